This design comes from an exercise in tuning for small area on the open sky130 flow, not from production work.
Where RTL was checked, it was by simulation tests only, not by an equivalence proof against the original.
The runs stand in the order in which they began. Some may have run side by side, so a run need not build on the results above it, and the first need not be the original design.
Not every run is shown, and edits may drop behaviour that the tests do not exercise.
No functional check of the RTL was part of runs 3, 4 and 10.
No activity file was given, so power comes from the tool's default toggle rates.

`design/flow/run.sh`:
```
#!/bin/bash
# synth_recipe.tcl (not shown) runs the flow's synth.tcl, then flattens the netlist and writes it again
# the make line also repeats each setting of config.mk as NAME=value (left out here)
make -C /OpenROAD-flow-scripts/flow DESIGN_CONFIG=/design/flow/config.mk WORK_HOME=/design/flow/orfs CLKGATE_MAP_FILE= SYNTH_SCRIPT=/design/flow/synth_recipe.tcl finish
```
`design/flow/config.mk`:
```
export PLATFORM = sky130hd
export DESIGN_NAME = riscv
export DESIGN_NICKNAME = riscv
export VERILOG_FILES = /design/flow/design.v
export SDC_FILE = /design/flow/constraint.sdc
export NUM_CORES = 4
export LEC_CHECK = 0
export CAP_MARGIN = 20
export CORE_MARGIN = 2
export CORE_UTILIZATION = 40
export SETUP_SLACK_MARGIN = 0.8
export SLEW_MARGIN = 20
```
`design/flow/constraint.sdc`:
```
create_clock -name core_clock -period 10.0 [get_ports {clk}]
set_input_delay 2.0000 -clock core_clock [delete_from_list [all_inputs] [get_ports {clk}]]
set_output_delay 2.0000 -clock core_clock [all_outputs]
set_load 0.01 [all_outputs]
```
`design/flow/design.v`:
```
`timescale 1ns / 1ps
module PC(
	input	wire 		clk,
	input	wire		rst,
	input 	wire		Branch,   
	input 	wire[31:0] 	Addr,	  
	output 	reg 	 	ce,
	output	reg [31:0] 	PC
);
always @ (posedge clk) begin
	if (rst)
		ce <= 1'b0;
	else
		ce <= 1'b1;
end
always @ (posedge clk) begin
	if (rst)
		PC <= 32'b0;
	else if (Branch)
		PC <= Addr;
	else
		PC <= PC + 32'd4;  
end
endmodule
`timescale 1ns / 1ps
module ID(
    input   wire        rst,
    input   wire[31:0]  pc_i,
    input   wire[31:0]  inst_i,
    input   wire[31:0]  RegData1,
    input   wire[31:0]  RegData2,
    output  reg         RegRead1,      
    output  reg         RegRead2,      
    output  reg [4:0]   RegAddr1,
    output  reg [4:0]   RegAddr2,
    output  reg [4:0]   ALUop,
    output  reg [31:0]  Reg1,
    output  reg [31:0]  Reg2,
    output  reg [4:0]   WriteData,
    output  reg         WriteReg,      
    output  reg         Branch,        
    output  reg [31:0]  BranchAddr,    
    output  reg [31:0]  LinkAddr,      
    output  wire[31:0]  inst_o
);
    reg inst_valid;
    reg [31:0] imm;
    wire[31:0] pc_add_4;
    wire[31:0] pc_add_imm_B;
    wire[31:0] pc_add_imm_J;
    wire[4:0]  rs1_addr = inst_i[19:15];
    wire[4:0]  rs2_addr = inst_i[24:20];
    wire[4:0]  rd_addr  = inst_i[11:7];
    wire[31:0] imm_I = {{21{inst_i[31:31]}}, inst_i[30:20]};
    wire[31:0] imm_B = {{20{inst_i[31:31]}}, inst_i[ 7: 7], inst_i[30:25], inst_i[11:8], 1'b0};
    wire[31:0] imm_J = {{12{inst_i[31:31]}}, inst_i[19:12], inst_i[20:20], inst_i[30:25], inst_i[24:21], 1'b0};
    assign inst_o = inst_i;
    assign pc_add_4 = pc_i + 4;
    assign pc_add_imm_B = pc_i + imm_B;
    assign pc_add_imm_J = pc_i + imm_J;
always @ (*) begin
    if (rst)
        ALUop <= 5'b0;
    else begin
        casex (inst_i)
            32'bxxxxxxxxxxxxxxxxxxxxxxxxx1101111: ALUop <= 5'b10000;   
            32'bxxxxxxxxxxxxxxxxx000xxxxx1100011: ALUop <= 5'b10001;   
            32'bxxxxxxxxxxxxxxxxx100xxxxx1100011: ALUop <= 5'b10010;   
            32'bxxxxxxxxxxxxxxxxx010xxxxx0000011: ALUop <= 5'b10100;   
            32'bxxxxxxxxxxxxxxxxx010xxxxx0100011: ALUop <= 5'b10101;   
            32'bxxxxxxxxxxxxxxxxx000xxxxx0010011: ALUop <= 5'b01100;   
            32'b0000000xxxxxxxxxx000xxxxx0110011: ALUop <= 5'b01101;   
            32'b0100000xxxxxxxxxx000xxxxx0110011: ALUop <= 5'b01110;   
            32'b0000000xxxxxxxxxx001xxxxx0110011: ALUop <= 5'b01000;   
            32'b0000000xxxxxxxxxx100xxxxx0110011: ALUop <= 5'b00110;   
            32'b0000000xxxxxxxxxx101xxxxx0110011: ALUop <= 5'b01001;   
            32'b0000000xxxxxxxxxx110xxxxx0110011: ALUop <= 5'b00101;   
            32'b0000000xxxxxxxxxx111xxxxx0110011: ALUop <= 5'b00100;   
            default: ALUop <= 5'b0;
        endcase
    end
end
always @ (*) begin
    if (rst)
        WriteReg <= 1'b0;
    else begin
        casex (inst_i)
            32'bxxxxxxxxxxxxxxxxxxxxxxxxx1101111: WriteReg <= 1'b1;   
            32'bxxxxxxxxxxxxxxxxx000xxxxx1100011: WriteReg <= 1'b0;   
            32'bxxxxxxxxxxxxxxxxx100xxxxx1100011: WriteReg <= 1'b0;   
            32'bxxxxxxxxxxxxxxxxx010xxxxx0000011: WriteReg <= 1'b1;   
            32'bxxxxxxxxxxxxxxxxx010xxxxx0100011: WriteReg <= 1'b0;   
            32'bxxxxxxxxxxxxxxxxx000xxxxx0010011: WriteReg <= 1'b1;   
            32'b0000000xxxxxxxxxx000xxxxx0110011: WriteReg <= 1'b1;   
            32'b0100000xxxxxxxxxx000xxxxx0110011: WriteReg <= 1'b1;   
            32'b0000000xxxxxxxxxx001xxxxx0110011: WriteReg <= 1'b1;   
            32'b0000000xxxxxxxxxx100xxxxx0110011: WriteReg <= 1'b1;   
            32'b0000000xxxxxxxxxx101xxxxx0110011: WriteReg <= 1'b1;   
            32'b0000000xxxxxxxxxx110xxxxx0110011: WriteReg <= 1'b1;   
            32'b0000000xxxxxxxxxx111xxxxx0110011: WriteReg <= 1'b1;   
            default: WriteReg <= 1'b0;
        endcase
    end
end
always @ (*) begin
    if (rst)
        inst_valid <= 1'b0;
    else begin
        casex (inst_i)
            32'bxxxxxxxxxxxxxxxxxxxxxxxxx1101111: inst_valid <= 1'b0;   
            32'bxxxxxxxxxxxxxxxxx000xxxxx1100011: inst_valid <= 1'b0;   
            32'bxxxxxxxxxxxxxxxxx100xxxxx1100011: inst_valid <= 1'b0;   
            32'bxxxxxxxxxxxxxxxxx010xxxxx0000011: inst_valid <= 1'b0;   
            32'bxxxxxxxxxxxxxxxxx010xxxxx0100011: inst_valid <= 1'b0;   
            32'bxxxxxxxxxxxxxxxxx000xxxxx0010011: inst_valid <= 1'b0;   
            32'b0000000xxxxxxxxxx000xxxxx0110011: inst_valid <= 1'b0;   
            32'b0100000xxxxxxxxxx000xxxxx0110011: inst_valid <= 1'b0;   
            32'b0000000xxxxxxxxxx001xxxxx0110011: inst_valid <= 1'b0;   
            32'b0000000xxxxxxxxxx100xxxxx0110011: inst_valid <= 1'b0;   
            32'b0000000xxxxxxxxxx101xxxxx0110011: inst_valid <= 1'b0;   
            32'b0000000xxxxxxxxxx110xxxxx0110011: inst_valid <= 1'b0;   
            32'b0000000xxxxxxxxxx111xxxxx0110011: inst_valid <= 1'b0;   
            default: inst_valid <= 1'b1;
        endcase
    end
end
always @ (*) begin
    if (rst)
        RegRead1 <= 1'b0;
    else begin
        casex (inst_i)
            32'bxxxxxxxxxxxxxxxxxxxxxxxxx1101111: RegRead1 <= 1'b0;   
            32'bxxxxxxxxxxxxxxxxx000xxxxx1100011: RegRead1 <= 1'b1;   
            32'bxxxxxxxxxxxxxxxxx100xxxxx1100011: RegRead1 <= 1'b1;   
            32'bxxxxxxxxxxxxxxxxx010xxxxx0000011: RegRead1 <= 1'b1;   
            32'bxxxxxxxxxxxxxxxxx010xxxxx0100011: RegRead1 <= 1'b1;   
            32'bxxxxxxxxxxxxxxxxx000xxxxx0010011: RegRead1 <= 1'b1;   
            32'b0000000xxxxxxxxxx000xxxxx0110011: RegRead1 <= 1'b1;   
            32'b0100000xxxxxxxxxx000xxxxx0110011: RegRead1 <= 1'b1;   
            32'b0000000xxxxxxxxxx001xxxxx0110011: RegRead1 <= 1'b1;   
            32'b0000000xxxxxxxxxx100xxxxx0110011: RegRead1 <= 1'b1;   
            32'b0000000xxxxxxxxxx101xxxxx0110011: RegRead1 <= 1'b1;   
            32'b0000000xxxxxxxxxx110xxxxx0110011: RegRead1 <= 1'b1;   
            32'b0000000xxxxxxxxxx111xxxxx0110011: RegRead1 <= 1'b1;   
            default: RegRead1 <= 1'b0;
        endcase
    end
end
always @ (*) begin
    if (rst)
        RegRead2 <= 1'b0;
    else begin
        casex (inst_i)
            32'bxxxxxxxxxxxxxxxxxxxxxxxxx1101111: RegRead2 <= 1'b0;   
            32'bxxxxxxxxxxxxxxxxx000xxxxx1100011: RegRead2 <= 1'b1;   
            32'bxxxxxxxxxxxxxxxxx100xxxxx1100011: RegRead2 <= 1'b1;   
            32'bxxxxxxxxxxxxxxxxx010xxxxx0000011: RegRead2 <= 1'b0;   
            32'bxxxxxxxxxxxxxxxxx010xxxxx0100011: RegRead2 <= 1'b1;   
            32'bxxxxxxxxxxxxxxxxx000xxxxx0010011: RegRead2 <= 1'b0;   
            32'b0000000xxxxxxxxxx000xxxxx0110011: RegRead2 <= 1'b1;   
            32'b0100000xxxxxxxxxx000xxxxx0110011: RegRead2 <= 1'b1;   
            32'b0000000xxxxxxxxxx001xxxxx0110011: RegRead2 <= 1'b1;   
            32'b0000000xxxxxxxxxx100xxxxx0110011: RegRead2 <= 1'b1;   
            32'b0000000xxxxxxxxxx101xxxxx0110011: RegRead2 <= 1'b1;   
            32'b0000000xxxxxxxxxx110xxxxx0110011: RegRead2 <= 1'b1;   
            32'b0000000xxxxxxxxxx111xxxxx0110011: RegRead2 <= 1'b1;   
            default: RegRead2 <= 1'b0;
        endcase
    end
end
always @ (*) begin
    if (rst)
        imm <= 32'b0;
    else if (inst_i[14:12] == 3'b000 && inst_i[6:0] == 7'b0010011)   
        imm <= imm_I;
    else
        imm <= 32'b0;
end
always @ (*) begin
    if (rst)
        LinkAddr <= 32'b0;
    else if (inst_i[6:0] == 7'b1101111)   
        LinkAddr <= pc_add_4;  
    else
        LinkAddr <= 32'b0;
end
always @ (*) begin
    if (rst)
        BranchAddr <= 32'b0;
    else if (inst_i[6:0] == 7'b1101111)   
        BranchAddr <= pc_add_imm_J;  
    else if (inst_i[6:0] == 7'b1100011 && inst_i[13:12] == 2'b0) begin  
        if (inst_i[14] && $signed(RegData1) < $signed(RegData2)) begin        
            BranchAddr <= pc_add_imm_B;
        end
        else if (!inst_i[14] && RegData1 == RegData2) begin                    
            BranchAddr <= pc_add_imm_B;
        end
        else begin
            BranchAddr <= pc_add_4;
        end
    end
    else
        BranchAddr <= 32'b0;
end
always @ (*) begin
    if (rst)
        Branch <= 1'b0;
    else if (inst_i[6:0] == 7'b1101111 || (inst_i[6:0] == 7'b1100011 && inst_i[13:12] == 2'b0))   
        Branch <= 1'b1;
    else
        Branch <= 1'b0;
end
always @ (*) begin
    if (rst)
        WriteData <= 5'b0;
    else
        WriteData <= rd_addr;
end
always @ (*) begin
    if (rst)
        RegAddr1 <= 5'b0;
    else
        RegAddr1 <= rs1_addr;
end
always @ (*) begin
    if (rst)
        RegAddr2 <= 5'b0;
    else
        RegAddr2 <= rs2_addr;
end
always @ (*) begin
    if (rst)
        Reg1 <= 32'b0;
    else if (RegRead1)
        Reg1 <= RegData1;
    else
        Reg1 <= imm;
end
always @ (*) begin
    if (rst)
        Reg2 <=  32'b0;
    else if (RegRead2)
        Reg2 <= RegData2;
    else
        Reg2 <= imm;
end
endmodule
`timescale 1ns / 1ps
module EX(
	input	wire	    rst,
	input	wire[4:0]   ALUop_i,
    input   wire[31:0]  Oprend1,
    input   wire[31:0]  Oprend2,
    input   wire[4:0]   WriteDataNum_i,
	input 	wire		WriteReg_i,
	input	wire[31:0]  LinkAddr,
	input   wire[31:0]  inst_i,
	output	reg 		WriteReg_o,
	output	wire[4:0]	ALUop_o,
	output	reg [4:0]	WriteDataNum_o,
	output	reg [31:0]	WriteData_o,
    output  wire[31:0]  MemAddr_o,
    output  wire[31:0]  Result
);
always @ (*) begin
	if (rst)
		WriteDataNum_o <= 5'b0;
	else
    	WriteDataNum_o <= WriteDataNum_i;
end
always @ (*) begin
  if (rst)
    WriteReg_o <= 1'b0;
  else
    WriteReg_o <= WriteReg_i;
end
always @ (*) begin
  if (rst)
    WriteData_o <= 32'b0;
  else begin
    case (ALUop_i)
      5'b10000: WriteData_o <= LinkAddr; 					       
      5'b10001: WriteData_o <= LinkAddr; 				         
      5'b10010: WriteData_o <= LinkAddr; 					       
      5'b10100: WriteData_o <= 32'b0;                    
      5'b10101: WriteData_o <= 32'b0;                    
      5'b01100: WriteData_o <= Oprend1 +  Oprend2;  		 
      5'b01101: WriteData_o <= Oprend1 +  Oprend2;  		 
      5'b01110: WriteData_o <= Oprend1 -  Oprend2;  		 
      5'b01000: WriteData_o <= Oprend1 << Oprend2[4:0];	 
      5'b00110: WriteData_o <= Oprend1 ^  Oprend2; 		   
      5'b01001: WriteData_o <= Oprend1 >> Oprend2[4:0];  
      5'b00101: WriteData_o <= Oprend1 |  Oprend2;  		 
      5'b00100: WriteData_o <= Oprend1 &  Oprend2;  		 
      default:  WriteData_o <= 32'b0;
    endcase
  end
end
assign ALUop_o   = ALUop_i;
assign Result    = Oprend2;
assign MemAddr_o = Oprend1 + ((inst_i[6:0] == 7'b0000011) ? {{20{inst_i[31:31]}}, 
        inst_i[31:20]} :  {{20{inst_i[31:31]}}, inst_i[31:25], inst_i[11:7]});
endmodule
`timescale 1ns / 1ps
module MEM (
    input   wire        rst,
    input   wire        WriteReg_i,
    input   wire[4:0]   WriteDataAddr_i,
    input   wire[4:0]   ALUop_i,
    input   wire[31:0]  WriteData_i,
    input   wire[31:0]  MemAddr_i,
    input   wire[31:0]  Reg_i,
    input   wire[31:0]  MemData_i,
    output  wire        MemWE_o,
    output  reg         WriteReg_o,
    output  reg         MemCE_o,
    output  reg [4:0]   WriteDataAddr_o,
    output  reg [31:0]  WriteData_o,
    output  reg [31:0]  MemAddr_o,
    output  reg [31:0]  MemData_o
);
    reg mem_we;
    assign MemWE_o = mem_we;
always @ (*) begin
    if (rst)
        WriteDataAddr_o <= 5'b0;
    else
        WriteDataAddr_o <= WriteDataAddr_i;
end
always @ (*) begin
    if (rst)
        WriteReg_o <= 1'b0;
    else
        WriteReg_o <= WriteReg_i;
end
always @ (*) begin
    if (rst)
        MemData_o <= 32'b0;
    else if (ALUop_i == 5'b10101)   
        MemData_o <= Reg_i;
    else
        MemData_o <= 32'b0;
end
always @ (*) begin
    if (rst)
        WriteData_o <= 32'b0;
    else begin
        if (ALUop_i == 5'b10100)   
            WriteData_o <= MemData_i;
        else
            WriteData_o <= WriteData_i;
    end
end
always @ (*) begin
    if (rst)
        MemAddr_o <= 32'b0;
    else begin
        if (ALUop_i == 5'b10101 || ALUop_i ==5'b10100)   
            MemAddr_o <= MemAddr_i;  
        else
            MemAddr_o <= 32'b0;
    end
end
always @ (*) begin
    if (rst)
        MemCE_o <= 1'b0;
    else begin
        if (ALUop_i == 5'b10101 || ALUop_i==5'b10100)   
            MemCE_o <= 1'b1;
        else
            MemCE_o <= 1'b0;
    end
end
always @ (*) begin
    if (rst)
        mem_we <= 1'b0;
    else begin
        if (ALUop_i == 5'b10100)   
            mem_we <= 1'b0;
        else if (ALUop_i == 5'b10101)   
            mem_we <= 1'b1;
        else
            mem_we <= 1'b0;
    end
end
endmodule
`timescale 1ns / 1ps
module WB (
    input   wire        rst,
    input   wire[4:0]   MemWriteNum,
    input   wire        MemWriteReg,
    input   wire[31:0]  MemWriteData,
    output  reg [4:0]   WriteBackNum,
    output  reg         WriteBackReg,
    output  reg [31:0]  WriteBackData
);
always @ (*) begin
    if (rst)
        WriteBackNum <= 5'b0;
    else
        WriteBackNum <= MemWriteNum;
end
always @ (*) begin
    if (rst)
        WriteBackReg <= 1'b0;
    else
        WriteBackReg <= MemWriteReg;
end
always @ (*) begin
    if (rst)
        WriteBackData <= 32'b0;
    else
        WriteBackData <= MemWriteData;
end
endmodule
`timescale 1ns / 1ps
module Registers(
    input   wire clk, rst, we,
    input   wire[4:0]   WriteAddr,
    input   wire[31:0]  WriteData,
    input   wire ReadReg1, ReadReg2,
    input   wire[4:0]   ReadAddr1,
    input   wire[4:0]   ReadAddr2,
    output  reg [31:0]  ReadData1,
    output  reg [31:0]  ReadData2
    );
    integer i;
    reg [31:0] regFile [0:32];  
always @ (posedge clk) begin
    regFile[32'b0] <= 32'b0;  
    if (rst)
        for (i = 0; i < 32; i = i + 1)
            regFile[i] <= 32'b0;  
    if (!rst && we && WriteAddr != 5'h0) begin
        regFile[WriteAddr] <= WriteData;  
    end
end
always @ (*) begin
    if (rst || ReadAddr1 == 5'h0)
        ReadData1 <= 32'b0;
    else if (ReadReg1) begin
        ReadData1 <= regFile[ReadAddr1];
    end else
        ReadData1 <= 32'b0;
end
always @ (*) begin
    if (rst || ReadAddr2 == 5'h0)
        ReadData2 <= 32'b0;
    else if (ReadReg2) begin
        ReadData2 <= regFile[ReadAddr2];
    end else
        ReadData2 <= 32'b0;
end
endmodule
`timescale 1ns / 1ps
module riscv(
	input wire				 clk,
	input wire				 rst,          
	input wire[31:0]         inst_i,	   
	output wire[31:0]        inst_addr_o,  
	output wire              inst_ce_o,	   
	input wire[31:0]         data_i,       
	output wire              data_we_o,
    output wire              data_ce_o,
	output wire[31:0]        data_addr_o,
	output wire[31:0]        data_o        
);
	wire [4:0] 	id_ex_ALUop;
	wire [31:0] id_ex_Reg1;
	wire [31:0] id_ex_Reg2;
	wire        id_ex_WriteReg;
	wire [4:0] 	id_ex_WriteData;
	wire [31:0] id_ex_LinkAddress;	
	wire [31:0] id_ex_Inst;
	wire 		id_reg_Read1;
	wire 	    id_reg_Read2;
	wire [31:0] id_reg_Data1;
	wire [31:0] id_reg_Data2;
	wire [4:0] 	id_reg_Addr1;
	wire [4:0] 	id_reg_Addr2;
	wire 		ex_mem_WriteReg;
	wire [4:0]  ex_mem_WriteNum;
	wire [31:0] ex_mem_WriteData;
	wire [4:0]  ex_mem_ALUop;
	wire [31:0] ex_mem_Addr;
	wire [31:0] ex_mem_Reg;
	wire 		mem_wb_WriteReg;
	wire [4:0]  mem_wb_WriteNum;
	wire [31:0] mem_wb_WriteData;
	wire [4:0]  wb_reg_WriteAddr;
	wire 		wb_reg_we;
	wire [31:0] wb_reg_WriteData;
	wire 		pc_id_branch;
	wire [31:0] pc_id_address;
	PC pc(
		.clk(clk),
		.rst(rst),
		.Branch(pc_id_branch),
		.Addr(pc_id_address),
		.ce(inst_ce_o),
		.PC(inst_addr_o)
	);
	ID id(
		.rst(rst),
		.pc_i(inst_addr_o),
		.inst_i(inst_i),
		.RegData1(id_reg_Data1),
		.RegData2(id_reg_Data2),
		.RegRead1(id_reg_Read1),
		.RegRead2(id_reg_Read2),
		.RegAddr1(id_reg_Addr1),
		.RegAddr2(id_reg_Addr2),
		.ALUop(id_ex_ALUop),
		.Reg1(id_ex_Reg1),
		.Reg2(id_ex_Reg2),
		.WriteData(id_ex_WriteData),
		.WriteReg(id_ex_WriteReg),
		.Branch(pc_id_branch),
		.BranchAddr(pc_id_address),
		.LinkAddr(id_ex_LinkAddress),
		.inst_o(id_ex_Inst)
	);
	Registers registers(
		.clk(clk),
		.rst(rst),
		.we(wb_reg_we),
		.WriteAddr(wb_reg_WriteAddr),
		.WriteData(wb_reg_WriteData),
		.ReadReg1(id_reg_Read1),
		.ReadReg2(id_reg_Read2),
		.ReadAddr1(id_reg_Addr1),
		.ReadAddr2(id_reg_Addr2),
		.ReadData1(id_reg_Data1),
		.ReadData2(id_reg_Data2)
	);
	EX ex(
		.rst(rst),
		.ALUop_i(id_ex_ALUop),
		.Oprend1(id_ex_Reg1),
		.Oprend2(id_ex_Reg2),
		.WriteDataNum_i(id_ex_WriteData),
		.WriteReg_i(id_ex_WriteReg),
		.LinkAddr(id_ex_LinkAddress),
		.inst_i(id_ex_Inst),
		.WriteReg_o(ex_mem_WriteReg),
		.ALUop_o(ex_mem_ALUop),
		.WriteDataNum_o(ex_mem_WriteNum),
		.WriteData_o(ex_mem_WriteData),
		.MemAddr_o(ex_mem_Addr),
		.Result(ex_mem_Reg)
	);
	MEM mem(
		.rst(rst),
		.WriteReg_i(ex_mem_WriteReg),
		.WriteDataAddr_i(ex_mem_WriteNum),
		.ALUop_i(ex_mem_ALUop),
		.WriteData_i(ex_mem_WriteData),
		.MemAddr_i(ex_mem_Addr),
		.Reg_i(ex_mem_Reg),
		.MemData_i(data_i),
		.MemWE_o(data_we_o),
		.WriteReg_o(mem_wb_WriteReg),
		.MemCE_o(data_ce_o),
		.WriteDataAddr_o(mem_wb_WriteNum),
		.WriteData_o(mem_wb_WriteData),
		.MemAddr_o(data_addr_o),
		.MemData_o(data_o)
	);
	WB wb(
		.rst(rst),
		.MemWriteNum(mem_wb_WriteNum),
		.MemWriteReg(mem_wb_WriteReg),
		.MemWriteData(mem_wb_WriteData),
		.WriteBackNum(wb_reg_WriteAddr),
		.WriteBackReg(wb_reg_we),
		.WriteBackData(wb_reg_WriteData)
	);
endmodule
```
==> run notes, run 1 <==
* Status: no timing/DRC/antenna violations
* Post-DP HPWL at roughly 310 mm
* Final period util at 92.7%
* Relative slew slack at 16.8%
* Global-route wire length before repair at ~560 mm
* Hold buffers post-CTS at 0
* Iter 0 DRT Violations at 11,200
* Ys Warns at 6
* Setup TNS at 0 ps
* Root Driver: clkbuf_16
* Vias per Instance at 6.67
* PortBufs at 163
* Nature of the critical path startpoint: primary input
* Final Hold Vio Count at 0
* Clock Path Buffers at 3
* Tot Pwr at 11.7 mW
* CP max stage delay at 860 ps
* Worst Path Arrival at slightly above 7000 ps
* XOR/XNOR share of the synthesized area at 1.67%
* Num rows at 155
* Fin area at 88,100 µm²
* Post-synth EDFFs at just under 1,000
* Yosys reg bits at 1,056
* Tot GR Track Use at 45.3%
* DRC Markers at 0
* Vias at about 70,000
* Critical Path Slowest Stage Cell: a221oi_1
* Max Cap Violations at 0
* Cell variety after synth at 136
* Setup-failing EPs final at 0
* DRT Pass-1 Iters at 9
* R2R Setup Slk at 2390 ps
* Post-synthesis sequential area ratio at 43.5%
* Cell count after synthesis at 7,132
* Worst Tran Pin Value at approximately 1200 ps
* Clk latency of the worst-skew pair at 810 ps
* GPL Wtd Cong at 1.07
* Clock share of power at 39.8%
* Pwr/cell area at 133 nW/µm²
* Largest family of logic cells by synthesized area: compound AO/OA/AOI/OAI gates
* GR Overflow Total at 0
* Total CTS buffers at approximately 120
* Finished Core Util at 49.6%
* CORE AREA at 178,000 µm²
* Number of global-route vias before repair at 65,000
* Comb power frac at 16.9%
* Worst VDD drop at 0.164 mV
* HP Class: reg2reg
* Clock sink count at 1,056
* Largest net degree at the start of global routing at 70
* Final Hold Slack at 790 ps
* Post-Syn Area at 71,300 µm²
* Worst path cell trace: buf_12, buf_16, o21ba_2, buf_12, buf_4, buf_4, o221a_2, a221oi_1, a211oi_1, o21ai_1, inv_1, ha_1, and3_1, a211oi_4, o31ai_2, a21o_1, a21oi_2, xnor2_1, nor2_1, dlygate4sd2_1
* Async set or reset register ratio after synthesis at 0%
* Buf+Inv Stages, Crit Path at 7
* RSZ-0062 raised after global routing: false
* Mux cell area share after synthesis at between 10 and 15%
* Initial core utilization at 40.1%
* Post-Synth Adder-Cell Area at about 3.7%
* WP data required at approximately 8000 ps
* Final wirelength at 424 mm
* Nets at 8,243
* I/O Pins at 165
* Full die area at 182,000 µm²
* Fillcell total at 16,600
* Int Power at 8.31 mW
* Critical path capture point type: output port
* Layout cells sized above 1 at 25.1%
* Final max-slew violation count at 0
* Sw Share at approximately 29%
* Compound-Gate Fraction of Synth Area at between 10% and 20%
* Sequential share of power at 43.3%
* Post-Synth Simple-Gate Area at 16.4%
* Top Family by Delay on Critical Path: compound AO/OA/AOI/OAI gates
* Crit path kind: in2out
* Placed Area at 83,100 µm²
* Wirelength per Cell at 40.6 µm
* Die Ht at between 400 and 500 µm
* Primary FF master, synth: edfxtp_1
* Worst-path fanout max at 22
* Area delta synth->final at 23.5%
* Peak Freq at 0.108 GHz
* Post-Syn Area per Cell at 10.0 µm²
* Clock skew at 86.5 ps
* Switching power at ~3.4 mW
* Tmin final at 9270 ps
* Final ANT Viol Nets at 0
* Width of the die at approximately 430 µm
* CTS tree: built
* CTS clk-pin slew, worst paths at 60 ps
* Leak at 33.2 nW
* Initial antenna violation count at 27
* Htree depth at 3
[metrics by stage]
stage / cells / worst slack [ps]
3_5_place_dp: 10200 / -83.1
6_report: 10400 / 731
5_1_grt: 10400 / 775
4_1_cts: 10400 / 688
2_1_floorplan: 7164 / 1350
3_3_place_gp: 10200 / -185
[synthesized netlist by cell type (34+ instances only)]
master    instances  area share (%)
buf_6            72             1.1
edfxtp_1        992              42
o221ai_1         85             1.0
a21oi_2          37            0.45
o21ai_1          60            0.42
o21a_1           36            0.38
a221oi_1        101             1.2
buf_4            87            0.92
or2_0            40            0.35
nor2_1         1262             6.6
mux2i_1         331             4.6
xor2_1           48            0.59
clkbuf_1        239             1.3
nor3_1          176             1.2
xnor2_1          88             1.1
or2_2            42            0.37
o211ai_1         53            0.56
buf_2           197             1.4
a31oi_1          66            0.58
nand2_1         466             2.5
ha_1            203             3.6
nor2_2           68            0.60
a211oi_1        132             1.4
nand3_1         109            0.76
nand2b_1         58            0.51
dfxtp_1          64             1.8
mux2_2          122             1.9
a221o_1          34            0.48
inv_1           138            0.73
nor2b_1          95            0.83
o21ai_0         292             2.0
a21oi_1         311             2.2
a21o_1           71            0.75
o22ai_1         127             1.1
mux4_2          140             4.4
[area by class of cell]
type	instances	area [µm²]	share of cell area (%)
multi-input cells	5339	37400	42.4
clock inverters	91	982	1.11
inverters	152	577	0.654
flip-flops and latches	1056	31100	35.3
clock buffers	134	3060	3.48
diodes	16	40.0	0.0454
repair buffers	1303	12100	13.7
well taps	2355	2950	3.34
[routing by layer]
| metal | wire (µm) | vias to the layer above | global-route usage [%] |
|---|---|---|---|
| li1 | - | 28400 | - |
| met4 | 39600 | 26 | 34.5 |
| met2 | 183000 | 5504 | 68.7 |
| met3 | 48700 | 1283 | 11.4 |
| met1 | 152000 | 34500 | 55.5 |
| met5 | 173 | - | 0.0265 |
[tightest hold or removal path, stage by stage (launching register included)]
cell,delay [ps]
dfxtp_1,400
xnor2_1,190
o22ai_1,150
[final timing paths]
| kind | from | to | cells after the start |
|---|---|---|---|
| max | inst_i[15] | data_addr_o[31] | 20 |
| min | pc.PC[14] | pc.PC[14] | 2 |
| max reg2reg | registers.regFile[25][1] | registers.regFile[16][30] | 33 |
| min reg2reg | pc.PC[14] | pc.PC[14] | 2 |
[placed cells by master (no fill, tap or decap), drive strengths merged, types with 96 or more instances in the layout]
cell type,netlist,final
buf,378,1149
a211oi,141,141
o22ai,127,127
mux2i,331,331
nand3,110,110
nor3,187,187
edfxtp,992,992
nor2b,96,96
a21oi,350,350
mux4,140,140
o21ai,370,370
nor2,1330,1330
a221oi,111,111
ha,203,203
clkdlybuf4s50,0,139
mux2,128,128
inv,151,153
nand2,469,469
or2,96,96
clkbuf,239,135
[registers in the layout (all words and copies together) (netlist names)]
name	flops
pc.PC	31
registers.regFile	1024
pc.ce	1
[power by group through the flow]
stage / Combinational (mW) / Clock, mW / Sequential (mW)
3_3_place_gp: 1.85 / 0 / 5.15
2_1_floorplan: 0.850 / 0 / 5.11
3_5_place_dp: 1.85 / 0 / 5.16
5_1_grt: 1.98 / 4.79 / 5.08
4_1_cts: 1.87 / 4.64 / 5.07
6_report: 1.98 / 4.66 / 5.07
[timing repair]
item	4_1_cts	5_1_grt
pin swaps	16	23
buffers inserted	15	9
resized for setup	71	68
endpoints found under the setup margin	52	108
[logic make-up (layout without fill, tap and decap cells)]
logic type,after synthesis,count (layout)
compound gates,1806,1806
other cells,1,49
mux,599,599
buf+inv,769,1680
flops,1056,1056
fa+ha+maj,207,207
xor+xnor,136,136
simple gates,2558,2558
==> inputs of run 2 (changes only) <==
==> design/flow/design.v (replaced) <==
`timescale 1ns / 1ps
module riscv(
    input  wire        clk,
    input  wire        rst,
    input  wire [31:0] inst_i,
    output wire [31:0] inst_addr_o,
    output reg         inst_ce_o,
    input  wire [31:0] data_i,
    output wire        data_we_o,
    output wire        data_ce_o,
    output wire [31:0] data_addr_o,
    output wire [31:0] data_o
);
always @(posedge clk) inst_ce_o <= ~rst;
reg  [2:0]  ph;
reg         clr;           
reg  [31:2] pc;
reg  [31:0] res;           
reg  [31:0] adr;           
reg         cy;            
reg         eqf;           
reg  [4:0]  sa;            
reg  [4:0]  sb;            
reg         wb_en, ld_p, st_p, srl_p;
reg  [4:0]  wb_rd;
wire ph0 = (ph == 3'd0);
wire ph1 = (ph == 3'd1);
wire ph7 = (ph == 3'd7);
wire [6:0] op = inst_i[6:0];
wire [2:0] f3 = inst_i[14:12];
wire [6:0] f7 = inst_i[31:25];
wire [4:0] rd  = inst_i[11:7];
wire [4:0] rs1 = inst_i[19:15];
wire [4:0] rs2 = inst_i[24:20];
wire is_jal  = (op == 7'b1101111);
wire is_br   = (op == 7'b1100011) && (f3[1:0] == 2'b00);
wire is_lw   = (op == 7'b0000011) && (f3 == 3'b010);
wire is_sw   = (op == 7'b0100011) && (f3 == 3'b010);
wire is_addi = (op == 7'b0010011) && (f3 == 3'b000);
wire r_op    = (op == 7'b0110011);
wire r_f7z   = (f7 == 7'b0000000);
wire is_add  = r_op && r_f7z && (f3 == 3'b000);
wire is_sub  = r_op && (f7 == 7'b0100000) && (f3 == 3'b000);
wire is_sll  = r_op && r_f7z && (f3 == 3'b001);
wire is_xor  = r_op && r_f7z && (f3 == 3'b100);
wire is_srl  = r_op && r_f7z && (f3 == 3'b101);
wire is_or   = r_op && r_f7z && (f3 == 3'b110);
wire is_and  = r_op && r_f7z && (f3 == 3'b111);
wire writes  = (is_jal | is_lw | is_addi | is_add | is_sub | is_sll | is_xor |
                is_srl | is_or | is_and) && (rd != 5'd0);
wire sub_op  = is_sub | is_br;
wire [3:0] wdata;
wire [3:0] wd = clr ? 4'd0 : wdata;
wire [3:0] tail [0:31];
assign tail[0] = 4'd0;
genvar r;
generate for (r = 1; r < 32; r = r + 1) begin : g_rf
    reg [31:0] q;
    wire we = clr | (wb_en && wb_rd == r);
    assign tail[r] = we ? wd : q[3:0];
    always @(posedge clk) q <= {tail[r], q[31:4]};
end endgenerate
wire [3:0] ra = tail[rs1];
wire [3:0] rb = tail[rs2];
wire [31:0] pcw   = {pc, 2'b00};
wire [3:0]  pcnib = pcw[{ph, 2'b00} +: 4];
wire [31:0] immI  = {{20{inst_i[31]}}, inst_i[31:20]};
wire [31:0] immS  = {{20{inst_i[31]}}, inst_i[31:25], inst_i[11:7]};
wire [31:0] immB  = {{20{inst_i[31]}}, inst_i[7], inst_i[30:25], inst_i[11:8], 1'b0};
wire [31:0] immJ  = {{12{inst_i[31]}}, inst_i[19:12], inst_i[20], inst_i[30:21], 1'b0};
wire [3:0]  iInib = immI[{ph, 2'b00} +: 4];
wire [3:0]  iSnib = immS[{ph, 2'b00} +: 4];
wire [3:0] a = is_jal ? pcnib : ra;
wire [3:0] b = (is_addi | is_lw) ? iInib :
               is_sw ? iSnib :
               is_jal ? {1'b0, ph0, 2'b00} :
               (is_sll | is_srl) ? 4'd0 : rb;
wire       cin = ph0 ? sub_op : cy;
wire [4:0] sum = {1'b0, a} + {1'b0, (sub_op ? ~b : b)} + {4'd0, cin};
wire       zero_now = (sum[3:0] == 4'd0) & (ph0 | eqf);
wire       lt = (a[3] ^ b[3]) ? a[3] : sum[3];
wire       taken = is_jal | (is_br & (f3[2] ? lt : zero_now));
wire [4:0] s_cur = ph0 ? {1'b0, rb} : ph1 ? {rb[0], sa[3:0]} : sa;
wire [35:0] vl  = {a, adr};
wire [35:0] shl = vl >> (6'd32 - {1'b0, s_cur});
wire [6:0]  kl  = {2'b00, ph, 2'b00} - {2'b00, s_cur};
wire [3:0]  win_l;
genvar j;
generate for (j = 0; j < 4; j = j + 1) begin : g_wl
    wire [6:0] m = {2'b00, ph, 2'b00} + j - {2'b00, s_cur};
    assign win_l[j] = shl[j] & ~m[6];
end endgenerate
wire [31:0] shr = adr >> sb;
wire [3:0]  win_r;
generate for (j = 0; j < 4; j = j + 1) begin : g_wr
    wire [6:0] m = {2'b00, ph, 2'b00} + j + {2'b00, sb};
    assign win_r[j] = shr[j] & ~m[5];
end endgenerate
wire [3:0] rnib = is_sw  ? rb :
                  is_sll ? win_l :
                  is_xor ? (a ^ b) :
                  is_or  ? (a | b) :
                  is_and ? (a & b) : sum[3:0];
wire ldin = ld_p & ph0;
assign wdata = ldin ? data_i[3:0] : srl_p ? win_r : res[3:0];
always @(posedge clk) begin
    cy  <= sum[4];
    eqf <= zero_now;
    adr <= {sum[3:0], adr[31:4]};
    res[31:28] <= rnib;
    res[27:24] <= ldin ? data_i[31:28] : (ph1 & is_sll & rb[0]) ? 4'd0 : res[31:28];
    res[23:0]  <= ldin ? data_i[27:4] : res[27:4];
    if (ph0) sa[3:0] <= rb;
    if (ph1) sa[4] <= rb[0];
end
wire [31:2] npc = pc + (taken ? (is_jal ? immJ[31:2] : immB[31:2]) : 30'd1);
always @(posedge clk) begin
    if (rst) begin
        ph    <= 3'd0;
        clr   <= 1'b1;
        pc    <= 30'd0;
        wb_en <= 1'b0;
        ld_p  <= 1'b0;
        st_p  <= 1'b0;
        srl_p <= 1'b0;
    end else begin
        ph <= ph + 3'd1;
        if (ph7) begin
            clr   <= 1'b0;
            pc    <= npc;
            wb_en <= writes;
            wb_rd <= rd;
            ld_p  <= is_lw;
            st_p  <= is_sw;
            srl_p <= is_srl;
            sb    <= s_cur;
        end
    end
end
assign inst_addr_o = {pc, 2'b00};
assign data_addr_o = adr;
assign data_o      = res;
assign data_ce_o   = ph0 & (ld_p | st_p);
assign data_we_o   = ph0 & st_p;
endmodule
==> run notes, run 2 <==
* CTS clk-pin slew, worst paths at 70 ps (about the same)
* Crit path kind: in2reg
* Tmin final at 9110 ps (-154 ps)
* Leak at 17.0 nW (-49%)
* Post-Syn Area per Cell at 11.3 µm² (+13%)
* Wirelength per Cell at 26.6 µm (-34%)
* Cell mode on critical path: buf_4
* Global-route wire length before repair at 178 mm (-68%)
* DRC Markers at 0 (unchanged)
* DRT Pass-1 Iters at 6 (-3)
* Register area at 22,400 µm² (-28%)
* Switching power at 1.86 mW (-45%)
* CP max stage delay at 510 ps (-350 ps)
* Final wirelength at 126 mm (-70%)
* Top cells by count, synth: dfxtp_1, nand2_1, o21ai_0, nand3_1, nor2_1
* Htree depth at 3 (unchanged)
* Final period util at 91.1% (-1.5 points)
* PortBufs at 162 (-0.61%)
* Clock Path Buffers at 3 (unchanged)
* Number of global-route vias before repair at 25,000 (-62%)
* Yosys reg bits at 1,112 (+5.3%)
* Largest regs: g_rf.q: 992 flops, adr: 32 flops, res: 32 flops
* Nature of the critical path startpoint: primary input
* Cell variety after synth at 95 (-30%)
* Die Ht at 299 µm (-30%)
* Final Hold Vio Count at 0 (unchanged)
* Dpl cells at 4,525 (-56%)
* GR Overflow Total at 0 (unchanged)
* Synth area leaders: dfxtp_1, nand2_1, o21ai_0, mux4_2, nand3_1
* Worst VDD drop at 0.210 mV (+28%)
* Iter 0 DRT Violations at 2,365 (-79%)
* Most frequent cell after synthesis: dfxtp_1
* Fillcell total at 7,741 (-53%)
* Layout cells sized above 1 at 18.0% (-7.1 points)
* RSZ-0062 raised after global routing: false
* Tot GR Track Use at 27.6% (-18 points)
* Sequential share of power at 51.7% (+8.4 points)
* Worst reg2reg path depth at 34 (+3.0%)
* Peak Freq at 0.110 GHz (+1.7%)
* Worst-path fanout max at 12 (-45%)
* Nets at 3,613 (-56%)
* Status: no timing/DRC/antenna violations
* CTS tree: built
* Clock share of power at 44.3% (+4.5 points)
* HP Class: reg2reg
* Critical path capture point type: flip-flop
* Post-DP HPWL at 93.4 mm (-70%)
* Largest net degree at the start of global routing at 62 (-11%)
* CORE AREA at 86,500 µm² (-51%)
* Post-synth top area share at 63.1% (+21 points)
* Vias per Instance at 5.45 (-18%)
* Worst Path Arrival at 9690 ps (+2420 ps)
* Synth area leader: dfxtp_1
* Clk latency of the worst-skew pair at 690 ps (-120 ps)
* GPL Wtd Cong at 1.07 (-0.30%)
* Multi-input logic area at 12,000 µm² (-68%)
* Int Power at 6.75 mW (-19%)
* Clock skew at 49.6 ps (-36.9 ps)
* Post-synthesis sequential area ratio at 64.4% (+21 points)
* Vias at 25,800 (-63%)
* Max Cap Violations at 0 (unchanged)
* Tot Pwr at 8.61 mW (-26%)
* Primary FF master, synth: dfxtp_1
* Area delta synth->final at 25.3%
* Root Driver: clkbuf_16
* Final max-slew violation count at 0 (unchanged)
* Worst Tran Pin Value at 1010 ps (-217 ps)
* Critical Path Slowest Stage Cell: clkdlybuf4s50_1
* Worst hold path depth at 0 (-2)
* Total CTS buffers at 101 (-14%)
* Async set or reset register ratio after synthesis at 0% (unchanged)
* Initial core utilization at 40.2% (+0.13 points)
* Setup-failing EPs final at 0 (unchanged)
* Largest Register: g_rf.q
* Max reg flops at 992 (-3.1%)
* Clock sink count at 1,112 (+5.3%)
* Relative slew slack at 32.3% (+15 points)
* Width of the die at 299 µm (-30%)
* Comb power frac at 4.0% (-13 points)
* Cell count after synthesis at 3,071 (-57%)
* Ys Warns at 1 (-5)
* Pwr/cell area at 197 nW/µm² (+49%)
* Post-Layout Cell Count at 4,735 (-55%)
* I/O Pins at 165 (unchanged)
* Initial antenna violation count at 4 (-85%)
* Post-Syn Area at 34,800 µm² (-51%)
* Commonest cells after routing, fill and taps aside: dfxtp_1, buf_4, nand2_1, o21ai_0, clkdlybuf4s50_1
* Num rows at 108 (-30%)
* Full die area at 89,400 µm² (-51%)
* Post-synth EDFFs at 15 (-98%)
* WP data required at 10,570 ps (+2570 ps)
* Final ANT Viol Nets at 0 (unchanged)
* Most common cell after layout, fill and taps aside: dfxtp_1
* Sw Share at 21.6% (-7.5 points)
[run 2: through the flow]
step	hold WS (ps)	setup slack [ps]	TNS [ps]	utilization (%)	cell area, µm²
3_5_place_dp	312	-332	-1700	45.8	39600
4_1_cts	292	854	0	49.8	43100
6_report	286	885	0	50.4	43600
5_1_grt	301	754	0	50.4	43600
2_1_floorplan	310	860	0	-	34800
3_3_place_gp	310	-284	-1150	45.8	39600
[run 2: final cells by class]
type | count | area share, %
Tap cell | 1155 | 3.31
Antenna cell | 2 | 0.0115
Clock inverter | 39 | 0.866
Clock buffer | 151 | 6.92
Multi-Input combinational cell | 1740 | 27.4
Timing Repair Buffer | 476 | 9.56
Inverter | 60 | 0.519
Sequential cell | 1112 | 51.4
[run 2: kinds of logic (layout without fill, tap and decap cells)]
logic type / Yosys count / count (layout) / synth area share [%]
buf+inv: 220 / 726 / 2.57
other cells: 1 / 4 / 0.0108
fa+ha+maj: 56 / 56 / 2.08
mux: 107 / 107 / 4.49
xor+xnor: 32 / 32 / 0.827
flops: 1112 / 1112 / 64.4
compound gates: 600 / 600 / 11.7
simple gates: 943 / 943 / 13.9
[run 2: routing by layer]
metal / GRT usage, % / share of wire (%) / vias up
met3: 5.07 / 7.0 / 355
met1: 35.9 / 42 / 12400
li1: - / - / 11800
met2: 42.4 / 44 / 1185
met4: 17.2 / 7.1 / 2
met5: 0 / 0.0087 / -
[run 2: path summary, 6_finish.rpt]
check                 startpoint             end  slack (ps)
setup reg to reg        wb_rd[0]          pc[30]         940
hold reg to reg   g_rf[11].q[16]  g_rf[11].q[12]         290
hold / removal    g_rf[11].q[16]  g_rf[11].q[12]         290
setup / recovery      inst_i[17]          pc[30]         890
[run 2: critical path, delay by kind of cell]
family | cells | cell delay (ps)
buffers and inverters | 14 | 2330
xor gates and xnor gates | 1 | 100
and+or+nand+nor | 11 | 2340
AOI/OAI and AO/OA | 11 | 2500
adders and majority gates | 2 | 410
[run 2: repair_timing]
action | CTS | global route
setup endpoints to repair | 14 | 17
gates cloned | 0 | 4
gates resized for setup | 17 | 86
hold buffers | 0 | 0
pin swaps | 7 | 34
hold endpoints to repair | 0 | 0
buffers inserted | 1 | 13
[run 2: power by group through the flow]
| stage | combinational (mW) | sequential [mW] | clock, mW |
|---|---|---|---|
| after floorplan | 0.199 | 4.55 | 0 |
| after global placement | 0.330 | 4.55 | 0 |
| after detailed placement | 0.329 | 4.55 | 0 |
| after CTS | 0.330 | 4.45 | 3.91 |
| after global routing | 0.368 | 4.45 | 4.08 |
| final | 0.346 | 4.45 | 3.82 |
==> inputs of run 3 (changes only) <==
--- a/design/flow/design.v
+++ b/design/flow/design.v
@@ -19,8 +19,9 @@
 reg  [31:0] adr;           
 reg         cy;            
+reg         cy2;           
 reg         eqf;           
 reg  [4:0]  sa;            
 reg  [4:0]  sb;            
-reg         wb_en, ld_p, st_p, srl_p;
+reg         wb_en, srl_p;
 reg  [4:0]  wb_rd;
 wire ph0 = (ph == 3'd0);
@@ -52,15 +53,15 @@
 wire [3:0] wdata;
 wire [3:0] wd = clr ? 4'd0 : wdata;
-wire [3:0] tail [0:31];
-assign tail[0] = 4'd0;
+wire [3:0] head [0:31];
+assign head[0] = 4'd0;
 genvar r;
 generate for (r = 1; r < 32; r = r + 1) begin : g_rf
     reg [31:0] q;
     wire we = clr | (wb_en && wb_rd == r);
-    assign tail[r] = we ? wd : q[3:0];
-    always @(posedge clk) q <= {tail[r], q[31:4]};
+    assign head[r] = q[3:0];
+    always @(posedge clk) q <= {(we ? wd : q[3:0]), q[31:4]};
 end endgenerate
-wire [3:0] ra = tail[rs1];
-wire [3:0] rb = tail[rs2];
+wire [3:0] ra = (clr | (wb_en && wb_rd == rs1)) ? wd : head[rs1];
+wire [3:0] rb = (clr | (wb_en && wb_rd == rs2)) ? wd : head[rs2];
 wire [31:0] pcw   = {pc, 2'b00};
 wire [3:0]  pcnib = pcw[{ph, 2'b00} +: 4];
@@ -82,37 +83,68 @@
 wire       taken = is_jal | (is_br & (f3[2] ? lt : zero_now));
 wire [4:0] s_cur = ph0 ? {1'b0, rb} : ph1 ? {rb[0], sa[3:0]} : sa;
-wire [35:0] vl  = {a, adr};
-wire [35:0] shl = vl >> (6'd32 - {1'b0, s_cur});
-wire [6:0]  kl  = {2'b00, ph, 2'b00} - {2'b00, s_cur};
-wire [3:0]  win_l;
-genvar j;
-generate for (j = 0; j < 4; j = j + 1) begin : g_wl
-    wire [6:0] m = {2'b00, ph, 2'b00} + j - {2'b00, s_cur};
-    assign win_l[j] = shl[j] & ~m[6];
-end endgenerate
-wire [31:0] shr = adr >> sb;
-wire [3:0]  win_r;
-generate for (j = 0; j < 4; j = j + 1) begin : g_wr
-    wire [6:0] m = {2'b00, ph, 2'b00} + j + {2'b00, sb};
-    assign win_r[j] = shr[j] & ~m[5];
-end endgenerate
-wire [3:0] rnib = is_sw  ? rb :
+wire [35:0] vv = {a, adr};
+wire [2:0] lc = s_cur[4:2];
+wire [1:0] lf = s_cur[1:0];
+reg  [3:0]  lsel;                                        
+always @(*) case (lc)
+    3'd0: lsel = a;
+    3'd1: lsel = adr[31:28];
+    3'd2: lsel = adr[27:24];
+    3'd3: lsel = adr[23:20];
+    3'd4: lsel = adr[19:16];
+    3'd5: lsel = adr[15:12];
+    3'd6: lsel = adr[11:8];
+    default: lsel = adr[7:4];
+endcase
+wire [3:0]  l_hi = (ph < lc) ? 4'd0 : lsel;
+reg  [3:1]  l_h;
+wire [3:1]  l_lo = (ph <= lc) ? 3'd0 : l_h;
+wire [6:0]  l_cat = {l_hi, l_lo};
+wire [3:0]  win_l = l_cat[3 - lf +: 4];
+wire [4:0]  s_r = ph7 ? sa : sb;
+reg  [3:0]  r_hi_raw;                                    
+always @(*) case (s_r[4:2])
+    3'd0: r_hi_raw = adr[7:4];
+    3'd1: r_hi_raw = adr[11:8];
+    3'd2: r_hi_raw = adr[15:12];
+    3'd3: r_hi_raw = adr[19:16];
+    3'd4: r_hi_raw = adr[23:20];
+    3'd5: r_hi_raw = adr[27:24];
+    3'd6: r_hi_raw = adr[31:28];
+    default: r_hi_raw = a;
+endcase
+reg  [3:0]  r_h;
+wire [3:0]  r_add = {1'b0, ph} + {1'b0, sb[4:2]};
+wire [3:0]  r_hi = (r_add >= 4'd7) ? 4'd0 : r_hi_raw;
+wire [3:0]  r_lo = (r_add >= 4'd8) ? 4'd0 : r_h;
+wire [7:0]  r_cat = {r_hi, r_lo};
+wire [3:0]  win_r = r_cat[sb[1:0] +: 4];
+always @(posedge clk) begin
+    l_h <= l_hi[3:1];
+    r_h <= r_hi_raw;
+end
+wire [3:0] rnib = is_lw  ? 4'd0 :
+                  is_sw  ? rb :
                   is_sll ? win_l :
                   is_xor ? (a ^ b) :
                   is_or  ? (a | b) :
                   is_and ? (a & b) : sum[3:0];
-wire ldin = ld_p & ph0;
-assign wdata = ldin ? data_i[3:0] : srl_p ? win_r : res[3:0];
+assign wdata = srl_p ? win_r : res[3:0];
 always @(posedge clk) begin
     cy  <= sum[4];
     eqf <= zero_now;
-    adr <= {sum[3:0], adr[31:4]};
-    res[31:28] <= rnib;
-    res[27:24] <= ldin ? data_i[31:28] : (ph1 & is_sll & rb[0]) ? 4'd0 : res[31:28];
-    res[23:0]  <= ldin ? data_i[27:4] : res[27:4];
+    adr <= {((is_jal | is_br) ? sum2[3:0] : sum[3:0]), adr[31:4]};
+    cy2 <= sum2[4];
+    res[31:28] <= rnib | data_i[31:28];
+    res[27:24] <= ((ph1 & is_sll & rb[0]) ? 4'd0 : res[31:28]) | data_i[27:24];
+    res[23:0]  <= res[27:4] | data_i[23:0];
     if (ph0) sa[3:0] <= rb;
     if (ph1) sa[4] <= rb[0];
 end
-wire [31:2] npc = pc + (taken ? (is_jal ? immJ[31:2] : immB[31:2]) : 30'd1);
+wire [31:0] immBJ = is_jal ? immJ : immB;
+wire [3:0]  bjnib = immBJ[{ph, 2'b00} +: 4];
+wire [4:0]  sum2  = {1'b0, pcnib} + {1'b0, bjnib} + {4'd0, ~ph0 & cy2};
+wire [31:2] tgt   = {sum2[3:0], adr[31:6]};
+wire [31:2] inc = pc + 30'd1;
 always @(posedge clk) begin
     if (rst) begin
@@ -121,6 +153,4 @@
         pc    <= 30'd0;
         wb_en <= 1'b0;
-        ld_p  <= 1'b0;
-        st_p  <= 1'b0;
         srl_p <= 1'b0;
     end else begin
@@ -128,9 +158,7 @@
         if (ph7) begin
             clr   <= 1'b0;
-            pc    <= npc;
+            pc    <= taken ? tgt : inc;
             wb_en <= writes;
             wb_rd <= rd;
-            ld_p  <= is_lw;
-            st_p  <= is_sw;
             srl_p <= is_srl;
             sb    <= s_cur;
@@ -139,7 +167,7 @@
 end
 assign inst_addr_o = {pc, 2'b00};
-assign data_addr_o = adr;
-assign data_o      = res;
-assign data_ce_o   = ph0 & (ld_p | st_p);
-assign data_we_o   = ph0 & st_p;
+assign data_addr_o = {sum[3:0], adr[31:4]};
+assign data_o      = {rnib, res[31:4]};
+assign data_ce_o   = ph7 & (is_lw | is_sw);
+assign data_we_o   = ph7 & is_sw;
 endmodule
--- a/design/flow/config.mk
+++ b/design/flow/config.mk
@@ -6,7 +6,11 @@
 export NUM_CORES = 4
 export LEC_CHECK = 0
+export ABC_AREA = 1
 export CAP_MARGIN = 20
 export CORE_MARGIN = 2
-export CORE_UTILIZATION = 40
-export SETUP_SLACK_MARGIN = 0.8
+export CORE_UTILIZATION = 45
+export CTS_CLUSTER_DIAMETER = 100
+export CTS_CLUSTER_SIZE = 24
+export GPL_TIMING_DRIVEN = 0
+export SETUP_SLACK_MARGIN = 0
 export SLEW_MARGIN = 20
==> run notes, run 3 <==
* Status: no timing/DRC/antenna violations
* CTS clk-pin slew, worst paths at 100 ps (+30 ps)
* Root Driver: clkbuf_16
* PortBufs at 159 (-1.9%)
* Sw Share at 21.7% (+0.17 points)
* Most frequent cell after synthesis: dfxtp_1
* Max Cap Violations at 0 (unchanged)
* Most common cell after layout, fill and taps aside: dfxtp_1
* Clock sink count at 1,114 (+0.18%)
* CP max stage delay at 470 ps (-40 ps)
* Clock skew at 42.6 ps (-7.00 ps)
* Initial core utilization at 45.2% (+5.0 points)
* Tmin final at 9590 ps (+474 ps)
* Final ANT Viol Nets at 0 (unchanged)
* Dpl cells at 4,049 (-11%)
* Post-Layout Cell Count at 4,137 (-13%)
* Largest Register: g_rf.q
* Crit path kind: in2out
* Pwr/cell area at 197 nW/µm² (-0.18%)
* Primary FF master, synth: dfxtp_1
* Clk latency of the worst-skew pair at 660 ps (-30 ps)
* I/O Pins at 165 (unchanged)
* Commonest cells after routing, fill and taps aside: dfxtp_1, nand2_1, inv_1, o21ai_0, nor2_1
* Int Power at 5.59 mW (-17%)
* Cell mode on critical path: nand2_1
* Switching power at 1.55 mW (-16%)
* Post-Syn Area per Cell at 10.7 µm² (-5.6%)
* Wirelength per Cell at 21.8 µm (-18%)
* Tot GR Track Use at 24.8% (-2.8 points)
* Final period util at 95.9% (+4.7 points)
* Area delta synth->final at 14.8%
* Ys Warns at 8 (+7)
* Tot Pwr at 7.14 mW (-17%)
* Post-synth EDFFs at 15 (unchanged)
* Final wirelength at 90.2 mm (-28%)
* Critical path capture point type: output port
* Leak at 14.5 nW (-15%)
* Global-route wire length before repair at 130 mm (-27%)
* Vias per Instance at 4.98 (-8.5%)
* Worst Tran Pin Value at 1150 ps (+136 ps)
* Synth area leader: dfxtp_1
* Worst-path fanout max at 10 (-2)
* Comb power frac at 4.0% (about the same)
* Iter 0 DRT Violations at 1,546 (-35%)
* DRT Pass-1 Iters at 9 (+3)
* Number of global-route vias before repair at 19,600 (-22%)
* Relative slew slack at 23.4% (-8.9 points)
* Num rows at 97 (-10%)
* Initial antenna violation count at 8 (+4)
* Cell variety after synth at 59 (-38%)
* GPL Wtd Cong at 0.980 (-8.2%)
* Post-Syn Area at 31,600 µm² (-9.3%)
* Layout cells sized above 1 at 8.28% (-9.7 points)
* Full die area at 72,300 µm² (-19%)
* Die Ht at 269 µm (-10%)
* HP Class: reg2reg
* Yosys reg bits at 1,114 (+0.18%)
* Sequential share of power at 63.3% (+12 points)
* Final Hold Slack at 304 ps (+17.3 ps)
* Clock Path Buffers at 3 (unchanged)
* Top cells by count, synth: dfxtp_1, nand2_1, inv_1, o21ai_0, nor2_1
* Nets at 3,275 (-9.4%)
* Async set or reset register ratio after synthesis at 0% (unchanged)
* Vias at 20,600 (-20%)
* DRC Markers at 0 (unchanged)
* WP data required at 8000 ps (-2570 ps)
* Post-DP HPWL at 69.3 mm (-26%)
* Htree depth at 2 (-1)
* Worst VDD drop at 0.188 mV (-11%)
* Synth area leaders: dfxtp_1, nand2_1, o21ai_0, inv_1, nor2_1
* Top Family by Delay on Critical Path: simple AND/OR/NAND/NOR gates
* Peak Freq at 0.104 GHz (-4.9%)
* Clock share of power at 32.8% (-12 points)
* Worst Path Arrival at 7590 ps (-2100 ps)
* Nature of the critical path startpoint: primary input
* Buf+Inv Stages, Crit Path at 8 (-6)
* Final Hold Vio Count at 0 (unchanged)
* R2R Setup Slk at 2830 ps (+1890 ps)
* Max reg flops at 992 (unchanged)
* Setup-failing EPs final at 0 (unchanged)
* CTS tree: built
* Post-synthesis sequential area ratio at 71.1% (+6.7 points)
* Critical Path Slowest Stage Cell: clkdlybuf4s50_1
* CORE AREA at 69,800 µm² (-19%)
* Cell count after synthesis at 2,949 (-4.0%)
* Total CTS buffers at 54 (-47%)
* Final max-slew violation count at 0 (unchanged)
* Largest regs: g_rf.q: 992 flops, res: 32 flops, pc: 30 flops
* Width of the die at 269 µm (-10%)
* GR Overflow Total at 0 (unchanged)
* Largest net degree at the start of global routing at 26 (-58%)
* Post-synth top area share at 69.7% (+6.6 points)
## run 3: through the flow
stage / util, % / instance area [µm²] / worst slack, ps / setup TNS, ps
finish: 51.9 / 36200 / 411 / 0
floorplan: - / 31600 / 1990 / 0
CTS: 51.7 / 36100 / 2.27 / 0
global route: 51.9 / 36200 / -29.5 / -29.5
global placement: 49.2 / 34300 / -1100 / -4480
detailed placement: 49.2 / 34300 / -1100 / -4350
## run 3: layer usage
metal,up-vias,global-route usage (%),share of wire [%]
met5,-,0,0.028
met4,4,7.40,2.9
met3,127,3.34,5.8
met2,612,39.9,45
met1,9871,34.7,46
li1,10000,-,-
## run 3: layout make-up
type | count | area (µm²)
clock buffer | 56 | 1370
multi-input combinational | 1466 | 7790
clock inverter | 10 | 150
fill | 6348 | 33500
antenna | 8 | 20.0
timing repair buffer | 173 | 1700
buffer | 95 | 551
sequential | 1114 | 22500
tap | 940 | 1180
inverter | 275 | 1030
## run 3: cell families after synthesis
kind of cell	Yosys count	share of synthesized area, %
xor gates and xnor gates	28	0.777
other	1	0.0119
buffers and inverters	370	4.98
and+or+nand+nor	930	12.9
adders and majority gates	30	1.31
DFF	1114	71.1
AOI/OAI and AO/OA	476	8.85
## run 3: path summary, 6_finish.rpt
kind | startpoint | end | depth (start not counted)
setup / recovery | inst_i[19] | data_o[28] | 42
hold / removal | g_rf[15].q[6] | g_rf[15].q[2] | 0
setup reg to reg | ph[0] | pc[15] | 52
hold reg to reg | g_rf[15].q[6] | g_rf[15].q[2] | 0
## run 3: power groups by stage
stage	clock, mW	combinational (mW)	sequential [mW]
floorplan	0	0.145	4.61
global placement	0	0.268	4.62
detailed placement	0	0.269	4.62
CTS	2.41	0.275	4.52
global route	2.57	0.305	4.52
finish	2.34	0.284	4.52
## run 3: what timing repair did
item | CTS | global route
hold buffers | 0 | 0
buffers inserted | 8 | 6
gates resized for setup | 53 | 53
setup endpoints to repair | 6 | 5
pin swaps | 4 | 8
==> inputs of run 4 (changes only) <==
==> design/flow/flow/run.sh (new file) <==
#!/bin/bash
# The standard layout (standard.sh), except that:
#  - synthesis maps the logic with an area-only ABC script
#    (flow/abc_area.script) in place of ORFS's abc_area.script; everything
#    else in synthesis is ORFS's unchanged, so the registers keep the
#    standard synthesis's names and cells;
#  - clock tree synthesis inserts no dummy loads and clusters up to 24 sinks.
set -euo pipefail
W=$(pwd)
rm -rf "$W/scripts_mod"
cp -r "$FLOW_HOME/scripts" "$W/scripts_mod"
cp "$W/flow/abc_area.script" "$W/scripts_mod/abc_area.script"
SCRIPTS_DIR="$W/scripts_mod" bash "$W/standard.sh" synth > "$W/synth.log" 2>&1
export CTS_ARGS="-sink_clustering_enable -repair_clock_nets -dont_use_dummy_load -sink_clustering_size 24 -sink_clustering_max_diameter 100"
bash "$W/standard.sh" finish > "$W/layout.log" 2>&1
==> design/flow/flow/abc_area.script (new file) <==
strash
dch -f
map -a
topo
==> design/flow/standard.sh (new file) <==
#!/bin/bash
# synth_recipe.tcl (not shown) runs the flow's synth.tcl, then flattens the netlist and writes it again
# the make line also repeats each setting of config.mk as NAME=value (left out here)
make -C /OpenROAD-flow-scripts/flow DESIGN_CONFIG=/design/flow/config.mk WORK_HOME=/design/flow/orfs CLKGATE_MAP_FILE= SYNTH_SCRIPT=/design/flow/synth_recipe.tcl "${@:-finish}"
--- a/design/flow/config.mk
+++ b/design/flow/config.mk
@@ -10,6 +10,4 @@
 export CORE_MARGIN = 2
 export CORE_UTILIZATION = 45
-export CTS_CLUSTER_DIAMETER = 100
-export CTS_CLUSTER_SIZE = 24
 export GPL_TIMING_DRIVEN = 0
 export SETUP_SLACK_MARGIN = 0
removed: design/flow/run.sh
==> run notes, run 4 <==
* Status: finished with violations
* Violated checks: negative setup slack
* Relative slew slack at 22.9% (-0.45 points)
* Most common cell after layout, fill and taps aside: dfxtp_1
* Worst-path fanout max at 4 (-6)
* Cell count after synthesis at 2,659 (-9.8%)
* Layout cells sized above 1 at 11.1% (+2.8 points)
* Max Cap Violations at 0 (unchanged)
* Vias per Instance at 5.17 (+3.6%)
* Htree depth at 2 (unchanged)
* CTS clk-pin slew, worst paths at 100 ps (about the same)
* Hold buffers post-CTS at 0 (unchanged)
* Worst Tran Pin Value at 1140 ps (-5.37 ps)
* Placed Area at 33,500 µm² (-2.5%)
* Cell variety after synth at 44 (-25%)
* Worst reg2reg path depth at 52 (unchanged)
* Most frequent cell after synthesis: dfxtp_1
* Yosys reg bits at 1,114 (unchanged)
* Critical Path Slowest Stage Cell: a211o_2
* Width of the die at 264 µm (-1.8%)
* Commonest cells after routing, fill and taps aside: dfxtp_1, nand2_1, o21ai_0, nor2_1, clkinv_1
* XOR/XNOR share of the synthesized area at 0.806% (+0.029 points)
* Post-Synth Simple-Gate Area at 9.35% (-3.6 points)
* Die Ht at 264 µm (-1.8%)
* Critical path capture point type: output port
* Tmin final at 11,060 ps (+1480 ps)
* WP data required at 8000 ps (about the same)
* Final wirelength at 80.0 mm (-11%)
* Ant diodes at 0 (-8)
* Worst VDD drop at 0.153 mV (-19%)
* Post-synth EDFFs at 15 (unchanged)
* Final period util at 111% (+15 points)
* Largest family of logic cells by synthesized area: compound AO/OA/AOI/OAI gates
* Initial core utilization at 45.4% (+0.15 points)
* DRC Markers at 0 (unchanged)
* Vias at 19,600 (-4.7%)
* PortBufs at 162 (+1.9%)
* Max reg flops at 992 (unchanged)
* Largest regs: g_rf.q: 992 flops, res: 32 flops, pc: 30 flops
* GR Overflow Total at 0 (unchanged)
* Cell mode on critical path: nor2_4
* Post-Syn Area at 30,400 µm² (-3.6%)
* Final ANT Viol Nets at 0 (unchanged)
* Synth area leader: dfxtp_1
* Wirelength per Cell at 21.0 µm (-3.4%)
* CORE AREA at 67,000 µm² (-3.9%)
* Setup-failing EPs final at 6 (+6)
* Async set or reset register ratio after synthesis at 0% (unchanged)
* Synth area leaders: dfxtp_1, nand2_1, o21ai_0, nor2_1, clkinv_1
* Clk latency of the worst-skew pair at 640 ps (-20 ps)
* Clock sink count at 1,114 (unchanged)
* Fillcell total at 5,810 (-8.5%)
* Iter 0 DRT Violations at 1,842 (+19%)
* Post-Synth Adder-Cell Area at 1.36% (+0.049 points)
* Total CTS buffers at 53 (-1.9%)
* CP max stage delay at 380 ps (-90 ps)
* Final max-slew violation count at 0 (unchanged)
* Final Hold Vio Count at 0 (unchanged)
* Ys Warns at 8 (unchanged)
* Post-Layout Cell Count at 3,803 (-8.1%)
* DRT Pass-1 Iters at 7 (-2)
* Dpl cells at 3,702 (-8.6%)
* I/O Pins at 165 (unchanged)
* Number of global-route vias before repair at 18,600 (-5.1%)
* Global-route wire length before repair at 118 mm (-9.3%)
* Num rows at 95 (-2.1%)
* Pwr/cell area at 196 nW/µm² (-0.57%)
* Compound-Gate Fraction of Synth Area at 11.2% (+2.3 points)
* Clock skew at 84.7 ps (+42.1 ps)
* Crit path kind: in2out
* Worst hold path depth at 0 (unchanged)
* Post-Syn Area per Cell at 11.4 µm² (+6.9%)
* Nets at 3,028 (-7.5%)
* Fin area at 35,800 µm² (-1.3%)
* Root Driver: clkbuf_16
* Clock Path Buffers at 3 (unchanged)
* Post-DP HPWL at 55.6 mm (-20%)
* Full die area at 69,700 µm² (-3.6%)
* Tot GR Track Use at 22.6% (-2.2 points)
* CTS tree: built
* Leak at 13.2 nW (-8.5%)
* Top cells by count, synth: dfxtp_1, nand2_1, nor2_1, o21ai_0, clkinv_1
* Peak Freq at 0.0904 GHz (-13%)
* Area delta synth->final at 17.7%
* Largest Register: g_rf.q
* HP Class: reg2reg
* GPL Wtd Cong at 0.979 (about the same)
* Initial antenna violation count at 1 (-7)
* Post-synth top area share at 72.3% (+2.6 points)
* Largest net degree at the start of global routing at 46 (+77%)
* Post-synthesis sequential area ratio at 73.8% (+2.7 points)
* Nature of the critical path startpoint: primary input
* Worst Path Arrival at 9060 ps (+1470 ps)
* Primary FF master, synth: dfxtp_1
* RSZ-0062 raised after global routing: true
* Mux cell area share after synthesis at 0.0658% (+0.066 points)
* Worst Setup Slack, final at -1060 ps (-1480 ps)
[run 4: cell count changes after synthesis, moves of 37 or more]
cell / change
inv_1: -259
clkinv_1: +205
nand3_1: -68
nor2_1: +46
clkbuf_1: -37
a22oi_1: +74
nand2_1: -163
[run 4: cell type report]
| class | instances | area, µm² | share of cell area [%] |
|---|---|---|---|
| Buffer | 34 | 259 | 0.724 |
| Clock buffer | 53 | 1330 | 3.71 |
| Inverter | 210 | 881 | 2.46 |
| Multi-Input combinational cell | 1305 | 7670 | 21.4 |
| Sequential cell | 1114 | 22500 | 62.8 |
| Tap cell | 873 | 1090 | 3.05 |
| Timing Repair Buffer | 214 | 2100 | 5.87 |
[run 4: final timing paths]
path                  from       endpoint  slack (ps)
min reg2reg  g_rf[6].q[16]  g_rf[6].q[12]         260
max reg2reg          ph[2]          pc[8]         550
max             inst_i[15]     data_o[31]       -1060
min          g_rf[6].q[16]  g_rf[6].q[12]         260
[run 4: metal layers]
layer / track usage (%) / vias to the layer above / part of all wire, %
met5: 0 / - / 0.014
met4: 9.09 / 2 / 4.1
met3: 3.29 / 176 / 5.6
met2: 36.1 / 679 / 45
met1: 30.9 / 9379 / 45
li1: - / 9408 / -
[run 4: metrics by stage]
stage                     util (%)  TNS, ps  power, mW  hold WS [ps]  worst slack [ps]
final                         53.4    -4560       7.01           260             -1060
after global routing          53.4    -5960       7.26           257             -1310
after CTS                     53.1    -3860       7.07           259              -900
after detailed placement      49.9  -243650       4.87           312             -5890
after global placement        49.7  -263860       4.86           310             -6010
after floorplan                  -     -280       4.74           310             -92.1
[run 4: power breakdown]
group | internal, mW | switching [mW]
logic | 0.115 | 0.172
clock network | 0.944 | 1.26
registers | 4.49 | 0.0339
[run 4: kinds of logic (layout without fill, tap and decap cells)]
logic type	count (synthesis)	after routing
AND/OR/NAND/NOR	684	687
XOR/XNOR	28	28
flip-flops	1114	1114
AO/OA/AOI/OAI	556	556
adder cells (fa/ha/maj)	30	30
buffers and inverters	244	511
other	1	2
multiplexers	2	2
[run 4: critical path, delay by kind of cell]
kind	cells	cell delay, ps
compound gates	21	3430
xor+xnor	1	160
fa+ha+maj	1	330
buf+inv	11	1090
simple gates	17	2010
[run 4: what timing repair did]
action                     in CTS  in global routing
setup endpoints to repair      82                 29
resized for setup             165                 30
pin swaps                      44                 16
cloned                          3                  0
setup buffers                  34                 12
==> inputs of run 5 (changes only) <==
--- a/design/flow/design.v
+++ b/design/flow/design.v
@@ -23,5 +23,5 @@
 reg  [4:0]  sa;            
 reg  [4:0]  sb;            
-reg         wb_en, srl_p;
+reg         wb_en, ld_p, st_p, srl_p;
 reg  [4:0]  wb_rd;
 wire ph0 = (ph == 3'd0);
@@ -112,5 +112,5 @@
     3'd5: r_hi_raw = adr[27:24];
     3'd6: r_hi_raw = adr[31:28];
-    default: r_hi_raw = a;
+    default: r_hi_raw = 4'd0;    
 endcase
 reg  [3:0]  r_h;
@@ -122,5 +122,5 @@
 always @(posedge clk) begin
     l_h <= l_hi[3:1];
-    r_h <= r_hi_raw;
+    r_h <= (s_r[4:2] == 3'd7) ? a : r_hi_raw;
 end
 wire [3:0] rnib = is_lw  ? 4'd0 :
@@ -130,5 +130,5 @@
                   is_or  ? (a | b) :
                   is_and ? (a & b) : sum[3:0];
-assign wdata = srl_p ? win_r : res[3:0];
+assign wdata = srl_p ? win_r : (res[3:0] | data_i[3:0]);
 always @(posedge clk) begin
     cy  <= sum[4];
@@ -136,7 +136,7 @@
     adr <= {((is_jal | is_br) ? sum2[3:0] : sum[3:0]), adr[31:4]};
     cy2 <= sum2[4];
-    res[31:28] <= rnib | data_i[31:28];
-    res[27:24] <= ((ph1 & is_sll & rb[0]) ? 4'd0 : res[31:28]) | data_i[27:24];
-    res[23:0]  <= res[27:4] | data_i[23:0];
+    res[31:28] <= rnib;
+    res[27:24] <= ((ph1 & is_sll & rb[0]) ? 4'd0 : res[31:28]) | data_i[31:28];
+    res[23:0]  <= res[27:4] | data_i[27:4];
     if (ph0) sa[3:0] <= rb;
     if (ph1) sa[4] <= rb[0];
@@ -153,4 +153,6 @@
         pc    <= 30'd0;
         wb_en <= 1'b0;
+        ld_p  <= 1'b0;
+        st_p  <= 1'b0;
         srl_p <= 1'b0;
     end else begin
@@ -160,4 +162,6 @@
             pc    <= taken ? tgt : inc;
             wb_en <= writes;
+            ld_p  <= is_lw;
+            st_p  <= is_sw;
             wb_rd <= rd;
             srl_p <= is_srl;
@@ -167,7 +171,7 @@
 end
 assign inst_addr_o = {pc, 2'b00};
-assign data_addr_o = {sum[3:0], adr[31:4]};
-assign data_o      = {rnib, res[31:4]};
-assign data_ce_o   = ph7 & (is_lw | is_sw);
-assign data_we_o   = ph7 & is_sw;
+assign data_addr_o = adr;
+assign data_o      = res;
+assign data_ce_o   = ph0 & (ld_p | st_p);
+assign data_we_o   = ph0 & st_p;
 endmodule
==> design/flow/run.sh (new file) <==
#!/bin/bash
# synth_recipe.tcl (not shown) runs the flow's synth.tcl, then flattens the netlist and writes it again
# the make line also repeats each setting of config.mk as NAME=value (left out here)
make -C /OpenROAD-flow-scripts/flow DESIGN_CONFIG=/design/flow/config.mk WORK_HOME=/design/flow/orfs CLKGATE_MAP_FILE= SYNTH_SCRIPT=/design/flow/synth_recipe.tcl finish
--- a/design/flow/config.mk
+++ b/design/flow/config.mk
@@ -10,4 +10,6 @@
 export CORE_MARGIN = 2
 export CORE_UTILIZATION = 45
+export CTS_CLUSTER_DIAMETER = 100
+export CTS_CLUSTER_SIZE = 24
 export GPL_TIMING_DRIVEN = 0
 export SETUP_SLACK_MARGIN = 0
removed: design/flow/flow/run.sh
removed: design/flow/flow/abc_area.script
removed: design/flow/standard.sh
==> run notes, run 5 <==
* Status: no timing/DRC/antenna violations
* Leak at 14.3 nW (+8.1%)
* Critical path capture point type: flip-flop
* Synth area leaders: dfxtp_1, nand2_1, o21ai_0, inv_1, nor2_1
* WP data required at 10,510 ps (+2510 ps)
* PortBufs at 160 (-1.2%)
* Iter 0 DRT Violations at 1,671 (-9.3%)
* Primary FF master, synth: dfxtp_1
* Area delta synth->final at 13.9%
* CORE AREA at 69,800 µm² (+4.1%)
* Width of the die at 269 µm (+1.8%)
* Cell variety after synth at 69 (+57%)
* Cell mode on critical path: inv_1
* Worst VDD drop at 0.183 mV (+20%)
* Comb power frac at 3.8% (-0.3 points)
* CTS tree: built
* Global-route wire length before repair at 131 mm (+11%)
* Worst Setup Slack, final at 2550 ps (+3620 ps)
* Post-Syn Area per Cell at 10.7 µm² (-6.7%)
* Final ANT Viol Nets at 0 (unchanged)
* CTS clk-pin slew, worst paths at 90 ps (about the same)
* Clock Path Buffers at 3 (unchanged)
* Setup-failing EPs final at 0 (-6)
* Root Driver: clkbuf_16
* Synth area leader: dfxtp_1
* Die Ht at 269 µm (+1.8%)
* Hold buffers post-CTS at 0 (unchanged)
* Tot GR Track Use at 24.9% (+2.3 points)
* Full die area at 72,300 µm² (+3.7%)
* Commonest cells after routing, fill and taps aside: dfxtp_1, nand2_1, inv_1, o21ai_0, nor2_1
* Layout cells sized above 1 at 5.43% (-5.7 points)
* Number of global-route vias before repair at 19,700 (+6.0%)
* Worst Tran Pin Value at 1080 ps (-59.3 ps)
* Post-Syn Area at 31,600 µm² (+3.8%)
* Post-Layout Cell Count at 4,132 (+8.7%)
* Nets at 3,271 (+8.0%)
* Final period util at 74.5% (-36 points)
* Post-Place Worst Slack at 2070 ps (+7950 ps)
* Dpl cells at 4,058 (+9.6%)
* Clk latency of the worst-skew pair at 660 ps (+20 ps)
* Top Family by Delay on Critical Path: simple AND/OR/NAND/NOR gates
* Top cells by count, synth: dfxtp_1, nand2_1, inv_1, o21ai_0, nor2_1
* Nature of the critical path startpoint: primary input
* HP Class: reg2reg
* Sw Share at 21.7% (+0.78 points)
* Total CTS buffers at 55 (+3.8%)
* Async set or reset register ratio after synthesis at 0% (unchanged)
* Htree depth at 2 (unchanged)
* Clock share of power at 33.1% (+1.7 points)
* DRC Markers at 0 (unchanged)
* Setup TNS at 0 ps (+4560 ps)
* Post-synth top area share at 70.1% (-2.2 points)
* Vias at 20,500 (+4.2%)
* Peak Freq at 0.134 GHz (+49%)
* Vias per Instance at 4.95 (-4.1%)
* Max Cap Violations at 0 (unchanged)
* Cell count after synthesis at 2,956 (+11%)
* Worst Path Arrival at 7950 ps (-1110 ps)
* Most frequent cell after synthesis: dfxtp_1
* Most common cell after layout, fill and taps aside: dfxtp_1
* Switching power at 1.56 mW (+6.4%)
* Num rows at 97 (+2.1%)
* Clock skew at 38.1 ps (-46.6 ps)
* Post-CTS setup buffers at 0 (-100%)
* CP max stage delay at 680 ps (+300 ps)
* Clock sink count at 1,120 (+0.54%)
* Final Hold Vio Count at 0 (unchanged)
* Initial core utilization at 45.2% (-0.14 points)
* Post-synth EDFFs at 15 (unchanged)
* Worst-path fanout max at 10 (+6)
* Crit path kind: in2reg
* DRT Pass-1 Iters at 5 (-2)
* Yosys reg bits at 1,120 (+0.54%)
* Post-DP HPWL at 71.1 mm (+28%)
* Post-CTS sizing at 0 (-100%)
* Final max-slew violation count at 0 (unchanged)
* RSZ-0062 raised after global routing: false
* Pwr/cell area at 200 nW/µm² (+2.1%)
* Largest Register: g_rf.q
* Int Power at 5.63 mW (+1.6%)
* Relative slew slack at 27.7% (+4.8 points)
* Post-synthesis sequential area ratio at 71.5% (-2.3 points)
* GR Overflow Total at 0 (unchanged)
* Buf+Inv Stages, Crit Path at 7 (-4)
* Wirelength per Cell at 22.0 µm (+4.4%)
* I/O Pins at 165 (unchanged)
* Tot Pwr at 7.19 mW (+2.6%)
* Critical Path Slowest Stage Cell: clkdlybuf4s50_1
* Sequential share of power at 63.1% (-1.4 points)
* Ys Warns at 1 (-7)
* Largest regs: g_rf.q: 992 flops, adr: 32 flops, res: 32 flops
* Largest net degree at the start of global routing at 26 (-43%)
* Initial antenna violation count at 4 (+3)
* Final wirelength at 90.8 mm (+13%)
* GPL Wtd Cong at 0.978 (-0.16%)
* Max reg flops at 992 (unchanged)
* Tmin final at 7450 ps (-3620 ps)
[run 5: cell count changes after synthesis, moves of 53 or more]
cell	delta
nand2_1	+216
nand3_1	+58
inv_1	+280
a22oi_1	-82
clkinv_1	-208
nor2_1	-53
[run 5: layout make-up]
class                   instances  area (µm²)
diodes                          5        12.5
clock inverters                10         160
inverters                     290        1100
repair buffers                161        1610
flip-flops and latches       1120       22600
fillers                      6325       33900
clock buffers                  59        1400
well taps                     940        1180
multi-input cells            1490        7570
plain buffers                  57         334
[run 5: kinds of logic after synthesis]
group / share of synthesized area [%]
other cells: 0.0119
simple gates: 13.3
xor+xnor: 0.777
buf+inv: 4.54
fa+ha+maj: 1.31
compound gates: 8.50
flops: 71.5
mux: 0.0674
[run 5: worst paths after layout]
kind | start | endpoint | slack [ps] | cells after the start
setup / recovery | inst_i[15] | pc[8] | 2550 | 26
hold / removal | g_rf[28].q[21] | g_rf[28].q[17] | 320 | 0
setup reg to reg | ph[1] | pc[8] | 3160 | 28
hold reg to reg | g_rf[28].q[21] | g_rf[28].q[17] | 320 | 0
[run 5: power by group through the flow]
| stage | clock network, mW | logic [mW] | registers (mW) |
|---|---|---|---|
| 2_1_floorplan | 0 | 0.146 | 4.64 |
| 3_3_place_gp | 0 | 0.265 | 4.64 |
| 3_5_place_dp | 0 | 0.267 | 4.64 |
| 4_1_cts | 2.45 | 0.269 | 4.54 |
| 5_1_grt | 2.61 | 0.294 | 4.55 |
| 6_report | 2.38 | 0.272 | 4.54 |
[run 5: through the flow]
stage | cell area [µm²] | hold slack, ps | utilization (%)
after floorplan | 31600 | 310 | -
after detailed placement | 34400 | 312 | 49.2
after global routing | 35900 | 317 | 51.5
after CTS | 35900 | 322 | 51.5
after global placement | 34300 | 309 | 49.2
final | 35900 | 318 | 51.5
[run 5: layer usage]
metal	track usage [%]	wire length (µm)
met5	0	34
met2	39.4	40600
met1	35.0	42600
met3	3.93	4790
met4	7.97	2800
==> inputs of run 6 (changes only) <==
--- a/design/flow/config.mk
+++ b/design/flow/config.mk
@@ -10,6 +10,7 @@
 export CORE_MARGIN = 2
 export CORE_UTILIZATION = 45
-export CTS_CLUSTER_DIAMETER = 100
-export CTS_CLUSTER_SIZE = 24
+export CTS_BUF_LIST = sky130_fd_sc_hd__clkbuf_8
+export CTS_CLUSTER_DIAMETER = 80
+export CTS_CLUSTER_SIZE = 16
 export GPL_TIMING_DRIVEN = 0
 export SETUP_SLACK_MARGIN = 0
==> run notes, run 6 <==
* GR Overflow Total at 0 (unchanged)
* Critical Path Slowest Stage Cell: clkdlybuf4s50_1
* Ys Warns at 1 (unchanged)
* Setup TNS at 0 ps (unchanged)
* Clock skew at 44.9 ps (+6.77 ps)
* Post-synthesis sequential area ratio at 71.5% (unchanged)
* Sw Share at 22.3% (+0.60 points)
* Primary FF master, synth: dfxtp_1
* Layout cells sized above 1 at 6.37% (+0.94 points)
* I/O Pins at 165 (unchanged)
* Root Driver: clkbuf_8
* Number of global-route vias before repair at 19,900 (+1.0%)
* Top cells by count, synth: dfxtp_1, nand2_1, inv_1, o21ai_0, nor2_1
* Final ANT Viol Nets at 0 (unchanged)
* Crit path kind: in2reg
* Clk latency of the worst-skew pair at 730 ps (+70 ps)
* Max Cap Violations at 0 (unchanged)
* Leak at 14.3 nW (-0.43%)
* Worst Tran Pin Value at 1040 ps (-43.6 ps)
* Area delta synth->final at 13.2%
* CTS clk-pin slew, worst paths at 90 ps (about the same)
* Worst setup startpoint: inst_i[15]
* Fillcell total at 6,374 (+0.77%)
* Clock sink count at 1,120 (unchanged)
* Initial core utilization at 45.2% (unchanged)
* Worst reg2reg path depth at 28 (unchanged)
* Final period util at 74.5% (about the same)
* Tot Pwr at 6.98 mW (-3.0%)
* Int Power at 5.42 mW (-3.7%)
* Global-route wire length before repair at 131 mm (+0.32%)
* Status: no timing/DRC/antenna violations
* Tmin final at 7450 ps (+3.80 ps)
* DRT Pass-1 Iters at 5 (unchanged)
* Most frequent cell after synthesis: dfxtp_1
* Largest regs: g_rf.q: 992 flops, adr: 32 flops, res: 32 flops
* PortBufs at 160 (unchanged)
* Setup-failing EPs final at 0 (unchanged)
* Finished Core Util at 51.2% (-0.30 points)
* Async set or reset register ratio after synthesis at 0% (unchanged)
* Post-DP HPWL at 71.1 mm (unchanged)
* Wirelength per Cell at 21.9 µm (-0.41%)
* Worst-path fanout max at 10 (unchanged)
* Nature of the critical path startpoint: primary input
* Max reg flops at 992 (unchanged)
* Post-Syn Area at 31,600 µm² (unchanged)
* Most common cell after layout, fill and taps aside: dfxtp_1
* Final wirelength at 91.2 mm (+0.36%)
* Total CTS buffers at 82 (+49%)
* Tot GR Track Use at 25.1% (+0.19 points)
* Cell variety after synth at 69 (unchanged)
* Sequential share of power at 65.1% (+2.0 points)
* GPL Wtd Cong at 0.978 (unchanged)
* Largest Register: g_rf.q
* CP endpoint: pc[8]
* Initial antenna violation count at 6 (+2)
* Comb power frac at 3.9% (about the same)
* CORE AREA at 69,800 µm² (unchanged)
* Pwr/cell area at 195 nW/µm² (-2.4%)
* RSZ-0062 raised after global routing: false
* Nets at 3,298 (+0.83%)
* Cell mode on critical path: inv_1
* DRC Markers at 0 (unchanged)
* Clock Path Buffers at 3 (unchanged)
* Commonest cells after routing, fill and taps aside: dfxtp_1, nand2_1, inv_1, o21ai_0, nor2_1
* Top Family by Delay on Critical Path: simple AND/OR/NAND/NOR gates
* Post-synth EDFFs at 15 (unchanged)
* Relative slew slack at 30.6% (+2.9 points)
* Reg2reg end: pc[8]
* CTS tree: built
* Worst VDD drop at 0.198 mV (+8.0%)
* Cell count after synthesis at 2,956 (unchanged)
* Largest net degree at the start of global routing at 20 (-23%)
* Critical R2R Launch: ph[1]
* Full die area at 72,300 µm² (unchanged)
* HP Class: reg2reg
* R2R Setup Slk at 3190 ps (+30 ps)
* Htree depth at 3 (+1)
* Post-CTS sizing at 0 (unchanged)
* Post-synth top area share at 70.1% (unchanged)
* Worst Path Arrival at 8040 ps (+90 ps)
* CP max stage delay at 680 ps (about the same)
* Buf+Inv Stages, Crit Path at 7 (unchanged)
* Peak Freq at 0.134 GHz (about the same)
* Yosys reg bits at 1,120 (unchanged)
* Clock share of power at 31.0% (-2.1 points)
* Num rows at 97 (unchanged)
* Hold buffers post-CTS at 0 (unchanged)
* Vias per Instance at 4.97 (+0.25%)
* Cell count along the critical path at 26 (unchanged)
* Die Ht at 269 µm (unchanged)
* Iter 0 DRT Violations at 1,716 (+2.7%)
* Synth area leaders: dfxtp_1, nand2_1, o21ai_0, inv_1, nor2_1
* Final Hold Vio Count at 0 (unchanged)
* Post-Syn Area per Cell at 10.7 µm² (unchanged)
* Width of the die at 269 µm (unchanged)
* WP data required at 10,590 ps (+80 ps)
* Vias at 20,700 (+1.0%)
* Final max-slew violation count at 0 (unchanged)
* Switching power at 1.55 mW (-0.30%)
* Post-CTS setup buffers at 0 (unchanged)
* Critical path capture point type: flip-flop
* Synth area leader: dfxtp_1
## run 6: cell families after synthesis
group	synth area share [%]
AOI/OAI and AO/OA	8.50
other	0.0119
buffers and inverters	4.54
xor gates and xnor gates	0.777
muxes	0.0674
DFF	71.5
and+or+nand+nor	13.3
adders and majority gates	1.31
## run 6: cell type report
class                      instances  area [µm²]  share of cell area (%)
antenna                            6        15.0                  0.0420
timing repair buffer             161        1610                    4.50
buffer                            57         334                   0.935
tap                              940        1180                    3.29
sequential                      1120       22600                    63.2
clock buffer                      84        1160                    3.24
clock inverter                    16         190                   0.532
multi-input combinational       1490        7570                    21.2
inverter                         290        1100                    3.08
## run 6: power by group through the flow
stage | logic (mW) | registers (mW) | clock network (mW)
after floorplan | 0.146 | 4.64 | 0
after global placement | 0.265 | 4.64 | 0
after detailed placement | 0.267 | 4.64 | 0
after CTS | 0.269 | 4.54 | 2.24
after global routing | 0.294 | 4.55 | 2.41
final | 0.273 | 4.54 | 2.17
## run 6: how the worst min path moves through the flow
| stage | endpoint | slack (ps) | cells past startpoint | startpoint |
|---|---|---|---|---|
| 2_1_floorplan | g_rf[10].q[0] | 310 | 0 | g_rf[10].q[4] |
| 3_3_place_gp | g_rf[27].q[8] | 310 | 0 | g_rf[27].q[12] |
| 3_5_place_dp | g_rf[22].q[5] | 310 | 0 | g_rf[22].q[9] |
| 4_1_cts | g_rf[29].q[18] | 310 | 0 | g_rf[29].q[22] |
| 5_1_grt | g_rf[29].q[18] | 310 | 0 | g_rf[29].q[22] |
| 6_report | g_rf[29].q[18] | 310 | 0 | g_rf[29].q[22] |
## run 6: stage by stage
| stage | area [µm²] | std cells | hold WS, ps | setup slack (ps) |
|---|---|---|---|---|
| 4_1_cts | 35700 | 4158 | 308 | 2870 |
| 3_3_place_gp | 34300 | 4057 | 309 | 2010 |
| 5_1_grt | 35700 | 4160 | 305 | 2460 |
| 6_report | 35700 | 4164 | 310 | 2550 |
| 2_1_floorplan | 31600 | 2957 | 310 | 4480 |
| 3_5_place_dp | 34400 | 4058 | 312 | 2070 |
## run 6: routing by layer
layer | part of all wire, % | global-route usage (%) | vias up
met5 | 0.038 | 0 | -
met4 | 3.5 | 9.08 | 6
met3 | 5.3 | 4.08 | 159
met2 | 45 | 39.3 | 601
met1 | 47 | 35.1 | 9900
li1 | - | - | 10000
==> inputs of run 7 (changes only) <==
==> design/flow/flow/run.sh (new file) <==
#!/bin/bash
# The standard layout (standard.sh), except that:
#  - synthesis maps the logic with an area-only ABC script
#    (flow/abc_area.script) in place of ORFS's abc_area.script; everything
#    else in synthesis is ORFS's unchanged, so the registers keep the
#    standard synthesis's names and cells;
#  - clock tree synthesis inserts no dummy loads and clusters up to 24 sinks.
set -euo pipefail
W=$(pwd)
rm -rf "$W/scripts_mod"
cp -r "$FLOW_HOME/scripts" "$W/scripts_mod"
cp "$W/flow/abc_area.script" "$W/scripts_mod/abc_area.script"
SCRIPTS_DIR="$W/scripts_mod" bash "$W/standard.sh" synth > "$W/synth.log" 2>&1
export CTS_ARGS="-sink_clustering_enable -repair_clock_nets -dont_use_dummy_load -sink_clustering_size 24 -sink_clustering_max_diameter 100"
bash "$W/standard.sh" finish > "$W/layout.log" 2>&1
==> design/flow/flow/abc_area.script (new file) <==
strash
dch -f
map -a
topo
==> design/flow/standard.sh (new file) <==
#!/bin/bash
# synth_recipe.tcl (not shown) runs the flow's synth.tcl, then flattens the netlist and writes it again
# the make line also repeats each setting of config.mk as NAME=value (left out here)
make -C /OpenROAD-flow-scripts/flow DESIGN_CONFIG=/design/flow/config.mk WORK_HOME=/design/flow/orfs CLKGATE_MAP_FILE= SYNTH_SCRIPT=/design/flow/synth_recipe.tcl "${@:-finish}"
--- a/design/flow/config.mk
+++ b/design/flow/config.mk
@@ -10,7 +10,4 @@
 export CORE_MARGIN = 2
 export CORE_UTILIZATION = 45
-export CTS_BUF_LIST = sky130_fd_sc_hd__clkbuf_8
-export CTS_CLUSTER_DIAMETER = 80
-export CTS_CLUSTER_SIZE = 16
 export GPL_TIMING_DRIVEN = 0
 export SETUP_SLACK_MARGIN = 0
removed: design/flow/run.sh
==> run notes, run 7 <==
* Max reg flops at 992 (unchanged)
* Register area at 22,600 µm² (about the same)
* Final Hold Vio Count at 0 (unchanged)
* CTS tree: built
* Clk latency of the worst-skew pair at 660 ps (-70 ps)
* CP max stage delay at 860 ps (+180 ps)
* Int Power at 5.58 mW (+2.8%)
* Leak at 12.9 nW (-9.8%)
* GRT met3 Usage at 3.79% (-0.29 points)
* Critical R2R Launch: ph[2]
* Initial core utilization at 45.3% (+0.063 points)
* Reg2reg end: pc[15]
* Finished Core Util at 51.8% (+0.58 points)
* WP data required at 10,520 ps (-70 ps)
* Largest regs: g_rf.q: 992 flops, adr: 32 flops, res: 32 flops
* DRT Pass-1 Iters at 6 (+1)
* Final wirelength at 81.0 mm (-11%)
* Tot GR Track Use at 22.9% (-2.2 points)
* Root Driver: clkbuf_16
* CORE AREA at 66,900 µm² (-4.1%)
* Post-Place Worst Slack at -1610 ps (-3670 ps)
* Status: no timing/DRC/antenna violations
* Max Cap Violations at 0 (unchanged)
* Worst setup startpoint: inst_i[19]
* Multi-input logic area at 6990 µm² (-7.7%)
* R2R Setup Slk at 900 ps (-2290 ps)
* Post-synthesis sequential area ratio at 74.5% (+3.0 points)
* Post-Syn Area at 30,300 µm² (-4.0%)
* Largest net degree at the start of global routing at 45 (+130%)
* CTS clk-pin slew, worst paths at 90 ps (about the same)
* Switching power at 1.46 mW (-6.1%)
* Wirelength per Cell at 21.7 µm (-1.0%)
* Met2 global-route usage at 36.3% (-3.0 points)
* Final max-slew violation count at 0 (unchanged)
* Iter 0 DRT Violations at 1,288 (-25%)
* Primary FF master, synth: dfxtp_1
* Post-DP HPWL at 60.8 mm (-15%)
* Crit path kind: in2reg
* Fillcell total at 5,888 (-7.6%)
* Busiest grt layer: met2
* Met1 GRT Util at 31.7% (-3.4 points)
* Post-synth top area share at 73.0% (+2.9 points)
* Cell mode on critical path: clkinv_1
* Worst Path Arrival at 9920 ps (+1880 ps)
* Clock share of power at 32.0% (+1.0 points)
* Clock Path Buffers at 3 (unchanged)
* Synth area leader: dfxtp_1
* HP Class: reg2reg
* RSZ-0062 raised after global routing: false
* I/O Pins at 165 (unchanged)
* Clock sink count at 1,120 (unchanged)
* Full die area at 69,400 µm² (-3.9%)
* Sequential share of power at 64.6% (-0.5 points)
* Post-Syn Area per Cell at 11.5 µm² (+7.7%)
* Number of global-route vias before repair at 18,300 (-8.2%)
* DRC Markers at 0 (unchanged)
* Most common cell after layout, fill and taps aside: dfxtp_1
* Width of the die at 264 µm (-2.0%)
* Vias per Instance at 5.16 (+3.8%)
* Setup-failing EPs final at 0 (unchanged)
* CP endpoint: pc[15]
* Peak Freq at 0.106 GHz (-21%)
* Comb power frac at 3.3% (-0.6 points)
* Final period util at 94.0% (+19 points)
* Worst reg2reg path depth at 36 (+29%)
* Hold buffers post-CTS at 0 (unchanged)
* Worst VDD drop at 0.177 mV (-11%)
* Fin area at 34,600 µm² (-3.0%)
* Tmin final at 9400 ps (+1950 ps)
* Placed Area at 33,200 µm² (-3.3%)
* Nets at 2,962 (-10%)
* Worst-path fanout max at 41 (+31)
* Largest Register: g_rf.q
* GR Overflow Total at 0 (unchanged)
* Vias at 19,300 (-6.8%)
* PortBufs at 162 (+1.3%)
* Commonest cells after routing, fill and taps aside: dfxtp_1, nand2_1, o21ai_0, nor2_1, clkinv_1
* Area delta synth->final at 14.3%
* Worst Tran Pin Value at 1090 ps (+50.8 ps)
* Num rows at 95 (-2.1%)
* Worst Setup Slack, final at 601 ps (-1950 ps)
* Layout cells sized above 1 at 4.40% (-2.0 points)
* Post-synth EDFFs at 15 (unchanged)
* Global-route wire length before repair at 118 mm (-10%)
* GPL Wtd Cong at 0.938 (-4.0%)
* Pwr/cell area at 203 nW/µm² (+4.0%)
* Initial antenna violation count at 5 (-1)
* Clock skew at 105 ps (+60.3 ps)
* Die Ht at 264 µm (-2.0%)
* Async set or reset register ratio after synthesis at 0% (unchanged)
* Relative slew slack at 27.0% (-3.7 points)
* Cell variety after synth at 43 (-38%)
* Worst hold path depth at 0 (unchanged)
* Final ANT Viol Nets at 0 (unchanged)
* Ys Warns at 1 (unchanged)
* Sw Share at 20.7% (-1.5 points)
* Critical path capture point type: flip-flop
* Most frequent cell after synthesis: dfxtp_1
* Nature of the critical path startpoint: primary input
* Top cells by count, synth: dfxtp_1, nand2_1, o21ai_0, nor2_1, clkinv_1
* Final Hold Slack at 269 ps (-40.4 ps)
* Total CTS buffers at 55 (-33%)
* Critical Path Slowest Stage Cell: clkdlybuf4s50_1
* Yosys reg bits at 1,120 (unchanged)
* Htree depth at 2 (-1)
* Synth area leaders: dfxtp_1, nand2_1, o21ai_0, nor2_1, clkinv_1
* Cell count after synthesis at 2,635 (-11%)
run 7: cell types whose count changed in the layout (fill, tap and decap cells not counted), moves of 55 or more:
cell	before	now
inv_1	282	0
clkinv_1	2	209
nand3_1	96	31
clkbuf_16	0	55
a22oi_1	1	87
clkbuf_8	84	0
nand2_1	523	320
run 7: layout make-up:
cell class	instances	area share, %
flip-flops and latches	1120	65.2
multi-input cells	1300	20.2
repair buffers	173	5.10
clock buffers	55	3.97
well taps	873	3.15
inverters	214	2.38
plain buffers	2	0.0433
diodes	1	0.00722
run 7: power groups by stage:
| stage | logic, mW | clock network (mW) | registers, mW |
|---|---|---|---|
| CTS | 0.233 | 2.32 | 4.55 |
| global route | 0.254 | 2.47 | 4.55 |
| global placement | 0.228 | 0 | 4.65 |
| floorplan | 0.112 | 0 | 4.64 |
| finish | 0.235 | 2.25 | 4.55 |
| detailed placement | 0.231 | 0 | 4.65 |
run 7: kinds of logic after synthesis:
group,count (synthesis),share of synthesized area [%]
other cells,1,0.0124
xor+xnor,30,0.867
simple gates,666,9.07
fa+ha+maj,30,1.36
buf+inv,216,2.70
compound gates,572,11.5
flops,1120,74.5
run 7: worst min path at each step:
stage                   startpoint              to
detailed placement   g_rf[30].q[6]   g_rf[30].q[2]
finish              g_rf[21].q[13]   g_rf[21].q[9]
floorplan            g_rf[10].q[4]   g_rf[10].q[0]
global route        g_rf[29].q[13]   g_rf[29].q[9]
CTS                 g_rf[16].q[23]  g_rf[16].q[19]
global placement    g_rf[12].q[12]   g_rf[12].q[8]
run 7: metal layers:
metal / wire length (µm) / vias to the layer above
met3: 4630 / 151
met2: 35600 / 640
met4: 3010 / 6
met1: 37700 / 9200
li1: - / 9282
met5: 43 / -
run 7: timing repair:
item | CTS | global route
buffers inserted | 0 | 0
setup endpoints to repair | 38 | 21
resized for setup | 7 | 6
run 7: critical path: cells and delay by family:
kind	cells	cell delay (ps)
AOI/OAI and AO/OA	12	2620
and+or+nand+nor	9	2560
buffers and inverters	8	2290
adders and majority gates	1	400
run 7: metrics by stage:
step,power (mW),setup TNS (ps),cells
finish,7.04,0,3738
global route,7.28,0,3737
CTS,7.10,0,3737
detailed placement,4.88,-44460,3682
global placement,4.88,-586030,3671
floorplan,4.75,0,2636
==> inputs of run 8 (changes only) <==
--- a/design/flow/flow/run.sh
+++ b/design/flow/flow/run.sh
@@ -5,5 +5,7 @@
 #    else in synthesis is ORFS's unchanged, so the registers keep the
 #    standard synthesis's names and cells;
-#  - clock tree synthesis inserts no dummy loads and clusters up to 24 sinks.
+#  - clock tree synthesis inserts no dummy loads and clusters up to 24 sinks;
+#  - every input and output port still gets its own buffer, but a
+#    sky130_fd_sc_hd__buf_1 rather than the buffer buffer_ports picks itself.
 set -euo pipefail
 W=$(pwd)
@@ -12,4 +14,5 @@
 cp "$W/flow/abc_area.script" "$W/scripts_mod/abc_area.script"
 SCRIPTS_DIR="$W/scripts_mod" bash "$W/standard.sh" synth > "$W/synth.log" 2>&1
+export BUFFER_PORTS_ARGS="-buffer_cell sky130_fd_sc_hd__buf_1"
 export CTS_ARGS="-sink_clustering_enable -repair_clock_nets -dont_use_dummy_load -sink_clustering_size 24 -sink_clustering_max_diameter 100"
 bash "$W/standard.sh" finish > "$W/layout.log" 2>&1
==> run notes, run 8 <==
* Comb power frac at 2.9% (-0.4 points)
* Leak at 12.4 nW (-3.5%)
* Largest Register: g_rf.q
* Worst Path Arrival at 9590 ps (-330 ps)
* Crit path kind: in2reg
* Post-synth EDFFs at 15 (unchanged)
* Worst Setup Slack, final at 848 ps (+247 ps)
* Fillcell total at 6,026 (+2.3%)
* CTS clk-pin slew, worst paths at 90 ps (about the same)
* DRT Pass-1 Iters at 6 (unchanged)
* Ys Warns at 1 (unchanged)
* Tmin final at 9150 ps (-247 ps)
* Root Driver: clkbuf_16
* Vias per Instance at 5.15 (about the same)
* Die Ht at 264 µm (unchanged)
* Max reg flops at 992 (unchanged)
* Top Family by Delay on Critical Path: simple AND/OR/NAND/NOR gates
* Post-Synth Adder-Cell Area at 1.36% (unchanged)
* Sw Share at 20.6% (-0.14 points)
* Async set or reset register ratio after synthesis at 0% (unchanged)
* Multi-input logic area at 7000 µm² (+0.11%)
* Peak Freq at 0.109 GHz (+2.7%)
* Num rows at 95 (unchanged)
* Critical R2R Launch: ph[0]
* Critical Path Slowest Stage Cell: a2111oi_0
* Most frequent cell after synthesis: dfxtp_1
* Worst VDD drop at 0.155 mV (-12%)
* Primary FF master, synth: dfxtp_1
* Commonest cells after routing, fill and taps aside: dfxtp_1, nand2_1, o21ai_0, nor2_1, clkinv_1
* WP data required at 10,440 ps (-80 ps)
* Clock share of power at 31.6% (-0.4 points)
* Register area at 22,600 µm² (unchanged)
* Compound-Gate Fraction of Synth Area at 11.5% (unchanged)
* Int Power at 5.52 mW (-1.1%)
* Critical path capture point type: flip-flop
* Final ANT Viol Nets at 0 (unchanged)
* Cell variety after synth at 43 (unchanged)
* Clock sink count at 1,120 (unchanged)
* Iter 0 DRT Violations at 1,613 (+25%)
* Yosys reg bits at 1,120 (unchanged)
* Largest family of logic cells by synthesized area: compound AO/OA/AOI/OAI gates
* Max Cap Violations at 0 (unchanged)
* Global-route wire length before repair at 115 mm (-2.5%)
* DRC Markers at 0 (unchanged)
* Clock skew at 56.7 ps (-48.5 ps)
* Fin area at 33,600 µm² (-3.1%)
* Sequential share of power at 65.4% (+0.8 points)
* Synth area leader: dfxtp_1
* HP Start: g_rf[15].q[6]
* Clk latency of the worst-skew pair at 620 ps (-40 ps)
* Hold buffers post-CTS at 0 (unchanged)
* Cell mode on critical path: clkinv_1
* Layout cells sized above 1 at 4.26% (-0.14 points)
* CP max stage delay at 810 ps (-50 ps)
* Switching power at 1.43 mW (-1.9%)
* Final wirelength at 78.0 mm (-3.7%)
* Worst-path fanout max at 41 (unchanged)
* Final max-slew violation count at 0 (unchanged)
* Full die area at 69,400 µm² (unchanged)
* Htree depth at 2 (unchanged)
* GPL Wtd Cong at 0.987 (+5.1%)
* Width of the die at 264 µm (unchanged)
* Post-Syn Area at 30,300 µm² (unchanged)
* Pwr/cell area at 207 nW/µm² (+1.9%)
* Relative slew slack at 16.5% (-10 points)
* Nature of the critical path startpoint: primary input
* Placed Area at 32,200 µm² (-3.1%)
* Setup TNS at 0 ps (unchanged)
* PortBufs at 162 (unchanged)
* Post-synthesis sequential area ratio at 74.5% (unchanged)
* Largest net degree at the start of global routing at 45 (unchanged)
* XOR/XNOR share of the synthesized area at 0.867% (unchanged)
* CTS tree: built
* I/O Pins at 165 (unchanged)
* Number of global-route vias before repair at 18,100 (-0.88%)
* Worst setup startpoint: inst_i[19]
* Wirelength per Cell at 20.9 µm (-3.7%)
* Vias at 19,300 (-0.078%)
* Cell count after synthesis at 2,635 (unchanged)
* Largest regs: g_rf.q: 992 flops, adr: 32 flops, res: 32 flops
* Post-DP HPWL at 58.3 mm (-4.0%)
* Status: no timing/DRC/antenna violations
* Post-synth top area share at 73.0% (unchanged)
* Initial core utilization at 45.3% (unchanged)
* Nets at 2,959 (-0.10%)
* RSZ-0062 raised after global routing: false
* Post-Place Worst Slack at -1820 ps (-212 ps)
* Tot GR Track Use at 22.1% (-0.81 points)
* HP Class: reg2reg
* Synth area leaders: dfxtp_1, nand2_1, o21ai_0, nor2_1, clkinv_1
* Clock Path Buffers at 3 (unchanged)
* Worst Tran Pin Value at 1250 ps (+156 ps)
* Initial antenna violation count at 4 (-1)
* Area delta synth->final at 10.8%
* Top cells by count, synth: dfxtp_1, nand2_1, o21ai_0, nor2_1, clkinv_1
* Mux cell area share after synthesis at 0% (unchanged)
* Final Hold Slack at 309 ps (+40.1 ps)
* Buf+Inv Stages, Crit Path at 7 (-1)
* GR Overflow Total at 0 (unchanged)
* Final period util at 91.5% (-2.5 points)
* CORE AREA at 66,900 µm² (unchanged)
* Total CTS buffers at 53 (-3.6%)
* Post-Syn Area per Cell at 11.5 µm² (unchanged)
* Setup-failing EPs final at 0 (unchanged)
* Post-Synth Simple-Gate Area at 9.07% (unchanged)
* Final Hold Vio Count at 0 (unchanged)
* Most common cell after layout, fill and taps aside: dfxtp_1
run 8: worst paths after layout:
kind | to | slack [ps] | cells after the start
setup / recovery | pc[3] | 850 | 30
hold / removal | g_rf[15].q[2] | 310 | 0
setup reg to reg | pc[3] | 910 | 37
hold reg to reg | g_rf[15].q[2] | 310 | 0
run 8: area by class of cell:
type	count	share of cell area, %
timing repair buffer	172	2.20
buffer	2	0.0447
sequential	1120	67.2
clock buffer	53	3.95
inverter	214	2.45
multi-input combinational	1300	20.8
antenna	3	0.0224
tap	873	3.25
run 8: metal layers:
metal / GRT usage, % / wire length [µm] / up-vias
met5: 0 / 23 / -
met4: 6.78 / 2460 / 4
met3: 3.58 / 4560 / 146
met2: 35.3 / 34700 / 673
met1: 30.9 / 36200 / 9153
li1: - / - / 9288
run 8: timing repair:
item,4_1_cts,5_1_grt
resized for setup,9,4
setup endpoints to repair,37,26
cloned,0,0
buffers inserted,0,0
run 8: kinds of logic (layout without fill, tap and decap cells):
| kind of cell | after synthesis | after routing |
|---|---|---|
| and+or+nand+nor | 666 | 666 |
| other | 1 | 5 |
| buffers and inverters | 216 | 441 |
| xor gates and xnor gates | 30 | 30 |
| AOI/OAI and AO/OA | 572 | 572 |
| adders and majority gates | 30 | 30 |
| DFF | 1120 | 1120 |
run 8: power groups by stage:
stage                     logic [mW]  registers [mW]  clock network [mW]
after CTS                      0.200            4.55                2.27
after global placement         0.196            4.65                   0
after detailed placement       0.199            4.65                   0
after floorplan                0.112            4.64                   0
after global routing           0.223            4.55                2.42
final                          0.204            4.55                2.20
run 8: metrics by stage:
stage                     std cells  power (mW)  util, %
after global routing           3734        7.20     50.2
after detailed placement       3680        4.85     48.1
after floorplan                2636        4.75        -
after CTS                      3733        7.02     50.1
after global placement         3671        4.85     47.8
final                          3737        6.95     50.2
==> inputs of run 9 (changes only) <==
--- a/design/flow/flow/run.sh
+++ b/design/flow/flow/run.sh
@@ -5,5 +5,5 @@
 #    else in synthesis is ORFS's unchanged, so the registers keep the
 #    standard synthesis's names and cells;
-#  - clock tree synthesis inserts no dummy loads and clusters up to 24 sinks;
+#  - clock tree synthesis inserts no dummy loads and clusters up to 16 sinks, buffered with sky130_fd_sc_hd__clkbuf_8;
 #  - every input and output port still gets its own buffer, but a
 #    sky130_fd_sc_hd__buf_1 rather than the buffer buffer_ports picks itself.
@@ -15,4 +15,4 @@
 SCRIPTS_DIR="$W/scripts_mod" bash "$W/standard.sh" synth > "$W/synth.log" 2>&1
 export BUFFER_PORTS_ARGS="-buffer_cell sky130_fd_sc_hd__buf_1"
-export CTS_ARGS="-sink_clustering_enable -repair_clock_nets -dont_use_dummy_load -sink_clustering_size 24 -sink_clustering_max_diameter 100"
+export CTS_ARGS="-sink_clustering_enable -repair_clock_nets -dont_use_dummy_load -sink_clustering_size 16 -sink_clustering_max_diameter 80 -buf_list sky130_fd_sc_hd__clkbuf_8"
 bash "$W/standard.sh" finish > "$W/layout.log" 2>&1
==> run notes, run 9 <==
* Status: no timing/DRC/antenna violations
* HP Class: reg2reg
* Critical R2R Launch: ph[0]
* GPL Wtd Cong at 0.987 (unchanged)
* Worst-path fanout max at 44 (+7.3%)
* Largest net degree at the start of global routing at 45 (unchanged)
* Comb power frac at 3.0% (about the same)
* Fin area at 33,400 µm² (-0.62%)
* Final max-slew violation count at 0 (unchanged)
* Fillcell total at 6,043 (+0.28%)
* Post-synthesis sequential area ratio at 74.5% (unchanged)
* Largest Register: g_rf.q
* Commonest cells after routing, fill and taps aside: dfxtp_1, nand2_1, o21ai_0, nor2_1, clkinv_1
* Reg2reg end: pc[3]
* Worst Tran Pin Value at 1160 ps (-83.0 ps)
* Pwr/cell area at 202 nW/µm² (-2.4%)
* Cell mode on critical path: clkinv_1
* Root Driver: clkbuf_8
* Int Power at 5.30 mW (-3.9%)
* Critical path capture point type: flip-flop
* Max reg flops at 992 (unchanged)
* Relative slew slack at 21.7% (+5.1 points)
* DRC Markers at 0 (unchanged)
* Die Ht at 264 µm (unchanged)
* Width of the die at 264 µm (unchanged)
* Post-Syn Area at 30,300 µm² (unchanged)
* Clock Path Buffers at 3 (unchanged)
* CTS clk-pin slew, worst paths at 90 ps (about the same)
* PortBufs at 162 (unchanged)
* Vias per Instance at 5.12 (-0.58%)
* Post-Syn Area per Cell at 11.5 µm² (unchanged)
* Switching power at 1.44 mW (+0.36%)
* Synth area leader: dfxtp_1
* Placed Area at 32,200 µm² (unchanged)
* Post-synth top area share at 73.0% (unchanged)
* Crit path kind: reg2reg
* Layout cells sized above 1 at 5.19% (+0.93 points)
* Async set or reset register ratio after synthesis at 0% (unchanged)
* GR Overflow Total at 0 (unchanged)
* WP data required at 10,540 ps (+100 ps)
* Final Hold Vio Count at 0 (unchanged)
* Clock sink count at 1,120 (unchanged)
* Post-DP HPWL at 58.3 mm (unchanged)
* Ys Warns at 1 (unchanged)
* DRT Pass-1 Iters at 6 (unchanged)
* Most frequent cell after synthesis: dfxtp_1
* Wirelength per Cell at 20.8 µm (-0.46%)
* Clock share of power at 29.5% (-2.1 points)
* Nets at 2,987 (+0.95%)
* Synth area leaders: dfxtp_1, nand2_1, o21ai_0, nor2_1, clkinv_1
* R2R Setup Slk at 890 ps (-20 ps)
* Tmin final at 9110 ps (-44.2 ps)
* Yosys reg bits at 1,120 (unchanged)
* Nature of the critical path startpoint: flip-flop
* Cell count after synthesis at 2,635 (unchanged)
* Tot Pwr at 6.74 mW (-3.0%)
* Peak Freq at 0.110 GHz (+0.49%)
* Iter 0 DRT Violations at 1,592 (-1.3%)
* Worst Path Arrival at 9640 ps (+50 ps)
* Area delta synth->final at 10.1%
* Clock skew at 78.5 ps (+21.8 ps)
* Vias at 19,300 (+0.19%)
* CORE AREA at 66,900 µm² (unchanged)
* Tot GR Track Use at 22.3% (+0.24 points)
* Max Cap Violations at 0 (unchanged)
* Final wirelength at 78.3 mm (+0.31%)
* Global-route wire length before repair at 116 mm (+0.62%)
* Final period util at 91.1% (-0.44 points)
* Sequential share of power at 67.5% (+2.1 points)
* Clk latency of the worst-skew pair at 710 ps (+90 ps)
* Top cells by count, synth: dfxtp_1, nand2_1, o21ai_0, nor2_1, clkinv_1
* Number of global-route vias before repair at 18,300 (+1.1%)
* Sw Share at 21.3% (+0.72 points)
* Largest regs: g_rf.q: 992 flops, adr: 32 flops, res: 32 flops
* Initial core utilization at 45.3% (unchanged)
* CP endpoint: pc[3]
* Leak at 12.3 nW (-0.57%)
* Worst VDD drop at 0.209 mV (+35%)
* Initial antenna violation count at 5 (+1)
* Total CTS buffers at 81 (+53%)
* Primary FF master, synth: dfxtp_1
* Critical Path Slowest Stage Cell: dfxtp_4
* CTS tree: built
* Post-synth EDFFs at 15 (unchanged)
* Worst reg2reg path depth at 37 (unchanged)
* Num rows at 95 (unchanged)
* Most common cell after layout, fill and taps aside: dfxtp_1
* Post-CTS setup buffers at 0 (unchanged)
* RSZ-0062 raised after global routing: false
* Full die area at 69,400 µm² (unchanged)
* Final ANT Viol Nets at 0 (unchanged)
* Setup-failing EPs final at 0 (unchanged)
* CP max stage delay at 590 ps (-220 ps)
* Htree depth at 3 (+1)
* Worst setup startpoint: ph[0]
* Cell variety after synth at 43 (unchanged)
* I/O Pins at 165 (unchanged)
## run 9: cell counts after synthesis
No cell type changed its count.
## run 9: worst min path at each step
stage	from	end	cells past startpoint
after floorplan	g_rf[10].q[4]	g_rf[10].q[0]	0
after global placement	g_rf[6].q[19]	g_rf[6].q[15]	0
after detailed placement	g_rf[10].q[28]	g_rf[10].q[24]	0
after CTS	g_rf[25].q[17]	g_rf[25].q[13]	0
after global routing	g_rf[25].q[17]	g_rf[25].q[13]	0
final	g_rf[25].q[25]	g_rf[25].q[21]	0
## run 9: logic make-up (layout without fill, tap and decap cells)
| family | Yosys count | count (layout) | synth area share [%] |
|---|---|---|---|
| AO/OA/AOI/OAI | 572 | 572 | 11.5 |
| buffers and inverters | 216 | 469 | 2.70 |
| AND/OR/NAND/NOR | 666 | 666 | 9.07 |
| XOR/XNOR | 30 | 30 | 0.867 |
| adder cells (fa/ha/maj) | 30 | 30 | 1.36 |
| flip-flops | 1120 | 1120 | 74.5 |
| other | 1 | 6 | 0.0124 |
## run 9: layer usage
| metal | part of all wire, % | vias to the layer above | GRT usage (%) |
|---|---|---|---|
| li1 | - | 9310 | - |
| met1 | 46 | 9122 | 30.8 |
| met2 | 45 | 733 | 35.3 |
| met3 | 6.1 | 131 | 3.98 |
| met4 | 2.9 | 4 | 7.80 |
| met5 | 0.033 | - | 0 |
## run 9: area by class of cell
| cell class | count | area (µm²) | share of cell area [%] |
|---|---|---|---|
| multi-input cells | 1300 | 7000 | 21.0 |
| plain buffers | 2 | 15.0 | 0.0450 |
| well taps | 873 | 1090 | 3.27 |
| repair buffers | 172 | 739 | 2.22 |
| flip-flops and latches | 1120 | 22600 | 67.7 |
| clock buffers | 81 | 1110 | 3.34 |
| inverters | 214 | 823 | 2.47 |
| diodes | 4 | 10.0 | 0.0300 |
## run 9: repair_timing
action,CTS,global route
endpoints found under the hold margin,0,0
endpoints found under the setup margin,37,26
hold buffers,0,0
resized for setup,9,4
pin swaps,0,0
## run 9: power by group through the flow
stage	clock, mW	sequential [mW]	combinational, mW
after floorplan	0	4.64	0.112
after global placement	0	4.65	0.196
after detailed placement	0	4.65	0.199
after CTS	2.07	4.55	0.200
after global routing	2.23	4.55	0.223
final	1.99	4.55	0.203
## run 9: worst max-delay path: cells and delay by family (launching register included)
family | cells | cell delay [ps]
AND/OR/NAND/NOR | 9 | 1880
buffers and inverters | 10 | 2170
XOR/XNOR | 1 | 260
adder cells (fa/ha/maj) | 3 | 960
AO/OA/AOI/OAI | 14 | 3080
flip-flops | 1 | 590
## run 9: stage by stage
| stage | std cells | setup TNS, ps | util (%) | setup slack, ps | hold WS (ps) |
|---|---|---|---|---|---|
| floorplan | 2636 | 0 | - | 136 | 310 |
| global placement | 3671 | -552760 | 47.8 | -10300 | 309 |
| detailed placement | 3680 | -50470 | 48.1 | -1820 | 312 |
| CTS | 3761 | 0 | 49.8 | 116 | 297 |
| global route | 3764 | 0 | 49.9 | 88.4 | 298 |
| finish | 3766 | 0 | 49.9 | 892 | 297 |
==> inputs of run 10 (changes only) <==
--- a/design/flow/design.v
+++ b/design/flow/design.v
@@ -53,15 +53,24 @@
 wire [3:0] wdata;
 wire [3:0] wd = clr ? 4'd0 : wdata;
-wire [3:0] head [0:31];
-assign head[0] = 4'd0;
+wire [3:0] w_hi = clr ? 4'hf : wb_en ? (4'd1 << wb_rd[4:3]) : 4'd0;
+wire [7:0] w_lo = clr ? 8'hff : (8'd1 << wb_rd[2:0]);
+wire [3:0] a_hi = 4'd1 << rs1[4:3];
+wire [7:0] a_lo = 8'd1 << rs1[2:0];
+wire [3:0] b_hi = 4'd1 << rs2[4:3];
+wire [7:0] b_lo = 8'd1 << rs2[2:0];
+wire [3:0] pa [0:31];
+wire [3:0] pb [0:31];
+assign pa[0] = 4'd0;
+assign pb[0] = 4'd0;
 genvar r;
 generate for (r = 1; r < 32; r = r + 1) begin : g_rf
     reg [31:0] q;
-    wire we = clr | (wb_en && wb_rd == r);
-    assign head[r] = q[3:0];
+    wire we = w_hi[r / 8] & w_lo[r % 8];
     always @(posedge clk) q <= {(we ? wd : q[3:0]), q[31:4]};
+    assign pa[r] = pa[r-1] | (q[3:0] & {4{a_hi[r / 8] & a_lo[r % 8]}});
+    assign pb[r] = pb[r-1] | (q[3:0] & {4{b_hi[r / 8] & b_lo[r % 8]}});
 end endgenerate
-wire [3:0] ra = (clr | (wb_en && wb_rd == rs1)) ? wd : head[rs1];
-wire [3:0] rb = (clr | (wb_en && wb_rd == rs2)) ? wd : head[rs2];
+wire [3:0] ra = (clr | (wb_en && wb_rd == rs1)) ? wd : pa[31];
+wire [3:0] rb = (clr | (wb_en && wb_rd == rs2)) ? wd : pb[31];
 wire [31:0] pcw   = {pc, 2'b00};
 wire [3:0]  pcnib = pcw[{ph, 2'b00} +: 4];
==> design/flow/flow/abc_area.script (replaced) <==
strash
dch -f
map -a
strash
dch -f
map -a
strash
dch -f
map -a
topo
==> run notes, run 10 <==
* Int Power at 5.31 mW (about the same)
* Total CTS buffers at 81 (unchanged)
* Cell variety after synth at 41 (-4.7%)
* Mux cell area share after synthesis at 0% (unchanged)
* Full die area at 68,800 µm² (-0.92%)
* Final period util at 93.6% (+2.5 points)
* Iter 0 DRT Violations at 1,399 (-12%)
* Most frequent cell after synthesis: dfxtp_1
* Vias at 19,000 (-1.3%)
* Clk latency of the worst-skew pair at 690 ps (-20 ps)
* Initial core utilization at 45.6% (+0.30 points)
* Clock sink count at 1,120 (unchanged)
* Post-synth EDFFs at 15 (unchanged)
* CTS tree: built
* Post-synth top area share at 73.7% (+0.68 points)
* Tot Pwr at 6.74 mW (about the same)
* Pwr/cell area at 203 nW/µm² (+0.50%)
* Htree depth at 3 (unchanged)
* Synth area leaders: dfxtp_1, nand2_1, o21ai_0, nor2_1, a22oi_1
* Cell count after synthesis at 2,569 (-2.5%)
* Clock share of power at 29.2% (-0.3 points)
* Worst Setup Slack, final at 643 ps (-249 ps)
* Num rows at 94 (-1.1%)
* Initial antenna violation count at 1 (-4)
* Post-Place Worst Slack at -1050 ps (+773 ps)
* Reg2reg end: pc[23]
* Top cells by count, synth: dfxtp_1, nand2_1, o21ai_0, nor2_1, clkinv_1
* Nature of the critical path startpoint: primary input
* Ys Warns at 1 (unchanged)
* Switching power at 1.43 mW (-0.14%)
* Width of the die at 262 µm (-0.46%)
* Status: no timing/DRC/antenna violations
* Nets at 2,928 (-2.0%)
* Final max-slew violation count at 0 (unchanged)
* Post-Synth Simple-Gate Area at 9.21% (+0.14 points)
* Dpl cells at 3,612 (-1.8%)
* Largest regs: g_rf.q: 992 flops, adr: 32 flops, res: 32 flops
* Sw Share at 21.3% (-0.040 points)
* CTS clk-pin slew, worst paths at 90 ps (about the same)
* Worst Tran Pin Value at 1160 ps (-1.07 ps)
* DRT Pass-1 Iters at 8 (+2)
* Worst hold path depth at 0 (unchanged)
* R2R Setup Slk at 840 ps (-50 ps)
* Worst VDD drop at 0.147 mV (-30%)
* Clock Path Buffers at 3 (unchanged)
* DRC Markers at 0 (unchanged)
* Worst-path fanout max at 30 (-32%)
* Post-Syn Area per Cell at 11.7 µm² (+1.6%)
* Leak at 12.5 nW (+1.0%)
* Post-CTS setup buffers at 0 (unchanged)
* Yosys reg bits at 1,120 (unchanged)
* Hold Path Sink: g_rf[8].q[27]
* Fillcell total at 5,928 (-1.9%)
* GR Overflow Total at 0 (unchanged)
* Largest family of logic cells by synthesized area: compound AO/OA/AOI/OAI gates
* Register area at 22,600 µm² (about the same)
* Final Hold Vio Count at 0 (unchanged)
* Peak Freq at 0.107 GHz (-2.7%)
* Wirelength per Cell at 21.4 µm (+3.2%)
* Vias per Instance at 5.15 (+0.56%)
* Post-Layout Cell Count at 3,695 (-1.9%)
* Critical path capture point type: flip-flop
* Most common cell after layout, fill and taps aside: dfxtp_1
* HP Class: reg2reg
* Post-synthesis sequential area ratio at 75.2% (+0.70 points)
* Clock skew at 94.5 ps (+15.9 ps)
* Final ANT Viol Nets at 0 (unchanged)
* Post-DP HPWL at 58.6 mm (+0.50%)
* PortBufs at 162 (unchanged)
* Setup-failing EPs final at 0 (unchanged)
* Tot GR Track Use at 22.7% (+0.39 points)
* GPL Wtd Cong at 0.984 (-0.22%)
* RSZ-0062 raised after global routing: false
* Synth area leader: dfxtp_1
* HP Start: g_rf[8].q[31]
* Largest Register: g_rf.q
* Final Hold Slack at 258 ps (-39.2 ps)
* Final wirelength at 79.2 mm (+1.2%)
* Async set or reset register ratio after synthesis at 0% (unchanged)
* Layout cells sized above 1 at 5.87% (+0.67 points)
* Commonest cells after routing, fill and taps aside: dfxtp_1, nand2_1, o21ai_0, nor2_1, clkinv_1
* Worst reg2reg path depth at 35 (-5.4%)
* Number of global-route vias before repair at 18,700 (+2.2%)
* Area delta synth->final at 10.6%
* I/O Pins at 165 (unchanged)
* Comb power frac at 3.2% (+0.2 points)
* XOR/XNOR share of the synthesized area at 0.729% (-0.14 points)
* Relative slew slack at 20.4% (-1.2 points)
* Worst Path Arrival at 9960 ps (+320 ps)
* Crit path kind: in2reg
* Max reg flops at 992 (unchanged)
* Hold buffers post-CTS at 0 (unchanged)
* Critical R2R Launch: ph[2]
* WP data required at 10,600 ps (+60 ps)
* Die Ht at 262 µm (-0.46%)
* CORE AREA at 65,900 µm² (-1.6%)
* Primary FF master, synth: dfxtp_1
* Largest net degree at the start of global routing at 52 (+16%)
* Max Cap Violations at 0 (unchanged)
* Root Driver: clkbuf_8
* Tmin final at 9360 ps (+249 ps)
* Sequential share of power at 67.5% (about the same)
* Global-route wire length before repair at 118 mm (+1.7%)
* Post-Syn Area at 30,000 µm² (-0.93%)
* Post-Synth Adder-Cell Area at 1.38% (+0.013 points)
* Multi-input logic area at 6940 µm² (-0.73%)
* Compound-Gate Fraction of Synth Area at 11.4% (-0.13 points)
==> run 10: cell types whose count changed in the layout (fill, tap and decap cells not counted), moves of 6 or more <==
cell,delta
a221oi_1,+7
a31oi_1,-16
o22ai_1,-21
o21ai_0,+6
a22oi_1,+13
nand3_1,+13
clkinv_1,-48
o31ai_2,+12
==> run 10: cells by family (layout without fill, tap and decap cells) <==
family | count (synthesis) | count (layout)
and+or+nand+nor | 667 | 668
xor gates and xnor gates | 25 | 25
AOI/OAI and AO/OA | 559 | 559
other | 1 | 3
buffers and inverters | 167 | 426
adders and majority gates | 30 | 30
DFF | 1120 | 1120
==> run 10: cell type report <==
class	count	share of cell area [%]
sequential	1120	68.0
buffer	2	0.0452
inverter	165	1.89
antenna	1	0.00753
timing repair buffer	178	2.57
multi-input combinational	1284	20.9
tap	864	3.25
clock buffer	81	3.36
==> run 10: repair_timing <==
item / 4_1_cts / 5_1_grt
cloned: 1 / 0
resized for setup: 5 / 4
endpoints found under the hold margin: 0 / 0
pin swaps: 1 / 0
endpoints found under the setup margin: 30 / 30
==> run 10: worst max path at each step <==
stage,from,slack (ps),cells past startpoint,endpoint
after floorplan,ph[0],380,31,pc[20]
after global placement,ph[0],-9600,30,pc[23]
after detailed placement,ph[1],-1050,30,pc[23]
after CTS,ph[0],30,37,pc[23]
after global routing,ph[1],240,36,pc[23]
final,inst_i[22],640,26,pc[23]
==> run 10: per-stage QoR <==
step	utilization (%)	instance area, µm²	TNS (ps)
after floorplan	-	30000	0
after global placement	48.2	31700	-493350
after detailed placement	48.7	32100	-18000
after CTS	50.4	33200	0
after global routing	50.4	33200	0
final	50.4	33200	0
==> run 10: worst max-delay path, cell delays in order <==
cell      delay [ps]
buf_1            440
clkinv_1         420
nand2_1          360
nor2_1           170
a221oi_1         350
nand4_1          190
nor4_1           710
nand4_1          340
o21ai_0          300
clkinv_1         370
a221o_2          410
o21ai_0          260
xor2_1           180
fa_1             460
fa_1             410
xor2_1           510
nor3_1            80
o21ai_0           90
nor2_1           100
a211oi_2         600
nor2_4           260
clkinv_2         410
nor2_1           100
nor2_1           130
o21ai_0          120
a21oi_1          150
==> run 10: power by group through the flow <==
stage / combinational, mW / clock, mW / sequential (mW)
3_5_place_dp: 0.211 / 0 / 4.66
3_3_place_gp: 0.207 / 0 / 4.65
5_1_grt: 0.237 / 2.22 / 4.56
6_report: 0.218 / 1.97 / 4.55
2_1_floorplan: 0.116 / 0 / 4.64
4_1_cts: 0.214 / 2.06 / 4.55
==> run 10: layer usage <==
layer	global-route usage [%]	share of wire, %
met4	7.14	2.6
met1	30.8	46
met5	0	0
met2	37.3	46
met3	3.65	5.4
==> inputs of run 11 (changes only) <==
--- a/design/flow/design.v
+++ b/design/flow/design.v
@@ -155,5 +155,5 @@
 wire [4:0]  sum2  = {1'b0, pcnib} + {1'b0, bjnib} + {4'd0, ~ph0 & cy2};
 wire [31:2] tgt   = {sum2[3:0], adr[31:6]};
-wire [31:2] inc = pc + 30'd1;
+wire [31:2] inc = pc + {29'd0, ph7};
 always @(posedge clk) begin
     if (rst) begin
@@ -167,7 +167,7 @@
     end else begin
         ph <= ph + 3'd1;
+        pc <= (ph7 & taken) ? tgt : inc;
         if (ph7) begin
             clr   <= 1'b0;
-            pc    <= taken ? tgt : inc;
             wb_en <= writes;
             ld_p  <= is_lw;
==> design/flow/flow/run.sh (replaced) <==
#!/bin/bash
# The standard layout (standard.sh), except that:
#  - synthesis maps the logic with an area-only ABC script
#    (flow/abc_area.script) in place of ORFS's abc_area.script; everything
#    else in synthesis is ORFS's unchanged, so the registers keep the
#    standard synthesis's names and cells;
#  - clock tree synthesis inserts no dummy loads and clusters up to 10 sinks, buffered with sky130_fd_sc_hd__clkbuf_4;
#  - every input and output port still gets its own buffer, but a
#    sky130_fd_sc_hd__buf_1 rather than the buffer buffer_ports picks itself.
set -euo pipefail
W=$(pwd)
rm -rf "$W/scripts_mod"
cp -r "$FLOW_HOME/scripts" "$W/scripts_mod"
cp "$W/flow/abc_area.script" "$W/scripts_mod/abc_area.script"
SCRIPTS_DIR="$W/scripts_mod" bash "$W/standard.sh" synth > "$W/synth.log" 2>&1
export BUFFER_PORTS_ARGS="-buffer_cell sky130_fd_sc_hd__buf_1"
export CTS_ARGS="-sink_clustering_enable -repair_clock_nets -dont_use_dummy_load -sink_clustering_size 10 -sink_clustering_max_diameter 60 -buf_list sky130_fd_sc_hd__clkbuf_4"
bash "$W/standard.sh" finish > "$W/layout.log" 2>&1
==> run notes, run 11 <==
* Final max-slew violation count at 0 (unchanged)
* Busiest grt layer: met2
* WP data required at 10,940 ps (+340 ps)
* Critical path capture point type: flip-flop
* Clock sink count at 1,120 (unchanged)
* Hold buffers post-CTS at 0 (unchanged)
* Initial antenna violation count at 4 (+3)
* RSZ-0062 raised after global routing: false
* Largest net degree at the start of global routing at 34 (-35%)
* Relative slew slack at 30.2% (+9.7 points)
* Met2 global-route usage at 39.4% (+2.2 points)
* Number of global-route vias before repair at 18,300 (-2.0%)
* Synth area leaders: dfxtp_1, o21ai_0, nand2_1, nor2_1, a22oi_1
* Most common cell after layout, fill and taps aside: dfxtp_1
* DRT Pass-1 Iters at 6 (-2)
* Met1 GRT Util at 31.1% (+0.26 points)
* Final period util at 95.3% (+1.7 points)
* Most frequent cell after synthesis: dfxtp_1
* Post-Syn Area at 29,700 µm² (-0.99%)
* Worst Tran Pin Value at 1040 ps (-125 ps)
* Largest family of logic cells by synthesized area: compound AO/OA/AOI/OAI gates
* CTS tree: built
* Nets at 2,913 (-0.51%)
* Wirelength per Cell at 22.4 µm (+4.3%)
* Worst Setup Slack, final at 474 ps (-169 ps)
* Vias per Instance at 5.20 (+0.88%)
* Iter 0 DRT Violations at 1,577 (+13%)
* Post-synthesis sequential area ratio at 75.9% (+0.75 points)
* CP max stage delay at 590 ps (-120 ps)
* Pwr/cell area at 203 nW/µm² (about the same)
* Commonest cells after routing, fill and taps aside: dfxtp_1, nand2_1, o21ai_0, nor2_1, buf_1
* GRT met3 Usage at 5.41% (+1.8 points)
* Worst reg2reg path depth at 34 (-2.9%)
* DRC Markers at 0 (unchanged)
* Total CTS buffers at 132 (+63%)
* Leak at 12.4 nW (-0.52%)
* PortBufs at 162 (unchanged)
* Width of the die at 261 µm (-0.49%)
* I/O Pins at 165 (unchanged)
* Final wirelength at 82.3 mm (+3.9%)
* Post-Syn Area per Cell at 11.9 µm² (+1.6%)
* XOR/XNOR share of the synthesized area at 0.619% (-0.11 points)
* Primary FF master, synth: dfxtp_1
* Clk latency of the worst-skew pair at 1010 ps (+320 ps)
* Dpl cells at 3,546 (-1.8%)
* Post-Synth Adder-Cell Area at 1.43% (+0.056 points)
* HP Class: reg2reg
* Layout cells sized above 1 at 7.43% (+1.6 points)
* Worst hold path depth at 0 (unchanged)
* Max Cap Violations at 0 (unchanged)
* Largest Register: g_rf.q
* Root Driver: clkbuf_4
* Ys Warns at 1 (unchanged)
* Vias at 19,100 (+0.49%)
* Mux cell area share after synthesis at 0.0379% (+0.038 points)
* Post-DP HPWL at 60.9 mm (+3.9%)
* Final Hold Vio Count at 0 (unchanged)
* Critical Path Slowest Stage Cell: o21ai_4
* Post-Synth Simple-Gate Area at 9.28% (+0.063 points)
* Top cells by count, synth: dfxtp_1, nand2_1, o21ai_0, nor2_1, clkinv_1
* Clock skew at 117 ps (+22.4 ps)
* Tot GR Track Use at 24.2% (+1.5 points)
* Largest regs: g_rf.q: 992 flops, adr: 32 flops, res: 32 flops
* Worst-path fanout max at 26 (-13%)
* Global-route wire length before repair at 119 mm (+1.3%)
* Fillcell total at 5,894 (-0.57%)
* GR Overflow Total at 0 (unchanged)
* Htree depth at 4 (+1)
* Cell count after synthesis at 2,504 (-2.5%)
* Area delta synth->final at 10.4%
* CTS clk-pin slew, worst paths at 120 ps (+30 ps)
* Post-synth EDFFs at 15 (unchanged)
* Nature of the critical path startpoint: primary input
* Cell mode on critical path: clkinv_1
* Status: no timing/DRC/antenna violations
* Post-Place Worst Slack at -180 ps (+865 ps)
* CORE AREA at 65,600 µm² (-0.36%)
* Yosys reg bits at 1,120 (unchanged)
* Tmin final at 9530 ps (+169 ps)
* Clock Path Buffers at 3 (unchanged)
* Post-synth top area share at 74.4% (+0.74 points)
* Peak Freq at 0.105 GHz (-1.8%)
* Synth area leader: dfxtp_1
* Num rows at 94 (unchanged)
* Setup-failing EPs final at 0 (unchanged)
* Worst Path Arrival at 10,460 ps (+500 ps)
* Async set or reset register ratio after synthesis at 0% (unchanged)
* Initial core utilization at 45.3% (-0.29 points)
* Compound-Gate Fraction of Synth Area at 10.7% (-0.66 points)
* Post-Layout Cell Count at 3,681 (-0.38%)
* GPL Wtd Cong at 0.940 (-4.5%)
* Cell variety after synth at 43 (+4.9%)
* Final ANT Viol Nets at 0 (unchanged)
* Die Ht at 261 µm (-0.49%)
* Crit path kind: in2reg
* Worst VDD drop at 0.130 mV (-12%)
* Full die area at 68,100 µm² (-0.98%)
* Max reg flops at 992 (unchanged)
* Finished Core Util at 50.0% (-0.42 points)
## run 11: cell types whose count changed after synthesis, sizes merged, moves of 4 or more
cell    before  now
a221o        5    1
xor2        22   13
o211ai      25    9
a211oi       2   12
clkinv     165  152
xnor2        3    8
nand2      318  297
o21ai      231  241
a21oi      107   72
nor3        26   32
nor2       211  203
## run 11: power breakdown
group	total, mW	internal [mW]	leakage (nW)	switching, mW
registers	4.55	4.52	9.05	0.0355
clock network	1.89	0.611	0.607	1.28
logic	0.209	0.0608	2.75	0.149
## run 11: per-stage QoR
step	TNS (ps)	power (mW)	hold slack (ps)	area [µm²]
detailed placement	-900	4.86	312	31800
global placement	-301390	4.85	309	31400
global route	0	6.94	279	32800
floorplan	0	4.76	310	29700
finish	0	6.65	273	32800
CTS	0	6.73	253	32800
## run 11: worst paths after layout
path	start	end	slack, ps
hold reg to reg	g_rf[4].q[4]	g_rf[4].q[0]	270
setup reg to reg	ph[2]	pc[8]	780
hold / removal	g_rf[4].q[4]	g_rf[4].q[0]	270
setup / recovery	inst_i[22]	pc[8]	470
## run 11: cell families (layout without fill, tap and decap cells)
kind of cell	count (synthesis)	count (layout)
and+or+nand+nor	654	654
adders and majority gates	31	31
muxes	1	1
AOI/OAI and AO/OA	522	522
buffers and inverters	154	463
other	1	5
DFF	1120	1120
xor gates and xnor gates	21	21
## run 11: layout make-up
type                            count  area, µm²  area share [%]
Sequential cell                  1120      22600            68.8
Multi-Input combinational cell   1231       6700            20.4
Tap cell                          864       1080            3.29
Clock buffer                      132        991            3.02
Timing Repair Buffer              177        882            2.69
Inverter                          152        571            1.74
Buffer                              2       15.0          0.0457
Antenna cell                        3       7.51          0.0229
## run 11: routing by layer
layer,up-vias,wire [µm]
li1,9074,-
met1,9158,35900
met2,720,38300
met3,180,5000
met4,4,3070
met5,-,32
## run 11: what timing repair did
item                                    CTS  global route
pin swaps                                 0             0
endpoints found under the setup margin    9             9
setup buffers                             0             0
resized for setup                         1             4
## run 11: worst max-delay path, delay by kind of cell
family	cells	cell delay, ps
AND/OR/NAND/NOR	10	2060
AO/OA/AOI/OAI	13	4150
XOR/XNOR	2	270
buffers and inverters	6	1640
adder cells (fa/ha/maj)	1	320
==> inputs of run 12 (changes only) <==
==> design/flow/flow/run.sh (replaced) <==
#!/bin/bash
# The standard layout (standard.sh), except that:
#  - synthesis maps the logic with an area-only ABC script
#    (flow/abc_area.script) in place of ORFS's abc_area.script; everything
#    else in synthesis is ORFS's unchanged, so the registers keep the
#    standard synthesis's names and cells;
#  - clock tree synthesis inserts no dummy loads and clusters up to 16 sinks, buffered with sky130_fd_sc_hd__clkbuf_8;
#  - every input and output port still gets its own buffer, but a
#    sky130_fd_sc_hd__buf_1 rather than the buffer buffer_ports picks itself.
set -euo pipefail
W=$(pwd)
rm -rf "$W/scripts_mod"
cp -r "$FLOW_HOME/scripts" "$W/scripts_mod"
cp "$W/flow/abc_area.script" "$W/scripts_mod/abc_area.script"
SCRIPTS_DIR="$W/scripts_mod" bash "$W/standard.sh" synth > "$W/synth.log" 2>&1
export BUFFER_PORTS_ARGS="-buffer_cell sky130_fd_sc_hd__buf_1"
export CTS_ARGS="-sink_clustering_enable -repair_clock_nets -dont_use_dummy_load -sink_clustering_size 16 -sink_clustering_max_diameter 80 -buf_list sky130_fd_sc_hd__clkbuf_8"
bash "$W/standard.sh" finish > "$W/layout.log" 2>&1
==> run notes, run 12 <==
* CTS clk-pin slew, worst paths at 100 ps (-20 ps)
* Final wirelength at 81.6 mm (-0.90%)
* DRT Pass-1 Iters at 8 (+2)
* GPL Wtd Cong at 0.940 (unchanged)
* Post-synthesis sequential area ratio at 75.9% (unchanged)
* CTS tree: built
* GR Overflow Total at 0 (unchanged)
* Pwr/cell area at 204 nW/µm² (+0.82%)
* Commonest cells after routing, fill and taps aside: dfxtp_1, nand2_1, o21ai_0, nor2_1, buf_1
* Tot GR Track Use at 23.7% (-0.48 points)
* Critical Path Slowest Stage Cell: o21ai_4
* Vias per Instance at 5.19 (-0.16%)
* Worst-path fanout max at 26 (unchanged)
* Largest Register: g_rf.q
* Most frequent cell after synthesis: dfxtp_1
* Post-Syn Area per Cell at 11.9 µm² (unchanged)
* Initial antenna violation count at 4 (unchanged)
* Final ANT Viol Nets at 0 (unchanged)
* Num rows at 94 (unchanged)
* Top cells by count, synth: dfxtp_1, nand2_1, o21ai_0, nor2_1, clkinv_1
* Nature of the critical path startpoint: primary input
* Final period util at 96.3% (+1.0 points)
* Total CTS buffers at 81 (-39%)
* PortBufs at 162 (unchanged)
* Clk latency of the worst-skew pair at 700 ps (-310 ps)
* Vias at 18,800 (-1.6%)
* DRC Markers at 0 (unchanged)
* Setup TNS at 0 ps (unchanged)
* I/O Pins at 165 (unchanged)
* Critical path capture point type: flip-flop
* Full die area at 68,100 µm² (unchanged)
* Final Hold Vio Count at 0 (unchanged)
* Post-synth EDFFs at 15 (unchanged)
* Area delta synth->final at 10.8%
* Final max-slew violation count at 0 (unchanged)
* Htree depth at 3 (-1)
* Multi-input logic area at 6700 µm² (unchanged)
* Nets at 2,862 (-1.8%)
* Ys Warns at 1 (unchanged)
* CP max stage delay at 590 ps (about the same)
* Post-CTS setup buffers at 0 (unchanged)
* Primary FF master, synth: dfxtp_1
* Worst Path Arrival at 10,230 ps (-230 ps)
* Leak at 12.4 nW (-0.20%)
* Iter 0 DRT Violations at 1,500 (-4.9%)
* WP data required at 10,600 ps (-340 ps)
* Max Cap Violations at 0 (unchanged)
* Dpl cells at 3,546 (unchanged)
* Wirelength per Cell at 22.5 µm (+0.55%)
* Synth area leader: dfxtp_1
* Largest net degree at the start of global routing at 34 (unchanged)
* Clock sink count at 1,120 (unchanged)
* Yosys reg bits at 1,120 (unchanged)
* HP Class: reg2reg
* Async set or reset register ratio after synthesis at 0% (unchanged)
* Largest regs: g_rf.q: 992 flops, adr: 32 flops, res: 32 flops
* Peak Freq at 0.104 GHz (-1.1%)
* Cell count after synthesis at 2,504 (unchanged)
* Layout cells sized above 1 at 5.72% (-1.7 points)
* Clock Path Buffers at 3 (unchanged)
* Cell mode on critical path: clkinv_1
* Worst Tran Pin Value at 1220 ps (+181 ps)
* Crit path kind: in2reg
* Synth area leaders: dfxtp_1, o21ai_0, nand2_1, nor2_1, a22oi_1
* Register area at 22,600 µm² (unchanged)
* Die Ht at 261 µm (unchanged)
* Post-DP HPWL at 60.9 mm (unchanged)
* Most common cell after layout, fill and taps aside: dfxtp_1
* Worst VDD drop at 0.140 mV (+7.9%)
* Finished Core Util at 50.2% (+0.18 points)
* Max reg flops at 992 (unchanged)
* Fillcell total at 5,834 (-1.0%)
* Cell variety after synth at 43 (unchanged)
* Width of the die at 261 µm (unchanged)
* CORE AREA at 65,600 µm² (unchanged)
* RSZ-0062 raised after global routing: false
* Post-synth top area share at 74.4% (unchanged)
* Post-Syn Area at 29,700 µm² (unchanged)
* Relative slew slack at 16.6% (-14 points)
* Number of global-route vias before repair at 17,800 (-2.6%)
* Clock skew at 69.3 ps (-47.6 ps)
* Root Driver: clkbuf_8
* Global-route wire length before repair at 117 mm (-1.5%)
* Status: no timing/DRC/antenna violations
* Setup-failing EPs final at 0 (unchanged)
* Post-Layout Cell Count at 3,628 (-1.4%)
* Tmin final at 9630 ps (+103 ps)
* Initial core utilization at 45.3% (unchanged)
## run 12: cell counts after synthesis
No cell type changed its count.
## run 12: final timing paths
check                                   from           end  slack (ps)  cells after the start
worst max register to register         ph[0]         pc[8]         800                     35
worst min-delay path            g_rf[5].q[7]  g_rf[5].q[3]         290                      0
worst max-delay path              inst_i[22]         pc[8]         370                     32
worst min register to register  g_rf[5].q[7]  g_rf[5].q[3]         290                      0
## run 12: where the power goes
part	leakage, nW	internal, mW	switching (mW)	total, mW
Sequential	9.05	4.52	0.0353	4.55
Combinational	2.75	0.0608	0.148	0.209
Clock	0.582	0.728	1.24	1.97
Total	12.4	5.30	1.43	6.73
## run 12: logic make-up (layout without fill, tap and decap cells)
group                    count (synthesis)  in the layout  synth area share [%]
adder cells (fa/ha/maj)                 31             31                  1.43
AND/OR/NAND/NOR                        654            654                  9.28
multiplexers                             1              1                0.0379
XOR/XNOR                                21             21                 0.619
flip-flops                            1120           1120                  75.9
AO/OA/AOI/OAI                          522            522                  10.7
other                                    1              3                0.0126
buffers and inverters                  154            412                  1.97
## run 12: repair_timing
item | in CTS | in global routing
hold endpoints to repair | 0 | 0
hold buffers | 0 | 0
pin swaps | 0 | 0
gates resized for setup | 1 | 4
setup endpoints to repair | 9 | 9
## run 12: routing by layer
metal,vias up,global-route usage (%),wire length (µm)
li1,8930,-,-
met1,9028,31.1,35900
met2,693,38.8,37700
met3,175,4.67,4950
met4,4,9.22,2960
met5,-,0,23
## run 12: cell type report
class,instances,area share (%)
sequential,1120,68.5
multi-input combinational,1231,20.3
clock buffer,81,3.38
tap,864,3.28
timing repair buffer,177,2.68
inverter,152,1.73
buffer,2,0.0456
antenna,1,0.00760
## run 12: through the flow
stage | hold WS, ps | power (mW) | setup WS, ps | instance area [µm²]
2_1_floorplan | 310 | 4.76 | 110 | 29700
3_3_place_gp | 309 | 4.85 | -9440 | 31400
3_5_place_dp | 312 | 4.86 | -180 | 31800
4_1_cts | 283 | 6.81 | 108 | 32900
5_1_grt | 294 | 7.01 | 138 | 32900
6_report | 290 | 6.73 | 371 | 32900
## run 12: critical path, delay by kind of cell
family                   cells  cell delay, ps
buffers and inverters        6            1600
adder cells (fa/ha/maj)      1             320
XOR/XNOR                     2             270
AO/OA/AOI/OAI               13            3960
AND/OR/NAND/NOR             10            2040
==> inputs of run 13 (changes only) <==
--- a/design/flow/config.mk
+++ b/design/flow/config.mk
@@ -7,8 +7,8 @@
 export LEC_CHECK = 0
 export ABC_AREA = 1
-export CAP_MARGIN = 20
+export CAP_MARGIN = 10
 export CORE_MARGIN = 2
 export CORE_UTILIZATION = 45
 export GPL_TIMING_DRIVEN = 0
 export SETUP_SLACK_MARGIN = 0
-export SLEW_MARGIN = 20
+export SLEW_MARGIN = 10
==> run notes, run 13 <==
* HP Start: g_rf[28].q[12]
* Clock Path Buffers at 3 (unchanged)
* Critical R2R Launch: ph[0]
* Worst-path fanout max at 33 (+27%)
* Relative slew slack at 29.0% (+12 points)
* Top cells by count, synth: dfxtp_1, nand2_1, o21ai_0, nor2_1, clkinv_1
* HP Class: reg2reg
* Initial antenna violation count at 4 (unchanged)
* Clk latency of the worst-skew pair at 710 ps (about the same)
* Global-route wire length before repair at 117 mm (-0.36%)
* Die Ht at 261 µm (unchanged)
* Dpl cells at 3,543 (-0.085%)
* Iter 0 DRT Violations at 1,595 (+6.3%)
* Final Hold Vio Count at 0 (unchanged)
* Mux cell area share after synthesis at 0.0379% (unchanged)
* Final Hold Slack at 298 ps (+7.84 ps)
* Async set or reset register ratio after synthesis at 0% (unchanged)
* DRT Pass-1 Iters at 6 (-2)
* Wirelength per Cell at 22.5 µm (-0.12%)
* GR Overflow Total at 0 (unchanged)
* Peak Freq at 0.105 GHz (+1.1%)
* Tot Pwr at 6.73 mW (about the same)
* Setup-failing EPs final at 0 (unchanged)
* Width of the die at 261 µm (unchanged)
* Leak at 12.3 nW (-0.40%)
* Full die area at 68,100 µm² (unchanged)
* Commonest cells after routing, fill and taps aside: dfxtp_1, nand2_1, o21ai_0, nor2_1, buf_1
* Most frequent cell after synthesis: dfxtp_1
* CORE AREA at 65,600 µm² (unchanged)
* Compound-Gate Fraction of Synth Area at 10.7% (unchanged)
* Total CTS buffers at 80 (-1.2%)
* Post-Synth Simple-Gate Area at 9.28% (unchanged)
* Clock sink count at 1,120 (unchanged)
* Worst Tran Pin Value at 1070 ps (-154 ps)
* Crit path kind: reg2reg
* DRC Markers at 0 (unchanged)
* Post-Syn Area at 29,700 µm² (unchanged)
* Vias at 18,800 (+0.069%)
* Clock skew at 67.3 ps (-1.97 ps)
* Most common cell after layout, fill and taps aside: dfxtp_1
* Final period util at 95.2% (-1.1 points)
* PortBufs at 162 (unchanged)
* Num rows at 94 (unchanged)
* GPL Wtd Cong at 0.940 (unchanged)
* RSZ-0062 raised after global routing: false
* Final ANT Viol Nets at 0 (unchanged)
* Worst Path Arrival at 10,140 ps (-90 ps)
* Critical Path Slowest Stage Cell: dfxtp_2
* Post-synth top area share at 74.4% (unchanged)
* Synth area leader: dfxtp_1
* Initial core utilization at 45.3% (unchanged)
* Worst setup startpoint: ph[0]
* Synth area leaders: dfxtp_1, o21ai_0, nand2_1, nor2_1, a22oi_1
* Max Cap Violations at 0 (unchanged)
* Tot GR Track Use at 23.7% (about the same)
* CTS tree: built
* Primary FF master, synth: dfxtp_1
* Tmin final at 9520 ps (-106 ps)
* Cell mode on critical path: clkinv_1
* Critical path capture point type: flip-flop
* Largest Register: g_rf.q
* Layout cells sized above 1 at 5.58% (-0.14 points)
* Yosys reg bits at 1,120 (unchanged)
* Post-Syn Area per Cell at 11.9 µm² (unchanged)
* Largest family of logic cells by synthesized area: compound AO/OA/AOI/OAI gates
* Fillcell total at 5,832 (-0.034%)
* Post-DP HPWL at 60.7 mm (-0.22%)
* Pwr/cell area at 205 nW/µm² (+0.23%)
* Max reg flops at 992 (unchanged)
* Post-synth EDFFs at 15 (unchanged)
* Finished Core Util at 50.0% (-0.16 points)
* Hold buffers post-CTS at 0 (unchanged)
* Post-Layout Cell Count at 3,626 (-0.055%)
* Worst VDD drop at 0.127 mV (-9.5%)
* Final wirelength at 81.4 mm (-0.18%)
* XOR/XNOR share of the synthesized area at 0.619% (unchanged)
* Post-CTS setup buffers at 0 (unchanged)
* Largest net degree at the start of global routing at 34 (unchanged)
* I/O Pins at 165 (unchanged)
* Post-Synth Adder-Cell Area at 1.43% (unchanged)
* Status: no timing/DRC/antenna violations
* Root Driver: clkbuf_8
* Fin area at 32,800 µm² (-0.32%)
* Ys Warns at 1 (unchanged)
* Cell count after synthesis at 2,504 (unchanged)
* CP max stage delay at 790 ps (+200 ps)
* Placed Area at 31,700 µm² (-0.30%)
* Cell variety after synth at 43 (unchanged)
* Vias per Instance at 5.20 (+0.12%)
* Area delta synth->final at 10.5%
* CTS clk-pin slew, worst paths at 100 ps (about the same)
* WP data required at 10,610 ps (about the same)
* Htree depth at 3 (unchanged)
* Largest regs: g_rf.q: 992 flops, adr: 32 flops, res: 32 flops
* Nets at 2,858 (-0.14%)
* Number of global-route vias before repair at 17,700 (-0.84%)
* Post-synthesis sequential area ratio at 75.9% (unchanged)
* Nature of the critical path startpoint: flip-flop
* Final max-slew violation count at 0 (unchanged)
run 13: report_power, final:
group          internal [mW]  total, mW  switching (mW)
Combinational         0.0601      0.208           0.148
Clock                  0.719       1.97            1.25
Sequential              4.52       4.55          0.0355
run 13: cell type report:
cell class              instances  area [µm²]  share of cell area, %
plain buffers                   2        15.0                 0.0457
repair buffers                174         803                   2.45
inverters                     152         571                   1.74
multi-input cells            1231        6690                   20.4
well taps                     864        1080                   3.29
flip-flops and latches       1120       22600                   68.7
diodes                          3        7.51                 0.0229
clock buffers                  80        1100                   3.35
run 13: worst max-delay path: cells and delay by family (launching register included):
family	cells	cell delay, ps
DFF	1	790
buffers and inverters	8	2200
adders and majority gates	3	1130
and+or+nand+nor	6	1600
xor gates and xnor gates	1	160
AOI/OAI and AO/OA	10	3500
run 13: final timing paths:
kind,endpoint,slack (ps),cells after the start
setup / recovery,pc[8],480,28
hold / removal,g_rf[28].q[8],300,0
setup reg to reg,pc[8],480,28
hold reg to reg,g_rf[28].q[8],300,0
run 13: cells by family (layout without fill, tap and decap cells):
family,Yosys count,count (layout)
flops,1120,1120
simple gates,654,654
compound gates,522,522
buf+inv,154,408
fa+ha+maj,31,31
xor+xnor,21,21
other cells,1,5
mux,1,1
run 13: what timing repair did:
| item | 4_1_cts | 5_1_grt |
|---|---|---|
| gates resized for setup | 2 | 3 |
| endpoints found under the setup margin | 9 | 9 |
| endpoints found under the hold margin | 0 | 0 |
| pin swaps | 0 | 0 |
run 13: metal layers:
layer / part of all wire (%) / global-route usage (%)
met5: 0.034 / 0
met3: 6.0 / 4.33
met1: 44 / 31.2
met2: 47 / 39.1
met4: 3.6 / 8.90
run 13: stage by stage:
step / worst slack [ps] / TNS [ps]
after detailed placement: -400 / -2920
after floorplan: 110 / 0
after global placement: -9440 / -301390
after global routing: 87.3 / 0
after CTS: 180 / 0
final: 477 / 0
==> inputs of run 14 (changes only) <==
--- a/design/flow/config.mk
+++ b/design/flow/config.mk
@@ -9,5 +9,5 @@
 export CAP_MARGIN = 10
 export CORE_MARGIN = 2
-export CORE_UTILIZATION = 45
+export CORE_UTILIZATION = 55
 export GPL_TIMING_DRIVEN = 0
 export SETUP_SLACK_MARGIN = 0
==> run notes, run 14 <==
* Status: no timing/DRC/antenna violations
* Max Cap Violations at 0 (unchanged)
* Worst-path fanout max at 40 (+21%)
* Sequential share of power at 67.6% (about the same)
* CORE AREA at 53,600 µm² (-18%)
* Setup-failing EPs final at 0 (unchanged)
* Clock share of power at 29.3% (about the same)
* Switching power at 1.43 mW (about the same)
* I/O Pins at 165 (unchanged)
* PortBufs at 162 (unchanged)
* Top cells by count, synth: dfxtp_1, nand2_1, o21ai_0, nor2_1, clkinv_1
* Tot GR Track Use at 29.2% (+5.5 points)
* Clock Path Buffers at 3 (unchanged)
* Setup TNS at 0 ps (unchanged)
* Placed Area at 31,500 µm² (-0.75%)
* HP Class: reg2reg
* Most common cell after layout, fill and taps aside: dfxtp_1
* Yosys reg bits at 1,120 (unchanged)
* Num rows at 85 (-9.6%)
* Largest net degree at the start of global routing at 41 (+21%)
* Int Power at 5.30 mW (+0.15%)
* Iter 0 DRT Violations at 1,683 (+5.5%)
* Initial antenna violation count at 1 (-3)
* WP data required at 10,620 ps (about the same)
* Comb power frac at 3.1% (about the same)
* Clock sink count at 1,120 (unchanged)
* Die Ht at 236 µm (-9.4%)
* Primary FF master, synth: dfxtp_1
* Root Driver: clkbuf_8
* Max reg flops at 992 (unchanged)
* Fin area at 32,600 µm² (-0.70%)
* Final max-slew violation count at 0 (unchanged)
* Tot Pwr at 6.73 mW (about the same)
* Clk latency of the worst-skew pair at 700 ps (about the same)
* Top sig layer: met4
* Width of the die at 236 µm (-9.4%)
* Htree depth at 3 (unchanged)
* CTS tree: built
* Post-Syn Area at 29,700 µm² (unchanged)
* Tmin final at 9310 ps (-212 ps)
* DRT Pass-1 Iters at 7 (+1)
* Cell variety after synth at 43 (unchanged)
* Vias per Instance at 5.50 (+5.8%)
* GPL Wtd Cong at 1.03 (+9.3%)
* Final period util at 93.1% (-2.1 points)
* Final Hold Slack at 308 ps (+9.78 ps)
* Area delta synth->final at 9.68%
* GR Overflow Total at 0 (unchanged)
* Peak Freq at 0.107 GHz (+2.3%)
* Vias at 19,000 (+0.87%)
* CP max stage delay at 800 ps (about the same)
* Post-synth EDFFs at 15 (unchanged)
* Sw Share at 21.2% (-0.041 points)
* Worst Path Arrival at 9930 ps (-210 ps)
* Worst Tran Pin Value at 1340 ps (+270 ps)
* Finished Core Util at 60.8% (+11 points)
* Final ANT Viol Nets at 0 (unchanged)
* DRC Markers at 0 (unchanged)
* Metal2 WL at 38.2 mm (+0.71%)
* Crit path kind: reg2reg
* Fillcell total at 4,289 (-26%)
* Nature of the critical path startpoint: flip-flop
* RSZ-0062 raised after global routing: false
* CTS clk-pin slew, worst paths at 90 ps (about the same)
* Nets at 2,859 (+0.035%)
* Ys Warns at 1 (unchanged)
* Critical path capture point type: flip-flop
* Largest Register: g_rf.q
* Met3 WL post-DR at 5.21 mm (+6.0%)
* Global-route wire length before repair at 120 mm (+2.3%)
* Full die area at 55,900 µm² (-18%)
* Final Hold Vio Count at 0 (unchanged)
* Number of global-route vias before repair at 18,700 (+5.7%)
* Most frequent cell after synthesis: dfxtp_1
* Pwr/cell area at 207 nW/µm² (+0.81%)
* Final wirelength at 81.5 mm (about the same)
* Clock skew at 48.7 ps (-18.7 ps)
* Post-Route M1 WL at 34.2 mm (-4.0%)
* Async set or reset register ratio after synthesis at 0% (unchanged)
* Leak at 12.3 nW (about the same)
* Layout cells sized above 1 at 5.51% (-0.074 points)
* Initial core utilization at 55.5% (+10 points)
* Post-synth top area share at 74.4% (unchanged)
* Cell count after synthesis at 2,504 (unchanged)
* Synth area leader: dfxtp_1
* Relative slew slack at 10.2% (-19 points)
* Worst VDD drop at 0.217 mV (+71%)
* Post-synthesis sequential area ratio at 75.9% (unchanged)
* Synth area leaders: dfxtp_1, o21ai_0, nand2_1, nor2_1, a22oi_1
* Post-DP HPWL at 60.1 mm (-1.0%)
* Total CTS buffers at 81 (+1.3%)
* Largest regs: g_rf.q: 992 flops, adr: 32 flops, res: 32 flops
* Commonest cells after routing, fill and taps aside: dfxtp_1, nand2_1, o21ai_0, nor2_1, buf_1
* Critical Path Slowest Stage Cell: dfxtp_2
* Cell mode on critical path: clkinv_1
* Post-Syn Area per Cell at 11.9 µm² (unchanged)
* Wirelength per Cell at 23.6 µm (+5.0%)
-- run 14: power groups by stage --
stage	Sequential, mW	Combinational [mW]	Clock, mW
4_1_cts	4.55	0.206	2.03
3_5_place_dp	4.66	0.205	0
3_3_place_gp	4.65	0.200	0
2_1_floorplan	4.64	0.117	0
6_report	4.55	0.210	1.97
5_1_grt	4.56	0.230	2.18
-- run 14: cell type report --
class	count	area [µm²]	area share, %
Sequential cell	1120	22600	69.2
Multi-Input combinational cell	1231	6670	20.4
Clock buffer	81	1110	3.42
Tap cell	696	871	2.67
Timing Repair Buffer	174	792	2.43
Inverter	152	571	1.75
Buffer	2	15.0	0.0460
Antenna cell	1	2.50	0.00767
-- run 14: layer usage --
metal,vias up,global-route usage (%)
met2,777,48.3
met5,-,0
li1,8894,-
met4,0,13.5
met3,202,5.09
met1,9133,37.6
-- run 14: path summary, 6_finish.rpt --
check / startpoint / endpoint / slack (ps) / cells after the start
worst max-delay path: ph[0] / pc[15] / 690 / 33
worst min-delay path: g_rf[25].q[23] / g_rf[25].q[19] / 310 / 0
worst max register to register: ph[0] / pc[15] / 690 / 33
worst min register to register: g_rf[25].q[23] / g_rf[25].q[19] / 310 / 0
-- run 14: stage by stage --
| stage | setup slack, ps | cells |
|---|---|---|
| after floorplan | 110 | 2505 |
| final | 688 | 3457 |
| after global routing | 151 | 3457 |
| after detailed placement | 227 | 3375 |
| after global placement | -8340 | 3363 |
| after CTS | 178 | 3456 |
-- run 14: worst max-delay path: cells and delay by family (launching register included) --
kind | cells | cell delay (ps)
and+or+nand+nor | 10 | 1970
AOI/OAI and AO/OA | 12 | 3040
xor gates and xnor gates | 1 | 160
adders and majority gates | 3 | 1250
DFF | 1 | 800
buffers and inverters | 7 | 1990
-- run 14: logic make-up after synthesis --
family,after synthesis,share of synthesized area (%)
AO/OA/AOI/OAI,522,10.7
other,1,0.0126
adder cells (fa/ha/maj),31,1.43
buffers and inverters,154,1.97
flip-flops,1120,75.9
AND/OR/NAND/NOR,654,9.28
multiplexers,1,0.0379
XOR/XNOR,21,0.619
-- run 14: timing repair --
action	CTS	global route
hold buffers	0	0
buffers inserted	0	0
gates resized for setup	0	1
endpoints found under the setup margin	0	8
==> inputs of run 15 (changes only) <==
--- a/design/flow/design.v
+++ b/design/flow/design.v
@@ -92,5 +92,4 @@
 wire       taken = is_jal | (is_br & (f3[2] ? lt : zero_now));
 wire [4:0] s_cur = ph0 ? {1'b0, rb} : ph1 ? {rb[0], sa[3:0]} : sa;
-wire [35:0] vv = {a, adr};
 wire [2:0] lc = s_cur[4:2];
 wire [1:0] lf = s_cur[1:0];
@@ -133,4 +132,8 @@
     r_h <= (s_r[4:2] == 3'd7) ? a : r_hi_raw;
 end
+wire [31:0] immBJ = is_jal ? immJ : immB;
+wire [3:0]  bjnib = immBJ[{ph, 2'b00} +: 4];
+wire [4:0]  sum2  = {1'b0, pcnib} + {1'b0, bjnib} + {4'd0, ~ph0 & cy2};
+wire [31:2] tgt   = {sum2[3:0], adr[31:6]};
 wire [3:0] rnib = is_lw  ? 4'd0 :
                   is_sw  ? rb :
@@ -151,8 +154,4 @@
     if (ph1) sa[4] <= rb[0];
 end
-wire [31:0] immBJ = is_jal ? immJ : immB;
-wire [3:0]  bjnib = immBJ[{ph, 2'b00} +: 4];
-wire [4:0]  sum2  = {1'b0, pcnib} + {1'b0, bjnib} + {4'd0, ~ph0 & cy2};
-wire [31:2] tgt   = {sum2[3:0], adr[31:6]};
 wire [31:2] inc = pc + {29'd0, ph7};
 always @(posedge clk) begin
==> run notes, run 15 <==
* Sw Share at 21.2% (unchanged)
* Post-Place Worst Slack at 227 ps (unchanged)
* Final ANT Viol Nets at 0 (unchanged)
* Post-Syn Area at 29,700 µm² (unchanged)
* Worst Tran Pin Value at 1340 ps (unchanged)
* RSZ-0062 raised after global routing: false
* Layout cells sized above 1 at 5.51% (unchanged)
* GPL Wtd Cong at 1.03 (unchanged)
* Critical path capture point type: flip-flop
* Status: no timing/DRC/antenna violations
* Num rows at 85 (unchanged)
* Switching power at 1.43 mW (unchanged)
* Final Hold Vio Count at 0 (unchanged)
* CP endpoint: pc[15]
* Synth area leader: dfxtp_1
* Nets at 2,859 (unchanged)
* Comb power frac at 3.1% (about the same)
* Cell mode on critical path: clkinv_1
* Worst Path Arrival at 9930 ps (about the same)
* Post-Layout Cell Count at 3,457 (unchanged)
* Initial core utilization at 55.5% (unchanged)
* Tot GR Track Use at 29.2% (unchanged)
* Htree depth at 3 (unchanged)
* Final period util at 93.1% (unchanged)
* Setup TNS at 0 ps (unchanged)
* Final max-slew violation count at 0 (unchanged)
* Post-synthesis sequential area ratio at 75.9% (unchanged)
* GR Overflow Total at 0 (unchanged)
* Global-route wire length before repair at 120 mm (unchanged)
* Peak Freq at 0.107 GHz (unchanged)
* HP Class: reg2reg
* Full die area at 55,900 µm² (unchanged)
* Top cells by count, synth: dfxtp_1, nand2_1, o21ai_0, nor2_1, clkinv_1
* Reg2reg end: pc[15]
* Most frequent cell after synthesis: dfxtp_1
* Clock Path Buffers at 3 (unchanged)
* Wirelength per Cell at 23.6 µm (unchanged)
* Worst reg2reg path depth at 33 (unchanged)
* Nature of the critical path startpoint: flip-flop
* Primary FF master, synth: dfxtp_1
* Synth area leaders: dfxtp_1, o21ai_0, nand2_1, nor2_1, a22oi_1
* Post-CTS setup buffers at 0 (unchanged)
* Largest net degree at the start of global routing at 41 (unchanged)
* Setup-failing EPs final at 0 (unchanged)
* Pwr/cell area at 207 nW/µm² (unchanged)
* Post-synth EDFFs at 15 (unchanged)
* CORE AREA at 53,600 µm² (unchanged)
* Final wirelength at 81.5 mm (unchanged)
* Cell count along the critical path at 33 (unchanged)
* CTS clk-pin slew, worst paths at 90 ps (about the same)
* I/O Pins at 165 (unchanged)
* Critical R2R Launch: ph[0]
* Cell count after synthesis at 2,504 (unchanged)
* Initial antenna violation count at 1 (unchanged)
* Largest Register: g_rf.q
* Total CTS buffers at 81 (unchanged)
* Vias per Instance at 5.50 (unchanged)
* CP max stage delay at 800 ps (about the same)
* Width of the die at 236 µm (unchanged)
* Int Power at 5.30 mW (unchanged)
* Post-synth top area share at 74.4% (unchanged)
* Buf+Inv Stages, Crit Path at 7 (unchanged)
* Top Family by Delay on Critical Path: compound AO/OA/AOI/OAI gates
* DRC Markers at 0 (unchanged)
* HP Start: g_rf[25].q[23]
* Sequential share of power at 67.6% (about the same)
* Relative slew slack at 10.2% (unchanged)
* Area delta synth->final at 9.68% (unchanged)
* Cell variety after synth at 43 (unchanged)
* Number of global-route vias before repair at 18,700 (unchanged)
* Fillcell total at 4,289 (unchanged)
* Die Ht at 236 µm (unchanged)
* Tmin final at 9310 ps (unchanged)
* Vias at 19,000 (unchanged)
* Ys Warns at 1 (unchanged)
* Root Driver: clkbuf_8
* DRT Pass-1 Iters at 7 (unchanged)
* Clk latency of the worst-skew pair at 700 ps (about the same)
* Worst-path fanout max at 40 (unchanged)
* Max reg flops at 992 (unchanged)
* Leak at 12.3 nW (unchanged)
* Iter 0 DRT Violations at 1,683 (unchanged)
* Fin area at 32,600 µm² (unchanged)
* Most common cell after layout, fill and taps aside: dfxtp_1
* Worst Setup Slack, final at 688 ps (unchanged)
* Placed Area at 31,500 µm² (unchanged)
* Clock skew at 48.7 ps (unchanged)
* Commonest cells after routing, fill and taps aside: dfxtp_1, nand2_1, o21ai_0, nor2_1, buf_1
* Clock share of power at 29.3% (about the same)
* R2R Setup Slk at 690 ps (about the same)
* Yosys reg bits at 1,120 (unchanged)
* Critical Path Slowest Stage Cell: dfxtp_2
* Dpl cells at 3,375 (unchanged)
* Max Cap Violations at 0 (unchanged)
* WP data required at 10,620 ps (about the same)
* Worst VDD drop at 0.217 mV (unchanged)
* Post-Syn Area per Cell at 11.9 µm² (unchanged)
* Crit path kind: reg2reg
* Async set or reset register ratio after synthesis at 0% (unchanged)
* Largest regs: g_rf.q: 992 flops, adr: 32 flops, res: 32 flops
* PortBufs at 162 (unchanged)
* Post-DP HPWL at 60.1 mm (unchanged)
* Clock sink count at 1,120 (unchanged)
* Worst setup startpoint: ph[0]
* CTS tree: built
[run 15: cell counts in the layout (fill, tap and decap cells not counted)]
No cell type changed its count.
[run 15: cell type report]
type                            count  area, µm²  area share [%]
Multi-Input combinational cell   1231       6670            20.4
Timing Repair Buffer              174        792            2.43
Buffer                              2       15.0          0.0460
Clock buffer                       81       1110            3.42
Inverter                          152        571            1.75
Tap cell                          696        871            2.67
Sequential cell                  1120      22600            69.2
Antenna cell                        1       2.50         0.00767
[run 15: kinds of logic after synthesis]
group | after synthesis | share of synthesized area [%]
flip-flops | 1120 | 75.9
XOR/XNOR | 21 | 0.619
other | 1 | 0.0126
adder cells (fa/ha/maj) | 31 | 1.43
AND/OR/NAND/NOR | 654 | 9.28
multiplexers | 1 | 0.0379
buffers and inverters | 154 | 1.97
AO/OA/AOI/OAI | 522 | 10.7
[run 15: worst min-delay path by stage]
stage / to / slack, ps / cells past startpoint
CTS: g_rf[2].q[16] / 300 / 0
finish: g_rf[25].q[19] / 310 / 0
detailed placement: g_rf[17].q[22] / 310 / 0
global placement: g_rf[12].q[18] / 310 / 0
global route: g_rf[4].q[9] / 310 / 0
floorplan: g_rf[10].q[0] / 310 / 0
[run 15: repair_timing]
action | in CTS | in global routing
endpoints found under the setup margin | 0 | 8
resized for setup | 0 | 1
hold buffers | 0 | 0
[run 15: per-stage QoR]
stage          power (mW)  hold slack [ps]  utilization [%]
3_5_place_dp         4.86              312             58.7
3_3_place_gp         4.85              310             58.2
6_report             6.73              308             60.8
4_1_cts              6.79              302             60.8
5_1_grt              6.97              306             60.8
2_1_floorplan        4.76              310                -
[run 15: per-layer routing]
| metal | track usage, % | up-vias | part of all wire (%) |
|---|---|---|---|
| met1 | 37.6 | 9133 | 42 |
| met5 | 0 | - | 0 |
| met2 | 48.3 | 777 | 47 |
| met3 | 5.09 | 202 | 6.4 |
| li1 | - | 8894 | - |
| met4 | 13.5 | 0 | 4.8 |
[run 15: power by group through the flow]
stage	registers, mW	logic (mW)	clock network (mW)
global placement	4.65	0.200	0
CTS	4.55	0.206	2.03
floorplan	4.64	0.117	0
finish	4.55	0.210	1.97
detailed placement	4.66	0.205	0
global route	4.56	0.230	2.18
==> inputs of run 16 (changes only) <==
--- a/design/flow/config.mk
+++ b/design/flow/config.mk
@@ -9,5 +9,5 @@
 export CAP_MARGIN = 10
 export CORE_MARGIN = 2
-export CORE_UTILIZATION = 55
+export CORE_UTILIZATION = 65
 export GPL_TIMING_DRIVEN = 0
 export SETUP_SLACK_MARGIN = 0
==> run notes, run 16 <==
* Status: no timing/DRC/antenna violations
* Post-DP HPWL at 61.3 mm (+2.0%)
* Tmin final at 9320 ps (+12.2 ps)
* Worst reg2reg path depth at 33 (unchanged)
* Final period util at 93.2% (+0.12 points)
* Met2 global-route usage at 61.3% (+13 points)
* Global-route wire length before repair at 124 mm (+4.0%)
* Yosys reg bits at 1,120 (unchanged)
* Number of global-route vias before repair at 19,700 (+5.2%)
* Fin area at 32,500 µm² (-0.30%)
* Area delta synth->final at 9.35%
* Leak at 12.3 nW (about the same)
* Most common cell after layout, fill and taps aside: dfxtp_1
* Iter 0 DRT Violations at 2,072 (+23%)
* Final wirelength at 86.0 mm (+5.5%)
* Worst-path fanout max at 26 (-35%)
* Reg2reg end: pc[15]
* Cell count after synthesis at 2,504 (unchanged)
* Post-Place Worst Slack at 141 ps (-86.3 ps)
* Critical path capture point type: flip-flop
* Post-Syn Area at 29,700 µm² (unchanged)
* Worst Path Arrival at 9950 ps (+20 ps)
* I/O Pins at 165 (unchanged)
* Initial core utilization at 65.6% (+10 points)
* Htree depth at 3 (unchanged)
* HP Start: g_rf[2].q[28]
* Final Hold Slack at 284 ps (-23.8 ps)
* Clock skew at 88.9 ps (+40.2 ps)
* Met1 GRT Util at 43.6% (+6.1 points)
* Largest net degree at the start of global routing at 34 (-17%)
* Primary FF master, synth: dfxtp_1
* Final ANT Viol Nets at 0 (unchanged)
* Nature of the critical path startpoint: flip-flop
* Most frequent cell after synthesis: dfxtp_1
* Async set or reset register ratio after synthesis at 0% (unchanged)
* GPL Wtd Cong at 0.999 (-2.8%)
* Cell variety after synth at 43 (unchanged)
* Post-Layout Cell Count at 3,363 (-2.7%)
* Clock sink count at 1,120 (unchanged)
* Tot Pwr at 6.76 mW (+0.42%)
* Crit path kind: reg2reg
* Worst Tran Pin Value at 1400 ps (+64.9 ps)
* DRC Markers at 0 (unchanged)
* Worst VDD drop at 0.219 mV (+0.87%)
* Largest regs: g_rf.q: 992 flops, adr: 32 flops, res: 32 flops
* RSZ-0062 raised after global routing: false
* Wirelength per Cell at 25.6 µm (+8.4%)
* Nets at 2,860 (+0.035%)
* Busiest grt layer: met2
* Commonest cells after routing, fill and taps aside: dfxtp_1, nand2_1, o21ai_0, nor2_1, buf_1
* Synth area leaders: dfxtp_1, o21ai_0, nand2_1, nor2_1, a22oi_1
* Total CTS buffers at 80 (-1.2%)
* GRT met3 Usage at 6.99% (+1.9 points)
* Critical Path Slowest Stage Cell: dfxtp_1
* Hold Path Sink: g_rf[2].q[24]
* GR Overflow Total at 0 (unchanged)
* Fillcell total at 2,913 (-32%)
* Placed Area at 31,400 µm² (-0.29%)
* Worst Setup Slack, final at 676 ps (-12.2 ps)
* Max reg flops at 992 (unchanged)
* HP Class: reg2reg
* Synth area leader: dfxtp_1
* Clock Path Buffers at 3 (unchanged)
* Post-synth top area share at 74.4% (unchanged)
* Setup-failing EPs final at 0 (unchanged)
* Root Driver: clkbuf_8
* Initial antenna violation count at 3 (+2)
* CTS tree: built
* Full die area at 47,500 µm² (-15%)
* Dpl cells at 3,281 (-2.8%)
* CTS clk-pin slew, worst paths at 100 ps (about the same)
* Post-synth EDFFs at 15 (unchanged)
* DRT Pass-1 Iters at 8 (+1)
* Tot GR Track Use at 36.2% (+7.0 points)
* Critical R2R Launch: ph[1]
* Post-synthesis sequential area ratio at 75.9% (unchanged)
* CORE AREA at 45,300 µm² (-16%)
* Vias per Instance at 5.92 (+7.6%)
* Vias at 19,900 (+4.7%)
* Top cells by count, synth: dfxtp_1, nand2_1, o21ai_0, nor2_1, clkinv_1
* WP data required at 10,620 ps (about the same)
* Final Hold Vio Count at 0 (unchanged)
* Finished Core Util at 71.8% (+11 points)
* Hold buffers post-CTS at 0 (unchanged)
* CP max stage delay at 840 ps (+40 ps)
* PortBufs at 162 (unchanged)
* Post-Syn Area per Cell at 11.9 µm² (unchanged)
* Layout cells sized above 1 at 5.58% (+0.070 points)
* Cell mode on critical path: clkinv_1
* Pwr/cell area at 208 nW/µm² (+0.73%)
* Largest Register: g_rf.q
* Max Cap Violations at 0 (unchanged)
* Die Ht at 218 µm (-7.9%)
* Ys Warns at 1 (unchanged)
* Setup TNS at 0 ps (unchanged)
* Clk latency of the worst-skew pair at 720 ps (+20 ps)
* Num rows at 78 (-8.2%)
* R2R Setup Slk at 680 ps (about the same)
* Relative slew slack at 5.86% (-4.4 points)
* Post-CTS setup buffers at 0 (unchanged)
* Peak Freq at 0.107 GHz (-0.13%)
* Final max-slew violation count at 0 (unchanged)
* Width of the die at 218 µm (-7.9%)
* Worst hold path depth at 0 (unchanged)
[run 16: cell counts after synthesis]
Identical to the previous run, type by type.
[run 16: worst max path at each step]
stage,from,endpoint,slack [ps],cells past startpoint
final,ph[1],pc[15],680,33
after global routing,ph[1],pc[15],150,33
after CTS,ph[0],pc[15],20,33
after detailed placement,ph[0],pc[15],140,33
after global placement,ph[0],pc[15],-8260,32
after floorplan,ph[0],pc[15],110,32
[run 16: kinds of logic after synthesis]
kind of cell | share of synthesized area, %
multiplexers | 0.0379
AO/OA/AOI/OAI | 10.7
buffers and inverters | 1.97
other | 0.0126
adder cells (fa/ha/maj) | 1.43
flip-flops | 75.9
AND/OR/NAND/NOR | 9.28
XOR/XNOR | 0.619
[run 16: where the power goes]
part           switching (mW)  internal (mW)
clock network            1.28          0.721
logic                   0.147         0.0604
registers              0.0387           4.52
total                    1.46           5.30
[run 16: critical path: cells and delay by family, from the launching register on]
| kind | cells | cell delay [ps] |
|---|---|---|
| adders and majority gates | 3 | 1030 |
| AOI/OAI and AO/OA | 13 | 3600 |
| buffers and inverters | 7 | 1810 |
| xor gates and xnor gates | 2 | 310 |
| and+or+nand+nor | 8 | 1620 |
| DFF | 1 | 840 |
[run 16: timing repair]
action / CTS / global route
setup endpoints to repair: 0 / 16
gates resized for setup: 0 / 3
endpoints found under the hold margin: 0 / 0
[run 16: area by class of cell]
type                    instances  area, µm²  area share [%]
flip-flops and latches       1120      22600            69.4
multi-input cells            1231       6670            20.5
clock buffers                  80       1100            3.39
repair buffers                176        822            2.53
well taps                     600        751            2.31
inverters                     152        571            1.76
plain buffers                   2       15.0          0.0462
diodes                          2       5.00          0.0154
[run 16: metal layers]
metal | routed length (µm) | part of all wire, % | vias up
met3 | 6780 | 7.9 | 332
li1 | - | - | 8914
met2 | 41500 | 48 | 1086
met5 | 14 | 0.016 | -
met4 | 5160 | 6.0 | 2
met1 | 32600 | 38 | 9566
==> inputs of run 17 (changes only) <==
==> design/flow/flow/run.sh (replaced) <==
#!/bin/bash
# The standard layout (standard.sh), except that:
#  - synthesis maps the logic with an area-only ABC script
#    (flow/abc_area.script) in place of ORFS's abc_area.script; everything
#    else in synthesis is ORFS's unchanged, so the registers keep the
#    standard synthesis's names and cells;
#  - clock tree synthesis inserts no dummy loads and clusters up to 24 sinks, buffered with sky130_fd_sc_hd__clkbuf_16;
#  - every input and output port still gets its own buffer, but a
#    sky130_fd_sc_hd__buf_1 rather than the buffer buffer_ports picks itself.
set -euo pipefail
W=$(pwd)
rm -rf "$W/scripts_mod"
cp -r "$FLOW_HOME/scripts" "$W/scripts_mod"
cp "$W/flow/abc_area.script" "$W/scripts_mod/abc_area.script"
SCRIPTS_DIR="$W/scripts_mod" bash "$W/standard.sh" synth > "$W/synth.log" 2>&1
export BUFFER_PORTS_ARGS="-buffer_cell sky130_fd_sc_hd__buf_1"
export CTS_ARGS="-sink_clustering_enable -repair_clock_nets -dont_use_dummy_load -sink_clustering_size 24 -sink_clustering_max_diameter 100 -buf_list sky130_fd_sc_hd__clkbuf_16"
bash "$W/standard.sh" finish > "$W/layout.log" 2>&1
--- a/design/flow/config.mk
+++ b/design/flow/config.mk
@@ -9,5 +9,5 @@
 export CAP_MARGIN = 10
 export CORE_MARGIN = 2
-export CORE_UTILIZATION = 65
+export CORE_UTILIZATION = 55
 export GPL_TIMING_DRIVEN = 0
 export SETUP_SLACK_MARGIN = 0
==> run notes, run 17 <==
* Tot GR Track Use at 29.1% (-7.0 points)
* Worst Tran Pin Value at 1340 ps (-60.4 ps)
* Critical Path Slowest Stage Cell: dfxtp_1
* Wirelength per Cell at 23.9 µm (-6.5%)
* Pwr/cell area at 212 nW/µm² (+1.7%)
* Die Ht at 236 µm (+8.6%)
* Worst reg2reg path depth at 33 (unchanged)
* Nets at 2,831 (-1.0%)
* Synth area leader: dfxtp_1
* Htree depth at 2 (-1)
* Iter 0 DRT Violations at 1,823 (-12%)
* Final wirelength at 81.9 mm (-4.7%)
* CTS tree: built
* Synth area leaders: dfxtp_1, o21ai_0, nand2_1, nor2_1, a22oi_1
* Area delta synth->final at 10.3%
* Most common cell after layout, fill and taps aside: dfxtp_1
* Worst Setup Slack, final at 630 ps (-46.3 ps)
* Final Hold Vio Count at 0 (unchanged)
* Clock skew at 39.4 ps (-49.5 ps)
* Vias at 18,900 (-4.9%)
* Sw Share at 20.7% (-0.95 points)
* Switching power at 1.44 mW (-1.8%)
* Vias per Instance at 5.52 (-6.7%)
* Comb power frac at 3.1% (about the same)
* Full die area at 55,900 µm² (+18%)
* Root Driver: clkbuf_16
* Yosys reg bits at 1,120 (unchanged)
* Clock sink count at 1,120 (unchanged)
* Max reg flops at 992 (unchanged)
* Initial core utilization at 55.5% (-10 points)
* Critical path capture point type: flip-flop
* Final ANT Viol Nets at 0 (unchanged)
* Commonest cells after routing, fill and taps aside: dfxtp_1, nand2_1, o21ai_0, nor2_1, buf_1
* Dpl cells at 3,375 (+2.9%)
* Crit path kind: reg2reg
* Status: no timing/DRC/antenna violations
* CORE AREA at 53,600 µm² (+18%)
* PortBufs at 162 (unchanged)
* Ys Warns at 1 (unchanged)
* Post-synth EDFFs at 15 (unchanged)
* Total CTS buffers at 52 (-35%)
* Primary FF master, synth: dfxtp_1
* Global-route wire length before repair at 120 mm (-3.5%)
* DRC Markers at 0 (unchanged)
* Setup-failing EPs final at 0 (unchanged)
* Post-synthesis sequential area ratio at 75.9% (unchanged)
* Post-Syn Area per Cell at 11.9 µm² (unchanged)
* Worst VDD drop at 0.193 mV (-12%)
* GPL Wtd Cong at 1.03 (+2.9%)
* Layout cells sized above 1 at 4.50% (-1.1 points)
* Critical R2R Launch: ph[1]
* Post-Layout Cell Count at 3,428 (+1.9%)
* Tmin final at 9370 ps (+46.3 ps)
* Async set or reset register ratio after synthesis at 0% (unchanged)
* Width of the die at 236 µm (+8.6%)
* Largest Register: g_rf.q
* Ant diodes at 0 (-2)
* Leak at 12.4 nW (+0.49%)
* Clock share of power at 31.4% (+1.8 points)
* Number of global-route vias before repair at 18,600 (-5.6%)
* R2R Setup Slk at 630 ps (-50 ps)
* Clk latency of the worst-skew pair at 610 ps (-110 ps)
* Post-Place Worst Slack at 227 ps (+86.3 ps)
* CTS clk-pin slew, worst paths at 100 ps (about the same)
* Reg2reg end: pc[15]
* Largest regs: g_rf.q: 992 flops, adr: 32 flops, res: 32 flops
* Initial antenna violation count at 0 (-3)
* Relative slew slack at 9.92% (+4.1 points)
* Post-Syn Area at 29,700 µm² (unchanged)
* Final max-slew violation count at 0 (unchanged)
* HP Class: reg2reg
* Cell variety after synth at 43 (unchanged)
* I/O Pins at 165 (unchanged)
* Cell count after synthesis at 2,504 (unchanged)
* Nature of the critical path startpoint: flip-flop
* Top cells by count, synth: dfxtp_1, nand2_1, o21ai_0, nor2_1, clkinv_1
* Hold Path Sink: g_rf[10].q[6]
* CP max stage delay at 840 ps (about the same)
* RSZ-0062 raised after global routing: false
* Num rows at 85 (+9.0%)
* Int Power at 5.50 mW (+3.9%)
* HP Start: g_rf[10].q[10]
* Hold buffers post-CTS at 0 (unchanged)
* Final period util at 93.7% (+0.46 points)
* Worst Path Arrival at 9920 ps (-30 ps)
* DRT Pass-1 Iters at 6 (-2)
* Worst hold path depth at 0 (unchanged)
* Most frequent cell after synthesis: dfxtp_1
* Setup TNS at 0 ps (unchanged)
* Peak Freq at 0.107 GHz (-0.49%)
* Max Cap Violations at 0 (unchanged)
* WP data required at 10,550 ps (-70 ps)
* Clock Path Buffers at 3 (unchanged)
* GR Overflow Total at 0 (unchanged)
* Post-DP HPWL at 60.1 mm (-2.0%)
* Sequential share of power at 65.5% (-1.9 points)
* Largest net degree at the start of global routing at 41 (+21%)
* Post-synth top area share at 74.4% (unchanged)
* Worst-path fanout max at 40 (+54%)
* Cell mode on critical path: clkinv_1
run 17: routing by layer:
metal  global-route usage, %  wire length [µm]  up-vias
li1                        -                 -     8869
met1                    38.1             34600     9106
met2                    48.7             38700      757
met3                    4.66              5000      192
met4                    11.5              3610        0
met5                       0                 0        -
run 17: layout make-up:
cell class                 count  area (µm²)
multi-input combinational   1231        6670
sequential                  1120       22600
fill                        4251       20800
inverter                     152         571
tap                          696         871
timing repair buffer         175         807
buffer                         2        15.0
clock buffer                  52        1300
run 17: power groups by stage:
stage / combinational, mW / clock [mW] / sequential, mW
6_report: 0.214 / 2.18 / 4.55
5_1_grt: 0.233 / 2.37 / 4.56
4_1_cts: 0.206 / 2.23 / 4.55
3_5_place_dp: 0.205 / 0 / 4.66
3_3_place_gp: 0.200 / 0 / 4.65
2_1_floorplan: 0.117 / 0 / 4.64
run 17: repair_timing:
item | CTS | global route
resized for setup | 0 | 1
endpoints found under the setup margin | 0 | 9
buffers inserted | 0 | 0
run 17: logic make-up (layout without fill, tap and decap cells):
logic type | Yosys count | count (layout) | share of synthesized area [%]
AO/OA/AOI/OAI | 522 | 522 | 10.7
XOR/XNOR | 21 | 21 | 0.619
adder cells (fa/ha/maj) | 31 | 31 | 1.43
buffers and inverters | 154 | 381 | 1.97
flip-flops | 1120 | 1120 | 75.9
multiplexers | 1 | 1 | 0.0379
other | 1 | 2 | 0.0126
AND/OR/NAND/NOR | 654 | 654 | 9.28
run 17: worst max path at each step:
stage | from | end | slack [ps] | cells past startpoint
6_report | ph[1] | pc[15] | 630 | 33
4_1_cts | ph[0] | pc[8] | 160 | 33
2_1_floorplan | ph[0] | pc[15] | 110 | 32
5_1_grt | ph[1] | pc[15] | 90 | 34
3_5_place_dp | ph[0] | pc[8] | 230 | 33
3_3_place_gp | ph[0] | pc[29] | -8340 | 29
run 17: through the flow:
step                      util (%)  hold WS [ps]  power, mW  instance area [µm²]
final                         61.2           310       6.94                32800
after global routing          61.2           323       7.16                32800
after CTS                     61.2           315       6.99                32800
after detailed placement      58.7           312       4.86                31500
after global placement        58.2           310       4.85                31200
after floorplan                  -           310       4.76                29700
run 17: critical path: cells and delay by family, from the launching register on:
kind | cells | cell delay (ps)
AND/OR/NAND/NOR | 10 | 1990
flip-flops | 1 | 840
adder cells (fa/ha/maj) | 3 | 1250
AO/OA/AOI/OAI | 12 | 3020
buffers and inverters | 7 | 2000
XOR/XNOR | 1 | 160

## port drivers added, routing unchanged
No port has a modelled driver above. Below, the same layouts with a new extraction and two added sets of constraints.
Step 1 assumes that a clkbuf_16 drives the clock port and a buf_2 every other input.
Step 2 times the ports against the registers' clock, not the clock port: input delays grow and output delays shrink by t, the midpoint of the rising clock arrivals with the driver on.
Three values: ideal ports, drivers, drivers and shift; two values: the first two.
run | shift t [ns] | slack for setup (ns) | worst setup path at the end | cell pins on the clock port's net
run 1 | 0.867 | 0.731 / 0.657 / 0.112 | input to register | 1
run 2 | 0.730 | 0.885 / 0.930 / 0.199 | input to register | 1
run 3 | 0.705 | 0.411 / 0.265 / 0.265 | input to output | 1
run 4 | 0.659 | -1.064 / -1.115 / -1.115 | input to output | 1
run 5 | 0.708 | 2.554 / 2.533 / 1.825 | input to register | 1
run 6 | 0.774 | 2.550 / 2.511 / 1.737 | input to register | 1
run 7 | 0.675 | 0.601 / 0.622 / -0.053 | input to register | 1
run 8 | 0.656 | 0.848 / 0.852 / 0.196 | input to register | 1
run 9 | 0.729 | 0.892 / 0.892 / 0.309 | input to register | 1
run 10 | 0.703 | 0.643 / 0.667 / -0.036 | input to register | 1
run 11 | 1.008 | 0.474 / 0.436 / -0.572 | input to register | 1
run 12 | 0.722 | 0.371 / 0.334 / -0.388 | input to register | 1
run 13 | 0.728 | 0.477 / 0.447 / -0.281 | input to register | 1
run 14 | 0.724 | 0.688 / 0.688 / 0.688 | register to register | 1
run 15 | 0.724 | 0.688 / 0.688 / 0.688 | register to register | 1
run 16 | 0.727 | 0.676 / 0.676 / 0.111 | input to register | 1
run 17 | 0.655 | 0.630 / 0.630 / 0.630 | register to register | 1
With both steps, setup timing fails in 5 of these runs, where it was met with ideal ports. The setup slack of run 11, which loses most, moves by -0.038 ns with the drivers and by -1.046 ns with both steps.
